Background: an optimization exercise with open tools, aiming at small area and a short achievable clock period. Do not read the settings as production practice. Only simulation tests tie the RTL to the original design; equivalence was not proved. The runs stand in the order in which they began. Some may have run side by side, so a run need not build on the results above it, and the first need not be the original design. Some runs may be left out. An edit can pass the tests and still lose a function that they never use. Power is estimated from default activity; no workload was simulated.

--- config.mk ---
export PLATFORM = sky130hd
export DESIGN_NAME = cpu
export DESIGN_NICKNAME = cpu
export VERILOG_FILES = /design/flow/design.v
export SDC_FILE = /design/flow/constraint.sdc
export NUM_CORES = 4
export LEC_CHECK = 0
export CAP_MARGIN = 20
export CORE_MARGIN = 2
export CORE_UTILIZATION = 40
export SLEW_MARGIN = 20
--- run.sh ---
#!/bin/bash
# synth_recipe.tcl (not shown) runs the flow's synth.tcl, then flattens the netlist and writes it again
# the make line also repeats each setting of config.mk as NAME=value (left out here)
make -C /OpenROAD-flow-scripts/flow DESIGN_CONFIG=/design/flow/config.mk WORK_HOME=/design/flow/orfs CLKGATE_MAP_FILE= SYNTH_SCRIPT=/design/flow/synth_recipe.tcl finish
--- design.v ---
module ffD(clk, rst, Din, Dout);
input clk, rst;
input [31:0]Din;
output [31:0]Dout;
reg [31:0]Dout;
always@(posedge clk) 
begin
	if(rst==1)
	Dout <= 0;
	else
	Dout <= Din;
end
endmodule 
module mux1 (
		input [31:0] A, B,
		input Sel,
		output reg [31:0] Out
	);
	always @(Sel, A, B) begin
		case (Sel)
			0: Out = A;
			1:	Out = B;
		endcase
	end
endmodule
module extend (
	input [15:0]offset,
	output reg [31:0]offset32
);
always @(offset)
begin
 offset32[31:0] = {16'b0000000000000000,offset[15:0]};
end
endmodule
module alu(ctl, a, b, resultado);
  input [1:0] ctl;
  input [31:0] a, b;
  output reg [31:0] resultado;
  always @(*)
  begin
    case (ctl)
      2'b00 : resultado = a & b;  
      2'b01 : resultado = a | b;  
      2'b10 : resultado = a + b;  
      2'b11 : resultado = a - b;  
      default : resultado = 32'hxxxxxxxx;
   endcase
 end
endmodule
module control(instruction, ctrl);
    input [31:0] instruction;
	 output [20:0] ctrl;
    reg    [20:0] ctrl;
	 wire [11:0] opcode;
	 wire [4:0] rs, rt, rd;
    parameter LW = 12'b000111_xxxxxx;
    parameter SW = 12'b001000_xxxxxx;
    parameter ADD = 12'b000110_100000;
	 parameter SUB = 12'b000110_100010;
	 parameter AND = 12'b000110_100100;
	 parameter OR = 12'b000110_100101;
	 assign opcode[11:0] = {instruction[31:26], instruction[5:0]};
	 assign rs[4:0] = {instruction[25:21]};
	 assign rt[4:0] = {instruction[20:16]};
	 assign rd[4:0] = {instruction[15:11]};
    always @(instruction)
    begin
        casex (opcode)
          LW :
          begin
              ctrl[20:0]={6'b10_1_1_0_1,rs[4:0],5'b00000,rt[4:0]};
          end
          SW :
          begin
              ctrl[20:0]={6'b10_1_1_1_1,rs[4:0],5'b00000,rt[4:0]};
          end
          ADD :
          begin
              ctrl[20:0]={6'b10_0_0_0_1,rs[4:0],rt[4:0],rd[4:0]};
          end
          SUB :
          begin
              ctrl[20:0]={6'b11_0_0_0_1,rs[4:0],rt[4:0],rd[4:0]};
          end
          AND :
          begin
              ctrl[20:0]={6'b00_0_0_0_1,rs[4:0],rt[4:0],rd[4:0]};
          end
			 OR :
          begin
              ctrl[20:0]={6'b01_0_0_0_1,rs[4:0],rt[4:0],rd[4:0]};
          end
          default
          begin
              ctrl[20:0]={21'b0}; 
          end
        endcase
    end
endmodule
module PC(
  input rst,
  input clk,
  output reg [31:0]pc
  );
	always @(posedge clk or posedge rst)
		if (rst == 1)
		pc <= 0;
		else
		pc <= pc + 1;
  endmodule
module registerFile(addr1,addr2,out1,out2,addr_in,in,clk,rst);
input [4:0] addr1;	
input [4:0] addr2;	
output [31:0] out1;	
output [31:0] out2;	
input [4:0] addr_in;	
input [31:0] in;	
reg [31:0] out1;
reg [31:0] out2;
input clk, rst;
wire [511:0] regmem;
always @(posedge clk)
begin
		out1 <= addr1[4] ? 32'b0 : regmem[addr1[3:0]*32 +: 32];
		out2 <= addr2[4] ? 32'b0 : regmem[addr2[3:0]*32 +: 32];
end
genvar i;
generate
	for (i = 0; i < 16; i = i + 1) begin : REG
		reg [31:0] q;
		always @(negedge clk or posedge rst)
			if (rst)
				q <= 32'b0;
			else if (addr_in == i)
				q <= in;
		assign regmem[32*i +: 32] = q;
	end
endgenerate
endmodule
module data_memory(
clk , 
rst ,
address_0 , 
data_in , 
data_out,
cs_0 , 
we_0 
);
parameter data_0_WIDTH = 32 ;
parameter ADDR_WIDTH = 13 ;
input [ADDR_WIDTH-1:0] address_0 ;
input cs_0 ;
input we_0 ;
input clk;
input rst;
input [data_0_WIDTH-1:0] data_in ;
output reg [data_0_WIDTH-1:0] data_out;
wire [ADDR_WIDTH*data_0_WIDTH-1:0] mem;
genvar i;
generate
	for (i = 0; i < ADDR_WIDTH; i = i + 1) begin : WORD
		reg [data_0_WIDTH-1:0] q;
		always @ (posedge clk)
			if (rst)
				q <= (i == 0) ? 32'd1000 :
				     (i == 1) ? 32'd5000 :
				     (i == 2) ? 32'd2000 :
				     (i == 3) ? 32'd3000 : 32'd0;
			else if ( cs_0 && we_0 && address_0 == i )
				q <= data_in;
		assign mem[data_0_WIDTH*i +: data_0_WIDTH] = q;
	end
endgenerate
	always @ (posedge clk)
		begin : MEM_READ_0
			if (cs_0 && !we_0 && address_0 < ADDR_WIDTH) begin
				data_out <= mem[address_0*data_0_WIDTH +: data_0_WIDTH];
			end else begin
				data_out <= 0;
		end
	end
endmodule
module cpu (clk, rst, imem_addr, imem_data, test, test1);
	input clk, rst;
	output [6:0]imem_addr;
	input  [31:0]imem_data;
	output  [31:0]test;
	output [31:0]test1;
wire	 [31:0] inst;
wire   [31:0]ctrl, ctrl0, ctrl1, ctrl2;
wire   [20:0]controle;
wire	 [31:0]resultado;
wire   [31:0]data_out2;
wire   [31:0]pc;
wire	 [4:0]addr1, addr2, addr_in;
wire	 [31:0]out1, out2, out3;
wire	 [31:0]in;
wire	 rw;
wire	 [15:0]offset;
wire	 [31:0]offset32;
wire   sel1;
wire	 [31:0] imm;
wire   [31:0] data_out1;
wire	 [31:0]address_0;
wire	 [31:0] data_in;
wire	 [31:0]outrg1, outrg2;
wire	 [31:0] M, B, D, D1;
	assign imem_addr = pc[6:0];
	assign data_out2 = imem_data;
	PC PC(
		.rst(rst),
		.clk(clk),
		.pc(pc)
	);
ffD FF1(
		.rst(rst),
		.clk(clk),
		.Din(data_out2),
		.Dout(inst)
);
	registerFile RegisterFile(
		.addr1(inst[25:21]),
		.addr2(inst[20:16]),
		.out1(outrg1),
		.out2(outrg2),
		.addr_in(ctrl2[4:0]), 
		.in(out2),
		.rst(rst),
		.clk(clk)
	);
	control Controlador(
		.instruction(inst),
		.ctrl(controle)
	);
	extend Extend(
		.offset(inst[15:0]),
		.offset32(offset32)
	);
	ffD FF2(
		.rst(rst),
		.clk(clk),
		.Din(offset32),
		.Dout(imm)
		);
	ffD CONTROLE_0(
		.rst(rst),
		.clk(clk),
		.Din({11'b00000000000, controle[20:0]}),
		.Dout(ctrl0)
		);
	mux1 Mux1(
		.Sel(ctrl0[18]),
		.A(outrg2),
		.B(imm),
		.Out(out1)
	);
	alu Unidade_logica(
		.ctl(ctrl0[20:19]),
		.a(outrg1),
		.b(out1), 
		.resultado(resultado)
	);
	mux1 Mux3(
		.Sel(ctrl0[16]),
		.A(D),
		.B(resultado),
		.Out(out3)
	);
	ffD FF3(
		.rst(rst),
		.clk(clk),
		.Din(resultado),
		.Dout(D)
		);
	ffD CONTROLE_1(
		.rst(rst),
		.clk(clk),
		.Din(ctrl0),
		.Dout(ctrl1)
		);
	data_memory DataMemory(
		.address_0(out3[12:0]),
		.cs_0(ctrl1[15]),
		.we_0(ctrl0[16]),
		.data_in(outrg2),
		.data_out(M),
		.clk(clk),
		.rst(rst)
	);
	ffD FF5(
		.rst(rst),
		.clk(clk),
		.Din(D),
		.Dout(D1)
		);
	ffD CONTROLE_2(
		.rst(rst),
		.clk(clk),
		.Din(ctrl1),
		.Dout(ctrl2)
		);
	mux1 Mux2(
		.Sel(ctrl2[17]),
		.A(D1),
		.B(M),
		.Out(out2)
	);
	assign test[31:0] = inst[31:0];     
	assign test1[31:0] = out2[31:0];    
endmodule
--- constraint.sdc ---
create_clock -name core_clock -period 5.5 [get_ports {clk}]
set_input_delay 1.1000 -clock core_clock [delete_from_list [all_inputs] [get_ports {clk}]]
set_output_delay 1.1000 -clock core_clock [all_outputs]
set_load 0.01 [all_outputs]
==> qor.txt, run 1 <==
Outcome -> no timing/DRC/antenna violations
CP Buf/Inv Count -> 3
RSZ-0062 raised after global routing -> no
Fillers -> 12,544
Final antenna-violating net count -> 0
Max Used Layer -> met5
Synth Cell Area -> 0.05462 mm^2
Final Cycle Share -> 0.9417
Metal2 WL -> 71,930 um
Final WL -> 152,800 um
PD cells -> 295.7 mW/mm^2
Fmax -> 0.1931 GHz
CTS max path bufs -> 3
CTS-repair resized insts -> 0
Min Hold Slack -> 434.8 ps
Crit-path max cell delay -> 690 ps
Worst Path Arrival -> 5780 ps
Ranking of synthesized cells by area -> dfxtp_1 24%, dfrtn_1 23%, mux4_2 13%
H-tree levels -> 4
Routed length per instance -> 21.55 um
Initial antenna violation count -> 7
Synth warnings -> 8
Worst Hold Path Cells -> 1
M1 WL -> 68,710 um
Clk Latency, worst-skew pair -> 750 ps
Post-synth top flop -> dfxtp_1
Setup_tns -> 0 ps
Synth-to-Final Area Change -> 13.78%
Max cap viols -> 0
Sequential area share after synthesis -> 0.4749
CTS buffer count -> 130
Crit path max-delay cell type -> or4_2
# Post-CTS Setup Buffers -> 0
Syn_area_per_cell -> 10.38 um^2
Die width -> 373.5 um
Post-synthesis cell type count -> 77
Least-Margin Pin Slew -> 1092 ps
Worst path cell trace -> buf_4, nor3b_1, o211ai_1, or2_2, o21ai_0, xnor2_1, ha_1, and3_1, a31oi_1, o21ai_0, o21a_1, o31ai_1, nor4b_1, a22oi_1, buf_4, or4_2, buf_4, mux2i_1
Compound-Gate Fraction of Synth Area -> 0.07768
Mux contribution to synthesized area -> 0.2537
Num rows -> 135
HPWL Detailed -> 93,580 um
Routed via count -> 38,755
Number of iterations in the first detailed-routing pass -> 5
Largest area contributor in the netlist -> dfxtp_1
Peak supply drop -> 0.2948 mV
Total Routing Usage GR -> 0.2189
Count of final hold-check violations -> 0
Cell mode on critical path -> buf_4
Post-route setup slack -> 320.6 ps
Mapped Cells -> 5,260
Effective utilization at floorplan -> 0.4032
Worst setup EP type -> flop
Asr flop ratio synth -> 0.4451
Reg2reg path depth -> 18
Die Y-Extent -> 373.5 um
Port bufs -> 104
Simple-Gate Fraction of Synth Area -> 0.1377
CP top delay family -> simple AND/OR/NAND/NOR gates
Post-Synth XOR/XNOR Area -> 0.007216
Synth Net Count -> 5,330
#FFs+latches synth -> 1,166
Final worst path period need -> 5179 ps
Largest net degree at the start of global routing -> 200
WL met3 -> 8153 um
Crit Path Category -> flop to flop
Largest family of logic cells by synthesized area -> multiplexers
Worst rel slew slack -> 0.2723
Vias in the first global route -> 39,189
Drc violations -> 0
Crit. path cell count -> 18
Layout cells sized above 1 -> 0.1422
Top cell type's share of synthesized area -> 0.2371
Number of synthesized flops with an enable pin -> 0
Reg-to-reg slack, setup -> 320 ps
Initial drt markers -> 2,971
Via density -> 5.465
Required time worst endpoint -> 6100 ps
Final setup skew -> 84.36 ps
Clock Sink Count -> 1,166
CTS tree -> built
Setup violators final -> 0
Root Driver -> clkbuf_16
Grt total ovfl -> 0
Area of the core -> 0.1355 mm^2
CTS Hold Buffers Added -> 0
CP startpoint kind -> flop
Post-Synth Adder-Cell Area -> 0.01022
First-pass GRT wire length -> 238,100 um
Die ar. -> 0.1395 mm^2
Worst hold path class -> flop to flop
GPL Wtd Cong -> 0.9148
Nets@finish -> 5,281
Pre-CTS setup slack -> 263.8 ps
CTS clk-pin slew, worst paths -> 60 ps
CP max FO -> 23
IO Count -> 105
Static Leak -> 0.02795 uW
Count of pins over their slew limit -> 0
-- where the power goes --
group	internal, uW	leakage, uW	switching [uW]	total [uW]
Sequential	8560	0.0125	102	8660
Combinational	351	0.0134	540	890
Clock	5240	0.00214	3590	8820
Total	14100	0.0280	4230	18400
-- per-stage QoR --
step | total power, uW | utilization | instances | cell area, um^2
2_1_floorplan | 9418 | - | 5260 | 54690
3_3_place_gp | 9719 | 0.4266 | 6860 | 57790
3_5_place_dp | 9722 | 0.4266 | 6860 | 57790
4_1_cts | 18550 | 0.4586 | 7090 | 62130
5_1_grt | 18990 | 0.4587 | 7090 | 62140
6_report | 18380 | 0.4588 | 7092 | 62150
-- kinds of logic after synthesis --
| kind of cell | count (synthesis) |
|---|---|
| AO/OA/AOI/OAI | 763 |
| multiplexers | 981 |
| adder cells (fa/ha/maj) | 46 |
| buffers and inverters | 498 |
| XOR/XNOR | 45 |
| flip-flops | 1166 |
| AND/OR/NAND/NOR | 1761 |
-- area by class of cell --
| class | count | area [um^2] | area share |
|---|---|---|---|
| well taps | 1781 | 2228 | 0.03586 |
| clock buffers | 191 | 3882 | 0.06247 |
| repair buffers | 264 | 2664 | 0.04286 |
| flip-flops and latches | 1166 | 25970 | 0.4179 |
| clock inverters | 39 | 456.7 | 0.007349 |
| diodes | 2 | 5.005 | 0.00008053 |
| multi-input cells | 3596 | 26720 | 0.4300 |
| inverters | 53 | 215.2 | 0.003463 |
-- state kept, by name, summed over array words and instances (netlist names) --
| register | flops |
|---|---|
| CONTROLE_0.Dout | 10 |
| DataMemory.WORD.q | 416 |
| FF2.Dout | 16 |
| CONTROLE_2.Dout | 6 |
| PC.pc | 7 |
| CONTROLE_1.Dout | 7 |
| FF5.Dout | 32 |
| RegisterFile.REG.q | 512 |
| RegisterFile.out1 | 32 |
| DataMemory.data_out | 32 |
| RegisterFile.out2 | 32 |
| FF1.Dout | 32 |
| FF3.Dout | 32 |
-- routing by layer --
layer	vias to the layer above	GRT usage
met5	-	0
met4	2	0.06631
met3	271	0.03641
met2	1014	0.3548
met1	19207	0.3005
li1	18261	-
-- cell usage after synthesis, types with 9 or more instances --
master and instances:
nand2_1 1044, mux2i_1 653, dfxtp_1 647, dfrtn_1 512, o21ai_0 360, clkbuf_1 330, nor2_1 325, mux4_2 320
a21oi_1 257, nor2b_1 180, nand3_1 109, inv_1 52, buf_2 46, buf_1 45, ha_1 35, a41oi_1 32
xnor2_1 30, buf_6 24, nor3_1 23, a211oi_1 15, xor2_1 15, a21o_1 14, or4_1 14, nand2b_1 12
a22oi_1 11, maj3_1 10, a31oi_1 9, nor3b_1 9
-- layout by cell type, fill, tap and decap left out, drive strengths merged, types with 103 or more instances in the layout --
master         netlist  final
o21ai              369    369
nor2b              180    180
nand2             1044   1044
clkbuf             330    191
buf                115    161
mux2i              655    655
nand3              109    109
nor2               325    325
dfrtn              512    512
mux4               320    320
clkdlybuf4s50        0    103
dfxtp              647    647
a21oi              258    258
-- worst paths after layout --
check | start | end
worst max-delay path | CONTROLE_0.Dout[18] | DataMemory.WORD[6].q[16]
worst min-delay path | CONTROLE_1.Dout[17] | CONTROLE_2.Dout[17]
worst max register to register | CONTROLE_0.Dout[18] | DataMemory.WORD[6].q[16]
worst min register to register | CONTROLE_1.Dout[17] | CONTROLE_2.Dout[17]
max in group asynchronous | rst | RegisterFile.REG[0].q[27]
min in group asynchronous | rst | PC.pc[4]
==> run 2, diff against run 1 <==
==> design.v (replaced) <==
module cpu (clk, rst, imem_addr, imem_data, test, test1);
	input clk, rst;
	output [6:0] imem_addr;
	input  [31:0] imem_data;
	output [31:0] test;
	output [31:0] test1;
	reg [6:0] pc;
	always @(posedge clk or posedge rst)
		if (rst) pc <= 7'd0;
		else     pc <= pc + 7'd1;
	assign imem_addr = pc;
	reg [31:0] ir;
	always @(posedge clk)
		ir <= rst ? 32'd0 : imem_data;
	assign test = ir;
	wire [5:0] op = ir[31:26];
	wire [5:0] fn = ir[5:0];
	wire d_lw  = (op == 6'b000111);
	wire d_sw  = (op == 6'b001000);
	wire d_r   = (op == 6'b000110);
	wire d_add = d_r & (fn == 6'b100000);
	wire d_sub = d_r & (fn == 6'b100010);
	wire d_and = d_r & (fn == 6'b100100);
	wire d_or  = d_r & (fn == 6'b100101);
	wire d_mem = d_lw | d_sw;
	wire d_valid = d_mem | d_add | d_sub | d_and | d_or;
	wire d_arith = d_mem | d_add | d_sub;
	wire [4:0] d_dest = d_mem ? ir[20:16] : (d_valid ? ir[15:11] : 5'd0);
	wire [511:0] rf;      
	wire [15:0] rs_oh, rt_oh;
	genvar g;
	generate
		for (g = 0; g < 16; g = g + 1) begin : DEC
			assign rs_oh[g] = ~rst & (ir[25:21] == g);
			assign rt_oh[g] = ~rst & (ir[20:16] == g);
		end
	endgenerate
	reg [31:0] rd_a, rd_b;
	integer k;
	always @(*) begin
		rd_a = 32'd0;
		rd_b = 32'd0;
		for (k = 0; k < 16; k = k + 1) begin
			rd_a = rd_a | ({32{rs_oh[k]}} & rf[32*k +: 32]);
			rd_b = rd_b | ({32{rt_oh[k]}} & rf[32*k +: 32]);
		end
	end
	reg [31:0] ea, eb;        
	reg [15:0] eimm;
	reg e_arith, e_sub, e_or, e_imm, e_sw, e_mem, e_valid, e_nw;
	reg [3:0] e_dest;
	always @(posedge clk) begin
		ea   <= rd_a;
		eb   <= rd_b ^ {32{d_sub}};
		eimm <= ir[15:0];
		if (rst) begin
			e_arith <= 1'b0; e_sub <= 1'b0; e_or <= 1'b0; e_imm <= 1'b0;
			e_sw <= 1'b0; e_mem <= 1'b0; e_valid <= 1'b0; e_nw <= 1'b0;
			e_dest <= 4'd0;
		end else begin
			e_arith <= d_arith; e_sub <= d_sub; e_or <= d_or; e_imm <= d_mem;
			e_sw <= d_sw; e_mem <= d_mem; e_valid <= d_valid; e_nw <= d_dest[4];
			e_dest <= d_dest[3:0];
		end
	end
	wire [31:0] bop = e_imm ? {16'd0, eimm} : eb;
	wire [31:0] sum = ea + bop + {31'd0, e_sub};
	wire [31:0] res = e_arith ? sum : (e_or ? (ea | eb) : (ea & eb));
	reg m_mem, m_valid, m_nw;
	reg [3:0] m_dest;
	reg [31:0] md;
	reg [12:0] m_rsel;
	wire [415:0] dm;      
	wire [12:0] hit;
	generate
		for (g = 0; g < 13; g = g + 1) begin : ADEC
			assign hit[g] = (sum[12:0] == g);
		end
	endgenerate
	wire [12:0] wsel = hit & {13{e_sw & m_valid}};
	wire [12:0] rsel = hit & {13{e_mem & ~d_sw}};
	always @(posedge clk) begin
		m_rsel <= rsel;
		if (rst) begin
			m_mem <= 1'b0; m_valid <= 1'b0; m_nw <= 1'b0; m_dest <= 4'd0;
			md <= 32'd0;
		end else begin
			m_mem <= e_mem; m_valid <= e_valid; m_nw <= e_nw; m_dest <= e_dest;
			md <= res;
		end
	end
	wire [31:0] sd0 = eb & {32{~rst}};
	wire [31:0] sd1 = eb | {32{rst}};
	function [31:0] init_word(input integer i);
		init_word = (i == 0) ? 32'd1000 : (i == 1) ? 32'd5000 :
		            (i == 2) ? 32'd2000 : (i == 3) ? 32'd3000 : 32'd0;
	endfunction
	generate
		for (g = 0; g < 13; g = g + 1) begin : DM
			wire [31:0] iw = init_word(g);
			wire [31:0] nd = (sd1 & iw) | (sd0 & ~iw);
			reg [31:0] q;
			always @(posedge clk)
				if (wsel[g] | rst) q <= nd;
			assign dm[32*g +: 32] = q;
		end
	endgenerate
	reg [31:0] mrd;
	always @(*) begin
		mrd = 32'd0;
		for (k = 0; k < 13; k = k + 1)
			mrd = mrd | ({32{m_rsel[k]}} & dm[32*k +: 32]);
	end
	wire [31:0] wbn = (m_mem ? mrd : md) & {32{~rst}};
	reg [31:0] wb;
	always @(posedge clk) wb <= wbn;
	assign test1 = wb;
	generate
		for (g = 0; g < 16; g = g + 1) begin : RF
			reg [31:0] q;
			always @(posedge clk)
				if (rst | (~m_nw & (m_dest == g))) q <= wbn;
			assign rf[32*g +: 32] = q;
		end
	endgenerate
endmodule
==> run 2 against run 1 <==
Still clean. Sequential share of layout area grew 20 points. Worst hold slack worse by 73 ps. Wire length is 4.4% lower. Worst setup slack better by 180 ps. Final cell count down 35%. Combinational power fell by 1%. Fmax is 3.7% higher. Non-clock buffer count decreased by 40. Clock skew increased by 19 ps. Die area decreased by 19%. Critical endpoint is now DM[0].q[23].
==> qor.txt, run 2 <==
Outcome -> no timing/DRC/antenna violations
Final Cycle Share -> 0.9081
Asr flop ratio synth -> 0.006130
Final setup skew -> 103.4 ps
Worst path cell trace -> buf_4, mux2_2, fa_1, a21oi_1, o22ai_1, o31ai_2, o21ai_2, xnor2_2, nand4_1, nor3_2, nand2_1, buf_4, o31ai_4, buf_12
Grt total ovfl -> 0
Ranking of synthesized cells by area -> edfxtp_1 63%, dfxtp_1 9.4%, a221oi_1 5.4%
Via density -> 6.447
Final antenna-violating net count -> 0
Placement Cell Area -> 0.04813 mm^2
Synth-to-Final Area Change -> 17.69%
Syn_area_per_cell -> 15.30 um^2
Die Y-Extent -> 336.9 um
Registers with the most flip-flops -> RF.q (512), DM.q (416)
Top cell type's share of synthesized area -> 0.6288
Worst Path Arrival -> 5350 ps
CP max FO -> 33
Number of synthesized flops with an enable pin -> 928
Most frequent cells in the layout -> 928 x edfxtp_1, 271 x a221oi_1, 261 x a22o_1
Worst setup EP type -> flop
Fmax -> 0.2002 GHz
Root Driver -> clkbuf_16
Number of iterations in the first detailed-routing pass -> 9
IO Count -> 105
Finished Cell Area -> 0.05216 mm^2
Peak supply drop -> 0.3225 mV
Nets@finish -> 3,110
Crit-path max cell delay -> 590 ps
# placed instances -> 4,415
Synth Cell Area -> 0.04432 mm^2
Num rows -> 122
#FFs+latches synth -> 1,142
Largest net degree at the start of global routing -> 73
Worst rel slew slack -> 0.1801
Area of the core -> 0.1102 mm^2
Count leader, synth -> edfxtp_1
Routed via count -> 29,857
Post-synth top flop -> edfxtp_1
CTS-repair resized insts -> 0
First-pass GRT wire length -> 208,200 um
Reg with most FFs -> RF.q
Count of pins over their slew limit -> 0
Drc violations -> 0
Vias in the first global route -> 29,354
Synth warnings -> 1
CTS tree -> built
Crit path max-delay cell type -> o31ai_4
Commonest non-fill, non-tap cell in the layout -> edfxtp_1
Cell mode on critical path -> buf_4
Max FFs per register -> 512
CTS clk-pin slew, worst paths -> 60 ps
H-tree levels -> 3
RSZ-0062 raised after global routing -> no
Crit Path Category -> flop to flop
Required time worst endpoint -> 5850 ps
Total Routing Usage GR -> 0.2537
Top post-synthesis cells by count -> 928 x edfxtp_1, 271 x a221oi_1, 261 x a22o_1
Least-Margin Pin Slew -> 1227 ps
Die width -> 336.9 um
Post-synthesis cell type count -> 68
Final WL -> 146,100 um
CP startpoint kind -> flop
Die ar. -> 0.1135 mm^2
Initial drt markers -> 4,913
Effective utilization at floorplan -> 0.4021
Clock Sink Count -> 1,142
Port bufs -> 104
Layout cells sized above 1 -> 0.1419
Clk Latency, worst-skew pair -> 760 ps
Non-filler cells, final -> 4,631
Max cap viols -> 0
Routed length per instance -> 31.55 um
Setup violators final -> 0
CTS Hold Buffers Added -> 0
HPWL Detailed -> 88,030 um
PD cells -> 363.7 mW/mm^2
Static Leak -> 0.01823 uW
Count of final hold-check violations -> 0
Initial antenna violation count -> 10
Mapped Cells -> 2,896
Fillers -> 9,456
CTS buffer count -> 114
Synth Net Count -> 2,963
Largest area contributor in the netlist -> edfxtp_1
CTS max path bufs -> 3
GPL Wtd Cong -> 0.9022
Final worst path period need -> 4995 ps
Sequential area share after synthesis -> 0.7262
Worst hold path class -> flop to flop
# Post-CTS Setup Buffers -> 0
[run 2: final timing paths]
| check | start | endpoint | slack [ps] | cells after the start |
|---|---|---|---|---|
| min reg2reg | ir[10] | eimm[10] | 360 | 0 |
| min in group asynchronous | rst | pc[6] | 630 | 2 |
| max reg2reg | e_imm | DM[0].q[23] | 510 | 14 |
| max in group asynchronous | rst | pc[2] | 4400 | 2 |
| max | e_imm | DM[0].q[23] | 510 | 14 |
| min | ir[10] | eimm[10] | 360 | 0 |
[run 2: layer usage]
layer,vias to the layer above,part of all wire,global-route usage
li1,12247,-,-
met1,14799,0.39,0.3442
met2,2222,0.44,0.3862
met3,583,0.12,0.06470
met4,6,0.049,0.1092
met5,-,0.00023,0.003404
[run 2: stage by stage]
step / hold WS [ps] / total power [uW] / util / setup WS (ps) / setup TNS (ps)
floorplan: 381.7 / 10540 / - / -940.8 / -145150
global placement: 348.2 / 11000 / 0.4360 / 621.4 / 0
detailed placement: 350.9 / 11030 / 0.4367 / 556.5 / 0
CTS: 363.4 / 19030 / 0.4724 / 464.2 / 0
global route: 371.8 / 19460 / 0.4733 / 118.0 / 0
finish: 361.7 / 18970 / 0.4733 / 505.4 / 0
[run 2: cells by family after synthesis]
| group | share of synthesized area |
|---|---|
| flip-flops | 0.7262 |
| AO/OA/AOI/OAI | 0.1676 |
| buffers and inverters | 0.01790 |
| AND/OR/NAND/NOR | 0.05934 |
| multiplexers | 0.004319 |
| XOR/XNOR | 0.01341 |
| adder cells (fa/ha/maj) | 0.01124 |
[run 2: where the power goes]
group          internal [uW]  switching [uW]
Clock                   4660            3440
Combinational            250             629
Sequential              9770             225
Total                  14700            4300
[run 2: worst max-delay path: cells and delay by family (launching register included)]
family / cells / cell delay, ps
xor gates and xnor gates: 1 / 170
adders and majority gates: 1 / 450
DFF: 1 / 340
AOI/OAI and AO/OA: 5 / 1620
buffers and inverters: 3 / 950
muxes: 1 / 420
and+or+nand+nor: 3 / 660
[run 2: final cells by class]
| type | count | area, um^2 | share of cell area |
|---|---|---|---|
| clock buffers | 143 | 3002 | 0.05755 |
| multi-input cells | 1550 | 12120 | 0.2323 |
| clock inverters | 72 | 929.6 | 0.01782 |
| repair buffers | 224 | 2018 | 0.03869 |
| diodes | 1 | 2.502 | 0.00004798 |
| inverters | 11 | 41.29 | 0.0007916 |
| well taps | 1488 | 1862 | 0.03569 |
| flip-flops and latches | 1142 | 32190 | 0.6171 |
==> run 3, diff against run 2 <==
--- a/config.mk
+++ b/config.mk
@@ -9,3 +9,4 @@
 export CORE_MARGIN = 2
 export CORE_UTILIZATION = 40
+export SETUP_SLACK_MARGIN = 3.0
 export SLEW_MARGIN = 20
==> run 3 against run 2 <==
Highest routed layer unchanged. Combinational power rose by 35%. Global-route usage rose by 1.6 points. Sequential share of layout area fell by 3.9 points. Still clean on timing, DRC and antenna. Utilization rose by 3.3 points. Critical endpoint is now DM[5].q[3].
==> qor.txt, run 3 <==
Reg-to-reg slack, setup -> 1380 ps
Max cap viols -> 0
CTS buffer count -> 115
Ranking of synthesized cells by area -> edfxtp_1 63%, dfxtp_1 9.4%, a221oi_1 5.4%
Drc violations -> 0
CP max FO -> 9
Most frequent cells in the layout -> 928 x edfxtp_1, 261 x a22o_1, 259 x a221oi_1
Clock Sink Count -> 1,142
Worst r2r src -> e_imm
Worst setup EP type -> flop
Total Routing Usage GR -> 0.2702
Reg with most FFs -> RF.q
Outcome -> no timing/DRC/antenna violations
Post-Synth XOR/XNOR Area -> 0.01341
Sequential area share after synthesis -> 0.7262
Static Leak -> 0.02009 uW
Compound-Gate Fraction of Synth Area -> 0.1676
Number of iterations in the first detailed-routing pass -> 9
Least-Margin Pin Slew -> 1339 ps
Layout cells sized above 1 -> 0.2222
Count of final hold-check violations -> 0
Routed via count -> 31,483
Die Y-Extent -> 336.9 um
Switching pwr -> 4462 uW
Synth Net Count -> 2,963
RSZ-0062 raised after global routing -> yes
Worst rel slew slack -> 0.1041
Die ar. -> 0.1135 mm^2
Mapped Cells -> 2,896
Worst Path Arrival -> 4550 ps
Nets@finish -> 3,303
CP startpoint kind -> flop
Register area -> 0.03225 mm^2
PD cells -> 349.9 mW/mm^2
Mux contribution to synthesized area -> 0.004319
GPL Wtd Cong -> 0.8815
Seq pwr share -> 0.512
Num rows -> 122
Asr flop ratio synth -> 0.006130
Largest family of logic cells by synthesized area -> compound AO/OA/AOI/OAI gates
Logic pwr share -> 0.061
Final setup skew -> 95.05 ps
Synth warnings -> 1
Clk Latency, worst-skew pair -> 740 ps
Commonest non-fill, non-tap cell in the layout -> edfxtp_1
Die width -> 336.9 um
Top cell type's share of synthesized area -> 0.6288
Grt total ovfl -> 0
Peak supply drop -> 0.3023 mV
Largest net degree at the start of global routing -> 65
Hold Crit Start -> ir[8]
Area of the core -> 0.1102 mm^2
Top post-synthesis cells by count -> 928 x edfxtp_1, 271 x a221oi_1, 261 x a22o_1
HPWL Detailed -> 83,250 um
Worst r2r dst -> DM[5].q[3]
Registers with the most flip-flops -> RF.q (512), DM.q (416)
Routed length per instance -> 33.15 um
Crit Path Category -> flop to flop
Fmax -> 0.2429 GHz
CTS tree -> built
First-pass GRT wire length -> 220,000 um
Worst hold path class -> flop to flop
Count leader, synth -> edfxtp_1
Synth-to-Final Area Change -> 25.91%
Root Driver -> clkbuf_16
#FFs+latches synth -> 1,142
Final worst path period need -> 4117 ps
Vias in the first global route -> 30,610
Post-synth top flop -> edfxtp_1
Post-synthesis cell type count -> 68
Final Cycle Share -> 0.7485
Most Crowded Layer GR -> met2
Final antenna-violating net count -> 0
CTS clk-pin slew, worst paths -> 60 ps
H-tree levels -> 3
Count of pins over their slew limit -> 0
Initial antenna violation count -> 5
CTS max path bufs -> 3
Setup violators final -> 0
M2 GR Usage -> 0.4213
Switching Fraction -> 0.2285
Initial drt markers -> 5,427
Max FFs per register -> 512
Final WL -> 160,100 um
Power Total -> 19,520 uW
GR met1 Demand/Resource -> 0.3528
Multi-input gate area -> 0.01273 mm^2
Met3 GRT Util -> 0.06430
IO Count -> 105
CTS Hold Buffers Added -> 0
Largest area contributor in the netlist -> edfxtp_1
Port bufs -> 104
Post-route setup slack -> 1383 ps
Via density -> 6.520
Required time worst endpoint -> 5930 ps
Simple-Gate Fraction of Synth Area -> 0.05934
Reg2reg path depth -> 11
Effective utilization at floorplan -> 0.4021
Setup_tns -> 0 ps
Synth Cell Area -> 0.04432 mm^2
Hold EP -> eimm[8]
Fillers -> 9,044
Pre-CTS setup slack -> 807.6 ps
Clock network fraction of total power -> 0.427
Internal -> 15,060 uW
Syn_area_per_cell -> 15.30 um^2
Worst Hold Path Cells -> 0
Post-Synth Adder-Cell Area -> 0.01124
Number of synthesized flops with an enable pin -> 928
run 3: worst max-delay path, cell delays in order (launching register included):
cell	delay (ps)
dfxtp_4	380
mux2_4	310
fa_2	360
fa_2	380
buf_4	150
xor2_1	1010
and3_1	380
nand3_4	160
o21ai_4	260
buf_12	170
buf_6	100
clkbuf_16	150
run 3: worst max path at each step:
stage	slack [ps]	endpoint	cells after the start	start
after floorplan	1070	DM[0].q[0]	15	e_imm
after global routing	1310	DM[5].q[11]	11	e_imm
after detailed placement	810	DM[3].q[25]	13	e_imm
after CTS	1490	DM[11].q[27]	16	e_imm
final	1380	DM[5].q[3]	11	e_imm
after global placement	840	DM[3].q[19]	13	e_imm
run 3: what timing repair did:
| action | CTS | global route |
|---|---|---|
| setup buffers | 125 | 38 |
| gates cloned | 27 | 19 |
| pin swaps | 60 | 41 |
| resized for setup | 271 | 83 |
| endpoints found under the setup margin | 1044 | 627 |
run 3: area by class of cell:
class,instances,share of cell area
Inverter,11,0.0007623
Multi-Input combinational cell,1558,0.2281
Clock buffer,144,0.05482
Clock inverter,76,0.01765
Tap cell,1488,0.03336
Sequential cell,1142,0.5780
Timing Repair Buffer,408,0.08720
Antenna cell,2,0.00008969
run 3: cells by family (layout without fill, tap and decap cells):
family | Yosys count | in the layout
compound gates | 916 | 916
xor+xnor | 67 | 67
fa+ha+maj | 40 | 40
buf+inv | 204 | 639
flops | 1142 | 1142
mux | 17 | 17
other cells | 0 | 2
simple gates | 510 | 518
run 3: per-stage QoR:
stage                     instance area (um^2)  instances  hold slack [ps]  utilization
after CTS                                54630       4768            388.4       0.4957
after global routing                     55800       4827            382.5       0.5063
after detailed placement                 48070       4396            383.9       0.4362
final                                    55800       4829            385.7       0.5063
after global placement                   48020       4394            384.9       0.4357
after floorplan                          44660       2896            381.7            -
run 3: routing by layer:
| layer | vias to the layer above | share of wire |
|---|---|---|
| li1 | 12684 | - |
| met1 | 15693 | 0.37 |
| met2 | 2436 | 0.45 |
| met3 | 668 | 0.12 |
| met4 | 2 | 0.064 |
| met5 | - | 0.000075 |
run 3: power groups by stage:
| stage | clock (uW) | combinational (uW) | sequential (uW) |
|---|---|---|---|
| final | 8340 | 1190 | 10000 |
| after CTS | 8370 | 1040 | 9980 |
| after floorplan | 0 | 475 | 10100 |
| after global routing | 8720 | 1230 | 10000 |
| after global placement | 0 | 833 | 10200 |
| after detailed placement | 0 | 850 | 10200 |
==> run 4, diff against run 3 <==
--- a/config.mk
+++ b/config.mk
@@ -8,5 +8,5 @@
 export CAP_MARGIN = 20
 export CORE_MARGIN = 2
-export CORE_UTILIZATION = 40
+export CORE_UTILIZATION = 65
 export SETUP_SLACK_MARGIN = 3.0
 export SLEW_MARGIN = 20
==> run 4 against run 3 <==
Sequential power barely moved. First-iteration DRC count up 15%. Fmax rose by 1.3%. Critical path depth up 5. Worst hold slack worse by 1.5 ps. Die area is 38% lower. Worst setup slack better by 52 ps. Total power down 2.4%. Non-clock buffer count down 7. Sequential share of layout area is 0.54 points higher. Critical path type unchanged. Largest power group unchanged. Highest routed layer unchanged.
==> qor.txt, run 4 <==
Placement Cell Area -> 0.04719 mm^2
Die ar. -> 0.07029 mm^2
CTS tree -> built
Synth Cell Area -> 0.04432 mm^2
Crit Path Category -> flop to flop
Count of final hold-check violations -> 0
Post-synth top flop -> edfxtp_1
Worst Path Arrival -> 4440 ps
Sequential area share after synthesis -> 0.7262
Syn_area_per_cell -> 15.30 um^2
Post-Synth XOR/XNOR Area -> 0.01341
Root Driver -> clkbuf_16
Asr flop ratio synth -> 0.006130
Area of the core -> 0.06740 mm^2
H-tree levels -> 3
Synth Net Count -> 2,963
Worst setup EP type -> flop
Max cap viols -> 0
IO Count -> 105
Internal -> 14,760 uW
Num rows -> 95
Max FFs per register -> 512
Fillers -> 3,270
Total Routing Usage GR -> 0.4307
Post-Synth Adder-Cell Area -> 0.01124
Setup_tns -> 0 ps
Final WL -> 160,500 um
Outcome -> no timing/DRC/antenna violations
Peak supply drop -> 0.3095 mV
Final antenna-violating net count -> 0
CP max FO -> 8
CTS max path bufs -> 3
Post-synthesis cell type count -> 68
Clock network fraction of total power -> 0.410
Setup violators final -> 0
Worst rel slew slack -> 0.1853
Count of pins over their slew limit -> 0
Logic pwr share -> 0.065
Routed via count -> 32,627
Switching Fraction -> 0.2256
Grt total ovfl -> 0
Static Leak -> 0.02008 uW
Top post-synthesis cells by count -> 928 x edfxtp_1, 271 x a221oi_1, 261 x a22o_1
Count leader, synth -> edfxtp_1
Number of synthesized flops with an enable pin -> 928
Die Y-Extent -> 265.1 um
Top cell type's share of synthesized area -> 0.6288
Mux contribution to synthesized area -> 0.004319
Layout cells sized above 1 -> 0.2299
Mapped Cells -> 2,896
Initial drt markers -> 6,232
Port bufs -> 104
Number of iterations in the first detailed-routing pass -> 7
Initial antenna violation count -> 8
Reg with most FFs -> RF.q
Registers with the most flip-flops -> RF.q (512), DM.q (416)
Clock Sink Count -> 1,142
Simple-Gate Fraction of Synth Area -> 0.05934
Least-Margin Pin Slew -> 1220 ps
CTS clk-pin slew, worst paths -> 60 ps
Fmax -> 0.2460 GHz
CP startpoint kind -> flop
Final Cycle Share -> 0.7390
Final worst path period need -> 4064 ps
Effective utilization at floorplan -> 0.6576
Compound-Gate Fraction of Synth Area -> 0.1676
Worst hold path class -> flop to flop
Ranking of synthesized cells by area -> edfxtp_1 63%, dfxtp_1 9.4%, a221oi_1 5.4%
GPL Wtd Cong -> 0.9534
PD cells -> 344.8 mW/mm^2
CTS buffer count -> 106
Synth-to-Final Area Change -> 24.69%
Commonest non-fill, non-tap cell in the layout -> edfxtp_1
Pre-CTS setup slack -> 694.2 ps
Synth warnings -> 1
Seq pwr share -> 0.525
Final setup skew -> 33.72 ps
Most frequent cells in the layout -> 928 x edfxtp_1, 260 x a22o_1, 256 x a221oi_1
Nets@finish -> 3,287
Routed length per instance -> 38.34 um
Die width -> 265.1 um
#FFs+latches synth -> 1,142
Switching pwr -> 4300 uW
Vias in the first global route -> 30,826
First-pass GRT wire length -> 214,800 um
Finished Cell Area -> 0.05526 mm^2
Required time worst endpoint -> 5880 ps
Drc violations -> 0
HPWL Detailed -> 78,690 um
Largest net degree at the start of global routing -> 81
Via density -> 7.794
Post-route setup slack -> 1436 ps
Largest area contributor in the netlist -> edfxtp_1
RSZ-0062 raised after global routing -> yes
Clk Latency, worst-skew pair -> 690 ps
Largest family of logic cells by synthesized area -> compound AO/OA/AOI/OAI gates
run 4: worst paths after layout:
path                         from     endpoint  slack [ps]  cells past startpoint
min                        ir[15]     eimm[15]         380                      0
max in group asynchronous     rst        pc[6]        3800                      3
max reg2reg                 e_imm  DM[3].q[15]        1440                     16
min reg2reg                ir[15]     eimm[15]         380                      0
max                         e_imm  DM[3].q[15]        1440                     16
min in group asynchronous     rst        pc[1]        1280                      3
run 4: per-layer routing:
metal  vias to the layer above  track usage  wire (um)
met1                     15870       0.5503      51580
met4                        12       0.2556      13640
met5                         -     0.009009         94
met2                      3209       0.6557      71750
li1                      12644            -          -
met3                       892       0.1326      23430
run 4: worst max-delay path: stages (launching register included):
cell	delay, ps
dfxtp_2	320
buf_6	110
mux2_4	290
fa_2	360
fa_2	390
a21oi_4	180
o22ai_4	100
o31ai_4	310
buf_4	180
xor2_2	190
nand4_1	160
nor3_4	190
buf_12	160
nand2_8	90
o31ai_4	320
buf_6	220
clkbuf_16	190
run 4: repair_timing:
| item | CTS | global route |
|---|---|---|
| hold buffers | 0 | 0 |
| pin swaps | 71 | 60 |
| setup buffers | 119 | 46 |
| gates cloned | 22 | 28 |
| setup endpoints to repair | 1069 | 733 |
| gates resized for setup | 328 | 108 |
run 4: kinds of logic after synthesis:
logic type	after synthesis
xor+xnor	67
buf+inv	204
flops	1142
mux	17
simple gates	510
fa+ha+maj	40
compound gates	916
run 4: cell type report:
cell class                      count  area, um^2  share of cell area
Clock inverter                     51       599.3             0.01085
Tap cell                          873        1092             0.01977
Multi-Input combinational cell   1558       13250              0.2398
Antenna cell                        3       7.507           0.0001359
Sequential cell                  1142       32240              0.5834
Clock buffer                      147        3107             0.05622
Inverter                           11       41.29           0.0007472
Timing Repair Buffer              401        4922             0.08907
run 4: per-stage QoR:
step           cells  power (uW)    util  hold slack, ps
2_1_floorplan   2896       10550       -           381.7
3_3_place_gp    3770       10960  0.6996           383.9
3_5_place_dp    3770       11000  0.7001           369.3
4_1_cts         4109       18730  0.7942           374.6
5_1_grt         4184       19380  0.8199           380.5
6_report        4186       19060  0.8199           384.2
run 4: power by group through the flow:
stage | Sequential (uW) | Combinational [uW] | Clock [uW]
detailed placement | 10200 | 835 | 0
global placement | 10100 | 823 | 0
global route | 10000 | 1250 | 8100
finish | 10000 | 1230 | 7820
CTS | 9980 | 1030 | 7730
floorplan | 10100 | 475 | 0
==> run 5, diff against run 4 <==
--- a/design.v
+++ b/design.v
@@ -46,24 +46,25 @@
 		end
 	end
-	reg [31:0] ea, eb;        
-	reg [15:0] eimm;
-	reg e_arith, e_sub, e_or, e_imm, e_sw, e_mem, e_valid, e_nw;
+	reg [31:0] ea;            
+	reg [31:0] eb;            
+	reg [31:0] es;            
+	reg e_arith, e_sub, e_or, e_sw, e_mem, e_valid, e_nw;
 	reg [3:0] e_dest;
 	always @(posedge clk) begin
 		ea   <= rd_a;
-		eb   <= rd_b ^ {32{d_sub}};
-		eimm <= ir[15:0];
+		eb   <= d_mem ? {16'd0, ir[15:0]} : (rd_b ^ {32{d_sub}});
+		es   <= rd_b;
 		if (rst) begin
-			e_arith <= 1'b0; e_sub <= 1'b0; e_or <= 1'b0; e_imm <= 1'b0;
+			e_arith <= 1'b0; e_sub <= 1'b0; e_or <= 1'b0;
 			e_sw <= 1'b0; e_mem <= 1'b0; e_valid <= 1'b0; e_nw <= 1'b0;
 			e_dest <= 4'd0;
 		end else begin
-			e_arith <= d_arith; e_sub <= d_sub; e_or <= d_or; e_imm <= d_mem;
+			e_arith <= d_arith; e_sub <= d_sub; e_or <= d_or;
 			e_sw <= d_sw; e_mem <= d_mem; e_valid <= d_valid; e_nw <= d_dest[4];
 			e_dest <= d_dest[3:0];
 		end
 	end
-	wire [31:0] bop = e_imm ? {16'd0, eimm} : eb;
-	wire [31:0] sum = ea + bop + {31'd0, e_sub};
+	wire [32:0] sum1 = {ea, 1'b1} + {eb, e_sub};
+	wire [31:0] sum = sum1[32:1];
 	wire [31:0] res = e_arith ? sum : (e_or ? (ea | eb) : (ea & eb));
 	reg m_mem, m_valid, m_nw;
@@ -72,8 +73,19 @@
 	reg [12:0] m_rsel;
 	wire [415:0] dm;      
+	wire [12:0] ap = ea[12:0] ^ eb[12:0];
+	wire [12:0] aa = ea[12:0] & eb[12:0];
+	wire [12:0] ao = ea[12:0] | eb[12:0];
+	wire hi_ok = &(~(ap[12:5] ^ ao[11:4]));
 	wire [12:0] hit;
 	generate
 		for (g = 0; g < 13; g = g + 1) begin : ADEC
-			assign hit[g] = (sum[12:0] == g);
+			wire [4:0] K = g;
+			wire [4:0] cin  = ap[4:0] ^ K;
+			wire [3:0] cout;
+			genvar b;
+			for (b = 0; b < 4; b = b + 1) begin : B
+				assign cout[b] = K[b] ? aa[b] : ao[b];
+			end
+			assign hit[g] = hi_ok & ~cin[0] & (cin[4:1] == cout[3:0]);
 		end
 	endgenerate
@@ -90,6 +102,6 @@
 		end
 	end
-	wire [31:0] sd0 = eb & {32{~rst}};
-	wire [31:0] sd1 = eb | {32{rst}};
+	wire [31:0] sd0 = es & {32{~rst}};
+	wire [31:0] sd1 = es | {32{rst}};
 	function [31:0] init_word(input integer i);
 		init_word = (i == 0) ? 32'd1000 : (i == 1) ? 32'd5000 :
==> run 5 against run 4 <==
Non-clock buffer count shrank 5. Total power grew 0.65%. Sequential share of layout area shrank 0.60 points. Critical endpoint is now DM[12].q[9]. Wire length grew 7.5%. Combinational power grew 3%. Largest cell class unchanged. Utilization shrank 1.6 points. Highest routed layer unchanged. Still clean on timing, DRC and antenna. Global-route usage grew 0.74 points.
==> qor.txt, run 5 <==
CP max FO -> 6
Nets@finish -> 3,656
Synth warnings -> 1
Vias in the first global route -> 33,305
Total Routing Usage GR -> 0.4381
Number of iterations in the first detailed-routing pass -> 13
Max cap viols -> 0
CTS buffer count -> 107
Die ar. -> 0.07316 mm^2
Count leader, synth -> edfxtp_1
Least-Margin Pin Slew -> 1164 ps
Synth Cell Area -> 0.04616 mm^2
IO Count -> 105
Final worst path period need -> 3069 ps
Fillers -> 3,654
Drc violations -> 0
Static Leak -> 0.02067 uW
Area of the core -> 0.07015 mm^2
Internal -> 14,740 uW
Ranking of synthesized cells by area -> edfxtp_1 60%, dfxtp_1 9.7%, a22oi_1 7.1%
Port bufs -> 104
CTS clk-pin slew, worst paths -> 70 ps
Max FFs per register -> 512
Crit-path max cell delay -> 450 ps
Synth Net Count -> 3,358
Mapped Cells -> 3,254
Sequential area share after synthesis -> 0.7043
Setup violators final -> 0
GPL Wtd Cong -> 0.9800
Routed via count -> 35,131
HPWL Detailed -> 84,250 um
Worst setup EP type -> flop
Switching Fraction -> 0.2315
Top post-synthesis cells by count -> 928 x edfxtp_1, 436 x a22oi_1, 223 x dfxtp_1
Placement Cell Area -> 0.04875 mm^2
Synth-to-Final Area Change -> 22.24%
Top cell type's share of synthesized area -> 0.6037
Via density -> 7.655
Final setup skew -> 27.24 ps
CTS Hold Buffers Added -> 0
Layout cells sized above 1 -> 0.1951
Setup_tns -> 0 ps
Reg2reg path depth -> 10
H-tree levels -> 3
PD cells -> 339.9 mW/mm^2
Effective utilization at floorplan -> 0.6580
CTS max path bufs -> 3
Final antenna-violating net count -> 0
Grt total ovfl -> 0
Clk Latency, worst-skew pair -> 700 ps
Clock Sink Count -> 1,158
RSZ-0062 raised after global routing -> yes
Largest net degree at the start of global routing -> 65
Worst path cell trace -> inv_2, ha_4, xnor2_2, nor4_2, nand4_1, or3_4, or4_4, o21ai_4, buf_12, clkbuf_16
Die width -> 270.5 um
Seq pwr share -> 0.528
Asr flop ratio synth -> 0.006045
Worst rel slew slack -> 0.2227
Initial antenna violation count -> 10
Logic pwr share -> 0.066
CTS tree -> built
Finished Cell Area -> 0.05642 mm^2
Crit path max-delay cell type -> or4_4
Reg-to-reg slack, setup -> 2430 ps
Syn_area_per_cell -> 14.18 um^2
Routed length per instance -> 37.60 um
Crit Path Category -> flop to flop
Initial drt markers -> 6,591
Fmax -> 0.3259 GHz
Most frequent cells in the layout -> 928 x edfxtp_1, 435 x a22oi_1, 187 x dfxtp_1
Root Driver -> clkbuf_16
Multi-input gate area -> 0.01379 mm^2
Count of pins over their slew limit -> 0
#FFs+latches synth -> 1,158
Worst r2r dst -> DM[12].q[9]
Post-synthesis cell type count -> 69
Reg with most FFs -> RF.q
Peak supply drop -> 0.3278 mV
Post-synth top flop -> edfxtp_1
Worst hold path class -> flop to flop
CP endpoint -> DM[12].q[9]
Final WL -> 172,500 um
Clock network fraction of total power -> 0.406
Switching pwr -> 4440 uW
Worst r2r src -> eb[11]
Register area -> 0.03258 mm^2
Final Cycle Share -> 0.5579
CP startpoint kind -> flop
Num rows -> 97
Worst Path Arrival -> 3470 ps
Required time worst endpoint -> 5900 ps
Registers with the most flip-flops -> RF.q (512), DM.q (416)
CP startpoint -> eb[11]
Largest area contributor in the netlist -> edfxtp_1
Die Y-Extent -> 270.5 um
First-pass GRT wire length -> 229,300 um
Count of final hold-check violations -> 0
Commonest non-fill, non-tap cell in the layout -> edfxtp_1
Outcome -> no timing/DRC/antenna violations
Number of synthesized flops with an enable pin -> 928
[run 5: changes by cell type after synthesis, sizes merged, moves of 34 or more]
cell    previous run  this run
a221oi           271       120
inv               11       113
nand2             59       159
ha                31        65
buf               17        77
a22o             261       138
clkbuf           176       138
a22oi            160       436
[run 5: kinds of logic (layout without fill, tap and decap cells)]
logic type	count (synthesis)	in the layout	share of synthesized area
other	0	4	0
adder cells (fa/ha/maj)	70	70	0.01979
flip-flops	1158	1158	0.7043
XOR/XNOR	44	44	0.008349
buffers and inverters	328	711	0.02920
AND/OR/NAND/NOR	688	696	0.07547
multiplexers	18	18	0.003931
AO/OA/AOI/OAI	948	948	0.1590
[run 5: critical path: cells and delay by family, from the launching register on]
| family | cells | cell delay [ps] |
|---|---|---|
| adders and majority gates | 1 | 250 |
| AOI/OAI and AO/OA | 1 | 200 |
| and+or+nand+nor | 4 | 1420 |
| DFF | 1 | 330 |
| buffers and inverters | 3 | 450 |
| xor gates and xnor gates | 1 | 130 |
[run 5: final cells by class]
cell class / instances / share of cell area
Sequential cell: 1158 / 0.5773
Multi-Input combinational cell: 1776 / 0.2444
Timing Repair Buffer: 396 / 0.08560
Clock buffer: 150 / 0.05304
Tap cell: 940 / 0.02084
Clock inverter: 52 / 0.01095
Inverter: 113 / 0.007628
Antenna cell: 4 / 0.0001774
[run 5: repair_timing]
action,in CTS,in global routing
setup buffers,100,64
pin swaps,56,46
endpoints found under the setup margin,1252,574
gates cloned,27,19
resized for setup,308,125
endpoints found under the hold margin,0,0
[run 5: layer usage]
layer  global-route usage  part of all wire  up-vias
met1               0.5510              0.31    16563
li1                     -                 -    13539
met2               0.6733              0.44     3875
met3               0.1335              0.16     1145
met5                    0           0.00052        -
met4               0.2664             0.091        9
[run 5: how the worst min path moves through the flow]
stage / startpoint / to / cells after the start
final: e_dest[0] / m_dest[0] / 1
after CTS: e_valid / m_valid / 1
after floorplan: e_dest[0] / m_dest[0] / 1
after global placement: e_dest[0] / m_dest[0] / 1
after detailed placement: e_dest[0] / m_dest[0] / 1
after global routing: e_dest[0] / m_dest[0] / 1
[run 5: per-stage QoR]
| step | hold slack, ps | worst slack [ps] | instances | power [uW] | utilization |
|---|---|---|---|---|---|
| after floorplan | 413.8 | 2297 | 3254 | 10700 | - |
| after global placement | 443.5 | 1558 | 4173 | 11130 | 0.6941 |
| after detailed placement | 465.4 | 1519 | 4173 | 11170 | 0.6949 |
| after CTS | 475.6 | 2544 | 4502 | 18790 | 0.7832 |
| after global routing | 493.4 | 2391 | 4585 | 19480 | 0.8042 |
| final | 481.5 | 2431 | 4589 | 19180 | 0.8043 |
[run 5: power groups by stage]
| stage | combinational (uW) | clock [uW] | sequential, uW |
|---|---|---|---|
| after floorplan | 513 | 0 | 10200 |
| after global placement | 875 | 0 | 10300 |
| after detailed placement | 892 | 0 | 10300 |
| after CTS | 1090 | 7610 | 10100 |
| after global routing | 1280 | 8050 | 10100 |
| final | 1270 | 7790 | 10100 |
==> run 6, diff against run 5 <==
--- a/design.v
+++ b/design.v
@@ -49,5 +49,5 @@
 	reg [31:0] eb;            
 	reg [31:0] es;            
-	reg e_arith, e_sub, e_or, e_sw, e_mem, e_valid, e_nw;
+	reg e_arith, e_sub, e_or, e_swv, e_mem, e_valid, e_nw;
 	reg [3:0] e_dest;
 	always @(posedge clk) begin
@@ -57,9 +57,9 @@
 		if (rst) begin
 			e_arith <= 1'b0; e_sub <= 1'b0; e_or <= 1'b0;
-			e_sw <= 1'b0; e_mem <= 1'b0; e_valid <= 1'b0; e_nw <= 1'b0;
+			e_swv <= 1'b0; e_mem <= 1'b0; e_valid <= 1'b0; e_nw <= 1'b0;
 			e_dest <= 4'd0;
 		end else begin
 			e_arith <= d_arith; e_sub <= d_sub; e_or <= d_or;
-			e_sw <= d_sw; e_mem <= d_mem; e_valid <= d_valid; e_nw <= d_dest[4];
+			e_swv <= d_sw & e_valid; e_mem <= d_mem; e_valid <= d_valid; e_nw <= d_dest[4];
 			e_dest <= d_dest[3:0];
 		end
@@ -68,8 +68,10 @@
 	wire [31:0] sum = sum1[32:1];
 	wire [31:0] res = e_arith ? sum : (e_or ? (ea | eb) : (ea & eb));
-	reg m_mem, m_valid, m_nw;
+	reg m_nw;
 	reg [3:0] m_dest;
 	reg [31:0] md;
-	reg [12:0] m_rsel;
+	reg [12:0] m_rsel, m_wsel;
+	reg m_fwd;
+	reg [31:0] ss;
 	wire [415:0] dm;      
 	wire [12:0] ap = ea[12:0] ^ eb[12:0];
@@ -90,18 +92,21 @@
 		end
 	endgenerate
-	wire [12:0] wsel = hit & {13{e_sw & m_valid}};
+	wire [12:0] wsel = hit & {13{e_swv}};
 	wire [12:0] rsel = hit & {13{e_mem & ~d_sw}};
 	always @(posedge clk) begin
-		m_rsel <= rsel;
+		m_rsel <= rsel & ~wsel & {13{~rst}};
+		m_wsel <= wsel & {13{~rst}};
+		m_fwd  <= (|(rsel & wsel)) & ~rst;
+		ss     <= es;
 		if (rst) begin
-			m_mem <= 1'b0; m_valid <= 1'b0; m_nw <= 1'b0; m_dest <= 4'd0;
+			m_nw <= 1'b0; m_dest <= 4'd0;
 			md <= 32'd0;
 		end else begin
-			m_mem <= e_mem; m_valid <= e_valid; m_nw <= e_nw; m_dest <= e_dest;
-			md <= res;
+			m_nw <= e_nw; m_dest <= e_dest;
+			md <= e_mem ? 32'd0 : res;    
 		end
 	end
-	wire [31:0] sd0 = es & {32{~rst}};
-	wire [31:0] sd1 = es | {32{rst}};
+	wire [31:0] sd0 = ss & {32{~rst}};
+	wire [31:0] sd1 = ss | {32{rst}};
 	function [31:0] init_word(input integer i);
 		init_word = (i == 0) ? 32'd1000 : (i == 1) ? 32'd5000 :
@@ -114,5 +119,5 @@
 			reg [31:0] q;
 			always @(posedge clk)
-				if (wsel[g] | rst) q <= nd;
+				if (m_wsel[g] | rst) q <= nd;
 			assign dm[32*g +: 32] = q;
 		end
@@ -120,9 +125,9 @@
 	reg [31:0] mrd;
 	always @(*) begin
-		mrd = 32'd0;
+		mrd = {32{m_fwd}} & ss;
 		for (k = 0; k < 13; k = k + 1)
 			mrd = mrd | ({32{m_rsel[k]}} & dm[32*k +: 32]);
 	end
-	wire [31:0] wbn = (m_mem ? mrd : md) & {32{~rst}};
+	wire [31:0] wbn = (mrd | md) & {32{~rst}};
 	reg [31:0] wb;
 	always @(posedge clk) wb <= wbn;
--- a/config.mk
+++ b/config.mk
@@ -8,5 +8,5 @@
 export CAP_MARGIN = 20
 export CORE_MARGIN = 2
-export CORE_UTILIZATION = 65
-export SETUP_SLACK_MARGIN = 3.0
+export CORE_UTILIZATION = 55
+export SETUP_SLACK_MARGIN = 2.9
 export SLEW_MARGIN = 20
==> run 6 against run 5 <==
Still clean. Worst hold slack worse by 160 ps. Non-clock buffer count decreased by 112. Worst setup slack better by 270 ps. Final cell count is 2.5% higher. Fmax is 9.8% higher. Register-to-register slack better by 370 ps. Sequential power barely moved. Clock power about the same. Final area decreased by 1.2%. Clock-buffer cell count grew 32. Critical path depth stayed put. Critical path type is now input pin to flop. Largest cell class unchanged. Highest routed layer unchanged.
==> qor.txt, run 6 <==
Initial antenna violation count -> 7
Least-Margin Pin Slew -> 905.2 ps
IO Count -> 105
Routed via count -> 33,112
Effective utilization at floorplan -> 0.5551
HPWL Detailed -> 93,240 um
Die Y-Extent -> 297.1 um
CP max FO -> 32
Setup_tns -> 0 ps
Outcome -> no timing/DRC/antenna violations
Area of the core -> 0.08515 mm^2
Layout cells sized above 1 -> 0.1759
Peak supply drop -> 0.3033 mV
Crit Path Category -> input pin to flop
Largest net degree at the start of global routing -> 50
Synth Net Count -> 3,343
CP startpoint kind -> input pin
Max FFs per register -> 512
Worst hold path class -> flop to flop
Top post-synthesis cells by count -> 928 x edfxtp_1, 352 x a22oi_1, 267 x dfxtp_1
Port bufs -> 104
Final setup skew -> 22.78 ps
Max cap viols -> 0
Ranking of synthesized cells by area -> edfxtp_1 59%, dfxtp_1 11%, a22oi_1 5.6%
Post-synthesis cell type count -> 74
Number of synthesized flops with an enable pin -> 928
Required time worst endpoint -> 6050 ps
Total Routing Usage GR -> 0.3704
Root Driver -> clkbuf_16
First-pass GRT wire length -> 233,100 um
Min Hold Slack -> 325.1 ps
CTS clk-pin slew, worst paths -> 60 ps
Final WL -> 171,500 um
Via density -> 7.042
Setup violators final -> 0
Commonest non-fill, non-tap cell in the layout -> edfxtp_1
Worst setup EP type -> flop
Nets@finish -> 3,558
Initial drt markers -> 4,992
Worst Path Arrival -> 3340 ps
Top cell type's share of synthesized area -> 0.5896
Count leader, synth -> edfxtp_1
Reg with most FFs -> RF.q
Most frequent cells in the layout -> 928 x edfxtp_1, 333 x a22oi_1, 234 x dfxtp_1
Num rows -> 107
Synth-to-Final Area Change -> 17.90%
CTS max path bufs -> 3
#FFs+latches synth -> 1,202
PD cells -> 344.8 mW/mm^2
Grt total ovfl -> 0
Die width -> 297.1 um
Count of pins over their slew limit -> 0
Registers with the most flip-flops -> RF.q (512), DM.q (416)
CTS tree -> built
Mapped Cells -> 3,239
Fmax -> 0.3578 GHz
Synth warnings -> 1
Clock Sink Count -> 1,202
Syn_area_per_cell -> 14.59 um^2
Drc violations -> 0
Asr flop ratio synth -> 0.005824
Largest area contributor in the netlist -> edfxtp_1
Count of final hold-check violations -> 0
CTS Hold Buffers Added -> 0
Synth Cell Area -> 0.04726 mm^2
GPL Wtd Cong -> 0.9447
Final antenna-violating net count -> 0
CTS buffer count -> 117
Routed length per instance -> 36.48 um
Number of iterations in the first detailed-routing pass -> 9
Final worst path period need -> 2795 ps
Final Cycle Share -> 0.5081
Static Leak -> 0.01970 uW
Worst rel slew slack -> 0.3951
Clk Latency, worst-skew pair -> 700 ps
Post-synth top flop -> edfxtp_1
Vias in the first global route -> 31,781
RSZ-0062 raised after global routing -> yes
H-tree levels -> 3
Die ar. -> 0.08830 mm^2
Sequential area share after synthesis -> 0.7064
-- run 6: cells by family after synthesis --
logic type / Yosys count / synth area share
and+or+nand+nor: 592 / 0.06872
DFF: 1202 / 0.7064
buffers and inverters: 326 / 0.03195
xor gates and xnor gates: 50 / 0.009265
AOI/OAI and AO/OA: 979 / 0.1601
muxes: 20 / 0.004288
adders and majority gates: 70 / 0.01933
-- run 6: metrics by stage --
step                utilization  std cells  cell area [um^2]  setup WS (ps)  total power (uW)
floorplan                     -       3239             47940           2758             11020
global placement         0.5859       4349             49890           1652             11470
detailed placement       0.5861       4349             49910           1689             11490
CTS                      0.6421       4630             54670           2751             19150
global route             0.6543       4698             55710           2757             19690
finish                   0.6545       4702             55720           2705             19210
-- run 6: final timing paths --
path / start / to / slack [ps] / cells after the start
worst max-delay path: rst / ea[10] / 2710 / 10
worst min-delay path: es[4] / ss[4] / 330 / 0
worst max register to register: ea[2] / md[31] / 2800 / 10
worst min register to register: es[4] / ss[4] / 330 / 0
max in group asynchronous: rst / pc[5] / 3990 / 4
min in group asynchronous: rst / pc[3] / 1190 / 4
-- run 6: where the power goes --
part | total [uW] | internal [uW] | switching, uW
clock network | 7790 | 4470 | 3320
registers | 10400 | 10200 | 240
logic | 992 | 287 | 705
total | 19200 | 14900 | 4260
-- run 6: routing by layer --
layer / vias up / share of wire / global-route usage
met4: 4 / 0.073 / 0.1890
met1: 16217 / 0.35 / 0.4843
li1: 13415 / - / -
met3: 750 / 0.13 / 0.07917
met5: - / 0.00016 / 0
met2: 2726 / 0.45 / 0.5881
-- run 6: critical path: stages --
cell and delay [ps]:
buf_16 140, nor2_1 290, nand3b_1 220, buf_12 210
buf_4 160, nor3_2 220, clkbuf_16 370, a22o_1 200
a221oi_2 40, nand4_1 330
-- run 6: cell type report --
type	count	area (um^2)
clock inverters	37	295.3
fillers	6136	29420
flip-flops and latches	1202	33470
multi-input cells	1730	13940
inverters	119	449.2
repair buffers	284	2680
clock buffers	182	3450
diodes	4	10.01
well taps	1144	1431
-- run 6: timing repair --
item                                   in CTS  in global routing
pin swaps                                  25                 44
setup buffers                              55                 55
gates resized for setup                   192                106
cloned                                      7                 13
setup endpoints to repair                1417                958
endpoints found under the hold margin       0                  0
==> run 7, diff against run 6 <==
--- a/config.mk
+++ b/config.mk
@@ -9,4 +9,6 @@
 export CORE_MARGIN = 2
 export CORE_UTILIZATION = 55
+export CTS_CLUSTER_DIAMETER = 60
+export CTS_CLUSTER_SIZE = 30
 export SETUP_SLACK_MARGIN = 2.9
 export SLEW_MARGIN = 20
==> run 7 against run 6 <==
Still clean on timing, DRC and antenna. Clock-buffer cell count is 98 lower. Area after synthesis is the same. Non-clock buffer count rose by 11. Via count up 0.74%. Total power down 7.4%. Critical path type unchanged. Critical endpoint unchanged. Highest routed layer unchanged.
==> qor.txt, run 7 <==
Outcome -> no timing/DRC/antenna violations
Crit Path Category -> input pin to flop
Largest net degree at the start of global routing -> 60
Sequential area share after synthesis -> 0.7064
Hold EP -> ss[17]
Reg2reg path depth -> 10
Mapped Cells -> 3,239
Area of the core -> 0.08515 mm^2
Worst r2r dst -> md[31]
First-pass GRT wire length -> 238,600 um
Final antenna-violating net count -> 0
Hold Crit Start -> es[17]
Internal -> 13,420 uW
Reg-to-reg slack, setup -> 2830 ps
Most frequent cells in the layout -> 928 x edfxtp_1, 332 x a22oi_1, 225 x dfxtp_1
Die width -> 297.1 um
Worst setup EP type -> flop
Static Leak -> 0.01931 uW
Largest area contributor in the netlist -> edfxtp_1
Worst Hold Path Cells -> 0
Via density -> 7.175
Ranking of synthesized cells by area -> edfxtp_1 59%, dfxtp_1 11%, a22oi_1 5.6%
Max FFs per register -> 512
Layout cells sized above 1 -> 0.1769
CP Buf/Inv Count -> 3
Synth Net Count -> 3,343
M2 GR Usage -> 0.6000
Routed length per instance -> 37.75 um
Logic pwr share -> 0.058
Crit-path max cell delay -> 440 ps
Switching Fraction -> 0.2459
Final setup skew -> 31.81 ps
Number of synthesized flops with an enable pin -> 928
Worst path cell trace -> buf_12, nor3_1, nand2_2, nor2_4, buf_12, buf_4, a22o_1, a221oi_1, nand4_1
CP top delay family -> simple AND/OR/NAND/NOR gates
Least-Margin Pin Slew -> 1178 ps
Clock network fraction of total power -> 0.357
Cell mode on critical path -> buf_12
Setup_tns -> 0 ps
Commonest non-fill, non-tap cell in the layout -> edfxtp_1
CTS max path bufs -> 3
Clock Sink Count -> 1,202
Root Driver -> clkbuf_16
Crit path max-delay cell type -> nand4_1
Syn_area_per_cell -> 14.59 um^2
CTS buffer count -> 74
Peak supply drop -> 0.3329 mV
PD cells -> 323.4 mW/mm^2
Nets@finish -> 3,543
Top post-synthesis cells by count -> 928 x edfxtp_1, 352 x a22oi_1, 267 x dfxtp_1
Post-synth top flop -> edfxtp_1
Clk Latency, worst-skew pair -> 680 ps
IO Count -> 105
Routed via count -> 33,358
Synth Cell Area -> 0.04726 mm^2
Switching pwr -> 4374 uW
Num rows -> 107
CTS tree -> built
Most Crowded Layer GR -> met2
Count of pins over their slew limit -> 0
CTS clk-pin slew, worst paths -> 90 ps
RSZ-0062 raised after global routing -> yes
Initial antenna violation count -> 6
Pre-CTS setup slack -> 1689 ps
Die Y-Extent -> 297.1 um
Worst r2r src -> ea[2]
Fmax -> 0.3632 GHz
Die ar. -> 0.08830 mm^2
Reg with most FFs -> RF.q
CP startpoint -> rst
CP startpoint kind -> input pin
GR met1 Demand/Resource -> 0.4914
Count leader, synth -> edfxtp_1
Port bufs -> 104
Required time worst endpoint -> 5860 ps
Seq pwr share -> 0.585
Registers with the most flip-flops -> RF.q (512), DM.q (416)
Worst hold path class -> flop to flop
Asr flop ratio synth -> 0.005824
Count of final hold-check violations -> 0
CP max FO -> 27
Post-route setup slack -> 2747 ps
H-tree levels -> 3
Number of iterations in the first detailed-routing pass -> 9
HPWL Detailed -> 93,240 um
Drc violations -> 0
Met3 GRT Util -> 0.09290
Grt total ovfl -> 0
Setup violators final -> 0
Worst Path Arrival -> 3120 ps
#FFs+latches synth -> 1,202
Synth-to-Final Area Change -> 16.37%
Final Cycle Share -> 0.5006
Max cap viols -> 0
Initial drt markers -> 5,144
Vias in the first global route -> 31,789
Final worst path period need -> 2753 ps
CTS Hold Buffers Added -> 0
Final WL -> 175,500 um
Worst rel slew slack -> 0.2141
GPL Wtd Cong -> 0.9447
Synth warnings -> 1
Total Routing Usage GR -> 0.3827
Post-synthesis cell type count -> 74
Top cell type's share of synthesized area -> 0.5896
Effective utilization at floorplan -> 0.5551
-- run 7: cell type report --
type | instances | area (um^2)
flip-flops and latches | 1202 | 33480
fillers | 6157 | 30140
multi-input cells | 1747 | 14150
repair buffers | 295 | 2798
clock buffers | 84 | 2006
well taps | 1144 | 1431
clock inverters | 53 | 671.9
inverters | 119 | 451.7
diodes | 5 | 12.51
-- run 7: kinds of logic (layout without fill, tap and decap cells) --
group	after synthesis	in the layout	share of synthesized area
other cells	0	5	0
flops	1202	1202	0.7064
mux	20	20	0.004288
buf+inv	326	551	0.03195
compound gates	979	979	0.1601
simple gates	592	628	0.06872
xor+xnor	50	50	0.009265
fa+ha+maj	70	70	0.01933
-- run 7: worst max path at each step --
stage	to	cells past startpoint
6_report	ea[10]	9
5_1_grt	md[29]	11
4_1_cts	md[31]	10
3_5_place_dp	eb[5]	9
3_3_place_gp	eb[11]	9
2_1_floorplan	eb[30]	10
-- run 7: metal layers --
| layer | wire (um) | vias up | part of all wire |
|---|---|---|---|
| met5 | 8 | - | 0.000046 |
| met4 | 12990 | 2 | 0.074 |
| met3 | 22340 | 810 | 0.13 |
| met2 | 79180 | 2856 | 0.45 |
| met1 | 60990 | 16285 | 0.35 |
| li1 | - | 13405 | - |
-- run 7: repair_timing --
| item | CTS | global route |
|---|---|---|
| cloned | 27 | 9 |
| setup buffers | 59 | 63 |
| pin swaps | 47 | 36 |
| gates resized for setup | 238 | 80 |
| endpoints found under the setup margin | 1421 | 180 |
-- run 7: power by group through the flow --
stage / Sequential (uW) / Combinational (uW) / Clock, uW
3_3_place_gp: 10600 / 873 / 0
3_5_place_dp: 10600 / 882 / 0
6_report: 10400 / 1030 / 6350
5_1_grt: 10400 / 1070 / 6710
2_1_floorplan: 10500 / 517 / 0
4_1_cts: 10400 / 959 / 6360
-- run 7: stage by stage --
stage | std cells | total power [uW] | area (um^2) | utilization | hold slack (ps)
6_report | 4649 | 17790 | 55000 | 0.6460 | 325.8
5_1_grt | 4644 | 18220 | 54990 | 0.6458 | 322.9
4_1_cts | 4572 | 17710 | 53980 | 0.6340 | 325.4
3_5_place_dp | 4349 | 11490 | 49910 | 0.5861 | 312.1
3_3_place_gp | 4349 | 11470 | 49890 | 0.5859 | 315.7
2_1_floorplan | 3239 | 11020 | 47940 | - | 309.6
==> run 8, diff against run 7 <==
--- a/design.v
+++ b/design.v
@@ -32,6 +32,6 @@
 	generate
 		for (g = 0; g < 16; g = g + 1) begin : DEC
-			assign rs_oh[g] = ~rst & (ir[25:21] == g);
-			assign rt_oh[g] = ~rst & (ir[20:16] == g);
+			assign rs_oh[g] = (ir[25:21] == g);
+			assign rt_oh[g] = (ir[20:16] == g);
 		end
 	endgenerate
@@ -50,4 +50,5 @@
 	reg [31:0] es;            
 	reg e_arith, e_sub, e_or, e_swv, e_mem, e_valid, e_nw;
+	reg e_bub;
 	reg [3:0] e_dest;
 	always @(posedge clk) begin
@@ -55,4 +56,5 @@
 		eb   <= d_mem ? {16'd0, ir[15:0]} : (rd_b ^ {32{d_sub}});
 		es   <= rd_b;
+		e_bub <= rst;
 		if (rst) begin
 			e_arith <= 1'b0; e_sub <= 1'b0; e_or <= 1'b0;
@@ -101,9 +103,8 @@
 		if (rst) begin
 			m_nw <= 1'b0; m_dest <= 4'd0;
-			md <= 32'd0;
 		end else begin
 			m_nw <= e_nw; m_dest <= e_dest;
-			md <= e_mem ? 32'd0 : res;    
 		end
+		md <= (rst | e_mem | e_bub) ? 32'd0 : res;
 	end
 	wire [31:0] sd0 = ss & {32{~rst}};
--- a/config.mk
+++ b/config.mk
@@ -11,4 +11,4 @@
 export CTS_CLUSTER_DIAMETER = 60
 export CTS_CLUSTER_SIZE = 30
-export SETUP_SLACK_MARGIN = 2.9
+export SETUP_SLACK_MARGIN = 2.8
 export SLEW_MARGIN = 20
==> run 8 against run 7 <==
Global-route usage fell by 2.9 points. Total power increased by 3.7%. Die area down 1.6%. Final cell count down 3.9%. Critical path type unchanged. Largest power group unchanged.
==> qor.txt, run 8 <==
#FFs+latches synth -> 1,203
Largest area contributor in the netlist -> edfxtp_1
Top cell type's share of synthesized area -> 0.5993
Worst Path Arrival -> 3010 ps
Vias in the first global route -> 30,530
Worst rel slew slack -> 0.2015
Mapped Cells -> 3,115
Setup violators final -> 0
Clk Latency, worst-skew pair -> 660 ps
Count leader, synth -> edfxtp_1
Final antenna-violating net count -> 0
Layout cells sized above 1 -> 0.1438
CTS buffer count -> 77
Nets@finish -> 3,375
Die width -> 294.8 um
Port bufs -> 104
Root Driver -> clkbuf_16
Final core utilization -> 0.6393
Synth Net Count -> 3,219
Num rows -> 106
Top post-synthesis cells by count -> 928 x edfxtp_1, 268 x dfxtp_1, 251 x a22o_1
Number of synthesized flops with an enable pin -> 928
Synth warnings -> 1
Syn_area_per_cell -> 14.93 um^2
Outcome -> no timing/DRC/antenna violations
Least-Margin Pin Slew -> 1198 ps
Effective utilization at floorplan -> 0.5556
Sequential area share after synthesis -> 0.7185
Worst hold path class -> flop to flop
Reg with most FFs -> RF.q
Max FFs per register -> 512
Total Routing Usage GR -> 0.3540
Routed length per instance -> 34.65 um
CTS max path bufs -> 3
Most frequent cells in the layout -> 928 x edfxtp_1, 251 x a22o_1, 246 x a221oi_1
Post-synth top flop -> edfxtp_1
Peak supply drop -> 0.3001 mV
Number of iterations in the first detailed-routing pass -> 10
Fmax -> 0.3732 GHz
Setup_tns -> 0 ps
Asr flop ratio synth -> 0.005819
H-tree levels -> 3
Area of the core -> 0.08369 mm^2
Registers with the most flip-flops -> RF.q (512), DM.q (416)
Die ar. -> 0.08688 mm^2
Post-synthesis cell type count -> 64
CP startpoint kind -> input pin
Commonest non-fill, non-tap cell in the layout -> edfxtp_1
Fillers -> 6,086
Synth Cell Area -> 0.04650 mm^2
IO Count -> 105
CP max FO -> 62
Count of final hold-check violations -> 0
Count of pins over their slew limit -> 0
GPL Wtd Cong -> 0.9479
Synth-to-Final Area Change -> 15.05%
Static Leak -> 0.01865 uW
HPWL Detailed -> 87,750 um
Routed via count -> 31,429
Largest net degree at the start of global routing -> 63
Worst setup EP type -> flop
Die Y-Extent -> 294.8 um
Via density -> 7.034
Reg-to-reg slack, setup -> 2860 ps
Initial antenna violation count -> 3
Final WL -> 154,800 um
PD cells -> 344.9 mW/mm^2
Final Cycle Share -> 0.4872
RSZ-0062 raised after global routing -> yes
Final setup skew -> 33.22 ps
Finished Cell Area -> 0.05350 mm^2
Placement Cell Area -> 0.04937 mm^2
Clock Sink Count -> 1,203
Drc violations -> 0
Final worst path period need -> 2679 ps
CTS tree -> built
Ranking of synthesized cells by area -> edfxtp_1 60%, dfxtp_1 12%, a22o_1 4.7%
Crit Path Category -> input pin to flop
Required time worst endpoint -> 5830 ps
Grt total ovfl -> 0
Max cap viols -> 0
Initial drt markers -> 4,726
First-pass GRT wire length -> 218,300 um
CTS clk-pin slew, worst paths -> 90 ps
[run 8: cell count changes after synthesis, moves of 19 or more]
cell / change
a22oi_1: -172
a221oi_1: +83
a22o_1: +79
nand2_1: -64
buf_6: -26
clkbuf_1: +20
xnor2_1: +20
nor2_1: +19
[run 8: final timing paths]
| kind | start | end | cells after the start |
|---|---|---|---|
| setup / recovery | rst | RF[0].q[22] | 6 |
| hold / removal | es[0] | ss[0] | 0 |
| setup reg to reg | ir[18] | eb[17] | 9 |
| hold reg to reg | es[0] | ss[0] | 0 |
| max in group asynchronous | rst | pc[4] | 4 |
| min in group asynchronous | rst | pc[6] | 4 |
[run 8: what timing repair did]
item / CTS / global route
buffers inserted: 47 / 24
hold buffers: 0 / 0
gates resized for setup: 109 / 60
setup endpoints to repair: 1002 / 698
gates cloned: 7 / 1
pin swaps: 29 / 21
[run 8: critical path: stages]
cell and delay, ps:
buf_8 460, clkinvlp_4 180, buf_4 240, buf_4 200, nand2_4 320, buf_4 380
[run 8: kinds of logic (layout without fill, tap and decap cells)]
family	Yosys count	in the layout	synth area share
multiplexers	22	22	0.004763
adder cells (fa/ha/maj)	70	70	0.01964
flip-flops	1203	1203	0.7185
AO/OA/AOI/OAI	929	929	0.1598
XOR/XNOR	57	57	0.01074
buffers and inverters	300	509	0.02548
AND/OR/NAND/NOR	534	542	0.06108
other	0	2	0
[run 8: layer usage]
layer	up-vias	GRT usage	part of all wire
met4	0	0.1667	0.060
met5	-	0	0
li1	12912	-	-
met2	2414	0.5554	0.45
met1	15426	0.4603	0.36
met3	677	0.09547	0.12
[run 8: report_power, final]
part	switching [uW]	leakage (uW)	internal [uW]
Combinational	859	0.00533	387
Clock	3560	0.00141	3110
Sequential	257	0.0119	10300
[run 8: area by class of cell]
cell class,count,area [um^2],share of cell area
diodes,2,5.005,0.00009355
clock buffers,81,1986,0.03712
clock inverters,59,934.6,0.01747
inverters,112,424.2,0.007929
multi-input cells,1620,12910,0.2413
flip-flops and latches,1203,33470,0.6256
well taps,1134,1419,0.02652
repair buffers,257,2355,0.04402
[run 8: per-stage QoR]
step	instances	worst slack (ps)	hold WS [ps]	total power (uW)
3_3_place_gp	4246	1670	311.8	11820
5_1_grt	4466	2620	337.4	18940
6_report	4468	2821	333.3	18450
2_1_floorplan	3115	2410	309.6	11300
4_1_cts	4441	2666	333.8	18420
3_5_place_dp	4247	1687	314.3	11860
==> run 9, diff against run 8 <==
--- a/config.mk
+++ b/config.mk
@@ -11,4 +11,4 @@
 export CTS_CLUSTER_DIAMETER = 60
 export CTS_CLUSTER_SIZE = 30
-export SETUP_SLACK_MARGIN = 2.8
+export SETUP_SLACK_MARGIN = 3.0
 export SLEW_MARGIN = 20
==> run 9 against run 8 <==
Sequential power is essentially flat. Synthesized cell count unchanged. Final cell count increased by 0.22%. Non-clock buffer count rose by 7. Clock power up 3%. Register-to-register slack improved by 130 ps. Highest routed layer unchanged.
==> qor.txt, run 9 <==
Final Cycle Share -> 0.4563
Initial antenna violation count -> 7
Most Crowded Layer GR -> met2
Max cap viols -> 0
Number of synthesized flops with an enable pin -> 928
Worst setup EP type -> flop
Count of pins over their slew limit -> 0
CTS buffer count -> 77
Vias in the first global route -> 30,775
Worst Path Arrival -> 3040 ps
Non-filler cells, final -> 4,478
H-tree levels -> 3
Routed via count -> 31,548
Clock network fraction of total power -> 0.366
Clock Sink Count -> 1,203
Initial drt markers -> 4,292
Switching pwr -> 4715 uW
Placement Cell Area -> 0.04938 mm^2
Die Y-Extent -> 294.8 um
Post-synth top flop -> edfxtp_1
IO Count -> 105
Finished Cell Area -> 0.05422 mm^2
CTS clk-pin slew, worst paths -> 90 ps
Crit Path Category -> flop to flop
Grt total ovfl -> 0
Count leader, synth -> edfxtp_1
Routed length per instance -> 34.85 um
Top cell type's share of synthesized area -> 0.5993
Effective utilization at floorplan -> 0.5556
Met3 GRT Util -> 0.09290
Total Routing Usage GR -> 0.3552
Sequential area share after synthesis -> 0.7185
Fmax -> 0.3985 GHz
Final setup skew -> 39.09 ps
CTS max path bufs -> 3
Syn_area_per_cell -> 14.93 um^2
Least-Margin Pin Slew -> 856.3 ps
Required time worst endpoint -> 6030 ps
Logic pwr share -> 0.072
Layout cells sized above 1 -> 0.1659
Outcome -> no timing/DRC/antenna violations
Internal -> 13,990 uW
HPWL Detailed -> 86,630 um
Final WL -> 156,000 um
Static Leak -> 0.01888 uW
#FFs+latches synth -> 1,203
Peak supply drop -> 0.3407 mV
Final antenna-violating net count -> 0
PD cells -> 344.9 mW/mm^2
Registers with the most flip-flops -> RF.q (512), DM.q (416)
Synth warnings -> 1
GR met1 Demand/Resource -> 0.4693
Ranking of synthesized cells by area -> edfxtp_1 60%, dfxtp_1 12%, a22o_1 4.7%
Fillers -> 5,922
Clk Latency, worst-skew pair -> 660 ps
Root Driver -> clkbuf_16
Count of final hold-check violations -> 0
Commonest non-fill, non-tap cell in the layout -> edfxtp_1
Asr flop ratio synth -> 0.005819
Area of the core -> 0.08369 mm^2
CTS tree -> built
Num rows -> 106
Largest net degree at the start of global routing -> 62
CP startpoint kind -> flop
Worst hold path class -> flop to flop
Setup_tns -> 0 ps
Seq pwr share -> 0.562
Largest area contributor in the netlist -> edfxtp_1
Via density -> 7.045
M2 GR Usage -> 0.5475
CP max FO -> 10
Synth Cell Area -> 0.04650 mm^2
RSZ-0062 raised after global routing -> yes
Synth-to-Final Area Change -> 16.61%
Final worst path period need -> 2510 ps
Worst path cell trace -> or3_4, buf_4, nor2_4, buf_6, a22o_1, a221oi_1, and3_1, nand4_1, xnor2_1, nor2_1
Port bufs -> 104
Reg with most FFs -> RF.q
Crit-path max cell delay -> 450 ps
Most frequent cells in the layout -> 928 x edfxtp_1, 251 x a22o_1, 246 x a221oi_1
CTS Hold Buffers Added -> 0
Drc violations -> 0
Mapped Cells -> 3,115
Setup violators final -> 0
First-pass GRT wire length -> 219,100 um
Crit path max-delay cell type -> or3_4
CP Buf/Inv Count -> 2
Register area -> 0.03349 mm^2
Worst rel slew slack -> 0.4280
CP top delay family -> simple AND/OR/NAND/NOR gates
Nets@finish -> 3,380
Max FFs per register -> 512
# placed instances -> 4,247
Die ar. -> 0.08688 mm^2
Post-synthesis cell type count -> 64
Synth Net Count -> 3,219
Power Total -> 18,700 uW
Die width -> 294.8 um
Multi-input gate area -> 0.01344 mm^2
GPL Wtd Cong -> 0.9334
Number of iterations in the first detailed-routing pass -> 6
Switching Fraction -> 0.2521
Top post-synthesis cells by count -> 928 x edfxtp_1, 268 x dfxtp_1, 251 x a22o_1
==> run 9: cell types whose count changed in the layout (fill, tap and decap cells not counted), moves of 6 or more <==
| cell | delta |
|---|---|
| dlygate4sd2_1 | +35 |
| ha_4 | +10 |
| ha_1 | -11 |
| dfxtp_1 | -9 |
| buf_6 | +11 |
| inv_2 | +6 |
| inv_8 | -6 |
| dlymetal6s2s_1 | -7 |
| clkdlybuf4s50_1 | -30 |
| a31oi_1 | -7 |
| a21oi_1 | -7 |
| nor2_1 | -6 |
| a31oi_4 | +9 |
==> run 9: kinds of logic (layout without fill, tap and decap cells) <==
family / after synthesis / after routing / share of synthesized area
flops: 1203 / 1203 / 0.7185
simple gates: 534 / 538 / 0.06108
other cells: 0 / 4 / 0
xor+xnor: 57 / 57 / 0.01074
compound gates: 929 / 931 / 0.1598
fa+ha+maj: 70 / 70 / 0.01964
mux: 22 / 22 / 0.004763
buf+inv: 300 / 519 / 0.02548
==> run 9: final cells by class <==
class / count / area share
inverters: 112 / 0.007823
flip-flops and latches: 1203 / 0.6176
well taps: 1134 / 0.02617
clock inverters: 59 / 0.01853
multi-input cells: 1618 / 0.2479
diodes: 4 / 0.0001846
repair buffers: 264 / 0.04407
clock buffers: 84 / 0.03777
==> run 9: power groups by stage <==
| stage | clock network (uW) | logic, uW | registers [uW] |
|---|---|---|---|
| 2_1_floorplan | 0 | 683 | 10600 |
| 3_3_place_gp | 0 | 1130 | 10700 |
| 3_5_place_dp | 0 | 1150 | 10700 |
| 4_1_cts | 6920 | 1210 | 10500 |
| 5_1_grt | 7240 | 1410 | 10600 |
| 6_report | 6840 | 1350 | 10500 |
==> run 9: per-stage QoR <==
step,setup WS [ps],utilization,hold slack (ps)
after floorplan,2500,-,309.6
after global placement,2030,0.5900,313.6
after detailed placement,1978,0.5901,312.1
after CTS,2892,0.6394,330.6
after global routing,2916,0.6478,330.3
final,2990,0.6479,332.8
==> run 9: final timing paths <==
kind	start	end	slack (ps)	depth (start not counted)
setup / recovery	ir[19]	eb[27]	2990	10
hold reg to reg	es[23]	ss[23]	330	0
min in group asynchronous	rst	pc[2]	1070	5
setup reg to reg	ir[19]	eb[27]	2990	10
max in group asynchronous	rst	pc[1]	4270	5
hold / removal	es[23]	ss[23]	330	0
==> run 9: worst register-to-register path: stages (launching register included) <==
cell and delay [ps]:
dfxtp_2 360, or3_4 450, buf_4 160, nor2_4 270, buf_6 280, a22o_1 180, a221oi_1 50, and3_1 160
nand4_1 250, xnor2_1 160, nor2_1 50
==> run 9: what timing repair did <==
action,4_1_cts,5_1_grt
pin swaps,28,43
resized for setup,207,117
buffers inserted,49,29
cloned,5,1
endpoints found under the setup margin,1213,210
==> run 9: metal layers <==
| metal | vias up | share of wire |
|---|---|---|
| met5 | - | 0 |
| met4 | 0 | 0.056 |
| met3 | 591 | 0.12 |
| met2 | 2396 | 0.45 |
| met1 | 15650 | 0.37 |
| li1 | 12911 | - |
==> run 10, diff against run 9 <==
--- a/config.mk
+++ b/config.mk
@@ -11,4 +11,4 @@
 export CTS_CLUSTER_DIAMETER = 60
 export CTS_CLUSTER_SIZE = 30
-export SETUP_SLACK_MARGIN = 3.0
+export SETUP_SLACK_MARGIN = 3.3
 export SLEW_MARGIN = 20
==> run 10 against run 9 <==
Still clean. Non-clock buffer count up 157. Flip-flop and latch count unchanged. Total power up 0.41%. First-iteration DRC count up 6.7%. Sequential power about the same. Clock power down 3%. Clock skew up 12 ps. Sequential share of layout area down 3.7 points. Via count up 2.6%. Die area unchanged. Largest cell class unchanged.
==> qor.txt, run 10 <==
Outcome -> no timing/DRC/antenna violations
CTS Hold Buffers Added -> 0
Clock Sink Count -> 1,203
Post-synthesis cell type count -> 64
Static Leak -> 0.02033 uW
Routed via count -> 32,370
CTS buffer count -> 79
Final antenna-violating net count -> 0
RSZ-0062 raised after global routing -> yes
Synth warnings -> 1
Reg with most FFs -> RF.q
Number of synthesized flops with an enable pin -> 928
Least-Margin Pin Slew -> 798.6 ps
Required time worst endpoint -> 6040 ps
Final setup skew -> 51.33 ps
Final worst path period need -> 2496 ps
Setup violators final -> 0
CP startpoint kind -> flop
Ranking of synthesized cells by area -> edfxtp_1 60%, dfxtp_1 12%, a22o_1 4.7%
Fmax -> 0.4007 GHz
Vias in the first global route -> 31,131
Worst hold path class -> flop to flop
Mapped Cells -> 3,115
Asr flop ratio synth -> 0.005819
Commonest non-fill, non-tap cell in the layout -> edfxtp_1
Finished Cell Area -> 0.05786 mm^2
CTS max path bufs -> 3
Register area -> 0.03358 mm^2
Min Hold Slack -> 325.7 ps
Drc violations -> 0
Synth Cell Area -> 0.04650 mm^2
Registers with the most flip-flops -> RF.q (512), DM.q (416)
Worst r2r dst -> md[23]
Worst setup EP type -> flop
Placement Cell Area -> 0.04959 mm^2
Synth-to-Final Area Change -> 24.44%
Setup_tns -> 0 ps
Multi-input gate area -> 0.01449 mm^2
Num rows -> 106
Number of iterations in the first detailed-routing pass -> 7
Count of pins over their slew limit -> 0
Initial drt markers -> 4,581
Syn_area_per_cell -> 14.93 um^2
Pre-CTS setup slack -> 1897 ps
First-pass GRT wire length -> 220,700 um
Max FFs per register -> 512
Die ar. -> 0.08688 mm^2
Max cap viols -> 0
Sequential area share after synthesis -> 0.7185
Routed length per instance -> 34.76 um
Nets@finish -> 3,542
Die width -> 294.8 um
Die Y-Extent -> 294.8 um
Crit Path Category -> flop to flop
Total Routing Usage GR -> 0.3578
Reg-to-reg slack, setup -> 3000 ps
Most frequent cells in the layout -> 928 x edfxtp_1, 251 x a22o_1, 190 x dfxtp_1
Largest area contributor in the netlist -> edfxtp_1
Root Driver -> clkbuf_16
CTS clk-pin slew, worst paths -> 90 ps
Grt total ovfl -> 0
Effective utilization at floorplan -> 0.5556
Reg2reg path depth -> 11
CP endpoint -> md[23]
Final WL -> 161,300 um
Synth Net Count -> 3,219
Via density -> 6.975
Layout cells sized above 1 -> 0.2777
GPL Wtd Cong -> 0.8993
Count leader, synth -> edfxtp_1
Final Cycle Share -> 0.4538
Area of the core -> 0.08369 mm^2
Post-synth top flop -> edfxtp_1
HPWL Detailed -> 82,030 um
Count of final hold-check violations -> 0
Initial antenna violation count -> 4
Worst Path Arrival -> 3040 ps
H-tree levels -> 3
Port bufs -> 104
#FFs+latches synth -> 1,203
CTS tree -> built
Top cell type's share of synthesized area -> 0.5993
Top post-synthesis cells by count -> 928 x edfxtp_1, 268 x dfxtp_1, 251 x a22o_1
Post-route setup slack -> 3004 ps
Worst r2r src -> e_sub
Clk Latency, worst-skew pair -> 690 ps
Peak supply drop -> 0.3739 mV
IO Count -> 105
Largest net degree at the start of global routing -> 56
CP max FO -> 3
Fillers -> 5,614
PD cells -> 324.5 mW/mm^2
CP startpoint -> e_sub
Worst rel slew slack -> 0.4665
## run 10: timing repair
| action | 4_1_cts | 5_1_grt |
|---|---|---|
| setup buffers | 147 | 97 |
| pin swaps | 126 | 194 |
| endpoints found under the hold margin | 0 | 0 |
| setup endpoints to repair | 1437 | 530 |
| gates cloned | 13 | 11 |
| gates resized for setup | 683 | 242 |
## run 10: final cells by class
cell class,count,area share
Antenna cell,3,0.0001297
Clock inverter,60,0.01410
Clock buffer,87,0.03594
Tap cell,1134,0.02452
Timing Repair Buffer,421,0.08710
Sequential cell,1203,0.5803
Inverter,112,0.007438
Multi-Input combinational cell,1621,0.2505
## run 10: cell families after synthesis
family | after synthesis | share of synthesized area
buffers and inverters | 300 | 0.02548
AOI/OAI and AO/OA | 929 | 0.1598
and+or+nand+nor | 534 | 0.06108
adders and majority gates | 70 | 0.01964
muxes | 22 | 0.004763
DFF | 1203 | 0.7185
xor gates and xnor gates | 57 | 0.01074
## run 10: per-layer routing
layer / GRT usage / routed length [um] / vias to the layer above / part of all wire
li1: - / - / 13272 / -
met1: 0.4761 / 59200 / 16218 / 0.37
met2: 0.5691 / 74470 / 2342 / 0.46
met3: 0.08046 / 19080 / 538 / 0.12
met4: 0.1519 / 8588 / 0 / 0.053
met5: 0 / 0 / - / 0
## run 10: how the worst min path moves through the flow
stage / start / endpoint / depth (start not counted)
floorplan: es[0] / ss[0] / 0
global placement: es[29] / ss[29] / 0
detailed placement: es[18] / ss[18] / 0
CTS: es[29] / ss[29] / 0
global route: es[20] / ss[20] / 0
finish: es[2] / ss[2] / 0
## run 10: worst max-delay path: stages (launching register included)
cell and delay [ps]:
dfxtp_2 370, inv_2 50, fa_2 390, nand3b_1 190, nand4_1 180, nand3_4 120, a21oi_4 250, o21ai_4 110
a21oi_2 240, and3_4 230, mux2i_1 60, or2_1 200
## run 10: where the power goes
part / switching (uW) / internal [uW]
combinational: 997 / 608
sequential: 242 / 10300
clock: 3520 / 3140
## run 10: metrics by stage
step                      cells    util  total power [uW]
final                      4641  0.6914             18780
after global placement     4223  0.5925             11830
after global routing       4638  0.6913             19260
after CTS                  4530  0.6629             18610
after detailed placement   4223  0.5925             11860
after floorplan            3115       -             11320
==> run 11, diff against run 10 <==
--- a/config.mk
+++ b/config.mk
@@ -11,4 +11,4 @@
 export CTS_CLUSTER_DIAMETER = 60
 export CTS_CLUSTER_SIZE = 30
-export SETUP_SLACK_MARGIN = 3.3
+export SETUP_SLACK_MARGIN = 3.6
 export SLEW_MARGIN = 20
==> run 11 against run 10 <==
Still clean. Area after synthesis unchanged. Global-route usage grew 4.9 points. Sequential share of layout area is 3.7 points lower. Synthesized cell count is the same. Flip-flop and latch count unchanged. Wire length grew 14%. Clock power increased by 4.4%. Die area stayed put. Critical path type unchanged. Largest cell class unchanged.
==> qor.txt, run 11 <==
Outcome -> no timing/DRC/antenna violations
Number of iterations in the first detailed-routing pass -> 8
CTS tree -> built
Crit-path max cell delay -> 370 ps
Via density -> 7.180
Most Crowded Layer GR -> met2
Initial antenna violation count -> 10
Reg with most FFs -> RF.q
H-tree levels -> 3
Sequential area share after synthesis -> 0.7185
Port bufs -> 104
Crit path max-delay cell type -> dfxtp_4
Static Leak -> 0.02190 uW
CTS clk-pin slew, worst paths -> 110 ps
CTS Hold Buffers Added -> 0
Die width -> 294.8 um
First-pass GRT wire length -> 245,800 um
Least-Margin Pin Slew -> 810.5 ps
Cell mode on critical path -> buf_12
Final worst path period need -> 2489 ps
Switching Fraction -> 0.2661
Worst Path Arrival -> 3040 ps
GR met1 Demand/Resource -> 0.5070
Internal -> 14,250 uW
Min Hold Slack -> 325.5 ps
Commonest non-fill, non-tap cell in the layout -> edfxtp_1
Clock network fraction of total power -> 0.358
Worst rel slew slack -> 0.4597
Logic pwr share -> 0.098
Ranking of synthesized cells by area -> edfxtp_1 60%, dfxtp_1 12%, a22o_1 4.7%
Drc violations -> 0
Met3 GRT Util -> 0.1172
Max cap viols -> 0
Routed length per instance -> 38.31 um
Number of synthesized flops with an enable pin -> 928
GPL Wtd Cong -> 0.8933
Effective utilization at floorplan -> 0.5556
Largest net degree at the start of global routing -> 50
Switching pwr -> 5167 uW
Peak supply drop -> 0.4398 mV
Count leader, synth -> edfxtp_1
Die Y-Extent -> 294.8 um
Final WL -> 183,700 um
Top post-synthesis cells by count -> 928 x edfxtp_1, 268 x dfxtp_1, 251 x a22o_1
Post-synthesis cell type count -> 64
Registers with the most flip-flops -> RF.q (512), DM.q (416)
HPWL Detailed -> 84,650 um
IO Count -> 105
M2 GR Usage -> 0.6228
Vias in the first global route -> 32,625
Synth-to-Final Area Change -> 33.03%
Largest area contributor in the netlist -> edfxtp_1
Routed via count -> 34,427
Post-synth top flop -> edfxtp_1
Num rows -> 106
Nets@finish -> 3,694
CTS buffer count -> 80
Count of final hold-check violations -> 0
Asr flop ratio synth -> 0.005819
CP startpoint kind -> flop
Setup_tns -> 0 ps
CP Buf/Inv Count -> 4
Root Driver -> clkbuf_16
Mapped Cells -> 3,115
Final setup skew -> 53.83 ps
Max FFs per register -> 512
Final antenna-violating net count -> 0
Power Total -> 19,410 uW
Final Cycle Share -> 0.4526
Clock Sink Count -> 1,203
Synth Net Count -> 3,219
Worst hold path class -> flop to flop
Crit Path Category -> flop to flop
Seq pwr share -> 0.543
Grt total ovfl -> 0
Worst setup EP type -> flop
Die ar. -> 0.08688 mm^2
Count of pins over their slew limit -> 0
CP top delay family -> compound AO/OA/AOI/OAI gates
Top cell type's share of synthesized area -> 0.5993
RSZ-0062 raised after global routing -> yes
PD cells -> 313.8 mW/mm^2
CTS max path bufs -> 3
Area of the core -> 0.08369 mm^2
Setup violators final -> 0
CP max FO -> 6
#FFs+latches synth -> 1,203
Most frequent cells in the layout -> 928 x edfxtp_1, 251 x a22o_1, 186 x dfxtp_1
Initial drt markers -> 4,831
Clk Latency, worst-skew pair -> 690 ps
Layout cells sized above 1 -> 0.3600
Synth Cell Area -> 0.04650 mm^2
Fmax -> 0.4018 GHz
Syn_area_per_cell -> 14.93 um^2
Worst path cell trace -> buf_12, buf_12, nand2_8, nor2_4, buf_12, buf_12, a22o_1, a221oi_2, nand3_1, nor2_4, nor3_2, a221o_1
Synth warnings -> 1
Required time worst endpoint -> 6050 ps
Total Routing Usage GR -> 0.4064
-- run 11: cell counts after synthesis --
Identical to the previous run, type by type.
-- run 11: routing by layer --
layer  up-vias  wire [um]
met5         -         46
met4         6      15960
met3       913      25110
met2      2982      80720
met1     16905      61860
li1      13621          -
-- run 11: worst paths after layout --
check                            start      to  slack, ps  cells past startpoint
worst max-delay path            ir[17]  eb[11]       3010                     12
worst min-delay path             es[8]   ss[8]        330                      0
worst max register to register  ir[17]  eb[11]       3010                     12
worst min register to register   es[8]   ss[8]        330                      0
max in group asynchronous          rst   pc[5]       4830                      2
min in group asynchronous          rst   pc[1]        470                      2
-- run 11: power by group through the flow --
stage	logic [uW]	clock network (uW)	registers, uW
after detailed placement	1210	0	10700
after CTS	1650	6920	10500
final	1910	6950	10500
after floorplan	798	0	10600
after global routing	1950	7280	10600
after global placement	1190	0	10700
-- run 11: cell families after synthesis --
kind of cell	after synthesis	share of synthesized area
DFF	1203	0.7185
AOI/OAI and AO/OA	929	0.1598
and+or+nand+nor	534	0.06108
buffers and inverters	300	0.02548
adders and majority gates	70	0.01964
muxes	22	0.004763
xor gates and xnor gates	57	0.01074
-- run 11: timing repair --
action                                   CTS  global route
endpoints found under the setup margin  2053           825
gates cloned                              44             8
setup buffers                            268           100
pin swaps                                256           198
endpoints found under the hold margin      0             0
gates resized for setup                  901           259
-- run 11: final cells by class --
cell class                 count  area (um^2)
sequential                  1203        33590
fill                        4947        21830
multi-input combinational   1632        15950
timing repair buffer         561         7395
clock buffer                  86         2067
tap                         1134         1419
clock inverter                64        989.7
inverter                     112        441.7
antenna                        3        7.507
-- run 11: per-stage QoR --
| step | instance area (um^2) | setup WS, ps | utilization | cells |
|---|---|---|---|---|
| floorplan | 48190 | 3184 | - | 3115 |
| global placement | 50170 | 2075 | 0.5995 | 4222 |
| detailed placement | 50180 | 1983 | 0.5996 | 4222 |
| CTS | 59500 | 3072 | 0.7110 | 4684 |
| global route | 61850 | 2965 | 0.7391 | 4793 |
| finish | 61860 | 3011 | 0.7392 | 4795 |
==> run 12, diff against run 11 <==
--- a/design.v
+++ b/design.v
@@ -49,18 +49,18 @@
 	reg [31:0] eb;            
 	reg [31:0] es;            
-	reg e_arith, e_sub, e_or, e_swv, e_mem, e_valid, e_nw;
+	reg e_sub, e_swv, e_mem, e_valid, e_nw;
 	reg e_bub;
 	reg [3:0] e_dest;
 	always @(posedge clk) begin
-		ea   <= rd_a;
-		eb   <= d_mem ? {16'd0, ir[15:0]} : (rd_b ^ {32{d_sub}});
+		ea   <= d_arith ? rd_a : (d_or ? (rd_a | rd_b) : (rd_a & rd_b));
+		eb   <= d_mem ? {16'd0, ir[15:0]} : (d_arith ? (rd_b ^ {32{d_sub}}) : 32'd0);
 		es   <= rd_b;
 		e_bub <= rst;
 		if (rst) begin
-			e_arith <= 1'b0; e_sub <= 1'b0; e_or <= 1'b0;
+			e_sub <= 1'b0;
 			e_swv <= 1'b0; e_mem <= 1'b0; e_valid <= 1'b0; e_nw <= 1'b0;
 			e_dest <= 4'd0;
 		end else begin
-			e_arith <= d_arith; e_sub <= d_sub; e_or <= d_or;
+			e_sub <= d_sub;
 			e_swv <= d_sw & e_valid; e_mem <= d_mem; e_valid <= d_valid; e_nw <= d_dest[4];
 			e_dest <= d_dest[3:0];
@@ -69,8 +69,9 @@
 	wire [32:0] sum1 = {ea, 1'b1} + {eb, e_sub};
 	wire [31:0] sum = sum1[32:1];
-	wire [31:0] res = e_arith ? sum : (e_or ? (ea | eb) : (ea & eb));
+	wire [31:0] res = sum;
 	reg m_nw;
 	reg [3:0] m_dest;
 	reg [31:0] md;
+	reg m_alu;
 	reg [12:0] m_rsel, m_wsel;
 	reg m_fwd;
@@ -106,5 +107,6 @@
 			m_nw <= e_nw; m_dest <= e_dest;
 		end
-		md <= (rst | e_mem | e_bub) ? 32'd0 : res;
+		md <= res;
+		m_alu <= ~(rst | e_mem | e_bub);
 	end
 	wire [31:0] sd0 = ss & {32{~rst}};
@@ -130,5 +132,5 @@
 			mrd = mrd | ({32{m_rsel[k]}} & dm[32*k +: 32]);
 	end
-	wire [31:0] wbn = (mrd | md) & {32{~rst}};
+	wire [31:0] wbn = (mrd | (md & {32{m_alu}})) & {32{~rst}};
 	reg [31:0] wb;
 	always @(posedge clk) wb <= wbn;
--- a/config.mk
+++ b/config.mk
@@ -11,4 +11,4 @@
 export CTS_CLUSTER_DIAMETER = 60
 export CTS_CLUSTER_SIZE = 30
-export SETUP_SLACK_MARGIN = 3.6
+export SETUP_SLACK_MARGIN = 3.0
 export SLEW_MARGIN = 20
==> run 12 against run 11 <==
Clock power decreased by 6.3%. Wire length decreased by 13%. Final cell count decreased by 4.8%. Area after synthesis increased by 0.38%. Largest cell class unchanged.
==> qor.txt, run 12 <==
Num rows -> 106
Top cell type's share of synthesized area -> 0.5970
Synth Net Count -> 3,285
Port bufs -> 104
Die width -> 295.3 um
Synth warnings -> 1
Clock Sink Count -> 1,202
Crit Path Category -> flop to flop
HPWL Detailed -> 89,920 um
RSZ-0062 raised after global routing -> yes
CTS clk-pin slew, worst paths -> 100 ps
Max cap viols -> 0
Outcome -> no timing/DRC/antenna violations
Crit-path max cell delay -> 430 ps
Final worst path period need -> 2542 ps
Worst rel slew slack -> 0.3459
CTS tree -> built
Area of the core -> 0.08382 mm^2
Largest net degree at the start of global routing -> 136
Final Cycle Share -> 0.4622
First-pass GRT wire length -> 223,100 um
Synth Cell Area -> 0.04668 mm^2
Worst setup EP type -> flop
Total Routing Usage GR -> 0.3613
Drc violations -> 0
Syn_area_per_cell -> 14.58 um^2
Worst Path Arrival -> 3060 ps
Fillers -> 6,165
Final core utilization -> 0.6440
Die ar. -> 0.08721 mm^2
Finished Cell Area -> 0.05398 mm^2
H-tree levels -> 3
Vias in the first global route -> 30,833
Required time worst endpoint -> 6020 ps
Nets@finish -> 3,447
Root Driver -> clkbuf_16
Post-synthesis cell type count -> 78
Clk Latency, worst-skew pair -> 670 ps
Crit path max-delay cell type -> or3b_4
Number of iterations in the first detailed-routing pass -> 9
Static Leak -> 0.01933 uW
Reg with most FFs -> RF.q
Max FFs per register -> 512
CTS max path bufs -> 3
Most frequent cells in the layout -> 928 x edfxtp_1, 464 x a22oi_1, 227 x dfxtp_1
Mapped Cells -> 3,202
Count leader, synth -> edfxtp_1
Routed via count -> 31,914
Final antenna-violating net count -> 0
Final WL -> 159,400 um
#FFs+latches synth -> 1,202
Placement Cell Area -> 0.04941 mm^2
Initial antenna violation count -> 9
PD cells -> 334.2 mW/mm^2
Fmax -> 0.3934 GHz
Registers with the most flip-flops -> RF.q (512), DM.q (416)
Peak supply drop -> 0.2380 mV
Sequential area share after synthesis -> 0.7153
Grt total ovfl -> 0
CP Buf/Inv Count -> 2
Largest area contributor in the netlist -> edfxtp_1
Effective utilization at floorplan -> 0.5569
CTS buffer count -> 79
Worst hold path class -> flop to flop
Layout cells sized above 1 -> 0.1624
GPL Wtd Cong -> 0.9253
Routed length per instance -> 34.93 um
CP startpoint kind -> flop
Via density -> 6.993
CTS Hold Buffers Added -> 0
IO Count -> 105
Setup_tns -> 0 ps
Asr flop ratio synth -> 0.005824
Die Y-Extent -> 295.3 um
Pre-CTS setup slack -> 2069 ps
Ranking of synthesized cells by area -> edfxtp_1 60%, dfxtp_1 11%, a22oi_1 7.5%
Setup violators final -> 0
Count of pins over their slew limit -> 0
Final setup skew -> 37.25 ps
Least-Margin Pin Slew -> 981.1 ps
Synth-to-Final Area Change -> 15.65%
CP max FO -> 21
Post-synth top flop -> edfxtp_1
Count of final hold-check violations -> 0
Top post-synthesis cells by count -> 928 x edfxtp_1, 467 x a22oi_1, 267 x dfxtp_1
Min Hold Slack -> 330.8 ps
Initial drt markers -> 4,837
Commonest non-fill, non-tap cell in the layout -> edfxtp_1
Number of synthesized flops with an enable pin -> 928
Worst path cell trace -> or3b_4, buf_4, nor2_4, buf_8, a22oi_1, nand4_1, xnor2_1, o21ai_0
Post-route setup slack -> 2958 ps
CP top delay family -> simple AND/OR/NAND/NOR gates
## run 12: cell families after synthesis
logic type,synth area share
DFF,0.7153
buffers and inverters,0.02348
adders and majority gates,0.01394
xor gates and xnor gates,0.01426
muxes,0.007184
and+or+nand+nor,0.07924
AOI/OAI and AO/OA,0.1466
## run 12: what timing repair did
item | CTS | global route
pin swaps | 20 | 40
gates cloned | 3 | 1
endpoints found under the setup margin | 536 | 209
gates resized for setup | 213 | 111
buffers inserted | 41 | 40
## run 12: layout make-up
class / instances / area, um^2 / share of cell area
Antenna cell: 1 / 2.502 / 0.00004635
Clock buffer: 90 / 2138 / 0.03961
Clock inverter: 56 / 705.7 / 0.01307
Inverter: 61 / 232.7 / 0.004311
Multi-Input combinational cell: 1744 / 13450 / 0.2491
Sequential cell: 1202 / 33480 / 0.6202
Tap cell: 1134 / 1419 / 0.02628
Timing Repair Buffer: 276 / 2555 / 0.04733
## run 12: worst paths after layout
| path | start | endpoint | slack [ps] | depth (start not counted) |
|---|---|---|---|---|
| hold / removal | es[17] | ss[17] | 330 | 0 |
| setup / recovery | ir[17] | eb[6] | 2960 | 8 |
| max in group asynchronous | rst | pc[1] | 4760 | 3 |
| hold reg to reg | es[17] | ss[17] | 330 | 0 |
| setup reg to reg | ir[17] | eb[6] | 2960 | 8 |
| min in group asynchronous | rst | pc[3] | 580 | 3 |
## run 12: power by group
group | total (uW) | internal (uW) | switching, uW
logic | 1050 | 308 | 739
registers | 10500 | 10200 | 235
clock network | 6510 | 3080 | 3430
total | 18000 | 13600 | 4410
## run 12: per-stage QoR
step	std cells	power, uW
after CTS	4522	18010
after global placement	4332	11600
after global routing	4563	18490
final	4564	18040
after floorplan	3202	11110
after detailed placement	4332	11620
## run 12: worst register-to-register path, stage by stage (launching register included)
cell	delay, ps
dfxtp_4	420
or3b_4	440
buf_4	160
nor2_4	310
buf_8	340
a22oi_1	180
nand4_1	320
xnor2_1	160
o21ai_0	90
## run 12: per-layer routing
layer,vias up,track usage,share of wire
met2,2407,0.5764,0.46
li1,13052,-,-
met5,-,0,0.000082
met1,15867,0.4792,0.37
met3,586,0.07939,0.12
met4,2,0.1593,0.054
==> run 13, diff against run 12 <==
--- a/config.mk
+++ b/config.mk
@@ -11,4 +11,4 @@
 export CTS_CLUSTER_DIAMETER = 60
 export CTS_CLUSTER_SIZE = 30
-export SETUP_SLACK_MARGIN = 3.0
+export SETUP_SLACK_MARGIN = 3.2
 export SLEW_MARGIN = 20
==> run 13 against run 12 <==
Still clean. Non-clock buffer count rose by 113. Flip-flop and latch count unchanged. Clock power decreased by 0.9%. Combinational power up 17%. Sequential power hardly changed. Largest cell class unchanged. Largest power group unchanged.
==> qor.txt, run 13 <==
Least-Margin Pin Slew -> 878.2 ps
Static Leak -> 0.02008 uW
Post-synthesis cell type count -> 78
Synth warnings -> 1
Top cell type's share of synthesized area -> 0.5970
Area of the core -> 0.08382 mm^2
Worst Path Arrival -> 3010 ps
PD cells -> 322.4 mW/mm^2
CP Buf/Inv Count -> 2
Worst hold path class -> flop to flop
Num rows -> 106
Final Cycle Share -> 0.4477
Crit Path Category -> flop to flop
Layout cells sized above 1 -> 0.2444
Final antenna-violating net count -> 0
CTS Hold Buffers Added -> 0
Outcome -> no timing/DRC/antenna violations
Routed via count -> 32,306
CTS tree -> built
Sequential area share after synthesis -> 0.7153
Grt total ovfl -> 0
Top post-synthesis cells by count -> 928 x edfxtp_1, 467 x a22oi_1, 267 x dfxtp_1
Nets@finish -> 3,557
GPL Wtd Cong -> 0.9617
Initial antenna violation count -> 8
Number of synthesized flops with an enable pin -> 928
Count leader, synth -> edfxtp_1
Max cap viols -> 0
Crit path max-delay cell type -> or3b_4
Power Total -> 18,150 uW
CP top delay family -> simple AND/OR/NAND/NOR gates
RSZ-0062 raised after global routing -> yes
Largest area contributor in the netlist -> edfxtp_1
Placement Cell Area -> 0.04933 mm^2
Most frequent cells in the layout -> 928 x edfxtp_1, 423 x a22oi_1, 198 x dfxtp_1
Syn_area_per_cell -> 14.58 um^2
CP startpoint kind -> flop
#FFs+latches synth -> 1,202
Post-synth top flop -> edfxtp_1
CTS clk-pin slew, worst paths -> 90 ps
Total Routing Usage GR -> 0.3583
Drc violations -> 0
Effective utilization at floorplan -> 0.5569
Die width -> 295.3 um
Asr flop ratio synth -> 0.005824
Routed length per instance -> 34.65 um
Fmax -> 0.4061 GHz
H-tree levels -> 3
Worst setup EP type -> flop
Required time worst endpoint -> 6050 ps
Max FFs per register -> 512
Port bufs -> 104
Reg with most FFs -> RF.q
Crit-path max cell delay -> 440 ps
M2 GR Usage -> 0.5677
Root Driver -> clkbuf_16
Finished Cell Area -> 0.05632 mm^2
Worst path cell trace -> or3b_4, buf_4, nor2_4, buf_12, a22oi_1, and4_1, nand4_1, xnor2_1, o21ai_1
First-pass GRT wire length -> 221,200 um
Setup_tns -> 0 ps
CP max FO -> 31
CTS buffer count -> 75
Number of iterations in the first detailed-routing pass -> 9
CTS max path bufs -> 3
Mapped Cells -> 3,202
Final worst path period need -> 2462 ps
Final setup skew -> 43.60 ps
Commonest non-fill, non-tap cell in the layout -> edfxtp_1
Worst rel slew slack -> 0.4134
Ranking of synthesized cells by area -> edfxtp_1 60%, dfxtp_1 11%, a22oi_1 7.5%
Clk Latency, worst-skew pair -> 680 ps
Met3 GRT Util -> 0.07803
Synth-to-Final Area Change -> 20.65%
Die Y-Extent -> 295.3 um
Synth Net Count -> 3,285
IO Count -> 105
Synth Cell Area -> 0.04668 mm^2
Largest net degree at the start of global routing -> 53
Clock Sink Count -> 1,202
Count of pins over their slew limit -> 0
Count of final hold-check violations -> 0
Via density -> 6.915
GR met1 Demand/Resource -> 0.4727
Final WL -> 161,900 um
Die ar. -> 0.08721 mm^2
Final core utilization -> 0.6719
HPWL Detailed -> 86,000 um
Initial drt markers -> 4,479
Peak supply drop -> 0.3500 mV
Registers with the most flip-flops -> RF.q (512), DM.q (416)
Setup violators final -> 0
Most Crowded Layer GR -> met2
Vias in the first global route -> 31,169
run 13: cell counts after synthesis:
Identical to the previous run, type by type.
run 13: final cells by class:
class	instances	area, um^2
clock inverters	52	713.2
well taps	1134	1419
clock buffers	86	2067
flip-flops and latches	1202	33540
inverters	61	232.7
multi-input cells	1745	14170
fillers	5789	27510
diodes	3	7.507
repair buffers	389	4160
run 13: routing by layer:
metal	part of all wire	vias to the layer above
li1	-	13271
met1	0.36	16014
met2	0.46	2418
met3	0.12	601
met4	0.060	2
met5	0.000080	-
run 13: logic make-up (layout without fill, tap and decap cells):
family                     Yosys count  count (layout)  share of synthesized area
xor gates and xnor gates            76              76                    0.01426
DFF                               1202            1202                     0.7153
and+or+nand+nor                    685             688                    0.07924
muxes                               33              33                   0.007184
AOI/OAI and AO/OA                  899             899                     0.1466
other                                0               3                          0
buffers and inverters              258             588                    0.02348
adders and majority gates           49              49                    0.01394
run 13: final timing paths:
check                      slack [ps]    from  endpoint  depth (start not counted)
min in group asynchronous         670     rst     pc[1]                          3
max in group asynchronous        4680     rst     pc[6]                          3
hold / removal                    330  es[26]    ss[26]                          0
hold reg to reg                   330  es[26]    ss[26]                          0
setup / recovery                 3040  ir[17]    eb[13]                          9
setup reg to reg                 3040  ir[17]    eb[13]                          9
run 13: repair_timing:
item | 4_1_cts | 5_1_grt
pin swaps | 69 | 104
gates cloned | 10 | 13
buffers inserted | 114 | 85
setup endpoints to repair | 1532 | 297
gates resized for setup | 618 | 202
run 13: power by group:
group,switching [uW],leakage [uW],internal (uW)
clock,3460,0.00133,3000
combinational,808,0.00684,422
sequential,229,0.0119,10200
run 13: worst reg2reg max path: stages (launching register included):
cell     delay [ps]
dfxtp_4         400
or3b_4          450
buf_4           170
nor2_4          120
buf_12          270
a22oi_1         140
and4_1          190
nand4_1         260
xnor2_1         110
o21ai_1         230
run 13: metrics by stage:
stage | setup WS, ps | instances | hold slack (ps)
2_1_floorplan | 3044 | 3202 | 309.6
3_3_place_gp | 1964 | 4309 | 312.2
3_5_place_dp | 1915 | 4309 | 312.1
4_1_cts | 3087 | 4571 | 331.9
5_1_grt | 3046 | 4669 | 335.3
6_report | 3038 | 4672 | 332.1
==> run 14, diff against run 13 <==
--- a/design.v
+++ b/design.v
@@ -48,5 +48,5 @@
 	reg [31:0] ea;            
 	reg [31:0] eb;            
-	reg [31:0] es;            
+	reg [12:0] ei;            
 	reg e_sub, e_swv, e_mem, e_valid, e_nw;
 	reg e_bub;
@@ -54,6 +54,6 @@
 	always @(posedge clk) begin
 		ea   <= d_arith ? rd_a : (d_or ? (rd_a | rd_b) : (rd_a & rd_b));
-		eb   <= d_mem ? {16'd0, ir[15:0]} : (d_arith ? (rd_b ^ {32{d_sub}}) : 32'd0);
-		es   <= rd_b;
+		eb   <= d_arith ? (rd_b ^ {32{d_sub}}) : 32'd0;
+		ei   <= ir[12:0];
 		e_bub <= rst;
 		if (rst) begin
@@ -78,7 +78,7 @@
 	reg [31:0] ss;
 	wire [415:0] dm;      
-	wire [12:0] ap = ea[12:0] ^ eb[12:0];
-	wire [12:0] aa = ea[12:0] & eb[12:0];
-	wire [12:0] ao = ea[12:0] | eb[12:0];
+	wire [12:0] ap = ea[12:0] ^ ei;
+	wire [12:0] aa = ea[12:0] & ei;
+	wire [12:0] ao = ea[12:0] | ei;
 	wire hi_ok = &(~(ap[12:5] ^ ao[11:4]));
 	wire [12:0] hit;
@@ -101,5 +101,5 @@
 		m_wsel <= wsel & {13{~rst}};
 		m_fwd  <= (|(rsel & wsel)) & ~rst;
-		ss     <= es;
+		ss     <= eb;           
 		if (rst) begin
 			m_nw <= 1'b0; m_dest <= 4'd0;
@@ -126,11 +126,13 @@
 		end
 	endgenerate
-	reg [31:0] mrd;
+	wire [12:0] rs_en = m_rsel & {13{~rst}};
+	wire fwd_en = m_fwd & ~rst;
+	wire alu_en = m_alu & ~rst;
+	reg [31:0] wbn;
 	always @(*) begin
-		mrd = {32{m_fwd}} & ss;
+		wbn = ({32{fwd_en}} & ss) | ({32{alu_en}} & md);
 		for (k = 0; k < 13; k = k + 1)
-			mrd = mrd | ({32{m_rsel[k]}} & dm[32*k +: 32]);
+			wbn = wbn | ({32{rs_en[k]}} & dm[32*k +: 32]);
 	end
-	wire [31:0] wbn = (mrd | (md & {32{m_alu}})) & {32{~rst}};
 	reg [31:0] wb;
 	always @(posedge clk) wb <= wbn;
--- a/config.mk
+++ b/config.mk
@@ -11,4 +11,4 @@
 export CTS_CLUSTER_DIAMETER = 60
 export CTS_CLUSTER_SIZE = 30
-export SETUP_SLACK_MARGIN = 3.2
+export SETUP_SLACK_MARGIN = 3.0
 export SLEW_MARGIN = 20
==> run 14 against run 13 <==
Flip-flop and latch count shrank 19. First-iteration DRC count grew 7.2%. Wire length shrank 1.9%. Final cell count shrank 4.6%. Critical path type unchanged. Critical endpoint is now md[31].
==> qor.txt, run 14 <==
Outcome -> no timing/DRC/antenna violations
Die ar. -> 0.08500 mm^2
Vias in the first global route -> 30,612
Static Leak -> 0.01908 uW
Synth-to-Final Area Change -> 18.09%
Count of pins over their slew limit -> 0
Number of iterations in the first detailed-routing pass -> 7
CP max FO -> 3
Effective utilization at floorplan -> 0.5547
Sequential area share after synthesis -> 0.7258
Total Routing Usage GR -> 0.3675
Ranking of synthesized cells by area -> edfxtp_1 61%, dfxtp_1 11%, a22oi_1 7.0%
Synth Net Count -> 3,155
Post-synthesis cell type count -> 63
Final antenna-violating net count -> 0
Power Total -> 17,420 uW
Die width -> 291.6 um
Top post-synthesis cells by count -> 928 x edfxtp_1, 424 x a22oi_1, 248 x dfxtp_1
Required time worst endpoint -> 6050 ps
Syn_area_per_cell -> 14.80 um^2
Least-Margin Pin Slew -> 1091 ps
Nets@finish -> 3,407
Peak supply drop -> 0.2475 mV
Registers with the most flip-flops -> RF.q (512), DM.q (416)
Clk Latency, worst-skew pair -> 670 ps
Most frequent cells in the layout -> 928 x edfxtp_1, 424 x a22oi_1, 212 x dfxtp_1
Drc violations -> 0
Initial antenna violation count -> 7
CP startpoint kind -> flop
Commonest non-fill, non-tap cell in the layout -> edfxtp_1
Routed via count -> 31,672
Initial drt markers -> 4,801
Worst r2r src -> ea[0]
Root Driver -> clkbuf_16
Post-synth top flop -> edfxtp_1
Crit Path Category -> flop to flop
Layout cells sized above 1 -> 0.1962
Die Y-Extent -> 291.6 um
CTS tree -> built
CTS buffer count -> 78
Worst Hold Path Cells -> 0
Final worst path period need -> 2826 ps
Reg2reg path depth -> 11
Synth warnings -> 1
GPL Wtd Cong -> 0.9302
Largest area contributor in the netlist -> edfxtp_1
Max FFs per register -> 512
Num rows -> 105
Top cell type's share of synthesized area -> 0.6128
Number of synthesized flops with an enable pin -> 928
CTS max path bufs -> 3
Area of the core -> 0.08198 mm^2
Hold Crit Start -> ir[9]
HPWL Detailed -> 85,420 um
Worst setup EP type -> flop
Clock Sink Count -> 1,183
Reg-to-reg slack, setup -> 2670 ps
Reg with most FFs -> RF.q
Largest net degree at the start of global routing -> 45
Pre-CTS setup slack -> 1338 ps
Final WL -> 158,900 um
Mapped Cells -> 3,072
CTS clk-pin slew, worst paths -> 100 ps
Min Hold Slack -> 333.2 ps
Max cap viols -> 0
Count leader, synth -> edfxtp_1
Worst Path Arrival -> 3380 ps
Post-route setup slack -> 2674 ps
H-tree levels -> 3
RSZ-0062 raised after global routing -> yes
Worst r2r dst -> md[31]
PD cells -> 324.4 mW/mm^2
Hold EP -> ei[9]
# placed instances -> 4,140
Final setup skew -> 36.05 ps
#FFs+latches synth -> 1,183
Grt total ovfl -> 0
Setup violators final -> 0
Non-filler cells, final -> 4,457
First-pass GRT wire length -> 222,200 um
Worst rel slew slack -> 0.2729
Final Cycle Share -> 0.5138
IO Count -> 105
Count of final hold-check violations -> 0
Fmax -> 0.3539 GHz
Worst hold path class -> flop to flop
Routed length per instance -> 35.64 um
Port bufs -> 104
Setup_tns -> 0 ps
Via density -> 7.106
Asr flop ratio synth -> 0.005917
Synth Cell Area -> 0.04548 mm^2
==> run 14: how the worst max path moves through the flow <==
stage / startpoint / to / slack (ps) / depth (start not counted)
after floorplan: rst / RF[0].q[25] / 2890 / 6
after global placement: rst / RF[15].q[28] / 1470 / 6
after detailed placement: rst / RF[15].q[28] / 1340 / 6
after CTS: ea[0] / md[31] / 2690 / 11
after global routing: eb[17] / md[30] / 2620 / 9
final: ea[0] / md[31] / 2670 / 11
==> run 14: cell type report <==
cell class / instances / area [um^2]
fillers: 5782 / 28280
clock inverters: 53 / 732.0
well taps: 1070 / 1339
flip-flops and latches: 1183 / 33070
inverters: 42 / 167.7
repair buffers: 334 / 3246
diodes: 2 / 5.005
clock buffers: 88 / 2095
multi-input cells: 1685 / 13050
==> run 14: power breakdown <==
group | leakage (uW) | switching, uW | internal [uW]
sequential | 0.0117 | 157 | 9910
clock | 0.00135 | 3430 | 3040
combinational | 0.00599 | 643 | 251
==> run 14: critical path, cell delays in order (launching register included) <==
cell and delay (ps):
dfxtp_4 390, inv_4 40, fa_2 350, nor2b_2 170
o211ai_1 140, a2111o_1 560, nand4_1 230, nand3_2 130
a31oi_4 210, o21ai_2 100, a21oi_4 210, xnor2_2 170
==> run 14: routing by layer <==
metal / up-vias / track usage / share of wire / wire, um
li1: 12848 / - / - / -
met1: 15592 / 0.4882 / 0.36 / 57530
met2: 2570 / 0.5787 / 0.45 / 72270
met3: 658 / 0.07436 / 0.12 / 18970
met4: 4 / 0.1886 / 0.063 / 10050
met5: - / 0 / 0.00017 / 27
==> run 14: timing repair <==
item / in CTS / in global routing
hold buffers: 0 / 0
setup buffers: 128 / 28
cloned: 15 / 3
pin swaps: 64 / 34
gates resized for setup: 199 / 139
endpoints found under the setup margin: 1246 / 367
==> run 14: metrics by stage <==
stage	instance area [um^2]	util
after floorplan	46060	-
after global placement	48280	0.5890
after detailed placement	48280	0.5890
after CTS	52860	0.6449
after global routing	53700	0.6550
final	53700	0.6551
==> run 14: kinds of logic (layout without fill, tap and decap cells) <==
group	after synthesis	in the layout	synth area share
adders and majority gates	49	49	0.01365
and+or+nand+nor	641	656	0.07219
DFF	1183	1183	0.7258
xor gates and xnor gates	84	84	0.01618
buffers and inverters	219	517	0.01984
other	0	2	0
AOI/OAI and AO/OA	896	896	0.1524
==> run 15, diff against run 14 <==
--- a/design.v
+++ b/design.v
@@ -49,28 +49,29 @@
 	reg [31:0] eb;            
 	reg [12:0] ei;            
-	reg e_sub, e_swv, e_mem, e_valid, e_nw;
+	reg e_sub, e_log, e_or, e_swv, e_mem, e_valid, e_nw;
 	reg e_bub;
 	reg [3:0] e_dest;
 	always @(posedge clk) begin
-		ea   <= d_arith ? rd_a : (d_or ? (rd_a | rd_b) : (rd_a & rd_b));
-		eb   <= d_arith ? (rd_b ^ {32{d_sub}}) : 32'd0;
+		ea   <= rd_a;
+		eb   <= rd_b ^ {32{d_sub}};
 		ei   <= ir[12:0];
 		e_bub <= rst;
 		if (rst) begin
-			e_sub <= 1'b0;
+			e_sub <= 1'b0; e_log <= 1'b0; e_or <= 1'b0;
 			e_swv <= 1'b0; e_mem <= 1'b0; e_valid <= 1'b0; e_nw <= 1'b0;
 			e_dest <= 4'd0;
 		end else begin
-			e_sub <= d_sub;
+			e_sub <= d_sub; e_log <= ~d_arith; e_or <= d_or;
 			e_swv <= d_sw & e_valid; e_mem <= d_mem; e_valid <= d_valid; e_nw <= d_dest[4];
 			e_dest <= d_dest[3:0];
 		end
 	end
-	wire [32:0] sum1 = {ea, 1'b1} + {eb, e_sub};
-	wire [31:0] sum = sum1[32:1];
-	wire [31:0] res = sum;
+	wire [16:0] sum_lo = {1'b0, ea[15:0]} + {1'b0, eb[15:0]} + {16'd0, e_sub};
+	wire [15:0] res_lo = ~e_log ? sum_lo[15:0] :
+	                     e_or ? (ea[15:0] | eb[15:0]) : (ea[15:0] & eb[15:0]);
 	reg m_nw;
 	reg [3:0] m_dest;
-	reg [31:0] md;
+	reg [15:0] md_lo, m_ah;
+	reg m_c16, m_log, m_or;
 	reg m_alu;
 	reg [12:0] m_rsel, m_wsel;
@@ -107,5 +108,9 @@
 			m_nw <= e_nw; m_dest <= e_dest;
 		end
-		md <= res;
+		md_lo <= res_lo;
+		m_c16 <= sum_lo[16];
+		m_ah  <= ea[31:16];
+		m_log <= e_log;
+		m_or  <= e_or;
 		m_alu <= ~(rst | e_mem | e_bub);
 	end
@@ -126,4 +131,8 @@
 		end
 	endgenerate
+	wire [15:0] sum_hi = m_ah + ss[31:16] + {15'd0, m_c16};
+	wire [15:0] res_hi = ~m_log ? sum_hi :
+	                     m_or ? (m_ah | ss[31:16]) : (m_ah & ss[31:16]);
+	wire [31:0] md = {res_hi, md_lo};
 	wire [12:0] rs_en = m_rsel & {13{~rst}};
 	wire fwd_en = m_fwd & ~rst;
==> run 15 against run 14 <==
Flip-flop and latch count is 5 higher. Global-route usage grew 3.3 points. Critical path depth is 4 lower. Sequential power up 6%. Register-to-register slack worse by 20 ps. Area after synthesis increased by 2.3%. Non-clock buffer count shrank 7. Sequential share of layout area down 1.1 points. Critical endpoint is now RF[11].q[30]. Largest cell class unchanged. Highest routed layer is now met4.
==> qor.txt, run 15 <==
Crit path max-delay cell type -> dfxtp_1
Final Cycle Share -> 0.5172
Via density -> 6.991
Registers with the most flip-flops -> RF.q (512), DM.q (416)
Reg-to-reg slack, setup -> 2660 ps
CP startpoint -> ss[27]
Grt total ovfl -> 0
Effective utilization at floorplan -> 0.5557
Die width -> 294.8 um
Area of the core -> 0.08369 mm^2
Worst setup EP type -> flop
Worst Hold Path Cells -> 0
Worst path cell trace -> inv_1, ha_1, nand3_1, o21ai_0, o21ai_4, xnor2_4, a221o_2
Reg2reg path depth -> 7
Final antenna-violating net count -> 0
IO Count -> 105
CTS max path bufs -> 3
Clock Sink Count -> 1,188
Register area -> 0.03322 mm^2
HPWL Detailed -> 99,640 um
Count of pins over their slew limit -> 0
Layout cells sized above 1 -> 0.1789
CP top delay family -> compound AO/OA/AOI/OAI gates
Nets@finish -> 3,665
Setup_tns -> 0 ps
PD cells -> 344.3 mW/mm^2
Sequential area share after synthesis -> 0.7118
Port bufs -> 104
Crit-path max cell delay -> 570 ps
Synth-to-Final Area Change -> 18.18%
Initial antenna violation count -> 7
Synth Cell Area -> 0.04651 mm^2
Die ar. -> 0.08690 mm^2
Reg with most FFs -> RF.q
Clk Latency, worst-skew pair -> 670 ps
CTS clk-pin slew, worst paths -> 110 ps
RSZ-0062 raised after global routing -> yes
Top post-synthesis cells by count -> 928 x edfxtp_1, 615 x a22oi_1, 330 x nand2_1
Synth Net Count -> 3,412
Static Leak -> 0.02048 uW
Fillers -> 5,975
Largest net degree at the start of global routing -> 46
Count leader, synth -> edfxtp_1
Outcome -> no timing/DRC/antenna violations
Multi-input gate area -> 0.01388 mm^2
Post-route setup slack -> 2655 ps
Worst r2r dst -> RF[11].q[30]
Min Hold Slack -> 327.0 ps
Hold EP -> m_ah[11]
Routed via count -> 33,271
Asr flop ratio synth -> 0.005892
#FFs+latches synth -> 1,188
Number of iterations in the first detailed-routing pass -> 7
Root Driver -> clkbuf_16
Max FFs per register -> 512
Vias in the first global route -> 31,795
Max cap viols -> 0
Final WL -> 175,800 um
Commonest non-fill, non-tap cell in the layout -> edfxtp_1
CP Buf/Inv Count -> 1
Hold Crit Start -> ea[27]
Crit Path Category -> flop to flop
Most frequent cells in the layout -> 928 x edfxtp_1, 613 x a22oi_1, 312 x nand2_1
Mapped Cells -> 3,293
Setup violators final -> 0
Non-filler cells, final -> 4,759
Routed length per instance -> 36.94 um
Required time worst endpoint -> 5860 ps
# placed instances -> 4,453
Fmax -> 0.3515 GHz
Ranking of synthesized cells by area -> edfxtp_1 60%, dfxtp_1 11%, a22oi_1 9.9%
Peak supply drop -> 0.3170 mV
Crit. path cell count -> 7
CP max FO -> 8
Power Total -> 18,930 uW
GPL Wtd Cong -> 0.9607
Worst rel slew slack -> 0.1716
Total Routing Usage GR -> 0.4008
Final setup skew -> 35.95 ps
Post-synth top flop -> edfxtp_1
H-tree levels -> 3
Initial drt markers -> 5,151
Drc violations -> 0
Num rows -> 106
CP startpoint kind -> flop
CTS tree -> built
Largest area contributor in the netlist -> edfxtp_1
First-pass GRT wire length -> 241,900 um
Syn_area_per_cell -> 14.12 um^2
Top cell type's share of synthesized area -> 0.5992
Synth warnings -> 1
Pre-CTS setup slack -> 1163 ps
Number of synthesized flops with an enable pin -> 928
Die Y-Extent -> 294.8 um
Least-Margin Pin Slew -> 1241 ps
Post-synthesis cell type count -> 66
Worst Path Arrival -> 3210 ps
Worst hold path class -> flop to flop
Final worst path period need -> 2845 ps
CTS buffer count -> 79
Worst r2r src -> ss[27]
Count of final hold-check violations -> 0
-- run 15: what timing repair did --
item | in CTS | in global routing
gates cloned | 25 | 2
buffers inserted | 100 | 19
hold buffers | 0 | 0
pin swaps | 76 | 40
setup endpoints to repair | 1604 | 424
gates resized for setup | 270 | 68
-- run 15: power breakdown --
part | switching [uW] | internal (uW)
Combinational | 1040 | 478
Sequential | 366 | 10300
Clock | 3570 | 3190
-- run 15: through the flow --
stage	instance area, um^2	util
2_1_floorplan	46960	-
3_3_place_gp	49620	0.5929
3_5_place_dp	49620	0.5930
4_1_cts	54450	0.6506
5_1_grt	54930	0.6563
6_report	54960	0.6568
-- run 15: per-layer routing --
metal | vias up | track usage | share of wire
li1 | 13427 | - | -
met1 | 16266 | 0.5211 | 0.35
met2 | 2846 | 0.6144 | 0.44
met3 | 732 | 0.09848 | 0.13
met4 | 0 | 0.2357 | 0.073
met5 | - | 0 | 0
-- run 15: layout make-up --
type	instances	share of cell area
tap	1134	0.02581
sequential	1188	0.6043
clock inverter	61	0.01578
inverter	108	0.007421
multi-input combinational	1842	0.2525
antenna	14	0.0006374
timing repair buffer	327	0.05652
clock buffer	85	0.03695
-- run 15: worst max-delay path by stage --
stage | slack (ps) | endpoint
2_1_floorplan | 2810 | RF[0].q[6]
6_report | 2660 | RF[11].q[30]
5_1_grt | 2620 | RF[14].q[22]
3_5_place_dp | 1160 | RF[11].q[6]
3_3_place_gp | 1290 | RF[1].q[6]
4_1_cts | 2670 | RF[10].q[25]
-- run 15: kinds of logic after synthesis --
group / Yosys count / synth area share
flops: 1188 / 0.7118
compound gates: 900 / 0.1453
simple gates: 743 / 0.07737
buf+inv: 284 / 0.02392
fa+ha+maj: 85 / 0.02351
xor+xnor: 73 / 0.01375
mux: 20 / 0.004304
-- run 15: worst reg2reg max path, cell delays in order, from the launching register on --
cell	delay [ps]
dfxtp_1	570
inv_1	120
ha_1	460
nand3_1	190
o21ai_0	380
o21ai_4	150
xnor2_4	190
a221o_2	500
==> run 16, diff against run 15 <==
==> design.v: back to that of run 12 <==
--- a/config.mk
+++ b/config.mk
@@ -13,2 +13,3 @@
 export SETUP_SLACK_MARGIN = 3.0
 export SLEW_MARGIN = 20
+export TNS_END_PERCENT = 5
==> run 16 against run 15 <==
Final cell count shrank 4.9%. Utilization shrank 1.9 points. Worst setup slack gained 65 ps. Register-to-register slack gained 70 ps. Largest power group unchanged. Highest routed layer unchanged. Total power shrank 4.8%. Worst hold slack gained 3.6 ps. Global-route usage shrank 4.3 points. Fmax grew 2.4%. Largest cell class unchanged. Critical endpoint is now RF[2].q[16].
==> qor.txt, run 16 <==
Asr flop ratio synth -> 0.005824
Largest area contributor in the netlist -> edfxtp_1
Final worst path period need -> 2779 ps
Most frequent cells in the layout -> 928 x edfxtp_1, 467 x a22oi_1, 228 x dfxtp_1
Switching pwr -> 4389 uW
Worst path cell trace -> buf_4, a22oi_1, and3_1, a31oi_2
Clock network fraction of total power -> 0.362
Worst r2r dst -> RF[2].q[16]
Mapped Cells -> 3,202
Hold EP -> ss[17]
Seq pwr share -> 0.582
Grt total ovfl -> 0
Syn_area_per_cell -> 14.58 um^2
Top cell type's share of synthesized area -> 0.5970
Largest net degree at the start of global routing -> 136
Fillers -> 6,169
Initial drt markers -> 4,764
Simple-Gate Fraction of Synth Area -> 0.07924
Clock Sink Count -> 1,202
Worst Hold Path Cells -> 0
Multi-input gate area -> 0.01325 mm^2
Routed via count -> 31,503
Logic pwr share -> 0.056
Setup_tns -> 0 ps
Top post-synthesis cells by count -> 928 x edfxtp_1, 467 x a22oi_1, 267 x dfxtp_1
Nets@finish -> 3,407
CP startpoint kind -> flop
Least-Margin Pin Slew -> 1090 ps
Post-synthesis cell type count -> 78
Hold Crit Start -> es[17]
Outcome -> no timing/DRC/antenna violations
Reg with most FFs -> RF.q
Mux contribution to synthesized area -> 0.007184
Synth Net Count -> 3,285
Final Cycle Share -> 0.5053
GPL Wtd Cong -> 0.9253
First-pass GRT wire length -> 221,000 um
Root Driver -> clkbuf_16
Die Y-Extent -> 295.3 um
Registers with the most flip-flops -> RF.q (512), DM.q (416)
Synth warnings -> 1
Worst hold path class -> flop to flop
Die width -> 295.3 um
CTS tree -> built
Crit-path max cell delay -> 870 ps
CP max FO -> 17
Required time worst endpoint -> 5790 ps
Num rows -> 106
Worst rel slew slack -> 0.2713
Fmax -> 0.3598 GHz
Compound-Gate Fraction of Synth Area -> 0.1466
Port bufs -> 104
H-tree levels -> 3
Final antenna-violating net count -> 0
Crit Path Category -> flop to flop
RSZ-0062 raised after global routing -> yes
Vias in the first global route -> 30,642
Worst r2r src -> m_rsel[10]
Sequential area share after synthesis -> 0.7153
IO Count -> 105
Internal -> 13,620 uW
Effective utilization at floorplan -> 0.5569
CTS max path bufs -> 3
Setup violators final -> 0
Layout cells sized above 1 -> 0.1472
Post-Synth XOR/XNOR Area -> 0.01426
Reg-to-reg slack, setup -> 2720 ps
Count of final hold-check violations -> 0
Static Leak -> 0.01876 uW
Die ar. -> 0.08721 mm^2
Drc violations -> 0
Worst setup EP type -> flop
Final setup skew -> 31.01 ps
Post-synth top flop -> edfxtp_1
Number of iterations in the first detailed-routing pass -> 10
Switching Fraction -> 0.2437
Routed length per instance -> 34.74 um
Reg2reg path depth -> 4
Count of pins over their slew limit -> 0
HPWL Detailed -> 89,920 um
CTS buffer count -> 79
Area of the core -> 0.08382 mm^2
Total Routing Usage GR -> 0.3576
#FFs+latches synth -> 1,202
Peak supply drop -> 0.2404 mV
Synth-to-Final Area Change -> 14.46%
Synth Cell Area -> 0.04668 mm^2
Crit path max-delay cell type -> a31oi_2
Max FFs per register -> 512
Register area -> 0.03346 mm^2
Count leader, synth -> edfxtp_1
Worst Path Arrival -> 3060 ps
Max cap viols -> 0
CTS clk-pin slew, worst paths -> 90 ps
Initial antenna violation count -> 6
Via density -> 6.962
PD cells -> 337.1 mW/mm^2
Post-Synth Adder-Cell Area -> 0.01394
Min Hold Slack -> 330.6 ps
Final WL -> 157,200 um
Ranking of synthesized cells by area -> edfxtp_1 60%, dfxtp_1 11%, a22oi_1 7.5%
Clk Latency, worst-skew pair -> 660 ps
Largest family of logic cells by synthesized area -> compound AO/OA/AOI/OAI gates
Number of synthesized flops with an enable pin -> 928
Commonest non-fill, non-tap cell in the layout -> edfxtp_1
[run 16: layout make-up]
cell class | instances | share of cell area
diodes | 2 | 0.00009367
well taps | 1134 | 0.02656
multi-input cells | 1743 | 0.2481
flip-flops and latches | 1202 | 0.6263
clock inverters | 56 | 0.01321
repair buffers | 237 | 0.04138
inverters | 61 | 0.004356
clock buffers | 90 | 0.04002
[run 16: per-stage QoR]
step / total power [uW] / area (um^2) / worst slack, ps / std cells / utilization
after global routing: 18460 / 53420 / 2679 / 4523 / 0.6373
after detailed placement: 11620 / 49410 / 2069 / 4332 / 0.5895
final: 18010 / 53430 / 2721 / 4525 / 0.6374
after global placement: 11600 / 49410 / 2122 / 4332 / 0.5894
after floorplan: 11110 / 46960 / 2976 / 3202 / -
after CTS: 18000 / 52790 / 2709 / 4504 / 0.6299
[run 16: worst max-delay path by stage]
| stage | start | to | slack [ps] |
|---|---|---|---|
| detailed placement | ir[21] | ea[0] | 2070 |
| global route | m_rsel[10] | RF[1].q[16] | 2680 |
| CTS | m_rsel[12] | RF[5].q[10] | 2710 |
| global placement | ir[21] | ea[0] | 2120 |
| finish | m_rsel[10] | RF[2].q[16] | 2720 |
| floorplan | rst | RF[0].q[12] | 2980 |
[run 16: timing repair]
| item | in CTS | in global routing |
|---|---|---|
| endpoints found under the hold margin | 0 | 0 |
| endpoints found under the setup margin | 536 | 587 |
| setup buffers | 24 | 19 |
| pin swaps | 6 | 34 |
| gates resized for setup | 90 | 110 |
| hold buffers | 0 | 0 |
| gates cloned | 2 | 0 |
[run 16: kinds of logic after synthesis]
group           count (synthesis)
flops                        1202
compound gates                899
simple gates                  685
buf+inv                       258
xor+xnor                       76
fa+ha+maj                      49
mux                            33
[run 16: power groups by stage]
stage / clock [uW] / combinational, uW / sequential (uW)
after floorplan: 0 / 531 / 10600
after global placement: 0 / 920 / 10700
after detailed placement: 0 / 932 / 10700
after CTS: 6560 / 971 / 10500
after global routing: 6880 / 1050 / 10500
final: 6510 / 1010 / 10500
[run 16: worst max-delay path: cells and delay by family, from the launching register on]
kind	cells	cell delay (ps)
and+or+nand+nor	1	220
AOI/OAI and AO/OA	2	980
buffers and inverters	1	350
DFF	1	830
[run 16: layer usage]
| layer | vias to the layer above | part of all wire | track usage |
|---|---|---|---|
| met2 | 2303 | 0.46 | 0.5721 |
| li1 | 12981 | - | - |
| met4 | 0 | 0.051 | 0.1512 |
| met1 | 15663 | 0.37 | 0.4739 |
| met5 | - | 0 | 0 |
| met3 | 556 | 0.12 | 0.08051 |
==> run 17, diff against run 16 <==
--- a/design.v
+++ b/design.v
@@ -48,5 +48,5 @@
 	reg [31:0] ea;            
 	reg [31:0] eb;            
-	reg [31:0] es;            
+	reg [12:0] ei;            
 	reg e_sub, e_swv, e_mem, e_valid, e_nw;
 	reg e_bub;
@@ -54,6 +54,6 @@
 	always @(posedge clk) begin
 		ea   <= d_arith ? rd_a : (d_or ? (rd_a | rd_b) : (rd_a & rd_b));
-		eb   <= d_mem ? {16'd0, ir[15:0]} : (d_arith ? (rd_b ^ {32{d_sub}}) : 32'd0);
-		es   <= rd_b;
+		eb   <= d_arith ? (rd_b ^ {32{d_sub}}) : 32'd0;
+		ei   <= ir[12:0];
 		e_bub <= rst;
 		if (rst) begin
@@ -67,6 +67,27 @@
 		end
 	end
-	wire [32:0] sum1 = {ea, 1'b1} + {eb, e_sub};
-	wire [31:0] sum = sum1[32:1];
+	wire [32:0] xa = {ea, 1'b1};
+	wire [32:0] xb = {eb, e_sub};
+	wire [32:0] pg_p = xa ^ xb;
+	wire [32:0] pg_g = xa & xb;
+	wire [32:0] kg [0:6];
+	wire [32:0] kp [0:6];
+	assign kg[0] = pg_g;
+	assign kp[0] = pg_p;
+	genvar l;
+	generate
+		for (l = 0; l < 6; l = l + 1) begin : KS
+			for (g = 0; g < 33; g = g + 1) begin : BIT
+				if (g >= (1 << l)) begin : M
+					assign kg[l+1][g] = kg[l][g] | (kp[l][g] & kg[l][g - (1 << l)]);
+					assign kp[l+1][g] = kp[l][g] & kp[l][g - (1 << l)];
+				end else begin : P
+					assign kg[l+1][g] = kg[l][g];
+					assign kp[l+1][g] = kp[l][g];
+				end
+			end
+		end
+	endgenerate
+	wire [31:0] sum = pg_p[32:1] ^ kg[6][31:0];
 	wire [31:0] res = sum;
 	reg m_nw;
@@ -78,7 +99,7 @@
 	reg [31:0] ss;
 	wire [415:0] dm;      
-	wire [12:0] ap = ea[12:0] ^ eb[12:0];
-	wire [12:0] aa = ea[12:0] & eb[12:0];
-	wire [12:0] ao = ea[12:0] | eb[12:0];
+	wire [12:0] ap = ea[12:0] ^ ei;
+	wire [12:0] aa = ea[12:0] & ei;
+	wire [12:0] ao = ea[12:0] | ei;
 	wire hi_ok = &(~(ap[12:5] ^ ao[11:4]));
 	wire [12:0] hit;
@@ -101,5 +122,5 @@
 		m_wsel <= wsel & {13{~rst}};
 		m_fwd  <= (|(rsel & wsel)) & ~rst;
-		ss     <= es;
+		ss     <= eb;           
 		if (rst) begin
 			m_nw <= 1'b0; m_dest <= 4'd0;
@@ -126,11 +147,13 @@
 		end
 	endgenerate
-	reg [31:0] mrd;
+	wire [12:0] rs_en = m_rsel & {13{~rst}};
+	wire fwd_en = m_fwd & ~rst;
+	wire alu_en = m_alu & ~rst;
+	reg [31:0] wbn;
 	always @(*) begin
-		mrd = {32{m_fwd}} & ss;
+		wbn = ({32{fwd_en}} & ss) | ({32{alu_en}} & md);
 		for (k = 0; k < 13; k = k + 1)
-			mrd = mrd | ({32{m_rsel[k]}} & dm[32*k +: 32]);
+			wbn = wbn | ({32{rs_en[k]}} & dm[32*k +: 32]);
 	end
-	wire [31:0] wbn = (mrd | (md & {32{m_alu}})) & {32{~rst}};
 	reg [31:0] wb;
 	always @(posedge clk) wb <= wbn;
--- a/config.mk
+++ b/config.mk
@@ -13,3 +13,2 @@
 export SETUP_SLACK_MARGIN = 3.0
 export SLEW_MARGIN = 20
-export TNS_END_PERCENT = 5
==> run 17 against run 16 <==
Still clean on timing, DRC and antenna. Total power is 2.1% lower. Fmax is 7.0% higher. Final cell count is 1.4% lower. Wire length is 5.2% higher. Register-to-register slack better by 180 ps. Critical path depth is 4 higher. Sequential power is 4% lower. Clock skew is 2.7 ps higher. Highest routed layer is now met5.
==> qor.txt, run 17 <==
Outcome -> no timing/DRC/antenna violations
Number of iterations in the first detailed-routing pass -> 9
Peak supply drop -> 0.3027 mV
Setup_tns -> 0 ps
Seq pwr share -> 0.574
Ranking of synthesized cells by area -> edfxtp_1 61%, dfxtp_1 11%, a22oi_1 8.3%
GPL Wtd Cong -> 0.9264
Post-route setup slack -> 2902 ps
Layout cells sized above 1 -> 0.1908
Reg with most FFs -> RF.q
Synth Net Count -> 3,175
Final Cycle Share -> 0.4723
IO Count -> 105
Final worst path period need -> 2598 ps
Routed via count -> 32,249
Die width -> 291.8 um
Top cell type's share of synthesized area -> 0.6117
Top post-synthesis cells by count -> 928 x edfxtp_1, 504 x a22oi_1, 248 x dfxtp_1
Area of the core -> 0.08198 mm^2
Final setup skew -> 33.74 ps
Post-synthesis cell type count -> 71
Compound-Gate Fraction of Synth Area -> 0.1562
Clock Sink Count -> 1,183
Effective utilization at floorplan -> 0.5557
Final core utilization -> 0.6548
Crit Path Category -> flop to flop
Drc violations -> 0
Worst Path Arrival -> 3140 ps
Synth warnings -> 1
RSZ-0062 raised after global routing -> yes
Mux contribution to synthesized area -> 0.007718
Total Routing Usage GR -> 0.3802
Switching pwr -> 4440 uW
GR met1 Demand/Resource -> 0.5065
Post-Synth Adder-Cell Area -> 0.01362
Post-synth top flop -> edfxtp_1
Clk Latency, worst-skew pair -> 690 ps
Fmax -> 0.3849 GHz
M2 GR Usage -> 0.5870
Initial antenna violation count -> 7
Vias in the first global route -> 30,833
Count of pins over their slew limit -> 0
CTS max path bufs -> 3
Hold Crit Start -> ir[10]
Least-Margin Pin Slew -> 1023 ps
Power Total -> 17,630 uW
Max FFs per register -> 512
Count leader, synth -> edfxtp_1
Commonest non-fill, non-tap cell in the layout -> edfxtp_1
CTS clk-pin slew, worst paths -> 90 ps
Static Leak -> 0.01955 uW
PD cells -> 328.5 mW/mm^2
Switching Fraction -> 0.2518
Grt total ovfl -> 0
Clock network fraction of total power -> 0.370
Num rows -> 105
Root Driver -> clkbuf_16
Synth-to-Final Area Change -> 17.83%
First-pass GRT wire length -> 228,500 um
CP max FO -> 8
Largest family of logic cells by synthesized area -> compound AO/OA/AOI/OAI gates
Via density -> 7.226
Port bufs -> 104
Die ar. -> 0.08514 mm^2
Registers with the most flip-flops -> RF.q (512), DM.q (416)
Mapped Cells -> 3,092
H-tree levels -> 3
Asr flop ratio synth -> 0.005917
Most Crowded Layer GR -> met2
Worst hold path class -> flop to flop
Logic pwr share -> 0.056
Worst r2r src -> ir[19]
Pre-CTS setup slack -> 1563 ps
Simple-Gate Fraction of Synth Area -> 0.06817
Final antenna-violating net count -> 0
#FFs+latches synth -> 1,183
Synth Cell Area -> 0.04555 mm^2
Routed length per instance -> 37.04 um
Largest area contributor in the netlist -> edfxtp_1
CP startpoint kind -> flop
CTS tree -> built
Met3 GRT Util -> 0.08137
HPWL Detailed -> 90,460 um
Internal -> 13,190 uW
Count of final hold-check violations -> 0
Final WL -> 165,300 um
Post-Synth XOR/XNOR Area -> 0.009998
Number of synthesized flops with an enable pin -> 928
Die Y-Extent -> 291.8 um
Worst setup EP type -> flop
Worst rel slew slack -> 0.3168
Most frequent cells in the layout -> 928 x edfxtp_1, 501 x a22oi_1, 213 x dfxtp_1
Setup violators final -> 0
Syn_area_per_cell -> 14.73 um^2
Max cap viols -> 0
CTS buffer count -> 78
Required time worst endpoint -> 6050 ps
Initial drt markers -> 5,025
Sequential area share after synthesis -> 0.7245
Largest net degree at the start of global routing -> 58
CP startpoint -> ir[19]
Nets@finish -> 3,408
[run 17: cell count changes in the layout (fill, tap and decap cells not counted), sizes merged, moves of 19 or more]
cell           before  now
clkdlybuf4s50     100   32
xor2               36   16
and3               56    6
a221oi             79   98
a221o               1   21
buf               133  209
a222oi             53   34
dfxtp             267  248
a31oi              40    9
dlygate4sd2         1   66
a22oi             467  504
nand3              23   84
[run 17: timing repair]
item,4_1_cts,5_1_grt
gates resized for setup,221,120
buffers inserted,98,30
cloned,17,4
endpoints found under the setup margin,946,266
hold buffers,0,0
pin swaps,43,31
[run 17: logic make-up after synthesis]
| logic type | Yosys count |
|---|---|
| AOI/OAI and AO/OA | 922 |
| xor gates and xnor gates | 52 |
| adders and majority gates | 49 |
| buffers and inverters | 219 |
| DFF | 1183 |
| muxes | 35 |
| and+or+nand+nor | 632 |
[run 17: area by class of cell]
type | count | area (um^2)
Timing Repair Buffer | 318 | 3137
Clock buffer | 80 | 1959
Multi-Input combinational cell | 1705 | 13110
Inverter | 39 | 152.6
Antenna cell | 2 | 5.005
Fill cell | 5766 | 28300
Sequential cell | 1183 | 33090
Tap cell | 1070 | 1339
Clock inverter | 66 | 882.1
[run 17: path summary, 6_finish.rpt]
check / slack [ps] / to / depth (start not counted)
worst max-delay path: 2900 / ea[21] / 8
worst min-delay path: 350 / ei[10] / 0
worst max register to register: 2900 / ea[21] / 8
worst min register to register: 350 / ei[10] / 0
max in group asynchronous: 4540 / pc[5] / 3
min in group asynchronous: 630 / pc[0] / 3
[run 17: stage by stage]
stage / area (um^2) / hold slack (ps) / instances
floorplan: 46050 / 334.5 / 3092
global placement: 48350 / 339.9 / 4166
detailed placement: 48350 / 339.3 / 4166
CTS: 52790 / 352.5 / 4427
global route: 53670 / 363.0 / 4461
finish: 53680 / 349.7 / 4463
[run 17: critical path, cell delays in order (launching register included)]
cell and delay (ps):
dfxtp_4 390, or3b_4 490, nor2_4 530, buf_12 220
a22oi_1 90, nand4_1 150, nor2_2 100, o21a_1 170
a21oi_1 310
[run 17: per-layer routing]
metal  up-vias  routed length [um]
met3       664               21770
met1     15886               58440
met4         2               10920
li1      12948                   -
met5         -                  12
met2      2749               74160
[run 17: power groups by stage]
stage / combinational [uW] / sequential [uW] / clock (uW)
after global routing: 1010 / 10100 / 6910
after floorplan: 444 / 10200 / 0
after global placement: 810 / 10300 / 0
after CTS: 901 / 10100 / 6540
after detailed placement: 818 / 10300 / 0
final: 984 / 10100 / 6530
==> run 18, diff against run 17 <==
--- a/design.v
+++ b/design.v
@@ -67,27 +67,6 @@
 		end
 	end
-	wire [32:0] xa = {ea, 1'b1};
-	wire [32:0] xb = {eb, e_sub};
-	wire [32:0] pg_p = xa ^ xb;
-	wire [32:0] pg_g = xa & xb;
-	wire [32:0] kg [0:6];
-	wire [32:0] kp [0:6];
-	assign kg[0] = pg_g;
-	assign kp[0] = pg_p;
-	genvar l;
-	generate
-		for (l = 0; l < 6; l = l + 1) begin : KS
-			for (g = 0; g < 33; g = g + 1) begin : BIT
-				if (g >= (1 << l)) begin : M
-					assign kg[l+1][g] = kg[l][g] | (kp[l][g] & kg[l][g - (1 << l)]);
-					assign kp[l+1][g] = kp[l][g] & kp[l][g - (1 << l)];
-				end else begin : P
-					assign kg[l+1][g] = kg[l][g];
-					assign kp[l+1][g] = kp[l][g];
-				end
-			end
-		end
-	endgenerate
-	wire [31:0] sum = pg_p[32:1] ^ kg[6][31:0];
+	wire [32:0] sum1 = {ea, 1'b1} + {eb, e_sub};
+	wire [31:0] sum = sum1[32:1];
 	wire [31:0] res = sum;
 	reg m_nw;
@@ -147,13 +126,11 @@
 		end
 	endgenerate
-	wire [12:0] rs_en = m_rsel & {13{~rst}};
-	wire fwd_en = m_fwd & ~rst;
-	wire alu_en = m_alu & ~rst;
-	reg [31:0] wbn;
+	reg [31:0] mrd;
 	always @(*) begin
-		wbn = ({32{fwd_en}} & ss) | ({32{alu_en}} & md);
+		mrd = {32{m_fwd}} & ss;
 		for (k = 0; k < 13; k = k + 1)
-			wbn = wbn | ({32{rs_en[k]}} & dm[32*k +: 32]);
+			mrd = mrd | ({32{m_rsel[k]}} & dm[32*k +: 32]);
 	end
+	wire [31:0] wbn = (mrd | (md & {32{m_alu}})) & {32{~rst}};
 	reg [31:0] wb;
 	always @(posedge clk) wb <= wbn;
==> run 18 against run 17 <==
Clock skew is 2.5 ps higher. Synthesized cell count is 1.4% lower. Combinational power is 7.7% lower. Total power is 2.2% lower. Clock power is 4.0% lower. Die area is 0.18% lower. Sequential power hardly changed. Via count is 2.5% lower. Critical path depth is 3 higher. Critical endpoint is now md[31]. Largest cell class unchanged.
==> qor.txt, run 18 <==
Initial drt markers -> 5,202
H-tree levels -> 3
Registers with the most flip-flops -> RF.q (512), DM.q (416)
Root Driver -> clkbuf_16
CTS buffer count -> 74
CP max FO -> 3
Crit path max-delay cell type -> a2111o_1
Routed length per instance -> 35.41 um
CTS tree -> built
Top cell type's share of synthesized area -> 0.6129
Worst rel slew slack -> 0.1998
Layout cells sized above 1 -> 0.1799
Synth-to-Final Area Change -> 16.81%
Max cap viols -> 0
Die width -> 291.5 um
Least-Margin Pin Slew -> 1199 ps
CP startpoint kind -> flop
Effective utilization at floorplan -> 0.5546
Via density -> 7.144
GPL Wtd Cong -> 0.9415
Worst r2r src -> ea[0]
Asr flop ratio synth -> 0.005917
Post-Synth Adder-Cell Area -> 0.01365
Hold Crit Start -> ir[9]
Ranking of synthesized cells by area -> edfxtp_1 61%, dfxtp_1 11%, a22oi_1 5.5%
Pre-CTS setup slack -> 1859 ps
Synth warnings -> 1
IO Count -> 105
CP top delay family -> compound AO/OA/AOI/OAI gates
HPWL Detailed -> 86,050 um
Worst hold path class -> flop to flop
Min Hold Slack -> 350.0 ps
Switching Fraction -> 0.2450
Port bufs -> 104
Worst r2r dst -> md[31]
Post-synthesis cell type count -> 63
Worst setup EP type -> flop
Largest net degree at the start of global routing -> 66
Post-Synth XOR/XNOR Area -> 0.01618
Fmax -> 0.3653 GHz
Initial antenna violation count -> 6
#FFs+latches synth -> 1,183
Reg with most FFs -> RF.q
Syn_area_per_cell -> 14.91 um^2
Crit Path Category -> flop to flop
Die ar. -> 0.08499 mm^2
Final WL -> 155,900 um
Largest family of logic cells by synthesized area -> compound AO/OA/AOI/OAI gates
Logic pwr share -> 0.053
Count of final hold-check violations -> 0
Setup violators final -> 0
Synth Net Count -> 3,133
Peak supply drop -> 0.3581 mV
Final Cycle Share -> 0.4977
Grt total ovfl -> 0
Sequential area share after synthesis -> 0.7259
Simple-Gate Fraction of Synth Area -> 0.06480
Post-route setup slack -> 2762 ps
Count leader, synth -> edfxtp_1
Clock network fraction of total power -> 0.364
Worst Hold Path Cells -> 0
Final worst path period need -> 2738 ps
Internal -> 13,020 uW
Mux contribution to synthesized area -> 0
Switching pwr -> 4226 uW
Worst path cell trace -> inv_4, fa_2, nor2b_4, o211ai_1, a2111o_1, nand4_1, nand3_2, a31oi_4, o21ai_2, a21oi_2, xnor2_1
Num rows -> 105
Mapped Cells -> 3,050
Largest area contributor in the netlist -> edfxtp_1
Setup_tns -> 0 ps
Nets@finish -> 3,350
Final antenna-violating net count -> 0
Die Y-Extent -> 291.5 um
Hold EP -> ei[9]
Synth Cell Area -> 0.04547 mm^2
Static Leak -> 0.01866 uW
Most frequent cells in the layout -> 928 x edfxtp_1, 332 x a22oi_1, 216 x dfxtp_1
Seq pwr share -> 0.584
Post-synth top flop -> edfxtp_1
First-pass GRT wire length -> 219,800 um
Compound-Gate Fraction of Synth Area -> 0.1595
Clock Sink Count -> 1,183
Routed via count -> 31,447
Commonest non-fill, non-tap cell in the layout -> edfxtp_1
Drc violations -> 0
Reg2reg path depth -> 11
Total Routing Usage GR -> 0.3618
CTS clk-pin slew, worst paths -> 90 ps
CTS max path bufs -> 3
Worst Path Arrival -> 3310 ps
Area of the core -> 0.08198 mm^2
Count of pins over their slew limit -> 0
Required time worst endpoint -> 6070 ps
Top post-synthesis cells by count -> 928 x edfxtp_1, 332 x a22oi_1, 248 x dfxtp_1
Reg-to-reg slack, setup -> 2760 ps
Clk Latency, worst-skew pair -> 670 ps
Number of iterations in the first detailed-routing pass -> 18
RSZ-0062 raised after global routing -> yes
CP Buf/Inv Count -> 1
Final setup skew -> 36.27 ps
Number of synthesized flops with an enable pin -> 928
PD cells -> 324.8 mW/mm^2
Crit-path max cell delay -> 530 ps
Outcome -> no timing/DRC/antenna violations
Vias in the first global route -> 30,691
Max FFs per register -> 512
## run 18: cell types whose count changed after synthesis, moves of 32 or more
cell	before	now
a22oi_1	504	332
nand2_1	189	50
a22o_1	74	191
a221oi_1	96	186
nor2_1	114	197
a21oi_1	58	92
mux2i_1	34	0
and3_1	5	38
nand3_1	84	117
xor2_1	16	48
## run 18: final cells by class
| type | count | area (um^2) |
|---|---|---|
| fillers | 5850 | 28870 |
| multi-input cells | 1657 | 12990 |
| inverters | 42 | 172.7 |
| clock buffers | 81 | 1941 |
| flip-flops and latches | 1183 | 33080 |
| well taps | 1070 | 1339 |
| clock inverters | 57 | 737.0 |
| repair buffers | 309 | 2846 |
| diodes | 3 | 7.507 |
## run 18: how the worst max path moves through the flow
| stage | start | to | slack (ps) | depth (start not counted) |
|---|---|---|---|---|
| finish | ea[0] | md[31] | 2760 | 11 |
| global route | e_sub | md[31] | 2650 | 11 |
| CTS | ea[0] | md[31] | 2760 | 11 |
| floorplan | rst | RF[0].q[0] | 2650 | 3 |
| global placement | rst | RF[0].q[26] | 1070 | 3 |
| detailed placement | rst | RF[10].q[10] | 1860 | 4 |
## run 18: through the flow
step	area, um^2	util	instances	power, uW
final	53110	0.6479	4402	17250
after floorplan	45480	-	3050	10600
after CTS	52280	0.6377	4364	17180
after global routing	53100	0.6478	4399	17670
after detailed placement	48270	0.5888	4137	11030
after global placement	48170	0.5876	4135	11010
## run 18: cells by family after synthesis
logic type,count (synthesis)
compound gates,928
xor+xnor,84
fa+ha+maj,49
buf+inv,221
flops,1183
simple gates,585
## run 18: per-layer routing
metal  up-vias  GRT usage  routed length, um
met2      2523     0.5668              70350
li1      12772          -                  -
met1     15470     0.4766              55190
met4         2     0.1706               9510
met3       680    0.09101              20800
met5         -          0                  9
## run 18: power groups by stage
| stage | Combinational (uW) | Sequential [uW] | Clock [uW] |
|---|---|---|---|
| 6_report | 908 | 10100 | 6270 |
| 5_1_grt | 933 | 10100 | 6640 |
| 4_1_cts | 821 | 10100 | 6300 |
| 3_5_place_dp | 763 | 10300 | 0 |
| 3_3_place_gp | 744 | 10300 | 0 |
| 2_1_floorplan | 392 | 10200 | 0 |
## run 18: repair_timing
item / in CTS / in global routing
setup endpoints to repair: 775 / 335
pin swaps: 55 / 39
endpoints found under the hold margin: 0 / 0
setup buffers: 78 / 34
hold buffers: 0 / 0
cloned: 11 / 1
resized for setup: 219 / 119
## run 18: worst register-to-register path, stage by stage, from the launching register on
cell and delay [ps]:
dfxtp_4 410, inv_4 50, fa_2 370, nor2b_4 130, o211ai_1 150, a2111o_1 530
nand4_1 220, nand3_2 140, a31oi_4 200, o21ai_2 90, a21oi_2 230, xnor2_1 140
==> run 19, diff against run 18 <==
--- a/design.v
+++ b/design.v
@@ -48,5 +48,5 @@
 	reg [31:0] ea;            
 	reg [31:0] eb;            
-	reg [12:0] ei;            
+	reg [31:0] es;            
 	reg e_sub, e_swv, e_mem, e_valid, e_nw;
 	reg e_bub;
@@ -54,6 +54,6 @@
 	always @(posedge clk) begin
 		ea   <= d_arith ? rd_a : (d_or ? (rd_a | rd_b) : (rd_a & rd_b));
-		eb   <= d_arith ? (rd_b ^ {32{d_sub}}) : 32'd0;
-		ei   <= ir[12:0];
+		eb   <= d_mem ? {16'd0, ir[15:0]} : (d_arith ? (rd_b ^ {32{d_sub}}) : 32'd0);
+		es   <= rd_b;
 		e_bub <= rst;
 		if (rst) begin
@@ -78,7 +78,7 @@
 	reg [31:0] ss;
 	wire [415:0] dm;      
-	wire [12:0] ap = ea[12:0] ^ ei;
-	wire [12:0] aa = ea[12:0] & ei;
-	wire [12:0] ao = ea[12:0] | ei;
+	wire [12:0] ap = ea[12:0] ^ eb[12:0];
+	wire [12:0] aa = ea[12:0] & eb[12:0];
+	wire [12:0] ao = ea[12:0] | eb[12:0];
 	wire hi_ok = &(~(ap[12:5] ^ ao[11:4]));
 	wire [12:0] hit;
@@ -101,5 +101,5 @@
 		m_wsel <= wsel & {13{~rst}};
 		m_fwd  <= (|(rsel & wsel)) & ~rst;
-		ss     <= eb;           
+		ss     <= es;
 		if (rst) begin
 			m_nw <= 1'b0; m_dest <= 4'd0;
--- a/config.mk
+++ b/config.mk
@@ -8,5 +8,5 @@
 export CAP_MARGIN = 20
 export CORE_MARGIN = 2
-export CORE_UTILIZATION = 55
+export CORE_UTILIZATION = 65
 export CTS_CLUSTER_DIAMETER = 60
 export CTS_CLUSTER_SIZE = 30
==> run 19 against run 18 <==
Still clean on timing, DRC and antenna. Clock skew is 3.4 ps lower. Worst hold slack worse by 23 ps. Non-clock buffer count is 95 lower. Wire length is 3.8% lower. Synthesized cell count is 5.0% higher. Fmax is 8.7% higher. Largest power group unchanged.
==> qor.txt, run 19 <==
Reg2reg path depth -> 9
Synth Net Count -> 3,285
Antenna cells -> 0
Initial drt markers -> 5,516
Largest family of logic cells by synthesized area -> compound AO/OA/AOI/OAI gates
Commonest non-fill, non-tap cell in the layout -> edfxtp_1
Die Y-Extent -> 272.0 um
CP Buf/Inv Count -> 1
Hold Crit Start -> es[0]
Synth Cell Area -> 0.04668 mm^2
CP startpoint -> ir[0]
Drc violations -> 0
Sequential area share after synthesis -> 0.7153
Least-Margin Pin Slew -> 942.5 ps
Worst setup EP type -> output pin
Setup_tns -> 0 ps
Count leader, synth -> edfxtp_1
Count of final hold-check violations -> 0
Nets@finish -> 3,377
CTS tree -> built
Worst path cell trace -> dlygate4sd2_1
CTS Hold Buffers Added -> 0
Largest area contributor in the netlist -> edfxtp_1
Die width -> 272.0 um
CTS buffer count -> 69
CP top delay family -> flip-flops
Pre-CTS setup slack -> 1775 ps
Num rows -> 98
Routed length per instance -> 34.86 um
Final setup skew -> 32.91 ps
Max FFs per register -> 512
Final antenna-violating net count -> 0
Max cap viols -> 0
Grt total ovfl -> 0
CTS clk-pin slew, worst paths -> 100 ps
Final WL -> 149,900 um
Via density -> 7.409
CP max FO -> 6
Number of iterations in the first detailed-routing pass -> 7
Reg with most FFs -> RF.q
Post-route setup slack -> 2982 ps
Final Cycle Share -> 0.4579
Mux contribution to synthesized area -> 0.007184
Clock Sink Count -> 1,202
Worst Hold Path Cells -> 0
Synth warnings -> 1
Power Total -> 17,550 uW
Total Routing Usage GR -> 0.3964
Vias in the first global route -> 30,578
Seq pwr share -> 0.596
Port bufs -> 104
Peak supply drop -> 0.4465 mV
Setup violators final -> 0
Crit path max-delay cell type -> dfxtp_2
Static Leak -> 0.01881 uW
Layout cells sized above 1 -> 0.1349
Outcome -> no timing/DRC/antenna violations
Worst Path Arrival -> 1420 ps
Most frequent cells in the layout -> 928 x edfxtp_1, 465 x a22oi_1, 229 x dfxtp_1
Fmax -> 0.3971 GHz
Crit. path cell count -> 1
Post-Synth Adder-Cell Area -> 0.01394
Switching Fraction -> 0.2430
GPL Wtd Cong -> 0.9127
Worst rel slew slack -> 0.3697
Count of pins over their slew limit -> 0
Routed via count -> 31,865
Simple-Gate Fraction of Synth Area -> 0.07924
Post-synth top flop -> edfxtp_1
Compound-Gate Fraction of Synth Area -> 0.1466
Mapped Cells -> 3,202
CP startpoint kind -> flop
Root Driver -> clkbuf_16
Switching pwr -> 4264 uW
HPWL Detailed -> 80,580 um
#FFs+latches synth -> 1,202
Number of synthesized flops with an enable pin -> 928
IO Count -> 105
Die ar. -> 0.07397 mm^2
CTS max path bufs -> 3
Clock network fraction of total power -> 0.345
Worst r2r src -> ir[22]
Top cell type's share of synthesized area -> 0.5970
Crit Path Category -> flop to output pin
Clk Latency, worst-skew pair -> 660 ps
Synth-to-Final Area Change -> 13.05%
Syn_area_per_cell -> 14.58 um^2
Asr flop ratio synth -> 0.005824
Largest net degree at the start of global routing -> 56
RSZ-0062 raised after global routing -> yes
Initial antenna violation count -> 3
Area of the core -> 0.07124 mm^2
H-tree levels -> 3
PD cells -> 332.6 mW/mm^2
Registers with the most flip-flops -> RF.q (512), DM.q (416)
Post-synthesis cell type count -> 78
Internal -> 13,280 uW
Crit-path max cell delay -> 470 ps
Required time worst endpoint -> 4400 ps
Post-Synth XOR/XNOR Area -> 0.01426
Effective utilization at floorplan -> 0.6552
Ranking of synthesized cells by area -> edfxtp_1 60%, dfxtp_1 11%, a22oi_1 7.5%
Final core utilization -> 0.7407
Logic pwr share -> 0.059
Worst hold path class -> flop to flop
Final worst path period need -> 2518 ps
First-pass GRT wire length -> 209,900 um
Top post-synthesis cells by count -> 928 x edfxtp_1, 467 x a22oi_1, 267 x dfxtp_1
## run 19: power by group through the flow
stage	logic (uW)	registers, uW	clock network (uW)
2_1_floorplan	531	10600	0
3_3_place_gp	908	10600	0
3_5_place_dp	926	10700	0
4_1_cts	958	10500	6050
5_1_grt	1060	10500	6390
6_report	1030	10500	6050
## run 19: cell type report
class                      instances  area (um^2)
multi-input combinational       1746        13320
sequential                      1202        33460
clock inverter                    50        676.9
clock buffer                      78         1854
tap                              950         1189
inverter                          61        232.7
fill                            4506        18470
timing repair buffer             214         2034
## run 19: worst paths after layout
kind | slack (ps) | end
min in group asynchronous | 770 | pc[0]
max in group asynchronous | 4600 | pc[6]
min reg2reg | 330 | ss[0]
min | 330 | ss[0]
max | 2980 | test[0]
max reg2reg | 2990 | ea[26]
## run 19: cell families after synthesis
family / Yosys count
buf+inv: 258
fa+ha+maj: 49
flops: 1202
simple gates: 685
xor+xnor: 76
compound gates: 899
mux: 33
## run 19: routing by layer
layer / GRT usage / part of all wire / vias up
met5: 0 / 0 / -
met4: 0.1729 / 0.054 / 0
met3: 0.08745 / 0.14 / 581
met2: 0.6286 / 0.46 / 2815
met1: 0.5346 / 0.35 / 15569
li1: - / - / 12900
## run 19: what timing repair did
| action | in CTS | in global routing |
|---|---|---|
| hold endpoints to repair | 0 | 0 |
| setup endpoints to repair | 994 | 254 |
| resized for setup | 198 | 93 |
| pin swaps | 12 | 31 |
| cloned | 2 | 4 |
| buffers inserted | 21 | 10 |
## run 19: stage by stage
step / hold WS (ps) / cell area, um^2 / cells
detailed placement: 312.1 / 49090 / 4136
CTS: 326.1 / 52260 / 4287
finish: 326.9 / 52770 / 4301
global route: 329.0 / 52770 / 4301
global placement: 313.2 / 48950 / 4130
floorplan: 309.6 / 46960 / 3202
==> run 20, diff against run 19 <==
--- a/design.v
+++ b/design.v
@@ -48,26 +48,47 @@
 	reg [31:0] ea;            
 	reg [31:0] eb;            
-	reg [31:0] es;            
-	reg e_sub, e_swv, e_mem, e_valid, e_nw;
+	reg [12:0] ei;            
+	reg e_sub, e_log, e_or, e_swv, e_mem, e_valid, e_nw;
 	reg e_bub;
 	reg [3:0] e_dest;
 	always @(posedge clk) begin
-		ea   <= d_arith ? rd_a : (d_or ? (rd_a | rd_b) : (rd_a & rd_b));
-		eb   <= d_mem ? {16'd0, ir[15:0]} : (d_arith ? (rd_b ^ {32{d_sub}}) : 32'd0);
-		es   <= rd_b;
+		ea   <= rd_a;
+		eb   <= rd_b ^ {32{d_sub}};
+		ei   <= ir[12:0];
 		e_bub <= rst;
 		if (rst) begin
-			e_sub <= 1'b0;
+			e_sub <= 1'b0; e_log <= 1'b0; e_or <= 1'b0;
 			e_swv <= 1'b0; e_mem <= 1'b0; e_valid <= 1'b0; e_nw <= 1'b0;
 			e_dest <= 4'd0;
 		end else begin
-			e_sub <= d_sub;
+			e_sub <= d_sub; e_log <= ~d_arith; e_or <= d_or;
 			e_swv <= d_sw & e_valid; e_mem <= d_mem; e_valid <= d_valid; e_nw <= d_dest[4];
 			e_dest <= d_dest[3:0];
 		end
 	end
-	wire [32:0] sum1 = {ea, 1'b1} + {eb, e_sub};
-	wire [31:0] sum = sum1[32:1];
-	wire [31:0] res = sum;
+	wire [32:0] xa = {ea, 1'b1};
+	wire [32:0] xb = {eb, e_sub};
+	wire [32:0] pg_p = xa ^ xb;
+	wire [32:0] pg_g = xa & xb;
+	wire [32:0] kg [0:6];
+	wire [32:0] kp [0:6];
+	assign kg[0] = pg_g;
+	assign kp[0] = pg_p;
+	genvar l;
+	generate
+		for (l = 0; l < 6; l = l + 1) begin : KS
+			for (g = 0; g < 33; g = g + 1) begin : BIT
+				if (g >= (1 << l)) begin : M
+					assign kg[l+1][g] = kg[l][g] | (kp[l][g] & kg[l][g - (1 << l)]);
+					assign kp[l+1][g] = kp[l][g] & kp[l][g - (1 << l)];
+				end else begin : P
+					assign kg[l+1][g] = kg[l][g];
+					assign kp[l+1][g] = kp[l][g];
+				end
+			end
+		end
+	endgenerate
+	wire [31:0] sum = pg_p[32:1] ^ kg[6][31:0];
+	wire [31:0] res = ~e_log ? sum : e_or ? (ea | eb) : (ea & eb);
 	reg m_nw;
 	reg [3:0] m_dest;
@@ -78,7 +99,7 @@
 	reg [31:0] ss;
 	wire [415:0] dm;      
-	wire [12:0] ap = ea[12:0] ^ eb[12:0];
-	wire [12:0] aa = ea[12:0] & eb[12:0];
-	wire [12:0] ao = ea[12:0] | eb[12:0];
+	wire [12:0] ap = ea[12:0] ^ ei;
+	wire [12:0] aa = ea[12:0] & ei;
+	wire [12:0] ao = ea[12:0] | ei;
 	wire hi_ok = &(~(ap[12:5] ^ ao[11:4]));
 	wire [12:0] hit;
@@ -101,5 +122,5 @@
 		m_wsel <= wsel & {13{~rst}};
 		m_fwd  <= (|(rsel & wsel)) & ~rst;
-		ss     <= es;
+		ss     <= eb;           
 		if (rst) begin
 			m_nw <= 1'b0; m_dest <= 4'd0;
@@ -126,11 +147,13 @@
 		end
 	endgenerate
-	reg [31:0] mrd;
+	wire [12:0] rs_en = m_rsel & {13{~rst}};
+	wire fwd_en = m_fwd & ~rst;
+	wire alu_en = m_alu & ~rst;
+	reg [31:0] wbn;
 	always @(*) begin
-		mrd = {32{m_fwd}} & ss;
+		wbn = ({32{fwd_en}} & ss) | ({32{alu_en}} & md);
 		for (k = 0; k < 13; k = k + 1)
-			mrd = mrd | ({32{m_rsel[k]}} & dm[32*k +: 32]);
+			wbn = wbn | ({32{rs_en[k]}} & dm[32*k +: 32]);
 	end
-	wire [31:0] wbn = (mrd | (md & {32{m_alu}})) & {32{~rst}};
 	reg [31:0] wb;
 	always @(posedge clk) wb <= wbn;
--- a/config.mk
+++ b/config.mk
@@ -8,5 +8,5 @@
 export CAP_MARGIN = 20
 export CORE_MARGIN = 2
-export CORE_UTILIZATION = 65
+export CORE_UTILIZATION = 55
 export CTS_CLUSTER_DIAMETER = 60
 export CTS_CLUSTER_SIZE = 30
==> run 20 against run 19 <==
Still clean. Worst setup slack lost 350 ps. Critical path depth grew 10. First-iteration DRC count shrank 17%. Clock power grew 19%. Sequential power is essentially flat. Wire length grew 9.0%. Final cell count grew 2.5%. Clock skew grew 0.69 ps. Utilization shrank 9.1 points. Sequential share of layout area shrank 2.2 points. Highest routed layer is now met5.
==> qor.txt, run 20 <==
Outcome -> no timing/DRC/antenna violations
Layout cells sized above 1 -> 0.1883
Final worst path period need -> 2867 ps
First-pass GRT wire length -> 226,400 um
Logic pwr share -> 0.074
Routed length per instance -> 37.07 um
Post-synthesis cell type count -> 71
HPWL Detailed -> 86,490 um
Largest area contributor in the netlist -> edfxtp_1
CTS clk-pin slew, worst paths -> 80 ps
Synth warnings -> 1
CP max FO -> 3
Registers with the most flip-flops -> RF.q (512), DM.q (416)
Final Cycle Share -> 0.5212
Max FFs per register -> 512
IO Count -> 105
Count of final hold-check violations -> 0
Ranking of synthesized cells by area -> edfxtp_1 60%, dfxtp_1 11%, a22o_1 5.6%
Max cap viols -> 0
Synth-to-Final Area Change -> 17.46%
Count of pins over their slew limit -> 0
Total Routing Usage GR -> 0.3740
Sequential area share after synthesis -> 0.7172
CTS tree -> built
Fmax -> 0.3488 GHz
Syn_area_per_cell -> 15.18 um^2
Drc violations -> 0
Clock network fraction of total power -> 0.375
Switching pwr -> 5025 uW
Vias in the first global route -> 30,914
Initial drt markers -> 4,582
Routed via count -> 31,732
Worst Path Arrival -> 3420 ps
Top post-synthesis cells by count -> 928 x edfxtp_1, 293 x a22o_1, 288 x a221oi_1
Placement Cell Area -> 0.04900 mm^2
CTS max path bufs -> 3
Seq pwr share -> 0.551
CTS Hold Buffers Added -> 0
Count leader, synth -> edfxtp_1
Final WL -> 163,500 um
Via density -> 7.195
Register area -> 0.03314 mm^2
Largest net degree at the start of global routing -> 70
Least-Margin Pin Slew -> 1055 ps
CP startpoint kind -> flop
Nets@finish -> 3,370
RSZ-0062 raised after global routing -> yes
PD cells -> 355.7 mW/mm^2
Most frequent cells in the layout -> 928 x edfxtp_1, 293 x a22o_1, 267 x a221oi_1
Synth Net Count -> 3,151
Area of the core -> 0.08329 mm^2
GPL Wtd Cong -> 0.9085
CTS buffer count -> 87
Commonest non-fill, non-tap cell in the layout -> edfxtp_1
Min Hold Slack -> 357.1 ps
Reg-to-reg slack, setup -> 2630 ps
Asr flop ratio synth -> 0.005907
Worst setup EP type -> flop
Crit Path Category -> flop to flop
Switching Fraction -> 0.2610
Grt total ovfl -> 0
Worst hold path class -> flop to flop
Mapped Cells -> 3,035
Synth Cell Area -> 0.04608 mm^2
Final antenna-violating net count -> 0
Post-synth top flop -> edfxtp_1
Multi-input gate area -> 0.01334 mm^2
Clock Sink Count -> 1,185
Setup_tns -> 0 ps
H-tree levels -> 3
Die ar. -> 0.08611 mm^2
Setup violators final -> 0
Effective utilization at floorplan -> 0.5532
Clk Latency, worst-skew pair -> 680 ps
Num rows -> 106
Internal -> 14,230 uW
Top cell type's share of synthesized area -> 0.6048
Required time worst endpoint -> 6050 ps
Initial antenna violation count -> 7
Finished Cell Area -> 0.05412 mm^2
Static Leak -> 0.01925 uW
Die width -> 293.4 um
Die Y-Extent -> 293.4 um
Worst rel slew slack -> 0.2949
Port bufs -> 104
#FFs+latches synth -> 1,185
Number of synthesized flops with an enable pin -> 928
Root Driver -> clkbuf_16
Final setup skew -> 33.59 ps
Reg with most FFs -> RF.q
Peak supply drop -> 0.3482 mV
Fillers -> 5,967
Number of iterations in the first detailed-routing pass -> 8
Power Total -> 19,250 uW
-- run 20: power by group through the flow --
stage / sequential (uW) / clock, uW / combinational [uW]
after floorplan: 10600 / 0 / 743
after global placement: 10800 / 0 / 1200
after detailed placement: 10800 / 0 / 1230
after CTS: 10600 / 7260 / 1330
after global routing: 10700 / 7590 / 1490
final: 10600 / 7220 / 1420
-- run 20: cell type report --
class	count	area share
antenna	1	0.00004624
inverter	102	0.007213
tap	1080	0.02497
clock buffer	97	0.04325
sequential	1185	0.6123
timing repair buffer	289	0.04788
clock inverter	67	0.01785
multi-input combinational	1589	0.2465
-- run 20: final timing paths --
kind | depth (start not counted) | start | to
setup / recovery | 11 | e_sub | md[31]
hold / removal | 0 | ir[7] | ei[7]
setup reg to reg | 11 | e_sub | md[31]
hold reg to reg | 0 | ir[7] | ei[7]
max in group asynchronous | 3 | rst | pc[1]
min in group asynchronous | 3 | rst | pc[3]
-- run 20: worst max-delay path: stages (launching register included) --
cell	delay, ps
dfxtp_4	360
inv_2	40
fa_2	410
nor2b_4	130
o31a_1	260
o2111ai_2	180
buf_4	180
and3_4	160
o31ai_4	240
a41oi_2	200
o311a_1	370
nor3_4	210
-- run 20: cells by family after synthesis --
logic type / count (synthesis) / synth area share
AO/OA/AOI/OAI: 895 / 0.1600
XOR/XNOR: 78 / 0.01483
adder cells (fa/ha/maj): 82 / 0.02243
buffers and inverters: 281 / 0.02373
flip-flops: 1185 / 0.7172
multiplexers: 13 / 0.002824
AND/OR/NAND/NOR: 501 / 0.05901
-- run 20: layer usage --
layer	global-route usage	up-vias	part of all wire
met5	0	-	0.00017
met4	0.2068	4	0.069
met3	0.09380	686	0.12
met2	0.5919	2613	0.46
met1	0.4744	15591	0.35
li1	-	12838	-
-- run 20: timing repair --
item	in CTS	in global routing
gates resized for setup	225	65
pin swaps	57	26
endpoints found under the hold margin	0	0
buffers inserted	86	20
endpoints found under the setup margin	1561	378
gates cloned	19	3
-- run 20: metrics by stage --
stage / utilization / std cells / setup WS (ps)
after floorplan: - / 3035 / 2824
after global placement: 0.5883 / 4117 / 1614
after detailed placement: 0.5883 / 4117 / 1500
after CTS: 0.6442 / 4386 / 2650
after global routing: 0.6498 / 4409 / 2546
final: 0.6498 / 4410 / 2633
==> run 21, diff against run 20 <==
==> design.v: back to that of run 12 <==
--- a/config.mk
+++ b/config.mk
@@ -8,5 +8,5 @@
 export CAP_MARGIN = 20
 export CORE_MARGIN = 2
-export CORE_UTILIZATION = 55
+export CORE_UTILIZATION = 75
 export CTS_CLUSTER_DIAMETER = 60
 export CTS_CLUSTER_SIZE = 30
==> run 21 against run 20 <==
Still clean. Total power is 13% lower. Clock power is 28% lower. Via count is 4.6% higher. Final area is 3.3% lower. Combinational power is 26% lower. Synthesized cell count is 5.5% higher. Utilization is 20 points higher. Clock-buffer cell count is 28 lower. Worst setup slack better by 230 ps. Critical path depth is 1 lower. Area after synthesis is 1.3% higher. Critical endpoint is now md[18].
==> qor.txt, run 21 <==
GPL Wtd Cong -> 0.9915
Area of the core -> 0.06160 mm^2
Number of synthesized flops with an enable pin -> 928
WL met3 -> 26,270 um
Synth Net Count -> 3,285
Ranking of synthesized cells by area -> edfxtp_1 60%, dfxtp_1 11%, a22oi_1 7.5%
Final WL -> 153,600 um
Sequential area share after synthesis -> 0.7153
Port bufs -> 104
Number of iterations in the first detailed-routing pass -> 10
Mapped Cells -> 3,202
CTS tree -> built
CP startpoint kind -> flop
Max FFs per register -> 512
Setup violators final -> 0
CTS buffer count -> 55
Routed length per instance -> 36.49 um
M1 WL -> 47,280 um
Worst hold path class -> flop to flop
Largest area contributor in the netlist -> edfxtp_1
Reg with most FFs -> RF.q
Non-filler cells, final -> 4,211
CTS max path bufs -> 3
Die width -> 253.5 um
Metal2 WL -> 67,920 um
Registers with the most flip-flops -> RF.q (512), DM.q (416)
Effective utilization at floorplan -> 0.7578
Top post-synthesis cells by count -> 928 x edfxtp_1, 467 x a22oi_1, 267 x dfxtp_1
Vias in the first global route -> 32,039
Worst Path Arrival -> 3210 ps
Final worst path period need -> 2636 ps
First-pass GRT wire length -> 212,100 um
Max Used Layer -> met5
Asr flop ratio synth -> 0.005824
Static Leak -> 0.01879 uW
Power Total -> 16,730 uW
Total Routing Usage GR -> 0.4647
#FFs+latches synth -> 1,202
Crit Path Category -> flop to flop
Max cap viols -> 0
# placed instances -> 4,027
Drc violations -> 0
Layout cells sized above 1 -> 0.1449
Synth warnings -> 1
Count of pins over their slew limit -> 0
Worst setup EP type -> flop
Die ar. -> 0.06425 mm^2
Most frequent cells in the layout -> 928 x edfxtp_1, 467 x a22oi_1, 220 x dfxtp_1
Commonest non-fill, non-tap cell in the layout -> edfxtp_1
Fmax -> 0.3794 GHz
CTS Hold Buffers Added -> 0
PD cells -> 319.5 mW/mm^2
Largest net degree at the start of global routing -> 76
Grt total ovfl -> 0
Peak supply drop -> 0.3931 mV
Worst rel slew slack -> 0.3193
Nets@finish -> 3,405
H-tree levels -> 2
Clk Latency, worst-skew pair -> 690 ps
Initial antenna violation count -> 5
HPWL Detailed -> 83,500 um
Count of final hold-check violations -> 0
Num rows -> 91
Top cell type's share of synthesized area -> 0.5970
Final setup skew -> 26.64 ps
Via density -> 7.879
Post-synthesis cell type count -> 78
CTS clk-pin slew, worst paths -> 110 ps
RSZ-0062 raised after global routing -> yes
Synth Cell Area -> 0.04668 mm^2
Synth-to-Final Area Change -> 12.17%
Die Y-Extent -> 253.5 um
Final Cycle Share -> 0.4792
Setup_tns -> 0 ps
IO Count -> 105
Post-synth top flop -> edfxtp_1
Least-Margin Pin Slew -> 1021 ps
Syn_area_per_cell -> 14.58 um^2
Outcome -> no timing/DRC/antenna violations
Clock Sink Count -> 1,202
Required time worst endpoint -> 6080 ps
Routed via count -> 33,179
Root Driver -> clkbuf_16
Count leader, synth -> edfxtp_1
Initial drt markers -> 5,919
CP max FO -> 4
Fillers -> 2,819
Final antenna-violating net count -> 0
[run 21: cell count changes in the layout (fill, tap and decap cells not counted), moves of 25 or more]
cell	before	now
a21oi_1	22	52
a221oi_1	267	76
a22o_1	293	86
a22oi_1	129	467
a31oi_1	3	29
buf_4	158	122
clkbuf_16	94	56
ha_1	62	27
inv_1	94	52
nand2_1	70	186
nand4_1	106	54
nor2_1	56	110
nor2_4	27	2
[run 21: kinds of logic (layout without fill, tap and decap cells)]
family / count (synthesis) / after routing / synth area share
compound gates: 899 / 899 / 0.1466
xor+xnor: 76 / 76 / 0.01426
fa+ha+maj: 49 / 49 / 0.01394
buf+inv: 258 / 422 / 0.02348
flops: 1202 / 1202 / 0.7153
mux: 33 / 33 / 0.007184
other cells: 0 / 5 / 0
simple gates: 685 / 688 / 0.07924
[run 21: cell type report]
type                    instances  area, um^2  share of cell area
clock buffers                  69        1480             0.02827
multi-input cells            1745       13290              0.2538
well taps                     837        1047             0.02000
diodes                          5       12.51           0.0002390
clock inverters                35       441.7            0.008436
repair buffers                257        2374             0.04533
inverters                      61       232.7            0.004445
flip-flops and latches       1202       33480              0.6395
[run 21: report_power, final]
| part | total (uW) | switching (uW) | internal [uW] |
|---|---|---|---|
| clock network | 5170 | 3020 | 2150 |
| registers | 10500 | 259 | 10300 |
| logic | 1050 | 739 | 310 |
[run 21: layer usage]
layer	vias up	GRT usage
met1	15622	0.5924
li1	12946	-
met5	-	0
met3	1010	0.1362
met2	3599	0.7169
met4	2	0.2735
[run 21: worst max-delay path, stage by stage (launching register included)]
cell	delay, ps
dfxtp_2	420
inv_1	140
fa_2	420
a41o_1	320
nor3_4	280
buf_4	180
nor2_4	50
buf_4	130
o21ai_2	190
a21boi_2	100
xnor2_2	280
[run 21: final timing paths]
check / startpoint / to / slack, ps / cells after the start
worst max-delay path: ea[1] / md[18] / 2860 / 10
worst min-delay path: es[28] / ss[28] / 340 / 0
worst max register to register: ea[1] / md[18] / 2860 / 10
worst min register to register: es[28] / ss[28] / 340 / 0
max in group asynchronous: rst / pc[4] / 4800 / 3
min in group asynchronous: rst / pc[0] / 580 / 3
[run 21: timing repair]
item	4_1_cts	5_1_grt
endpoints found under the setup margin	408	291
gates cloned	1	2
gates resized for setup	215	114
pin swaps	19	48
setup buffers	29	43
[run 21: per-stage QoR]
stage,utilization,setup WS (ps),instance area (um^2),hold slack (ps)
finish,0.8500,2864,52360,337.8
global placement,0.7931,2285,48850,311.2
CTS,0.8357,2799,51480,337.7
floorplan,-,2976,46960,309.6
detailed placement,0.7931,2202,48850,313.6
global route,0.8498,2815,52350,341.9
==> run 22, diff against run 21 <==
--- a/design.v
+++ b/design.v
@@ -48,5 +48,5 @@
 	reg [31:0] ea;            
 	reg [31:0] eb;            
-	reg [31:0] es;            
+	reg [12:0] ei;            
 	reg e_sub, e_swv, e_mem, e_valid, e_nw;
 	reg e_bub;
@@ -54,6 +54,6 @@
 	always @(posedge clk) begin
 		ea   <= d_arith ? rd_a : (d_or ? (rd_a | rd_b) : (rd_a & rd_b));
-		eb   <= d_mem ? {16'd0, ir[15:0]} : (d_arith ? (rd_b ^ {32{d_sub}}) : 32'd0);
-		es   <= rd_b;
+		eb   <= d_arith ? (rd_b ^ {32{d_sub}}) : 32'd0;
+		ei   <= ir[12:0];
 		e_bub <= rst;
 		if (rst) begin
@@ -67,6 +67,27 @@
 		end
 	end
-	wire [32:0] sum1 = {ea, 1'b1} + {eb, e_sub};
-	wire [31:0] sum = sum1[32:1];
+	wire [32:0] xa = {ea, 1'b1};
+	wire [32:0] xb = {eb, e_sub};
+	wire [32:0] pg_p = xa ^ xb;
+	wire [32:0] pg_g = xa & xb;
+	wire [32:0] kg [0:6];
+	wire [32:0] kp [0:6];
+	assign kg[0] = pg_g;
+	assign kp[0] = pg_p;
+	genvar l;
+	generate
+		for (l = 0; l < 6; l = l + 1) begin : KS
+			for (g = 0; g < 33; g = g + 1) begin : BIT
+				if (g >= (1 << l)) begin : M
+					assign kg[l+1][g] = kg[l][g] | (kp[l][g] & kg[l][g - (1 << l)]);
+					assign kp[l+1][g] = kp[l][g] & kp[l][g - (1 << l)];
+				end else begin : P
+					assign kg[l+1][g] = kg[l][g];
+					assign kp[l+1][g] = kp[l][g];
+				end
+			end
+		end
+	endgenerate
+	wire [31:0] sum = pg_p[32:1] ^ kg[6][31:0];
 	wire [31:0] res = sum;
 	reg m_nw;
@@ -78,7 +99,7 @@
 	reg [31:0] ss;
 	wire [415:0] dm;      
-	wire [12:0] ap = ea[12:0] ^ eb[12:0];
-	wire [12:0] aa = ea[12:0] & eb[12:0];
-	wire [12:0] ao = ea[12:0] | eb[12:0];
+	wire [12:0] ap = ea[12:0] ^ ei;
+	wire [12:0] aa = ea[12:0] & ei;
+	wire [12:0] ao = ea[12:0] | ei;
 	wire hi_ok = &(~(ap[12:5] ^ ao[11:4]));
 	wire [12:0] hit;
@@ -101,5 +122,5 @@
 		m_wsel <= wsel & {13{~rst}};
 		m_fwd  <= (|(rsel & wsel)) & ~rst;
-		ss     <= es;
+		ss     <= eb;           
 		if (rst) begin
 			m_nw <= 1'b0; m_dest <= 4'd0;
@@ -126,11 +147,13 @@
 		end
 	endgenerate
-	reg [31:0] mrd;
+	wire [12:0] rs_en = m_rsel & {13{~rst}};
+	wire fwd_en = m_fwd & ~rst;
+	wire alu_en = m_alu & ~rst;
+	reg [31:0] wbn;
 	always @(*) begin
-		mrd = {32{m_fwd}} & ss;
+		wbn = ({32{fwd_en}} & ss) | ({32{alu_en}} & md);
 		for (k = 0; k < 13; k = k + 1)
-			mrd = mrd | ({32{m_rsel[k]}} & dm[32*k +: 32]);
+			wbn = wbn | ({32{rs_en[k]}} & dm[32*k +: 32]);
 	end
-	wire [31:0] wbn = (mrd | (md & {32{m_alu}})) & {32{~rst}};
 	reg [31:0] wb;
 	always @(posedge clk) wb <= wbn;
--- a/config.mk
+++ b/config.mk
@@ -8,5 +8,5 @@
 export CAP_MARGIN = 20
 export CORE_MARGIN = 2
-export CORE_UTILIZATION = 75
+export CORE_UTILIZATION = 65
 export CTS_CLUSTER_DIAMETER = 60
 export CTS_CLUSTER_SIZE = 30
==> run 22 against run 21 <==
Still clean on timing, DRC and antenna. Wire length increased by 2.1%. Highest routed layer unchanged. Clock-buffer cell count is 2 higher. Worst setup slack better by 100 ps. Clock skew about the same. Largest cell class unchanged. Combinational power is 8% lower. Non-clock buffer count increased by 42.
==> qor.txt, run 22 <==
Commonest non-fill, non-tap cell in the layout -> edfxtp_1
Registers with the most flip-flops -> RF.q (512), DM.q (416)
Post-Synth XOR/XNOR Area -> 0.009998
Setup violators final -> 0
Crit Path Category -> flop to flop
Worst Hold Path Cells -> 0
RSZ-0062 raised after global routing -> yes
Compound-Gate Fraction of Synth Area -> 0.1562
Count leader, synth -> edfxtp_1
GPL Wtd Cong -> 0.9444
Post-Synth Adder-Cell Area -> 0.01362
Synth warnings -> 1
Num rows -> 97
Synth Cell Area -> 0.04555 mm^2
HPWL Detailed -> 85,730 um
Reg with most FFs -> RF.q
Number of synthesized flops with an enable pin -> 928
Ranking of synthesized cells by area -> edfxtp_1 61%, dfxtp_1 11%, a22oi_1 8.3%
Worst Path Arrival -> 3110 ps
Outcome -> no timing/DRC/antenna violations
CTS tree -> built
Min Hold Slack -> 351.7 ps
CTS clk-pin slew, worst paths -> 100 ps
Post-synthesis cell type count -> 71
Static Leak -> 0.01907 uW
Max cap viols -> 0
Setup_tns -> 0 ps
Final antenna-violating net count -> 0
Worst rel slew slack -> 0.2980
Final WL -> 156,800 um
Routed length per instance -> 36.67 um
Final worst path period need -> 2532 ps
First-pass GRT wire length -> 216,100 um
Worst setup EP type -> flop
Vias in the first global route -> 30,442
CTS buffer count -> 59
Initial antenna violation count -> 3
Synth Net Count -> 3,175
Die ar. -> 0.07222 mm^2
Largest net degree at the start of global routing -> 47
Root Driver -> clkbuf_16
Simple-Gate Fraction of Synth Area -> 0.06817
Max FFs per register -> 512
Required time worst endpoint -> 6080 ps
Post-synth top flop -> edfxtp_1
Hold Crit Start -> ir[6]
Worst r2r dst -> ea[26]
Grt total ovfl -> 0
Hold EP -> ei[6]
CTS Hold Buffers Added -> 0
Port bufs -> 104
H-tree levels -> 2
Worst hold path class -> flop to flop
CP max FO -> 18
CTS max path bufs -> 3
Nets@finish -> 3,370
Mapped Cells -> 3,092
Initial drt markers -> 5,614
Die Y-Extent -> 268.7 um
Layout cells sized above 1 -> 0.1777
Worst r2r src -> ir[18]
Drc violations -> 0
CP startpoint kind -> flop
Final Cycle Share -> 0.4604
Area of the core -> 0.06966 mm^2
Clock Sink Count -> 1,183
Count of final hold-check violations -> 0
Clk Latency, worst-skew pair -> 690 ps
Final setup skew -> 26.51 ps
Syn_area_per_cell -> 14.73 um^2
#FFs+latches synth -> 1,183
Largest area contributor in the netlist -> edfxtp_1
Top post-synthesis cells by count -> 928 x edfxtp_1, 504 x a22oi_1, 248 x dfxtp_1
Via density -> 7.518
Count of pins over their slew limit -> 0
Peak supply drop -> 0.4119 mV
Antenna cells -> 0
IO Count -> 105
Effective utilization at floorplan -> 0.6539
Largest family of logic cells by synthesized area -> compound AO/OA/AOI/OAI gates
Total Routing Usage GR -> 0.4278
Asr flop ratio synth -> 0.005917
Reg2reg path depth -> 9
Least-Margin Pin Slew -> 1048 ps
Top cell type's share of synthesized area -> 0.6117
Die width -> 268.7 um
Routed via count -> 32,156
Number of iterations in the first detailed-routing pass -> 10
Fmax -> 0.3949 GHz
Most frequent cells in the layout -> 928 x edfxtp_1, 502 x a22oi_1, 211 x dfxtp_1
PD cells -> 313.8 mW/mm^2
Mux contribution to synthesized area -> 0.007718
Synth-to-Final Area Change -> 14.99%
Sequential area share after synthesis -> 0.7245
Reg-to-reg slack, setup -> 2970 ps
[run 22: cell types whose count changed after synthesis, sizes merged, moves of 19 or more]
cell    previous run  this run
and3              56         6
a22oi            467       504
inv               61        39
buf               79        55
a31oi             40         9
dfxtp            267       248
xor2              36        16
a221oi            79        98
nand3             23        84
a222oi            53        34
[run 22: cells by family (layout without fill, tap and decap cells)]
group / Yosys count / after routing
AOI/OAI and AO/OA: 922 / 927
xor gates and xnor gates: 52 / 52
adders and majority gates: 49 / 49
buffers and inverters: 219 / 449
DFF: 1183 / 1183
muxes: 35 / 35
and+or+nand+nor: 632 / 642
[run 22: per-layer routing]
metal,vias up,part of all wire,global-route usage
met5,-,0.00017,0
met4,4,0.071,0.2410
met3,767,0.15,0.09954
met2,3110,0.44,0.6454
met1,15463,0.34,0.5800
li1,12812,-,-
[run 22: layout make-up]
type | count | area [um^2]
tap | 940 | 1176
fill | 4310 | 17280
clock buffer | 71 | 1585
sequential | 1183 | 33090
clock inverter | 40 | 471.7
inverter | 39 | 152.6
multi-input combinational | 1705 | 13060
timing repair buffer | 299 | 2843
[run 22: worst max-delay path by stage]
stage                     startpoint     endpoint  slack [ps]  cells after the start
after global routing          ea[17]       md[28]        2880                     10
after global placement           rst  RF[2].q[21]        1600                      4
final                         ir[18]       ea[26]        2970                      9
after detailed placement         rst  RF[8].q[21]        1450                      4
after floorplan                  rst  RF[0].q[12]        2800                      7
after CTS                      ea[9]       md[28]        2940                     10
[run 22: where the power goes]
group / internal, uW / switching (uW)
Combinational: 284 / 684
Clock: 2270 / 3080
Sequential: 9940 / 180
[run 22: metrics by stage]
stage / utilization / worst slack, ps / instances / area (um^2) / power (uW)
after detailed placement: 0.6906 / 1451 / 4027 / 48110 / 11110
final: 0.7519 / 2968 / 4277 / 52380 / 16440
after CTS: 0.7426 / 2941 / 4255 / 51730 / 16300
after floorplan: - / 2798 / 3092 / 46050 / 10680
after global routing: 0.7519 / 2877 / 4277 / 52380 / 16740
after global placement: 0.6904 / 1597 / 4026 / 48090 / 11100
[run 22: repair_timing]
action | CTS | global route
setup endpoints to repair | 1191 | 359
gates cloned | 16 | 3
pin swaps | 51 | 35
buffers inserted | 101 | 19
resized for setup | 213 | 101
[run 22: worst max-delay path, stage by stage, from the launching register on]
cell       delay, ps
dfxtp_4          410
or3b_4           470
nor2_4           260
buf_4            440
a22o_1           220
a221oi_1          50
nand3_1          110
nor2_2            80
nor2_1            90
a2bb2oi_1        280
==> run 23, diff against run 22 <==
--- a/design.v
+++ b/design.v
@@ -48,5 +48,5 @@
 	reg [31:0] ea;            
 	reg [31:0] eb;            
-	reg [12:0] ei;            
+	reg [31:0] es;            
 	reg e_sub, e_swv, e_mem, e_valid, e_nw;
 	reg e_bub;
@@ -54,6 +54,6 @@
 	always @(posedge clk) begin
 		ea   <= d_arith ? rd_a : (d_or ? (rd_a | rd_b) : (rd_a & rd_b));
-		eb   <= d_arith ? (rd_b ^ {32{d_sub}}) : 32'd0;
-		ei   <= ir[12:0];
+		eb   <= d_mem ? {16'd0, ir[15:0]} : (d_arith ? (rd_b ^ {32{d_sub}}) : 32'd0);
+		es   <= rd_b;
 		e_bub <= rst;
 		if (rst) begin
@@ -67,27 +67,6 @@
 		end
 	end
-	wire [32:0] xa = {ea, 1'b1};
-	wire [32:0] xb = {eb, e_sub};
-	wire [32:0] pg_p = xa ^ xb;
-	wire [32:0] pg_g = xa & xb;
-	wire [32:0] kg [0:6];
-	wire [32:0] kp [0:6];
-	assign kg[0] = pg_g;
-	assign kp[0] = pg_p;
-	genvar l;
-	generate
-		for (l = 0; l < 6; l = l + 1) begin : KS
-			for (g = 0; g < 33; g = g + 1) begin : BIT
-				if (g >= (1 << l)) begin : M
-					assign kg[l+1][g] = kg[l][g] | (kp[l][g] & kg[l][g - (1 << l)]);
-					assign kp[l+1][g] = kp[l][g] & kp[l][g - (1 << l)];
-				end else begin : P
-					assign kg[l+1][g] = kg[l][g];
-					assign kp[l+1][g] = kp[l][g];
-				end
-			end
-		end
-	endgenerate
-	wire [31:0] sum = pg_p[32:1] ^ kg[6][31:0];
+	wire [32:0] sum1 = {ea, 1'b1} + {eb, e_sub};
+	wire [31:0] sum = sum1[32:1];
 	wire [31:0] res = sum;
 	reg m_nw;
@@ -99,7 +78,7 @@
 	reg [31:0] ss;
 	wire [415:0] dm;      
-	wire [12:0] ap = ea[12:0] ^ ei;
-	wire [12:0] aa = ea[12:0] & ei;
-	wire [12:0] ao = ea[12:0] | ei;
+	wire [12:0] ap = ea[12:0] ^ eb[12:0];
+	wire [12:0] aa = ea[12:0] & eb[12:0];
+	wire [12:0] ao = ea[12:0] | eb[12:0];
 	wire hi_ok = &(~(ap[12:5] ^ ao[11:4]));
 	wire [12:0] hit;
@@ -122,5 +101,5 @@
 		m_wsel <= wsel & {13{~rst}};
 		m_fwd  <= (|(rsel & wsel)) & ~rst;
-		ss     <= eb;           
+		ss     <= es;
 		if (rst) begin
 			m_nw <= 1'b0; m_dest <= 4'd0;
@@ -147,13 +126,11 @@
 		end
 	endgenerate
-	wire [12:0] rs_en = m_rsel & {13{~rst}};
-	wire fwd_en = m_fwd & ~rst;
-	wire alu_en = m_alu & ~rst;
-	reg [31:0] wbn;
+	reg [31:0] mrd;
 	always @(*) begin
-		wbn = ({32{fwd_en}} & ss) | ({32{alu_en}} & md);
+		mrd = {32{m_fwd}} & ss;
 		for (k = 0; k < 13; k = k + 1)
-			wbn = wbn | ({32{rs_en[k]}} & dm[32*k +: 32]);
+			mrd = mrd | ({32{m_rsel[k]}} & dm[32*k +: 32]);
 	end
+	wire [31:0] wbn = (mrd | (md & {32{m_alu}})) & {32{~rst}};
 	reg [31:0] wb;
 	always @(posedge clk) wb <= wbn;
--- a/config.mk
+++ b/config.mk
@@ -11,4 +11,4 @@
 export CTS_CLUSTER_DIAMETER = 60
 export CTS_CLUSTER_SIZE = 30
-export SETUP_SLACK_MARGIN = 3.0
+export SETUP_SLACK_MARGIN = 3.1
 export SLEW_MARGIN = 20
==> run 23 against run 22 <==
Critical endpoint is now eb[13]. Non-clock buffer count rose by 26. Combinational power up 18%. Global-route usage fell by 1.3 points. Via count increased by 2.8%. Largest cell class unchanged. Worst hold slack lost 17 ps. First-iteration DRC count increased by 6.8%. Wire length is 0.88% higher. Clock power is 16% higher. Still clean. Critical path depth unchanged. Sequential share of layout area fell by 2.0 points. Total power grew 8.6%.
==> qor.txt, run 23 <==
Synth warnings -> 1
Die width -> 272.0 um
Synth Net Count -> 3,285
First-pass GRT wire length -> 218,100 um
Commonest non-fill, non-tap cell in the layout -> edfxtp_1
Final worst path period need -> 2508 ps
Initial drt markers -> 5,994
Sequential area share after synthesis -> 0.7153
Count of final hold-check violations -> 0
Drc violations -> 0
Crit Path Category -> flop to flop
Non-filler cells, final -> 4,426
Worst rel slew slack -> 0.3992
Nets@finish -> 3,499
Count of pins over their slew limit -> 0
Post-synthesis cell type count -> 78
Routed via count -> 33,043
Required time worst endpoint -> 6040 ps
Final antenna-violating net count -> 0
Setup violators final -> 0
Area of the core -> 0.07124 mm^2
Asr flop ratio synth -> 0.005824
Layout cells sized above 1 -> 0.1964
CTS max path bufs -> 3
Port bufs -> 104
Max cap viols -> 0
Worst Path Arrival -> 3050 ps
GPL Wtd Cong -> 0.9255
RSZ-0062 raised after global routing -> yes
H-tree levels -> 3
Mapped Cells -> 3,202
Top post-synthesis cells by count -> 928 x edfxtp_1, 467 x a22oi_1, 267 x dfxtp_1
Setup_tns -> 0 ps
CTS clk-pin slew, worst paths -> 100 ps
Final Cycle Share -> 0.4560
Outcome -> no timing/DRC/antenna violations
Fmax -> 0.3988 GHz
Reg with most FFs -> RF.q
CTS tree -> built
Syn_area_per_cell -> 14.58 um^2
Pre-CTS setup slack -> 1663 ps
Ranking of synthesized cells by area -> edfxtp_1 60%, dfxtp_1 11%, a22oi_1 7.5%
# placed instances -> 4,137
PD cells -> 325.8 mW/mm^2
Synth-to-Final Area Change -> 17.35%
Max FFs per register -> 512
Largest area contributor in the netlist -> edfxtp_1
Synth Cell Area -> 0.04668 mm^2
IO Count -> 105
Final WL -> 158,200 um
Grt total ovfl -> 0
Register area -> 0.03351 mm^2
Min Hold Slack -> 335.1 ps
Registers with the most flip-flops -> RF.q (512), DM.q (416)
#FFs+latches synth -> 1,202
Vias in the first global route -> 31,534
Number of synthesized flops with an enable pin -> 928
Most frequent cells in the layout -> 928 x edfxtp_1, 442 x a22oi_1, 218 x dfxtp_1
Count leader, synth -> edfxtp_1
Worst hold path class -> flop to flop
CP max FO -> 5
Final core utilization -> 0.7689
HPWL Detailed -> 82,910 um
Least-Margin Pin Slew -> 893.0 ps
Via density -> 7.466
Clock Sink Count -> 1,202
Effective utilization at floorplan -> 0.6552
Fillers -> 4,116
Routed length per instance -> 35.74 um
Post-synth top flop -> edfxtp_1
Number of iterations in the first detailed-routing pass -> 9
Post-route setup slack -> 2992 ps
Largest net degree at the start of global routing -> 60
CTS buffer count -> 69
Static Leak -> 0.01959 uW
Initial antenna violation count -> 4
CP startpoint kind -> flop
Final setup skew -> 30.77 ps
Top cell type's share of synthesized area -> 0.5970
Worst setup EP type -> flop
Peak supply drop -> 0.3514 mV
Multi-input gate area -> 0.01383 mm^2
Root Driver -> clkbuf_16
Die ar. -> 0.07397 mm^2
Num rows -> 98
Clk Latency, worst-skew pair -> 670 ps
Die Y-Extent -> 272.0 um
Total Routing Usage GR -> 0.4146
run 23: changes by cell type after synthesis, sizes merged, moves of 22 or more:
cell and delta:
a22oi -37, buf +24, a31oi +31, and3 +50
nand3 -61, inv +22
run 23: layout make-up:
cell class / count / share of cell area
sequential: 1202 / 0.6117
multi-input combinational: 1757 / 0.2525
antenna: 3 / 0.0001371
tap: 950 / 0.02170
timing repair buffer: 325 / 0.06227
inverter: 61 / 0.004249
clock inverter: 50 / 0.01361
clock buffer: 78 / 0.03385
run 23: path summary, 6_finish.rpt:
path	from	to	slack (ps)	depth (start not counted)
max	ir[16]	eb[13]	2990	9
min	es[20]	ss[20]	340	0
min in group asynchronous	rst	pc[0]	910	4
max reg2reg	ir[16]	eb[13]	2990	9
min reg2reg	es[20]	ss[20]	340	0
max in group asynchronous	rst	pc[6]	4370	4
run 23: per-stage QoR:
step | area, um^2 | power [uW]
floorplan | 47040 | 11110
global placement | 49030 | 11540
detailed placement | 49050 | 11580
CTS | 53350 | 17670
global route | 54770 | 18220
finish | 54770 | 17850
run 23: cells by family (layout without fill, tap and decap cells):
| group | Yosys count | after routing | synth area share |
|---|---|---|---|
| AO/OA/AOI/OAI | 899 | 901 | 0.1466 |
| XOR/XNOR | 76 | 76 | 0.01426 |
| adder cells (fa/ha/maj) | 49 | 49 | 0.01394 |
| buffers and inverters | 258 | 514 | 0.02348 |
| flip-flops | 1202 | 1202 | 0.7153 |
| multiplexers | 33 | 33 | 0.007184 |
| other | 0 | 3 | 0 |
| AND/OR/NAND/NOR | 685 | 698 | 0.07924 |
run 23: report_power, final:
| part | internal (uW) | switching (uW) | total (uW) |
|---|---|---|---|
| registers | 10200 | 229 | 10500 |
| logic | 364 | 774 | 1140 |
| clock network | 2890 | 3340 | 6230 |
| total | 13500 | 4340 | 17800 |
run 23: metal layers:
metal / part of all wire / track usage / routed length (um) / vias to the layer above
li1: - / - / - / 13164
met1: 0.33 / 0.5420 / 52460 / 15981
met2: 0.46 / 0.6488 / 72140 / 3142
met3: 0.14 / 0.09495 / 22700 / 752
met4: 0.068 / 0.2302 / 10780 / 4
met5: 0.00073 / 0.009628 / 115 / -
run 23: timing repair:
item                                    4_1_cts  5_1_grt
cloned                                       15       10
endpoints found under the setup margin     1505      401
pin swaps                                    41       63
setup buffers                                65       68
hold buffers                                  0        0
resized for setup                           368      179
endpoints found under the hold margin         0        0
run 23: worst max-delay path: stages (launching register included):
cell and delay [ps]:
dfxtp_4 370, buf_12 130, or3b_4 440, nor3b_4 390, buf_12 190, a21oi_1 70
and4_1 250, nand4_1 300, xnor2_1 170, o21ai_1 70
==> run 24, diff against run 23 <==
--- a/design.v
+++ b/design.v
@@ -48,5 +48,5 @@
 	reg [31:0] ea;            
 	reg [31:0] eb;            
-	reg [31:0] es;            
+	reg [12:0] ei;            
 	reg e_sub, e_swv, e_mem, e_valid, e_nw;
 	reg e_bub;
@@ -54,6 +54,6 @@
 	always @(posedge clk) begin
 		ea   <= d_arith ? rd_a : (d_or ? (rd_a | rd_b) : (rd_a & rd_b));
-		eb   <= d_mem ? {16'd0, ir[15:0]} : (d_arith ? (rd_b ^ {32{d_sub}}) : 32'd0);
-		es   <= rd_b;
+		eb   <= d_arith ? (rd_b ^ {32{d_sub}}) : 32'd0;
+		ei   <= ir[12:0];
 		e_bub <= rst;
 		if (rst) begin
@@ -67,6 +67,27 @@
 		end
 	end
-	wire [32:0] sum1 = {ea, 1'b1} + {eb, e_sub};
-	wire [31:0] sum = sum1[32:1];
+	wire [32:0] xa = {ea, 1'b1};
+	wire [32:0] xb = {eb, e_sub};
+	wire [32:0] pg_p = xa ^ xb;
+	wire [32:0] pg_g = xa & xb;
+	wire [32:0] kg [0:6];
+	wire [32:0] kp [0:6];
+	assign kg[0] = pg_g;
+	assign kp[0] = pg_p;
+	genvar l;
+	generate
+		for (l = 0; l < 6; l = l + 1) begin : KS
+			for (g = 0; g < 33; g = g + 1) begin : BIT
+				if (g >= (1 << l)) begin : M
+					assign kg[l+1][g] = kg[l][g] | (kp[l][g] & kg[l][g - (1 << l)]);
+					assign kp[l+1][g] = kp[l][g] & kp[l][g - (1 << l)];
+				end else begin : P
+					assign kg[l+1][g] = kg[l][g];
+					assign kp[l+1][g] = kp[l][g];
+				end
+			end
+		end
+	endgenerate
+	wire [31:0] sum = pg_p[32:1] ^ kg[6][31:0];
 	wire [31:0] res = sum;
 	reg m_nw;
@@ -78,7 +99,7 @@
 	reg [31:0] ss;
 	wire [415:0] dm;      
-	wire [12:0] ap = ea[12:0] ^ eb[12:0];
-	wire [12:0] aa = ea[12:0] & eb[12:0];
-	wire [12:0] ao = ea[12:0] | eb[12:0];
+	wire [12:0] ap = ea[12:0] ^ ei;
+	wire [12:0] aa = ea[12:0] & ei;
+	wire [12:0] ao = ea[12:0] | ei;
 	wire hi_ok = &(~(ap[12:5] ^ ao[11:4]));
 	wire [12:0] hit;
@@ -101,5 +122,5 @@
 		m_wsel <= wsel & {13{~rst}};
 		m_fwd  <= (|(rsel & wsel)) & ~rst;
-		ss     <= es;
+		ss     <= eb;           
 		if (rst) begin
 			m_nw <= 1'b0; m_dest <= 4'd0;
@@ -126,11 +147,13 @@
 		end
 	endgenerate
-	reg [31:0] mrd;
+	wire [12:0] rs_en = m_rsel & {13{~rst}};
+	wire fwd_en = m_fwd & ~rst;
+	wire alu_en = m_alu & ~rst;
+	reg [31:0] wbn;
 	always @(*) begin
-		mrd = {32{m_fwd}} & ss;
+		wbn = ({32{fwd_en}} & ss) | ({32{alu_en}} & md);
 		for (k = 0; k < 13; k = k + 1)
-			mrd = mrd | ({32{m_rsel[k]}} & dm[32*k +: 32]);
+			wbn = wbn | ({32{rs_en[k]}} & dm[32*k +: 32]);
 	end
-	wire [31:0] wbn = (mrd | (md & {32{m_alu}})) & {32{~rst}};
 	reg [31:0] wb;
 	always @(posedge clk) wb <= wbn;
==> run 24 against run 23 <==
Clock-buffer cell count is 8 lower. Worst hold slack better by 24 ps. Critical path depth up 1. Highest routed layer unchanged.
==> qor.txt, run 24 <==
Outcome -> no timing/DRC/antenna violations
Via density -> 7.754
Area of the core -> 0.06966 mm^2
CP startpoint kind -> flop
Reg2reg path depth -> 10
#FFs+latches synth -> 1,183
Hold EP -> ei[8]
PD cells -> 313.4 mW/mm^2
Die Y-Extent -> 268.7 um
Drc violations -> 0
CTS clk-pin slew, worst paths -> 110 ps
Effective utilization at floorplan -> 0.6539
CTS tree -> built
CTS buffer count -> 67
Asr flop ratio synth -> 0.005917
Finished Cell Area -> 0.05479 mm^2
Clock Sink Count -> 1,183
Num rows -> 97
Required time worst endpoint -> 6040 ps
IO Count -> 105
First-pass GRT wire length -> 225,000 um
Setup_tns -> 0 ps
Top post-synthesis cells by count -> 928 x edfxtp_1, 504 x a22oi_1, 248 x dfxtp_1
Root Driver -> clkbuf_16
Final antenna-violating net count -> 0
Setup violators final -> 0
Layout cells sized above 1 -> 0.2300
CTS Hold Buffers Added -> 0
Static Leak -> 0.01996 uW
Worst path cell trace -> ha_4, a2111oi_4, o21ai_1, and3_1, a211o_1, and2_4, a221oi_4, buf_6, nand3_2, o311ai_1
Port bufs -> 104
# placed instances -> 4,033
Most frequent cells in the layout -> 928 x edfxtp_1, 495 x a22oi_1, 218 x buf_4
Final worst path period need -> 2624 ps
Nets@finish -> 3,500
Placement Cell Area -> 0.04831 mm^2
Crit-path max cell delay -> 410 ps
HPWL Detailed -> 86,440 um
Count of pins over their slew limit -> 0
Final setup skew -> 40.18 ps
Ranking of synthesized cells by area -> edfxtp_1 61%, dfxtp_1 11%, a22oi_1 8.3%
CTS max path bufs -> 3
Non-filler cells, final -> 4,411
Syn_area_per_cell -> 14.73 um^2
Die width -> 268.7 um
Fmax -> 0.3811 GHz
Post-synthesis cell type count -> 71
Fillers -> 3,929
Synth warnings -> 1
RSZ-0062 raised after global routing -> yes
Synth Net Count -> 3,175
Number of synthesized flops with an enable pin -> 928
Power Total -> 17,170 uW
Crit Path Category -> flop to flop
Final Cycle Share -> 0.4770
Count of final hold-check violations -> 0
Worst r2r src -> eb[9]
Max FFs per register -> 512
Routed length per instance -> 39.02 um
Synth-to-Final Area Change -> 20.26%
Largest area contributor in the netlist -> edfxtp_1
CP max FO -> 4
Count leader, synth -> edfxtp_1
Hold Crit Start -> ir[8]
Post-synth top flop -> edfxtp_1
Clk Latency, worst-skew pair -> 670 ps
Worst Path Arrival -> 3160 ps
Routed via count -> 34,202
Reg with most FFs -> RF.q
Worst rel slew slack -> 0.3670
Peak supply drop -> 0.5323 mV
Max cap viols -> 0
Worst r2r dst -> md[28]
CP startpoint -> eb[9]
GPL Wtd Cong -> 0.9655
Crit path max-delay cell type -> dfxtp_2
Worst Hold Path Cells -> 0
Initial drt markers -> 6,795
Initial antenna violation count -> 6
Least-Margin Pin Slew -> 947.6 ps
Final core utilization -> 0.7864
Largest net degree at the start of global routing -> 48
Mapped Cells -> 3,092
Die ar. -> 0.07222 mm^2
Sequential area share after synthesis -> 0.7245
Final WL -> 172,100 um
Grt total ovfl -> 0
Reg-to-reg slack, setup -> 2880 ps
H-tree levels -> 3
Worst hold path class -> flop to flop
Total Routing Usage GR -> 0.4479
Vias in the first global route -> 31,274
Worst setup EP type -> flop
Registers with the most flip-flops -> RF.q (512), DM.q (416)
Number of iterations in the first detailed-routing pass -> 10
Commonest non-fill, non-tap cell in the layout -> edfxtp_1
Synth Cell Area -> 0.04555 mm^2
Top cell type's share of synthesized area -> 0.6117
[run 24: cell count changes after synthesis, moves of 17 or more]
cell,previous run,this run
a31oi_1,40,9
inv_1,61,39
a222oi_1,53,34
o21a_1,3,20
dfxtp_1,267,248
and3_1,55,5
xor2_1,36,16
buf_2,66,41
a221oi_1,79,96
nand3_1,23,84
a22oi_1,467,504
and4_1,19,2
[run 24: where the power goes]
group / leakage (uW) / internal, uW / switching, uW
clock: 0.00117 / 2660 / 3310
combinational: 0.00704 / 327 / 734
sequential: 0.0117 / 9930 / 205
[run 24: cell families (layout without fill, tap and decap cells)]
family,Yosys count,after routing,synth area share
flip-flops,1183,1183,0.7245
other,0,2,0
adder cells (fa/ha/maj),49,49,0.01362
XOR/XNOR,52,52,0.009997
AO/OA/AOI/OAI,922,943,0.1562
multiplexers,35,35,0.007718
buffers and inverters,219,567,0.01975
AND/OR/NAND/NOR,632,640,0.06817
[run 24: layout make-up]
type | count | area (um^2) | area share
repair buffers | 407 | 4088 | 0.07461
flip-flops and latches | 1183 | 33120 | 0.6046
clock inverters | 51 | 673.1 | 0.01229
well taps | 940 | 1176 | 0.02147
inverters | 39 | 155.1 | 0.002832
clock buffers | 70 | 1730 | 0.03158
multi-input cells | 1719 | 13840 | 0.2526
diodes | 2 | 5.005 | 0.00009135
[run 24: worst max-delay path by stage]
stage	endpoint	slack [ps]	depth (start not counted)
final	md[28]	2880	10
after global routing	md[28]	2870	9
after detailed placement	RF[15].q[12]	1530	6
after global placement	RF[2].q[5]	1600	5
after floorplan	RF[0].q[12]	2800	7
after CTS	md[28]	2970	10
[run 24: repair_timing]
action                     in CTS  in global routing
gates resized for setup       336                197
cloned                         19                 17
buffers inserted              141                 78
setup endpoints to repair    1214                409
pin swaps                      67                 50
[run 24: per-stage QoR]
step	hold slack (ps)	setup WS, ps
2_1_floorplan	334.5	2798
3_3_place_gp	337.6	1595
3_5_place_dp	346.2	1531
4_1_cts	358.7	2966
5_1_grt	364.0	2866
6_report	359.1	2876
[run 24: routing by layer]
metal | routed length (um) | global-route usage
met1 | 54540 | 0.5847
met2 | 72090 | 0.6525
met3 | 31020 | 0.1551
met4 | 14150 | 0.2703
met5 | 314 | 0
[run 24: critical path: cells and delay by family (launching register included)]
| family | cells | cell delay (ps) |
|---|---|---|
| and+or+nand+nor | 3 | 480 |
| DFF | 1 | 410 |
| adders and majority gates | 1 | 240 |
| buffers and inverters | 1 | 160 |
| AOI/OAI and AO/OA | 5 | 1200 |

static timing again, ports no longer ideal:
The flow's constraints put no driver on any port. The routed layouts listed below were extracted and timed again, unchanged, in two steps. Step 1 assumes that a clkbuf_16 drives the clock port and a buf_2 every other input. Step 2 also shifts input and output timing later by t, the mid clock arrival at the registers, as if the neighbouring blocks saw the same clock. a / b / c = no drivers / after step 1 / after step 2; a / b = the first two.
run | shift t [ns] | setup slack, ns | hold WS [ns] | clock arrival spread, ns | worst register clock-pin slew, ns
run 2 | 0.767 | 0.505 / 0.505 / 0.505 | 0.362 / 0.362 / 0.362 | 0.109 / 0.109 | 0.07 / 0.07
run 3 | 0.765 | 1.383 / 1.383 / 1.383 | 0.386 / 0.386 / 0.386 | 0.096 / 0.096 | 0.07 / 0.07
run 4 | 0.746 | 1.436 / 1.436 / 1.436 | 0.384 / 0.384 / 0.384 | 0.037 / 0.037 | 0.07 / 0.07
run 5 | 0.748 | 2.431 / 2.431 / 1.925 | 0.482 / 0.481 / 0.481 | 0.028 / 0.027 | 0.07 / 0.07
run 6 | 0.757 | 2.705 / 2.521 / 1.764 | 0.325 / 0.325 / 0.325 | 0.026 / 0.026 | 0.07 / 0.07
run 7 | 0.739 | 2.747 / 2.756 / 2.017 | 0.326 / 0.326 / 0.326 | 0.032 / 0.032 | 0.11 / 0.11
run 8 | 0.708 | 2.821 / 2.778 / 2.130 | 0.333 / 0.333 / 0.333 | 0.034 / 0.034 | 0.11 / 0.11
run 9 | 0.712 | 2.990 / 2.938 / 2.312 | 0.333 / 0.333 / 0.333 | 0.044 / 0.043 | 0.11 / 0.11
run 10 | 0.725 | 3.004 / 3.004 / 2.545 | 0.326 / 0.326 / 0.326 | 0.057 / 0.056 | 0.11 / 0.11
run 11 | 0.734 | 3.011 / 3.011 / 2.726 | 0.326 / 0.326 / 0.326 | 0.059 / 0.059 | 0.11 / 0.11
run 12 | 0.717 | 2.958 / 2.947 / 2.449 | 0.331 / 0.331 / 0.331 | 0.037 / 0.038 | 0.11 / 0.11
run 13 | 0.726 | 3.038 / 3.032 / 2.536 | 0.332 / 0.332 / 0.332 | 0.054 / 0.054 | 0.10 / 0.10
run 14 | 0.720 | 2.674 / 2.674 / 2.280 | 0.333 / 0.333 / 0.333 | 0.037 / 0.037 | 0.10 / 0.10
run 15 | 0.724 | 2.655 / 2.655 / 1.949 | 0.327 / 0.327 / 0.327 | 0.036 / 0.036 | 0.11 / 0.11
run 16 | 0.722 | 2.721 / 2.666 / 2.176 | 0.331 / 0.331 / 0.331 | 0.034 / 0.034 | 0.11 / 0.11
run 17 | 0.740 | 2.902 / 2.832 / 2.092 | 0.350 / 0.350 / 0.350 | 0.041 / 0.041 | 0.11 / 0.11
run 18 | 0.715 | 2.762 / 2.762 / 2.384 | 0.350 / 0.350 / 0.350 | 0.039 / 0.040 | 0.10 / 0.10
run 19 | 0.713 | 2.982 / 2.913 / 2.317 | 0.327 / 0.327 / 0.327 | 0.034 / 0.034 | 0.11 / 0.11
run 20 | 0.732 | 2.633 / 2.633 / 2.171 | 0.357 / 0.357 / 0.357 | 0.034 / 0.035 | 0.10 / 0.10
run 21 | 0.739 | 2.864 / 2.864 / 2.343 | 0.338 / 0.338 / 0.338 | 0.031 / 0.030 | 0.12 / 0.12
run 22 | 0.749 | 2.968 / 2.858 / 2.109 | 0.352 / 0.352 / 0.352 | 0.027 / 0.026 | 0.12 / 0.12
run 23 | 0.727 | 2.992 / 2.939 / 2.528 | 0.335 / 0.335 / 0.335 | 0.031 / 0.032 | 0.11 / 0.11
run 24 | 0.716 | 2.876 / 2.745 / 2.029 | 0.359 / 0.359 / 0.359 | 0.042 / 0.041 | 0.11 / 0.11
After both steps setup and hold are still met in every run listed. The setup slack of run 6, which loses most, moves by -0.184 ns with the drivers and by -0.941 ns with both steps.
